This design comes from an exercise in tuning for small area, a short achievable clock period and few clock cycles per item on the open sky130 flow, not from production work.
RTL that was checked went through simulation tests only; none was proved equivalent to the original.
Runs are listed by start time; runs that overlapped did not see each other's results, and the first one shown may already differ from the original design.
The series may have gaps, and a smaller design here may also do less where the tests do not look.
The RTL of runs 2, 5 to 8, 16 to 18 and 32 was laid out without a check of its function.
Power is estimated from default activity; no workload was simulated.

[design/flow/config.mk]
export PLATFORM = sky130hd
export DESIGN_NAME = SQRT
export DESIGN_NICKNAME = SQRT
export VERILOG_FILES = /design/flow/design.v
export SDC_FILE = /design/flow/constraint.sdc
export NUM_CORES = 4
export LEC_CHECK = 0
export CAP_MARGIN = 20
export CORE_MARGIN = 2
export CORE_UTILIZATION = 40
export SLEW_MARGIN = 20
[design/flow/constraint.sdc]
create_clock -name core_clock -period 10.0 [get_ports {CLK}]
set_input_delay 2.0000 -clock core_clock [delete_from_list [all_inputs] [get_ports {CLK}]]
set_output_delay 2.0000 -clock core_clock [all_outputs]
set_load 0.01 [all_outputs]
[design/flow/run.sh]
#!/bin/bash
# synth_recipe.tcl (not shown) runs the flow's synth.tcl, then flattens the netlist and writes it again
# the make line also repeats each setting of config.mk as NAME=value (left out here)
make -C /OpenROAD-flow-scripts/flow DESIGN_CONFIG=/design/flow/config.mk WORK_HOME=/design/flow/orfs CLKGATE_MAP_FILE= SYNTH_SCRIPT=/design/flow/synth_recipe.tcl finish
[design/flow/design.v]
module SQRT(
	RST,
	CLK,
	IN_VALID,
	IN,
	OUT_VALID,
	OUT
);
input CLK;
input RST;
input [15:0] IN;
input IN_VALID;
output [11:0] OUT;
output OUT_VALID;
reg OUT_VALID;
reg [25:0]in_use;
reg [4:0] IN_count;
reg [13:0] ans;
reg [11:0] OUT;
reg [25:0] x;
reg [25:0] tmp;
reg [25:0] tmp2;
reg [25:0] tmp3;
reg [25:0] tmp4;
reg [25:0] tmp5;
reg [25:0] tmp6;
reg [25:0] tmp7;
reg [25:0] tmp8;
reg [25:0] tmp9;
reg [25:0] tmp10;
reg [25:0] tmp11;
reg [25:0] tmp12;
reg [25:0] w1, w2, w3, w4, w5, w6, w7, w8, w9, w10, w11, w12, w13;
reg [13:0] a13;
always @ (posedge CLK) begin
	if(~RST) begin
		if(IN_VALID)
			in_use <= IN << 10;
	end
end
always @ (posedge CLK) begin
	if(~RST) begin
		if(IN_count == 1) begin
			w1 = 13'b1_0000_0000_0000;
			if(in_use > (w1 * w1)) w1[11] = 1;
			else begin
				w1[12] = 0;
				w1[11] = 1;
			end
			x <= w1;
		end
	end
end
always @ (posedge CLK) begin
	if(~RST) begin
		if(IN_count == 2) begin
			w2 = x;
			if(in_use > (w2 * w2)) w2[10] = 1;
			else begin
				w2[11] = 0;
				w2[10] = 1;
			end
			tmp <= w2;
		end
	end	
end
always @ (posedge CLK) begin
	if(~RST) begin
		if(IN_count == 3) begin
			w3 = tmp;
			if(in_use > (w3 * w3)) w3[9] = 1;
			else begin
				w3[10] = 0;
				w3[9] = 1;
			end
			tmp2 <= w3;
		end
	end	
end
always @ (posedge CLK) begin
	if(~RST) begin
		if(IN_count == 4) begin
			w4 = tmp2;
			if(in_use > (w4 * w4)) w4[8] = 1;
			else begin
				w4[9] = 0;
				w4[8] = 1;
			end
			tmp3 <= w4;
		end
	end	
end
always @ (posedge CLK) begin
	if(~RST) begin
		if(IN_count == 5) begin
			w5 = tmp3;
			if(in_use > (w5 * w5)) w5[7] = 1;
			else begin
				w5[8] = 0;
				w5[7] = 1;
			end
			tmp4 <= w5;
		end
	end	
end
always @ (posedge CLK) begin
	if(~RST) begin
		if(IN_count == 6) begin
			w6 = tmp4;
			if(in_use > (w6 * w6)) w6[6] = 1;
			else begin
				w6[7] = 0;
				w6[6] = 1;
			end
			tmp5 <= w6;
		end
	end	
end
always @ (posedge CLK) begin
	if(~RST) begin
		if(IN_count == 7) begin
			w7 = tmp5;
			if(in_use > (w7 * w7)) w7[5] = 1;
			else begin
				w7[6] = 0;
				w7[5] = 1;
			end
			tmp6 <= w7;
		end
	end	
end
always @ (posedge CLK) begin
	if(~RST) begin
		if(IN_count == 8) begin
			w8 = tmp6;
			if(in_use > (w8 * w8)) w8[4] = 1;
			else begin
				w8[5] = 0;
				w8[4] = 1;
			end
			tmp7 <= w8;
		end
	end	
end
always @ (posedge CLK) begin
	if(~RST) begin
		if(IN_count == 9) begin
			w9 = tmp7;
			if(in_use > (w9 * w9)) w9[3] = 1;
			else begin
				w9[4] = 0;
				w9[3] = 1;
			end
			tmp8 <= w9;
		end
	end	
end
always @ (posedge CLK) begin
	if(~RST) begin
		if(IN_count == 10) begin
			w10 = tmp8;
			if(in_use > (w10 * w10)) w10[2] = 1;
			else begin
				w10[3] = 0;
				w10[2] = 1;
			end
			tmp9 <= w10;
		end
	end	
end
always @ (posedge CLK) begin
	if(~RST) begin
		if(IN_count == 11) begin
			w11 = tmp9;
			if(in_use > (w11 * w11)) w11[1] = 1;
			else begin
				w11[2] = 0;
				w11[1] = 1;
			end
			tmp10 <= w11;
		end
	end	
end
always @ (posedge CLK) begin
	if(~RST) begin
		if(IN_count == 12) begin
			w12 = tmp10;
			if(in_use > (w12 * w12)) w12[0] = 1;
			else begin
				w12[1] = 0;
				w12[0] = 1;
			end
			tmp11 <= w12;
		end
	end	
end
always @ (posedge CLK) begin
	if(~RST) begin
		if(IN_count == 13) begin
			w13 = tmp11;
			if(in_use > (w13 * w13)) w13[0] = 1;
			else begin
				w13[0] = 0;
			end
			tmp12 <= w13;
			a13 = w13;
			if(a13[0] == 1) a13 = a13 + 1;
			a13 = a13 >> 1;	
			ans <= a13;
		end
	end	
end
always @(posedge CLK) begin
	if(RST)
		OUT_VALID <= 1'b0;
	else if(IN_count == 14) begin
		OUT <= ans;
		OUT_VALID <= 1'b1;
	end	
	else begin
		OUT_VALID <= 1'b0;
	end
end
always @(posedge CLK) begin
   if(RST)
	IN_count <= 15;
   else if(IN_VALID)
	IN_count <= 1;
   else if(IN_count != 15)
	IN_count <= IN_count +1 ;
end
endmodule
==> results of run 1 <==
## routing by layer
layer | vias up | global-route usage [%]
met5 | - | 0
met4 | 0 | 4.88
met3 | 77 | 1.60
met2 | 299 | 32.0
met1 | 9171 | 24.6
li1 | 8786 | -
## worst max-delay path, delay by kind of cell, from the launching register on
kind                     cells  cell delay [ns]
adder cells (fa/ha/maj)      8             3.50
AO/OA/AOI/OAI                9             2.12
AND/OR/NAND/NOR              6             1.27
buffers and inverters        8             0.69
flip-flops                   1             0.68
XOR/XNOR                     2             0.24
## sequential cells by signal, indices dropped and copies added, names as in the netlist, 2 cells and up
signal,flops
tmp7,8
tmp3,4
tmp9,10
tmp8,9
IN_count,5
OUT,12
tmp6,7
tmp,2
tmp2,3
tmp10,11
tmp5,6
ans,12
tmp4,5
in_use,16
tmp11,12
## path summary, 6_finish.rpt
kind              slack (ns)     start  depth (start not counted)  endpoint
setup / recovery        1.23  tmp11[3]                         33    ans[9]
hold / removal          0.41    ans[1]                          0    OUT[1]
setup reg to reg        1.23  tmp11[3]                         33    ans[9]
hold reg to reg         0.41    ans[1]                          0    OUT[1]
## power by group through the flow
stage	registers, mW	clock network (mW)	logic [mW]
after floorplan	0.621	0	1.84
after global placement	0.632	0	2.26
after detailed placement	0.632	0	2.33
after CTS	0.621	0.697	2.36
after global routing	0.624	0.713	2.72
final	0.621	0.686	2.34
## cells in the final DEF (no fill, tap or decap), drive strengths merged, types with 10 or more instances in the layout
cell / synthesis / final
nand3: 17 / 17
inv: 557 / 558
nor2: 135 / 135
a21o: 61 / 61
nor2b: 23 / 23
o21bai: 17 / 17
xor2: 55 / 55
clkdlybuf4s50: 0 / 31
o21ai: 48 / 48
o21a: 50 / 50
edfxtp: 118 / 118
clkbuf: 33 / 19
fa: 366 / 366
and2: 130 / 130
ha: 506 / 506
nor3: 33 / 33
a21oi: 85 / 85
buf: 4 / 13
nand2: 141 / 141
or2: 26 / 26
nand2b: 10 / 10
or3: 17 / 17
nand4: 25 / 25
xnor2: 125 / 125
## area by class of cell
cell class / instances / area [um^2] / share of cell area (%)
clock buffer: 19 / 443 / 1.56
clock inverter: 13 / 191 / 0.674
inverter: 561 / 2110 / 7.41
multi-input combinational: 1975 / 20500 / 72.2
sequential: 124 / 3660 / 12.9
tap: 864 / 1080 / 3.81
timing repair buffer: 44 / 408 / 1.44
## cells by family after synthesis
kind of cell | count (synthesis)
other | 1
AND/OR/NAND/NOR | 585
AO/OA/AOI/OAI | 326
flip-flops | 124
XOR/XNOR | 180
multiplexers | 11
adder cells (fa/ha/maj) | 872
buffers and inverters | 598
## through the flow
step                instance area, um^2  std cells
floorplan                         26400       2697
global placement                  27800       3568
detailed placement                27800       3568
CTS                               28400       3600
global route                      28400       3600
finish                            28400       3600
==> impl_metrics.json, run 1 <==
{
  "wl_met3_um": 1940,
  "ant_nets": 0,
  "place_ws_ns": 1.31,
  "grt-ovfl-total": 0,
  "synth_fp_nets": 3588,
  "grtUsageTotal_pct": 18.4,
  "cp_slowest_stage_delay_ns": 0.68,
  "initial_core_util_pct": 40.3,
  "coreArea_mm2": 0.0656,
  "finalPower_mw": 3.65,
  "rsz0062_at_grt": "false",
  "drt-met1-wl_um": 26800,
  "grt_antenna_before_repair": 0,
  "synthFlopType": "edfxtp_1",
  "area_growth_pct": 7.48,
  "cts.sinks": 124,
  "final.period_utilization_pct": 87.7,
  "ys_top_cells_by_area": "fa_1, ha_1, edfxtp_1, inv_1, xnor2_1",
  "period_needed_ns": 8.77,
  "cts_root_buffer": "clkbuf_16",
  "max_freq_mhz": 114,
  "firstDrtPassIters": 5,
  "synth-simple-area-share_pct": 11.3,
  "end_kind": "register",
  "critPathMaxFanout": 14,
  "wl_met2_um": 28600,
  "cts_hold_buf": 0,
  "place_hpwl_um": 47900,
  "grt_pass1_wl_um": 100000,
  "drc": 0,
  "synth.most_common_cell": "inv_1",
  "synthXorXnorAreaFrac_pct": 5.96,
  "fill_cells": 6266,
  "ir_drop_mv": 0.136,
  "timing.final.ws_setup_ns": 1.23,
  "setup.worst_path.class": "reg2reg",
  "ys_ff_latch": 124,
  "cp_common_cell": "inv_1",
  "syn_inst": 2697,
  "required_ns": 10.21,
  "min_path_type": "reg2reg",
  "clkTransAtPathRegs_ns": 0.07,
  "diodes": 0,
  "grt_pass1_vias": 19959,
  "hold_ws_ns": 0.415,
  "timing.setup.tns_ns": 0,
  "synth.cell_area_mm2": 0.0264,
  "p_clk_share_pct": 18.8,
  "crit_arrival_ns": 8.98,
  "syn_area_per_cell_um2": 9.80,
  "synthTopCellsByCount": "inv_1, ha_1, fa_1",
  "p_leak_nw": 14.4,
  "rows": 94,
  "p_switching_mw": 1.54,
  "cts_tree": "done",
  "top_layer_used": "met4",
  "final_layout_size_suffix_gt1_share_pct": 3.51,
  "die_w_um": 261,
  "wirelength_um": 58700,
  "power_density_mw_per_mm2": 128,
  "gp_congestion": 0.906,
  "drv_cap": 0,
  "synth_top_area_share_pct": 27.7,
  "clk_latency_ns": 0.45,
  "synth_seq_area_share_pct": 13.9,
  "initialDrtViolationCount": 788,
  "ios": 32,
  "final_util_pct": 43.3,
  "synth_edf_count": 118,
  "die_area_mm2": 0.0682,
  "synth_top_family_by_area": "adder cells",
  "async_flop_share_pct": 0,
  "clock_skew_ns": 0.0176,
  "hold_violations": 0,
  "wl_per_cell_um": 16.3,
  "start_kind": "register",
  "slew_viol_final": 0,
  "cp_slowest_cell": "edfxtp_1",
  "setup_viol": 0,
  "yosys.area.top_type": "fa_1",
  "via_per_inst": 5.09,
  "ctsResizeCount": 0,
  "io_buffers": 31,
  "pwr-share-seq_pct": 17.0,
  "nNetsFinal": 3614,
  "cts_max_path_buffers": 2,
  "cts_setup_buffers": 0,
  "synthAdderAreaFrac_pct": 51.7,
  "synth_mux_area_share_pct": 0.459,
  "worst_pin_slew_ns": 0.832,
  "sw_frac_of_total_pct": 42.2,
  "die_h_um": 261,
  "synth_cell_type_count": 69,
  "ys_warn_count": 1,
  "internal-power_mw": 2.11,
  "h-tree-depth": 4,
  "combPwrFrac_pct": 64.2,
  "grt_start_max_net_pins": 17,
  "cts_made_buffers": 17,
  "vias": 18333,
  "status": "timing/DRC/antenna clean",
  "relSlewSlack_pct": 44.5,
  "synth-compound-area-share_pct": 8.26
}
Testbench counts, summed over its fixed seeds: cycles 48,008, items 3,200.
==> run 2: changes to the inputs <==
==> design/flow/design.v (replaced) <==
module SQRT(
	RST,
	CLK,
	IN_VALID,
	IN,
	OUT_VALID,
	OUT
);
input CLK;
input RST;
input [15:0] IN;
input IN_VALID;
output [11:0] OUT;
output OUT_VALID;
reg OUT_VALID;
reg [11:0] OUT;
wire [25:0] M = {IN - 16'd1, 10'h3ff};
reg [15:0] rem;
reg [15:0] trial;
reg [12:0] root;
integer i;
always @(*) begin
	rem = 16'd0;
	root = 13'd0;
	for (i = 12; i >= 0; i = i - 1) begin
		rem = {rem[13:0], M[2*i+1], M[2*i]};
		trial = {1'b0, root, 2'b01};
		if (rem >= trial) begin
			rem = rem - trial;
			root = {root[11:0], 1'b1};
		end else begin
			root = {root[11:0], 1'b0};
		end
	end
end
wire [12:0] rounded = root + {12'd0, root[0]};
always @(posedge CLK) begin
	if (RST)
		OUT_VALID <= 1'b0;
	else
		OUT_VALID <= IN_VALID;
	OUT <= rounded[12:1];
end
endmodule
==> impl_metrics.json, run 2 <==
{
  "ys_warn_count": 1,
  "grt_pass1_wl_um": 52600,
  "coreArea_mm2": 0.0180,
  "cts_made_buffers": 3,
  "die_area_mm2": 0.0196,
  "grt_start_max_net_pins": 17,
  "ys_top_cells_by_area": "ha_1, xnor2_1, a21oi_1, nor2_1, nand2_1",
  "top_register": "OUT",
  "die_h_um": 140,
  "seq_area_um2": 260,
  "required_ns": 10.14,
  "place_area_mm2": 0.0120,
  "nNetsFinal": 1802,
  "synth_edf_count": 0,
  "cts_root_buffer": "clkbuf_16",
  "grt_antenna_before_repair": 1,
  "vias": 11883,
  "critPathMaxFanout": 16,
  "gr-usage-met2_pct": 55.6,
  "top_regs": "OUT (12), OUT_VALID (1)",
  "grt-ovfl-total": 0,
  "setup_viol": 12,
  "cp_slowest_stage_delay_ns": 0.45,
  "yosys.area.top_type": "ha_1",
  "crit_path_start": "IN[6]",
  "final_layout_size_suffix_gt1_share_pct": 54.8,
  "cts_max_path_buffers": 2,
  "grt.met3_usage_pct": 3.35,
  "syn_area_per_cell_um2": 7.31,
  "multiInputGateArea_mm2": 0.00798,
  "timing.final.ws_setup_ns": -15.57,
  "io_buffers": 31,
  "firstDrtPassIters": 6,
  "synth_cell_type_count": 116,
  "cts_tree": "done",
  "h-tree-depth": 1,
  "end_kind": "register",
  "ios": 32,
  "synth_top_area_share_pct": 16.4,
  "place_hpwl_um": 22800,
  "worst_pin_slew_ns": 0.678,
  "grtUsageTotal_pct": 32.0,
  "ant_nets": 0,
  "rows": 49,
  "synthFlopType": "dfxtp_1",
  "period_needed_ns": 25.57,
  "die_w_um": 140,
  "area_growth_pct": 91.8,
  "design_area_mm2": 0.0142,
  "cts.sinks": 13,
  "via_per_inst": 6.21,
  "cp_common_cell": "a21oi_2",
  "initial_core_util_pct": 41.0,
  "cp_slowest_cell": "or4_4",
  "wirelength_um": 40600,
  "layout_common_cells": "buf_4, nor2_1, nand2_1",
  "slew_viol_final": 0,
  "fill_cells": 1009,
  "synth_fp_nets": 1128,
  "synth.most_common_cell": "ha_1",
  "synth.cell_area_mm2": 0.00739,
  "wl_per_cell_um": 21.2,
  "busiest_layer": "met2",
  "grtUsageMet1_pct": 41.6,
  "synth_seq_area_share_pct": 3.52,
  "setup.worst_path.class": "in2reg",
  "layout_commonest_cell": "buf_4",
  "relSlewSlack_pct": 54.4,
  "initialDrtViolationCount": 1114,
  "cts_hold_buf": 0,
  "min_path_type": "in2reg",
  "clkTransAtPathRegs_ns": 0.05,
  "crit_arrival_ns": 25.71,
  "ys_ff_latch": 13,
  "syn_inst": 1011,
  "hold_violations": 0,
  "whs_path_depth": 2,
  "async_flop_share_pct": 0,
  "largest_reg_flops": 12,
  "status": "failed layout checks",
  "check.faults": "setup timing",
  "start_kind": "primary input",
  "rsz0062_at_grt": "true",
  "drv_cap": 0,
  "synthTopCellsByCount": "ha_1, nor2_1, nand2_1",
  "drc": 0,
  "final.period_utilization_pct": 256,
  "endpoint": "OUT[10]",
  "max_freq_mhz": 39.1,
  "grt_pass1_vias": 10955,
  "gp_congestion": 0.960
}
run 2: cell count changes in the layout (fill, tap and decap cells not counted), sizes merged, moves of 113 or more:
cell,change
ha,-409
fa,-365
and2,-113
edfxtp,-118
inv,-499
buf,+649
run 2: routing by layer:
metal	routed length [um]	part of all wire [%]	up-vias
met1	14900	37	5535
met2	18700	46	890
met4	2850	7.0	0
met3	4170	10	312
li1	-	-	5146
met5	0	0	-
run 2: kinds of logic after synthesis:
kind of cell	share of synthesized area, %
other cells	0.0508
simple gates	28.1
xor+xnor	11.2
buf+inv	4.13
compound gates	33.0
mux	3.35
flops	3.52
fa+ha+maj	16.7
run 2: cell type report:
class                   instances  area share, %
multi-input cells             922           56.3
repair buffers                684           37.1
inverters                      61           2.15
well taps                     229           2.02
flip-flops and latches         13           1.84
clock buffers                   4          0.556
diodes                          1         0.0177
run 2: worst min path at each step:
stage          slack (ns)   endpoint  from
4_1_cts              2.31  OUT_VALID   RST
3_5_place_dp         2.55  OUT_VALID   RST
2_1_floorplan        2.07  OUT_VALID   RST
3_3_place_gp         2.54  OUT_VALID   RST
6_report             2.30  OUT_VALID   RST
5_1_grt              2.30  OUT_VALID   RST
run 2: what timing repair did:
| action | 4_1_cts | 5_1_grt |
|---|---|---|
| pin swaps | 122 | 104 |
| setup buffers | 134 | 44 |
| gates resized for setup | 128 | 87 |
| setup endpoints to repair | 12 | 12 |
run 2: critical path: cells and delay by family:
family / cells / cell delay [ns]
AO/OA/AOI/OAI: 56 / 8.90
XOR/XNOR: 3 / 0.68
adder cells (fa/ha/maj): 14 / 3.34
buffers and inverters: 15 / 1.74
multiplexers: 5 / 1.15
AND/OR/NAND/NOR: 50 / 7.89
run 2: through the flow:
stage          std cells  setup TNS [ns]  hold WS (ns)  util (%)  setup slack [ns]
5_1_grt             1913         -193.78          2.30      78.6            -16.40
3_3_place_gp        1738         -167.98          2.54      66.7            -14.11
2_1_floorplan       1011         -191.02          2.07         -            -16.12
3_5_place_dp        1738         -176.86          2.55      66.7            -14.96
4_1_cts             1875         -159.32          2.31      74.3            -13.50
6_report            1914         -184.28          2.30      78.6            -15.57
Power of run 2 is not shown: default switching activity piles up to over one toggle a cycle in this logic, so the estimate is an artifact.
==> run 3: changes to the inputs <==
==> design/flow/design.v (replaced) <==
module SQRT(
	RST,
	CLK,
	IN_VALID,
	IN,
	OUT_VALID,
	OUT
);
input CLK;
input RST;
input [15:0] IN;
input IN_VALID;
output [11:0] OUT;
output OUT_VALID;
reg OUT_VALID;
reg [3:0] k;        
reg [13:0] G;       
reg [2:0] L;        
reg [11:0] Y;       
reg flag;           
wire idle = (k == 4'd15);
wire first = (k == 4'd11);
wire last = (k == 4'd0);
reg [11:0] mask;
integer i;
always @(*) begin
	for (i = 0; i < 12; i = i + 1)
		mask[i] = (i < k);
end
wire [13:0] B = {1'b0, Y, 1'b0} | {2'b00, mask};
wire formP = |Y;                    
wire cin = formP | (|L);
wire [14:0] sum = {1'b0, G} + {1'b0, ~B} + {14'd0, cin};
wire acc = sum[14];
wire xbit = L[2] ^ ~(L[1] | L[0]);   
wire inbit = (formP | acc) ? xbit : L[2];
wire [13:0] rem = acc ? sum[13:0] : G;
wire flagc = (&G[12:1]) & (G[0] | (|L));
always @(posedge CLK) begin
	if (IN_VALID) begin
		G <= {1'b0, IN[15:3]};
		L <= IN[2:0];
	end else begin
		G <= {rem[12:0], inbit};
		L <= {L[1:0], 1'b0};
	end
end
always @(posedge CLK) begin
	if (first)
		flag <= flagc;
end
always @(posedge CLK) begin
	for (i = 0; i < 12; i = i + 1) begin
		if (IN_VALID)
			Y[i] <= 1'b0;
		else if (k == i)
			Y[i] <= acc & ~(last & flag);
		else if (last & flag)
			Y[i] <= 1'b0;
	end
end
assign OUT = Y;
always @(posedge CLK) begin
	if (RST)
		k <= 4'd15;
	else if (IN_VALID)
		k <= 4'd11;
	else if (!idle)
		k <= k - 4'd1;
end
always @(posedge CLK) begin
	if (RST)
		OUT_VALID <= 1'b0;
	else
		OUT_VALID <= last;
end
endmodule
==> impl_metrics.json, run 3 <==
{
  "required_ns": 10.18,
  "clk_latency_ns": 0.29,
  "power_density_mw_per_mm2": 176,
  "ff2ff_setup_slack_ns": 6.12,
  "critPathMaxFanout": 23,
  "synthXorXnorAreaFrac_pct": 2.52,
  "crit_cells": 9,
  "ctsResizeCount": 0,
  "seq_area_um2": 711,
  "layout_common_cells": "dfxtp_1, clkdlybuf4s50_1, a21oi_1",
  "top_regs": "G (14), Y (12), k (4)",
  "syn_area_per_cell_um2": 8.35,
  "critical_path_buf_inv_count": 0,
  "async_flop_share_pct": 0,
  "synth_top_area_share_pct": 27.9,
  "internal-power_uw": 300,
  "min_path_type": "reg2reg",
  "p_leak_nw": 1.07,
  "initialDrtViolationCount": 160,
  "synth-compound-area-share_pct": 29.2,
  "ant_nets": 0,
  "cts_root_buffer": "clkbuf_8",
  "worstHoldStart": "L[1]",
  "worst_pin_slew_ns": 0.866,
  "pwr-share-seq_pct": 37.7,
  "ys_top_cells_by_area": "dfxtp_1, ha_1, a21oi_1, a311oi_1, nor2_1",
  "setup.worst_path.class": "reg2reg",
  "firstDrtPassIters": 4,
  "hold_violations": 0,
  "ir_drop_mv": 0.0874,
  "final_layout_size_suffix_gt1_share_pct": 5.75,
  "whs_path_depth": 1,
  "grt_pass1_vias": 2115,
  "cts_tree": "done",
  "drt-met1-wl_um": 3200,
  "wirelength_um": 6430,
  "r2r_cells": 9,
  "timing.setup.tns_ns": 0,
  "synthFlopType": "dfxtp_1",
  "cts.sinks": 35,
  "period_needed_ns": 3.88,
  "wl_met3_um": 326,
  "diodes": 0,
  "synth.cell_area_mm2": 0.00244,
  "ys_warn_count": 1,
  "synth_cell_type_count": 54,
  "cp_common_cell": "fa_1",
  "min_to": "L[2]",
  "h-tree-depth": 2,
  "synth.most_common_cell": "dfxtp_1",
  "die_w_um": 82.1,
  "cp_slowest_stage_delay_ns": 0.66,
  "ys_ff_latch": 35,
  "synth_edf_count": 1,
  "drc": 0,
  "fill_cells": 606,
  "vias": 2259,
  "gp_congestion": 0.809,
  "final_util_pct": 47.8,
  "wl_met2_um": 2850,
  "clock_skew_ns": 0.00972,
  "top_register": "G",
  "layout_commonest_cell": "dfxtp_1",
  "io_buffers": 31,
  "final.period_utilization_pct": 38.8,
  "rr_startpoint": "k[3]",
  "drv_cap": 0,
  "rsz0062_at_grt": "false",
  "nNetsFinal": 352,
  "initial_core_util_pct": 41.2,
  "grtUsageTotal_pct": 20.4,
  "wl_per_cell_um": 16.6,
  "multiInputGateArea_mm2": 0.00157,
  "slew_viol_final": 0,
  "syn_inst": 292,
  "sw_frac_of_total_pct": 39.6,
  "instances_no_fill": 388,
  "area_growth_pct": 16.1,
  "p_clk_share_pct": 19.5,
  "die_h_um": 82.1,
  "setup_viol": 0,
  "die_area_mm2": 0.00673,
  "synth_mux_area_share_pct": 1.33,
  "grt-ovfl-total": 0,
  "start_kind": "register",
  "yosys.area.top_type": "dfxtp_1",
  "synth_seq_area_share_pct": 29.2,
  "grt_start_max_net_pins": 29,
  "synth_top_family_by_area": "compound AO/OA/AOI/OAI gates",
  "crit_arrival_ns": 4.06,
  "synth_fp_nets": 331,
  "status": "timing/DRC/antenna clean",
  "place_hpwl_um": 4850,
  "top_layer_used": "met4",
  "critical_path.top_delay_family": "simple AND/OR/NAND/NOR gates",
  "relSlewSlack_pct": 40.8,
  "cts_setup_buffers": 0,
  "grt_antenna_before_repair": 0,
  "clkTransAtPathRegs_ns": 0.07,
  "p_switching_uw": 197,
  "rr_endpoint": "G[4]",
  "ios": 32,
  "synthAdderAreaFrac_pct": 10.9,
  "synthTopCellsByCount": "dfxtp_1, a21oi_1, nor2_1",
  "hold_ws_ns": 0.481,
  "cts_max_path_buffers": 2,
  "rows": 28,
  "cp_slowest_cell": "nor2_1",
  "cts_made_buffers": 5,
  "via_per_inst": 5.82,
  "end_kind": "register",
  "finalPower_uw": 497,
  "coreArea_mm2": 0.00592,
  "combPwrFrac_pct": 42.7,
  "grt_pass1_wl_um": 10500,
  "dpl.cell_count": 381,
  "max_freq_mhz": 258,
  "largest_reg_flops": 14,
  "synth-simple-area-share_pct": 20.7,
  "crit_chain": "nor2_1, nand2_1, fa_1, fa_1, and2b_1, o2111ai_1, a211o_1, and2_4, a221o_1",
  "cts_hold_buf": 0
}
run 3: changes by cell type in the layout (fill, tap and decap cells not counted), sizes merged, moves of 21 or more:
cell    before  now
o21ai       60   11
nand2       89   20
a21o        34    0
nor3        29    5
dfxtp       13   34
ha          97   18
xor2        25    1
o21bai      25    0
xnor2       60    6
buf        662    2
a21oi       80   25
inv         59   12
nor2        88   21
run 3: cells by family (layout without fill, tap and decap cells):
kind of cell,count (synthesis),in the layout
compound gates,97,97
xor+xnor,7,7
fa+ha+maj,20,20
buf+inv,32,53
flops,35,35
mux,3,3
simple gates,98,98
run 3: final cells by class:
type / instances / area share (%)
multi-input combinational: 225 / 55.6
sequential: 35 / 25.1
timing repair buffer: 33 / 11.5
tap: 75 / 3.32
clock buffer: 7 / 2.70
inverter: 13 / 1.72
run 3: how the worst max path moves through the flow:
stage                         from  endpoint  slack, ns
after global routing          k[3]      G[3]       5.84
after CTS                     k[3]      G[3]       6.16
after floorplan               k[0]      Y[1]       6.76
after detailed placement  IN_VALID      Y[2]       5.95
after global placement    IN_VALID      Y[2]       5.99
final                         k[3]      G[4]       6.12
run 3: worst reg2reg max path, stage by stage (launching register included):
cell and delay [ns]:
dfxtp_1 0.46, nor2_1 0.66, nand2_1 0.22, fa_1 0.48
fa_1 0.41, and2b_1 0.22, o2111ai_1 0.19, a211o_1 0.51
and2_4 0.32, a221o_1 0.31
run 3: layer usage:
metal | track usage (%) | vias up
li1 | - | 1149
met1 | 29.0 | 1046
met2 | 32.2 | 57
met3 | 3.41 | 7
met4 | 4.50 | 0
met5 | 0 | -
run 3: power by group through the flow:
stage	clock [mW]	combinational, mW	sequential [mW]
2_1_floorplan	0	0.180	0.182
3_3_place_gp	0	0.208	0.191
3_5_place_dp	0	0.210	0.190
4_1_cts	0.0979	0.211	0.187
5_1_grt	0.104	0.237	0.192
6_report	0.0971	0.212	0.187
run 3: stage by stage:
| step | area [um^2] | setup slack [ns] |
|---|---|---|
| after floorplan | 2440 | 6.76 |
| after global placement | 2750 | 5.99 |
| after detailed placement | 2750 | 5.95 |
| after CTS | 2830 | 6.16 |
| after global routing | 2830 | 5.84 |
| final | 2830 | 6.12 |
Testbench counts for the RTL of run 3, summed over its fixed seeds: cycles 41,608, items 3,200.
==> run 4: changes to the inputs <==
--- a/design/flow/config.mk
+++ b/design/flow/config.mk
@@ -5,6 +5,7 @@
 export SDC_FILE = /design/flow/constraint.sdc
 export NUM_CORES = 4
 export LEC_CHECK = 0
+export ABC_AREA = 1
 export CAP_MARGIN = 20
 export CORE_MARGIN = 2
 export CORE_UTILIZATION = 40
==> impl_metrics.json, run 4 <==
{
  "status": "timing/DRC/antenna clean",
  "pwr-share-seq_pct": 39.6,
  "syn_inst": 411,
  "crit_arrival_ns": 4.32,
  "cts_tree": "done",
  "synth.cell_area_mm2": 0.00258,
  "ys_ff_latch": 35,
  "cts_max_path_buffers": 2,
  "sw_frac_of_total_pct": 39.3,
  "synth_fp_nets": 450,
  "h-tree-depth": 2,
  "cts.sinks": 35,
  "wirelength_um": 6690,
  "rsz0062_at_grt": "false",
  "cts_hold_buf": 0,
  "grt-ovfl-total": 0,
  "gp_congestion": 0.872,
  "rows": 29,
  "clk_latency_ns": 0.29,
  "layout_commonest_cell": "nand2_1",
  "combPwrFrac_pct": 38.3,
  "required_ns": 10.19,
  "p_clk_share_pct": 22.0,
  "grt_pass1_vias": 2299,
  "initialDrtViolationCount": 160,
  "grtUsageMet1_pct": 28.4,
  "top_regs": "G (14), Y (12), k (4)",
  "ys_top_cells_by_area": "dfxtp_1, nand2_1, inv_1, ha_1, nand3_1",
  "max_freq_mhz": 242,
  "cts_made_buffers": 5,
  "wl_per_cell_um": 13.0,
  "relSlewSlack_pct": 54.0,
  "start_kind": "primary input",
  "initial_core_util_pct": 41.0,
  "min_path_type": "reg2reg",
  "final_layout_size_suffix_gt1_share_pct": 3.88,
  "synth_seq_area_share_pct": 27.6,
  "firstDrtPassIters": 5,
  "busiest_layer": "met2",
  "worst_pin_slew_ns": 0.687,
  "async_flop_share_pct": 0,
  "place_hpwl_um": 5250,
  "hold_violations": 0,
  "slew_viol_final": 0,
  "largest_reg_flops": 14,
  "die_h_um": 84.3,
  "synth_cell_type_count": 31,
  "grt_start_max_net_pins": 30,
  "synth_top_area_share_pct": 26.4,
  "critPathMaxFanout": 19,
  "end_kind": "register",
  "final_util_pct": 47.6,
  "internal-power_uw": 270,
  "power_density_mw_per_mm2": 149,
  "io_buffers": 31,
  "synthFlopType": "dfxtp_1",
  "drv_cap": 0,
  "cts_setup_buffers": 0,
  "gr-usage-met2_pct": 30.3,
  "via_per_inst": 4.91,
  "ctsResizeCount": 0,
  "p_leak_nw": 1.61,
  "layout_common_cells": "nand2_1, inv_1, nand3_1",
  "grt.met3_usage_pct": 3.44,
  "ios": 32,
  "drc": 0,
  "ir_drop_mv": 0.0951,
  "clock_skew_ns": 0.00757,
  "period_needed_ns": 4.13,
  "synthTopCellsByCount": "nand2_1, inv_1, nand3_1",
  "vias": 2527,
  "timing.setup.tns_ns": 0,
  "final.period_utilization_pct": 41.3,
  "nNetsFinal": 477,
  "grtUsageTotal_pct": 19.8,
  "grt_antenna_before_repair": 0,
  "coreArea_mm2": 0.00628,
  "grt_pass1_wl_um": 11200,
  "synth_edf_count": 1,
  "top_register": "G",
  "die_area_mm2": 0.00710,
  "die_w_um": 84.3,
  "clkTransAtPathRegs_ns": 0.07,
  "synth.most_common_cell": "nand2_1",
  "setup.worst_path.class": "in2reg",
  "cts_root_buffer": "clkbuf_8",
  "area_growth_pct": 16.0,
  "syn_area_per_cell_um2": 6.27,
  "ant_nets": 0,
  "ys_warn_count": 1,
  "yosys.area.top_type": "dfxtp_1",
  "p_switching_uw": 174,
  "diodes": 0,
  "setup_viol": 0
}
-- run 4: cell types whose count changed in the layout (fill, tap and decap cells not counted), moves of 8 or more --
cell,before,now
a311oi_1,9,0
inv_1,12,79
nand3_1,7,35
o31ai_1,8,0
nand2_1,20,123
and2_1,9,0
nor2_1,21,32
-- run 4: path summary, 6_finish.rpt --
check / startpoint / end / slack [ns] / depth (start not counted)
hold reg to reg: L[0] / L[1] / 0.45 / 2
hold / removal: L[0] / L[1] / 0.45 / 2
setup / recovery: IN_VALID / Y[2] / 5.87 / 6
setup reg to reg: k[0] / G[13] / 6.53 / 13
-- run 4: worst max-delay path, stage by stage --
cell and delay [ns]:
clkdlybuf4s50_1 0.91, clkinv_1 0.62, nand2_1 0.55, a21oi_1 0.08, o21ai_0 0.09, inv_1 0.05
-- run 4: area by class of cell --
class / count / area [um^2]
clock buffers: 7 / 76.3
well taps: 77 / 96.3
repair buffers: 31 / 310
multi-input cells: 285 / 1500
fillers: 669 / 3290
inverters: 80 / 300
flip-flops and latches: 35 / 711
-- run 4: logic make-up after synthesis --
logic type      synth area share (%)
simple gates                    37.2
buf+inv                         14.4
compound gates                  8.84
flops                           27.6
fa+ha+maj                       10.3
xor+xnor                        1.70
-- run 4: per-layer routing --
layer | share of wire [%] | wire (um)
met5 | 0 | 0
met2 | 44 | 2930
met4 | 1.5 | 100
met1 | 50 | 3370
met3 | 4.3 | 291
-- run 4: per-stage QoR --
| stage | setup WS (ns) | hold WS, ns | std cells | total power, mW | instance area, um^2 |
|---|---|---|---|---|---|
| after floorplan | 7.10 | 0.420 | 411 | 0.311 | 2580 |
| after global placement | 5.63 | 0.441 | 508 | 0.348 | 2910 |
| after detailed placement | 5.53 | 0.440 | 508 | 0.349 | 2910 |
| after CTS | 5.83 | 0.454 | 515 | 0.447 | 2990 |
| after global routing | 5.56 | 0.483 | 515 | 0.479 | 2990 |
| final | 5.87 | 0.448 | 515 | 0.444 | 2990 |
-- run 4: power by group through the flow --
stage	Sequential, mW	Combinational [mW]	Clock [mW]
2_1_floorplan	0.173	0.139	0
3_5_place_dp	0.179	0.170	0
4_1_cts	0.176	0.171	0.100
3_3_place_gp	0.179	0.169	0
6_report	0.176	0.170	0.0979
5_1_grt	0.179	0.195	0.105
==> run 5: changes to the inputs <==
==> design/flow/design.v (replaced) <==
module SQRT(
	RST,
	CLK,
	IN_VALID,
	IN,
	OUT_VALID,
	OUT
);
input CLK;
input RST;
input [15:0] IN;
input IN_VALID;
output [11:0] OUT;
output OUT_VALID;
reg OUT_VALID;
reg [3:0] k;        
reg [13:0] G;       
reg [1:0] L;        
reg [11:0] Y;       
wire idle = (k == 4'd15);
wire last = (k == 4'd0);
reg [11:0] mask;
integer i;
always @(*) begin
	for (i = 0; i < 12; i = i + 1)
		mask[i] = (i < k);
end
wire [13:0] B = {1'b0, Y, 1'b0} | {2'b00, mask};
wire formP = |Y[10:0];                   
wire cin = formP | (|L);
wire [14:0] sum = {1'b0, G} + {1'b0, ~B} + {14'd0, cin};
wire acc = sum[14];
wire xbit = L[1] ^ ~L[0];           
wire inbit = (formP | acc) ? xbit : L[1];
wire [13:0] rem = acc ? sum[13:0] : G;
wire big = (&IN[15:4]) & (|IN[3:0]);
wire top = ~big & (IN[15] | IN[14] | ((&IN[13:3]) & (|IN[2:0])));
wire [13:0] G0 = IN[15:2] - (top ? 14'd4094 : 14'd0);
always @(posedge CLK) begin
	if (IN_VALID) begin
		G <= big ? 14'd0 : G0;
		L <= big ? 2'd0 : IN[1:0];
	end else begin
		G <= {rem[12:0], inbit};
		L <= {L[0], 1'b0};
	end
end
always @(posedge CLK) begin
	for (i = 0; i < 11; i = i + 1) begin
		if (IN_VALID)
			Y[i] <= 1'b0;
		else if (k == i)
			Y[i] <= acc;
	end
	if (IN_VALID)
		Y[11] <= top;
end
assign OUT = Y;
always @(posedge CLK) begin
	if (RST)
		k <= 4'd15;
	else if (IN_VALID)
		k <= 4'd10;
	else if (!idle)
		k <= k - 4'd1;
end
always @(posedge CLK) begin
	if (RST)
		OUT_VALID <= 1'b0;
	else
		OUT_VALID <= last;
end
endmodule
--- a/design/flow/config.mk
+++ b/design/flow/config.mk
@@ -5,7 +5,6 @@
 export SDC_FILE = /design/flow/constraint.sdc
 export NUM_CORES = 4
 export LEC_CHECK = 0
-export ABC_AREA = 1
 export CAP_MARGIN = 20
 export CORE_MARGIN = 2
 export CORE_UTILIZATION = 40
==> impl_metrics.json, run 5 <==
{
  "slew_viol_final": 0,
  "ctsResizeCount": 0,
  "synthXorXnorAreaFrac_pct": 7.36,
  "ys_ff_latch": 33,
  "via_per_inst": 5.73,
  "largest_reg_flops": 14,
  "setup.worst_path.class": "in2reg",
  "synth_edf_count": 1,
  "ys_warn_count": 1,
  "synth.cell_area_mm2": 0.00262,
  "ir_drop_mv": 0.112,
  "cts.sinks": 33,
  "diodes": 0,
  "end_kind": "register",
  "crit_arrival_ns": 5.37,
  "die_h_um": 84.9,
  "min_path_type": "reg2reg",
  "clkTransAtPathRegs_ns": 0.07,
  "synthTopCellsByCount": "a21oi_1, dfxtp_1, ha_1",
  "setup_viol": 0,
  "seq_area_um2": 671,
  "whs_path_depth": 2,
  "place_ws_ns": 4.56,
  "drv_cap": 0,
  "cts_made_buffers": 5,
  "synth_top_family_by_area": "compound AO/OA/AOI/OAI gates",
  "drc": 0,
  "sw_frac_of_total_pct": 36.9,
  "synth_seq_area_share_pct": 25.6,
  "cts_hold_buf": 0,
  "period_needed_ns": 5.17,
  "nNetsFinal": 399,
  "vias": 2434,
  "required_ns": 10.20,
  "synth-compound-area-share_pct": 25.6,
  "ios": 32,
  "synth-simple-area-share_pct": 17.3,
  "cts_setup_buffers": 0,
  "area_growth_pct": 17.0,
  "grt_pass1_vias": 2339,
  "clk_latency_ns": 0.28,
  "critPathMaxFanout": 13,
  "worstHoldStart": "L[0]",
  "top_register": "G",
  "clock_skew_ns": 0.00872,
  "syn_area_per_cell_um2": 8.21,
  "grt_pass1_wl_um": 11100,
  "finalPower_uw": 475,
  "cts_root_buffer": "clkbuf_8",
  "p_switching_uw": 175,
  "multiInputGateArea_mm2": 0.00183,
  "start_kind": "primary input",
  "relSlewSlack_pct": 52.6,
  "status": "timing/DRC/antenna clean",
  "synthFlopType": "dfxtp_1",
  "min_to": "L[1]",
  "yosys.area.top_type": "dfxtp_1",
  "worst_pin_slew_ns": 0.711,
  "timing.setup.tns_ns": 0,
  "final_layout_size_suffix_gt1_share_pct": 2.87,
  "fill_cells": 610,
  "gp_congestion": 0.843,
  "ff2ff_setup_slack_ns": 6.09,
  "timing.final.ws_setup_ns": 4.83,
  "p_leak_nw": 1.32,
  "syn_inst": 319,
  "p_clk_share_pct": 21.8,
  "pwr-share-seq_pct": 36.0,
  "final_util_pct": 48.2,
  "synth_cell_type_count": 45,
  "h-tree-depth": 2,
  "internal-power_uw": 300,
  "cts_max_path_buffers": 2,
  "ys_top_cells_by_area": "dfxtp_1, ha_1, a21oi_1, xnor2_1, nand2_1",
  "firstDrtPassIters": 4,
  "r2r_cells": 10,
  "io_buffers": 31,
  "max_freq_mhz": 194,
  "combPwrFrac_pct": 42.3,
  "synth_top_area_share_pct": 24.5,
  "ant_nets": 0,
  "synth_fp_nets": 371,
  "grt-ovfl-total": 0,
  "grtUsageTotal_pct": 18.8,
  "grt_start_max_net_pins": 34,
  "rsz0062_at_grt": "false",
  "synth_mux_area_share_pct": 3.06,
  "final.period_utilization_pct": 51.7,
  "die_w_um": 84.9,
  "rows": 29,
  "place_hpwl_um": 4930,
  "hold_violations": 0,
  "coreArea_mm2": 0.00635,
  "power_density_mw_per_mm2": 155,
  "rr_startpoint": "k[3]",
  "async_flop_share_pct": 0,
  "die_area_mm2": 0.00721,
  "initial_core_util_pct": 41.2,
  "initialDrtViolationCount": 198,
  "synthAdderAreaFrac_pct": 16.6,
  "top_regs": "G (14), Y (12), k (4)",
  "rr_endpoint": "G[12]",
  "wl_per_cell_um": 15.0,
  "wirelength_um": 6390,
  "layout_common_cells": "dfxtp_1, a21oi_1, clkdlybuf4s50_1",
  "cts_tree": "done",
  "grt_antenna_before_repair": 0
}
[run 5: cell types whose count changed after synthesis, moves of 7 or more]
cell      delta
a21oi_1     +12
a311oi_1     +7
buf_2        -7
clkbuf_1     +8
ha_1        +12
inv_1       -64
mux2i_1      +8
nand2_1     -97
nand2b_1     +7
nand3_1     -31
o22ai_1     +10
xnor2_1     +10
xor2_1       +7
[run 5: power groups by stage]
| stage | Sequential (mW) | Clock (mW) | Combinational, mW |
|---|---|---|---|
| 2_1_floorplan | 0.168 | 0 | 0.164 |
| 4_1_cts | 0.171 | 0.107 | 0.202 |
| 5_1_grt | 0.174 | 0.113 | 0.227 |
| 3_3_place_gp | 0.174 | 0 | 0.198 |
| 6_report | 0.171 | 0.103 | 0.201 |
| 3_5_place_dp | 0.174 | 0 | 0.201 |
[run 5: kinds of logic after synthesis]
kind of cell	after synthesis
simple gates	94
xor+xnor	22
buf+inv	26
flops	33
fa+ha+maj	33
mux	8
compound gates	103
[run 5: routing by layer]
layer  track usage (%)  share of wire, %  up-vias
li1                  -                 -     1234
met1              26.4                50     1156
met2              30.7                46       39
met3              2.92               3.4        5
met4              3.90              0.61        0
met5                 0                 0        -
[run 5: through the flow]
step           area (um^2)  hold slack [ns]  std cells
4_1_cts               3060            0.515        425
6_report              3060            0.513        425
5_1_grt               3060            0.553        425
3_3_place_gp          2970            0.499        417
3_5_place_dp          2970            0.501        417
2_1_floorplan         2620            0.457        319
[run 5: worst max-delay path: stages]
cell and delay (ns):
clkdlybuf4s50_1 0.42, or3_1 0.41, o2111ai_1 0.30, nand2_1 0.37, inv_1 0.17, ha_1 0.17
inv_1 0.05, fa_1 0.42, a211oi_1 0.28, o21ai_0 0.15, nand2_1 0.13, or3_1 0.11
o211ai_1 0.08, xor2_1 0.15, o22ai_1 0.15
[run 5: area by class of cell]
type / instances / area share, %
multi-input combinational: 260 / 59.8
sequential: 33 / 21.9
timing repair buffer: 32 / 10.4
tap: 77 / 3.15
clock buffer: 8 / 2.94
inverter: 15 / 1.84
[run 5: worst max path at each step]
stage / start / end / slack [ns] / cells past startpoint
floorplan: IN[1] / G[13] / 5.33 / 14
global placement: IN[1] / G[13] / 4.65 / 15
detailed placement: IN[1] / G[13] / 4.56 / 15
CTS: IN[1] / G[13] / 4.85 / 15
global route: IN[1] / G[13] / 4.42 / 15
finish: IN[1] / G[13] / 4.83 / 15
==> run 6: changes to the inputs <==
==> design/flow/design.v (replaced) <==
module SQRT(
	RST,
	CLK,
	IN_VALID,
	IN,
	OUT_VALID,
	OUT
);
input CLK;
input RST;
input [15:0] IN;
input IN_VALID;
output [11:0] OUT;
output OUT_VALID;
reg OUT_VALID;
reg [3:0] k;        
reg [13:0] G;       
reg [2:0] L;        
reg [11:0] Y;       
wire idle = (k == 4'd15);
wire last = (k == 4'd0);
reg [11:0] mask;
integer i;
always @(*) begin
	for (i = 0; i < 12; i = i + 1)
		mask[i] = (i < k);
end
wire [13:0] B = {1'b0, Y, 1'b0} | {2'b00, mask};
wire formP = |Y;                    
wire cin = formP | (|L);
wire [14:0] sum = {1'b0, G} + {1'b0, ~B} + {14'd0, cin};
wire acc = sum[14];
wire xbit = L[2] ^ ~(L[1] | L[0]);   
wire inbit = (formP | acc) ? xbit : L[2];
wire [13:0] rem = acc ? sum[13:0] : G;
wire big = (&IN[15:4]) & (|IN[3:0]);
always @(posedge CLK) begin
	if (IN_VALID) begin
		G <= big ? 14'd0 : {1'b0, IN[15:3]};
		L <= big ? 3'd0 : IN[2:0];
	end else begin
		G <= {rem[12:0], inbit};
		L <= {L[1:0], 1'b0};
	end
end
always @(posedge CLK) begin
	for (i = 0; i < 12; i = i + 1) begin
		if (IN_VALID)
			Y[i] <= 1'b0;
		else if (k == i)
			Y[i] <= acc;
	end
end
assign OUT = Y;
always @(posedge CLK) begin
	if (RST)
		k <= 4'd15;
	else if (IN_VALID)
		k <= 4'd11;
	else if (!idle)
		k <= k - 4'd1;
end
always @(posedge CLK) begin
	if (RST)
		OUT_VALID <= 1'b0;
	else
		OUT_VALID <= last;
end
endmodule
--- a/design/flow/config.mk
+++ b/design/flow/config.mk
@@ -7,5 +7,6 @@
 export LEC_CHECK = 0
 export CAP_MARGIN = 20
 export CORE_MARGIN = 2
-export CORE_UTILIZATION = 40
+export CORE_UTILIZATION = 60
+export CTS_BUF_LIST = sky130_fd_sc_hd__clkbuf_4
 export SLEW_MARGIN = 20
==> impl_metrics.json, run 6 <==
{
  "drc": 0,
  "critPathMaxFanout": 31,
  "ys_ff_latch": 34,
  "syn_inst": 277,
  "h-tree-depth": 2,
  "r2r_cells": 10,
  "crit_path_start": "IN_VALID",
  "worst_pin_slew_ns": 0.853,
  "clk_latency_ns": 0.34,
  "nNetsFinal": 343,
  "initial_core_util_pct": 62.7,
  "wirelength_um": 6270,
  "max_freq_mhz": 253,
  "status": "timing/DRC/antenna clean",
  "top_regs": "G (14), Y (12), k (4)",
  "ff2ff_setup_slack_ns": 6.13,
  "critical_path_buf_inv_count": 3,
  "instances_no_fill": 352,
  "grtUsageTotal_pct": 31.1,
  "layout_common_cells": "dfxtp_1, clkdlybuf4s50_1, nor2_1, nand2_1, ha_1",
  "ir_drop_mv": 0.0965,
  "min_path_type": "reg2reg",
  "via_per_inst": 6.51,
  "cts_max_path_buffers": 2,
  "grt_start_max_net_pins": 32,
  "power_density_mw_per_mm2": 162,
  "die_w_um": 66.1,
  "crit_arrival_ns": 4.20,
  "hold_violations": 0,
  "setup_viol": 0,
  "async_flop_share_pct": 0,
  "largest_reg_flops": 14,
  "relSlewSlack_pct": 42.9,
  "clock_skew_ns": 0.00425,
  "diodes": 0,
  "crit_chain": "clkdlybuf4s50_1, buf_4, inv_1, nor2_1, and2_1, a41oi_1, o31ai_1",
  "final_layout_size_suffix_gt1_share_pct": 6.91,
  "end_kind": "register",
  "io_buffers": 31,
  "vias": 2290,
  "synthTopCellsByCount": "dfxtp_1, nand2_1, nor2_1",
  "rr_endpoint": "G[4]",
  "synth.cell_area_mm2": 0.00231,
  "synth_top_area_share_pct": 29.5,
  "setup.worst_path.class": "in2reg",
  "cts_made_buffers": 5,
  "worstHoldStart": "L[0]",
  "ios": 32,
  "gp_congestion": 0.851,
  "initialDrtViolationCount": 223,
  "grt_antenna_before_repair": 0,
  "ant_nets": 0,
  "start_kind": "primary input",
  "wl_per_cell_um": 17.8,
  "yosys.area.top_type": "dfxtp_1",
  "cp_slowest_stage_delay_ns": 0.73,
  "synthFlopType": "dfxtp_1",
  "period_needed_ns": 3.95,
  "cts_hold_buf": 0,
  "min_to": "L[1]",
  "cts_tree": "done",
  "place_hpwl_um": 4610,
  "grt_pass1_wl_um": 10300,
  "synth.most_common_cell": "dfxtp_1",
  "rows": 22,
  "ys_top_cells_by_area": "dfxtp_1, ha_1, nand2_1, nor2_1, a21oi_1",
  "top_register": "G",
  "slew_viol_final": 0,
  "synth_seq_area_share_pct": 29.5,
  "syn_area_per_cell_um2": 8.34,
  "rsz0062_at_grt": "false",
  "whs_path_depth": 1,
  "drv_cap": 0,
  "ys_warn_count": 1,
  "cp_slowest_cell": "nor2_1",
  "coreArea_mm2": 0.00369,
  "die_area_mm2": 0.00436,
  "grt_pass1_vias": 2086,
  "ctsResizeCount": 0,
  "synth_edf_count": 0,
  "firstDrtPassIters": 5,
  "synth_fp_nets": 316,
  "cts.sinks": 34,
  "critical_path.top_delay_family": "buffers and inverters",
  "cts_setup_buffers": 0,
  "die_h_um": 66.1,
  "cts_root_buffer": "clkbuf_4",
  "rr_startpoint": "k[3]",
  "layout_commonest_cell": "dfxtp_1",
  "synth_cell_type_count": 53,
  "grt-ovfl-total": 0,
  "dpl.cell_count": 345,
  "timing.setup.tns_ns": 0,
  "p_leak_nw": 1.06,
  "area_growth_pct": 15.8,
  "final.period_utilization_pct": 39.5,
  "clkTransAtPathRegs_ns": 0.11,
  "required_ns": 10.25
}
[run 6: changes by cell type after synthesis, sizes merged, moves of 5 or more]
cell,previous run,this run
xnor2,13,5
and2,2,7
mux2i,8,1
ha,30,18
o21ai,16,11
a21oi,32,19
nand3,5,12
o311ai,0,6
o22ai,10,2
xor2,9,4
[run 6: worst max-delay path by stage]
stage	to	slack [ns]	cells past startpoint
detailed placement	G[7]	5.75	7
finish	G[7]	6.05	7
floorplan	G[4]	6.81	12
global route	G[4]	5.89	10
global placement	G[10]	5.80	7
CTS	G[7]	6.12	7
[run 6: logic make-up (layout without fill, tap and decap cells)]
family / Yosys count / count (layout) / synth area share, %
simple gates: 99 / 99 / 21.9
compound gates: 90 / 90 / 28.8
flops: 34 / 34 / 29.5
buf+inv: 24 / 51 / 4.55
fa+ha+maj: 20 / 20 / 11.5
xor+xnor: 9 / 9 / 3.41
mux: 1 / 1 / 0.433
[run 6: layout make-up]
cell class / instances / area (um^2)
multi-input combinational: 219 / 1530
inverter: 12 / 45.0
clock buffer: 5 / 37.5
timing repair buffer: 32 / 318
clock inverter: 2 / 10.0
fill: 322 / 1010
sequential: 34 / 681
tap: 48 / 60.1
[run 6: where the power goes]
group          total (mW)  switching (mW)  internal [mW]  leakage, nW
clock network      0.0741          0.0488         0.0253       0.0308
registers           0.174          0.0161          0.158        0.281
logic               0.185           0.111         0.0740        0.753
[run 6: metal layers]
| metal | GRT usage (%) | share of wire [%] |
|---|---|---|
| met4 | 6.12 | 1.2 |
| met2 | 47.2 | 43 |
| met1 | 45.6 | 49 |
| met5 | 0 | 0 |
| met3 | 6.64 | 7.0 |
[run 6: worst register-to-register path, delay by kind of cell, from the launching register on]
| family | cells | cell delay, ns |
|---|---|---|
| AO/OA/AOI/OAI | 4 | 1.27 |
| flip-flops | 1 | 0.50 |
| adder cells (fa/ha/maj) | 2 | 0.96 |
| AND/OR/NAND/NOR | 4 | 1.06 |
[run 6: per-stage QoR]
| stage | utilization (%) | area [um^2] | hold slack, ns | worst slack (ns) | total power, mW |
|---|---|---|---|---|---|
| 2_1_floorplan | - | 2310 | 0.448 | 6.81 | 0.313 |
| 3_3_place_gp | 71.3 | 2630 | 0.459 | 5.80 | 0.354 |
| 3_5_place_dp | 71.3 | 2630 | 0.480 | 5.75 | 0.359 |
| 4_1_cts | 72.6 | 2680 | 0.488 | 6.12 | 0.431 |
| 5_1_grt | 72.6 | 2680 | 0.530 | 5.89 | 0.462 |
| 6_report | 72.6 | 2680 | 0.492 | 6.05 | 0.434 |
==> run 7: changes to the inputs <==
--- a/design/flow/config.mk
+++ b/design/flow/config.mk
@@ -7,6 +7,5 @@
 export LEC_CHECK = 0
 export CAP_MARGIN = 20
 export CORE_MARGIN = 2
-export CORE_UTILIZATION = 60
-export CTS_BUF_LIST = sky130_fd_sc_hd__clkbuf_4
+export CORE_UTILIZATION = 40
 export SLEW_MARGIN = 20
==> impl_metrics.json, run 7 <==
{
  "ios": 32,
  "h-tree-depth": 2,
  "p_clk_share_pct": 22.7,
  "busiest_layer": "met2",
  "drv_cap": 0,
  "required_ns": 10.20,
  "initialDrtViolationCount": 146,
  "die_w_um": 80.0,
  "grt_pass1_wl_um": 10400,
  "synthFlopType": "dfxtp_1",
  "hold_ws_ns": 0.487,
  "initial_core_util_pct": 41.7,
  "gr-usage-met2_pct": 31.6,
  "coreArea_mm2": 0.00554,
  "final_layout_size_suffix_gt1_share_pct": 6.89,
  "internal-power_uw": 288,
  "via_per_inst": 5.84,
  "syn_inst": 277,
  "power_density_mw_per_mm2": 169,
  "grt_antenna_before_repair": 0,
  "synthTopCellsByCount": "dfxtp_1, nand2_1, nor2_1",
  "cts.sinks": 34,
  "place_hpwl_um": 4660,
  "synth_edf_count": 0,
  "io_buffers": 31,
  "period_needed_ns": 3.97,
  "sw_frac_of_total_pct": 38.0,
  "nNetsFinal": 343,
  "synth.cell_area_mm2": 0.00231,
  "instances_no_fill": 377,
  "gp_congestion": 0.871,
  "layout_commonest_cell": "dfxtp_1",
  "status": "timing/DRC/antenna clean",
  "ant_nets": 0,
  "grt.met3_usage_pct": 3.62,
  "final.period_utilization_pct": 39.7,
  "ir_drop_mv": 0.0684,
  "seq_area_um2": 681,
  "setup_viol": 0,
  "cts_max_path_buffers": 2,
  "ys_warn_count": 1,
  "clock_skew_ns": 0.00272,
  "diodes": 0,
  "yosys.area.top_type": "dfxtp_1",
  "cts_made_buffers": 5,
  "area_growth_pct": 19.0,
  "slew_viol_final": 0,
  "top_regs": "G (14), Y (12), k (4)",
  "ys_ff_latch": 34,
  "dpl.cell_count": 369,
  "multiInputGateArea_mm2": 0.00153,
  "drc": 0,
  "vias": 2203,
  "clkTransAtPathRegs_ns": 0.07,
  "layout_common_cells": "dfxtp_1, clkdlybuf4s50_1, nor2_1, nand2_1, ha_1",
  "timing.setup.tns_ns": 0,
  "hold_violations": 0,
  "rsz0062_at_grt": "false",
  "synth_cell_type_count": 53,
  "clk_latency_ns": 0.28,
  "ys_top_cells_by_area": "dfxtp_1, ha_1, nand2_1, nor2_1, a21oi_1",
  "worst_pin_slew_ns": 0.842,
  "r2r_cells": 10,
  "ctsResizeCount": 0,
  "min_path_type": "reg2reg",
  "worstHoldStart": "G[12]",
  "cts_setup_buffers": 0,
  "synth_seq_area_share_pct": 29.5,
  "grtUsageTotal_pct": 21.1,
  "cts_root_buffer": "clkbuf_8",
  "wirelength_um": 6220,
  "p_leak_nw": 1.08,
  "rr_startpoint": "k[3]",
  "wl_per_cell_um": 16.5,
  "rr_endpoint": "G[3]",
  "p_switching_uw": 177,
  "relSlewSlack_pct": 43.7,
  "cts_hold_buf": 0,
  "place_ws_ns": 5.74,
  "ff2ff_setup_slack_ns": 6.09,
  "synth.most_common_cell": "dfxtp_1",
  "async_flop_share_pct": 0,
  "rows": 27,
  "critPathMaxFanout": 31,
  "synth_fp_nets": 316,
  "grt-ovfl-total": 0,
  "min_to": "G[13]",
  "syn_area_per_cell_um2": 8.34,
  "largest_reg_flops": 14,
  "die_area_mm2": 0.00640,
  "grt_pass1_vias": 2057,
  "grt_start_max_net_pins": 32,
  "crit_arrival_ns": 4.17,
  "end_kind": "register",
  "setup.worst_path.class": "in2reg",
  "fill_cells": 564,
  "grtUsageMet1_pct": 30.9,
  "firstDrtPassIters": 4,
  "synth_top_area_share_pct": 29.5,
  "die_h_um": 80.0,
  "whs_path_depth": 2,
  "timing.final.ws_setup_ns": 6.03,
  "cts_tree": "done",
  "max_freq_mhz": 252,
  "combPwrFrac_pct": 39.7,
  "top_register": "G",
  "pwr-share-seq_pct": 37.6,
  "start_kind": "primary input"
}
run 7: cell count changes in the layout (fill, tap and decap cells not counted):
cell	change
clkbuf_1	+1
clkinv_2	-1
clkbuf_4	-5
clkbuf_8	+6
run 7: routing by layer:
layer	vias to the layer above	share of wire, %
met2	54	46
met1	1042	48
met3	6	5.1
li1	1101	-
met5	-	0
met4	0	1.1
run 7: power groups by stage:
stage / combinational [mW] / clock (mW) / sequential [mW]
floorplan: 0.141 / 0 / 0.172
global placement: 0.181 / 0 / 0.179
detailed placement: 0.181 / 0 / 0.178
CTS: 0.182 / 0.108 / 0.175
global route: 0.205 / 0.114 / 0.178
finish: 0.184 / 0.106 / 0.175
run 7: worst max path at each step:
stage,startpoint,end,depth (start not counted)
floorplan,k[0],G[4],12
global placement,IN_VALID,G[7],7
detailed placement,IN_VALID,G[7],7
CTS,IN_VALID,G[7],7
global route,k[3],G[3],10
finish,IN_VALID,G[7],7
run 7: area by class of cell:
| type | count | area share, % |
|---|---|---|
| multi-input cells | 219 | 55.5 |
| well taps | 72 | 3.28 |
| repair buffers | 32 | 11.6 |
| flip-flops and latches | 34 | 24.7 |
| clock inverters | 1 | 0.182 |
| clock buffers | 7 | 3.14 |
| inverters | 12 | 1.64 |
run 7: critical path, stage by stage:
cell and delay [ns]:
clkdlybuf4s50_1 0.45, buf_4 0.31, inv_1 0.28, nor2_1 0.72, and2_1 0.24, a41oi_1 0.05, o31ai_1 0.10
run 7: per-stage QoR:
step	power, mW	util, %	cell area, um^2
detailed placement	0.359	48.0	2660
floorplan	0.313	-	2310
finish	0.464	49.6	2750
global route	0.496	49.6	2750
global placement	0.360	48.0	2660
CTS	0.465	49.6	2750
run 7: cell families (layout without fill, tap and decap cells):
kind of cell	after synthesis	count (layout)	synth area share, %
XOR/XNOR	9	9	3.41
adder cells (fa/ha/maj)	20	20	11.5
buffers and inverters	24	52	4.55
AND/OR/NAND/NOR	99	99	21.9
AO/OA/AOI/OAI	90	90	28.8
multiplexers	1	1	0.433
flip-flops	34	34	29.5
==> run 8: changes to the inputs <==
--- a/design/flow/design.v
+++ b/design/flow/design.v
@@ -35,7 +35,7 @@
 wire [13:0] rem = acc ? sum[13:0] : G;
 wire big = (&IN[15:4]) & (|IN[3:0]);
 always @(posedge CLK) begin
-	if (IN_VALID) begin
+	if (idle) begin
 		G <= big ? 14'd0 : {1'b0, IN[15:3]};
 		L <= big ? 3'd0 : IN[2:0];
 	end else begin
@@ -45,7 +45,7 @@
 end
 always @(posedge CLK) begin
 	for (i = 0; i < 12; i = i + 1) begin
-		if (IN_VALID)
+		if (idle)
 			Y[i] <= 1'b0;
 		else if (k == i)
 			Y[i] <= acc;
--- a/design/flow/config.mk
+++ b/design/flow/config.mk
@@ -7,5 +7,5 @@
 export LEC_CHECK = 0
 export CAP_MARGIN = 20
 export CORE_MARGIN = 2
-export CORE_UTILIZATION = 40
+export CORE_UTILIZATION = 60
 export SLEW_MARGIN = 20
==> impl_metrics.json, run 8 <==
{
  "cts_made_buffers": 5,
  "wl_per_cell_um": 16.2,
  "cts_max_path_buffers": 2,
  "vias": 2060,
  "syn_area_per_cell_um2": 8.32,
  "ios": 32,
  "grt_pass1_wl_um": 9110,
  "slew_viol_final": 0,
  "status": "timing/DRC/antenna clean",
  "grt_antenna_before_repair": 0,
  "synth_fp_nets": 304,
  "die_area_mm2": 0.00418,
  "cts_setup_buffers": 0,
  "synth.cell_area_mm2": 0.00220,
  "instances_no_fill": 339,
  "synth_cell_type_count": 52,
  "crit_arrival_ns": 3.92,
  "place_ws_ns": 6.11,
  "ff2ff_setup_slack_ns": 6.26,
  "cts_tree": "done",
  "grt-ovfl-total": 0,
  "setup_viol": 0,
  "cts.sinks": 34,
  "synth_top_area_share_pct": 30.9,
  "ctsResizeCount": 0,
  "worst_pin_slew_ns": 0.963,
  "min_path_type": "reg2reg",
  "power_density_mw_per_mm2": 158,
  "clock_skew_ns": 0.00869,
  "coreArea_mm2": 0.00361,
  "area_growth_pct": 17.7,
  "synth_edf_count": 0,
  "end_kind": "register",
  "layout_common_cells": "dfxtp_1, clkdlybuf4s50_1, nand2_1",
  "grt_start_max_net_pins": 20,
  "wirelength_um": 5490,
  "async_flop_share_pct": 0,
  "top_register": "G",
  "ys_ff_latch": 34,
  "yosys.area.top_type": "dfxtp_1",
  "setup.worst_path.class": "reg2reg",
  "ys_top_cells_by_area": "dfxtp_1, ha_1, a21oi_1, nand2_1, nor2_1",
  "synthTopCellsByCount": "dfxtp_1, nand2_1, nor2_1",
  "drc": 0,
  "finalPower_uw": 409,
  "ir_drop_mv": 0.118,
  "ys_warn_count": 1,
  "start_kind": "register",
  "top_regs": "G (14), Y (12), k (4)",
  "final_util_pct": 72.0,
  "place_hpwl_um": 4200,
  "critPathMaxFanout": 19,
  "relSlewSlack_pct": 35.5,
  "final.period_utilization_pct": 37.4,
  "initialDrtViolationCount": 175,
  "drv_cap": 0,
  "final_layout_size_suffix_gt1_share_pct": 6.19,
  "dpl.cell_count": 331,
  "diodes": 0,
  "grt_pass1_vias": 1940,
  "synth_seq_area_share_pct": 30.9,
  "synthFlopType": "dfxtp_1",
  "die_h_um": 64.6,
  "via_per_inst": 6.08,
  "required_ns": 10.18,
  "rows": 22,
  "io_buffers": 31,
  "syn_inst": 265,
  "p_leak_nw": 1.09,
  "initial_core_util_pct": 61.1,
  "timing.setup.tns_ns": 0,
  "cts_hold_buf": 0,
  "timing.final.ws_setup_ns": 6.26,
  "grtUsageTotal_pct": 28.9,
  "period_needed_ns": 3.74,
  "hold_violations": 0,
  "clkTransAtPathRegs_ns": 0.07,
  "max_freq_mhz": 267,
  "h-tree-depth": 2,
  "rsz0062_at_grt": "false",
  "largest_reg_flops": 14,
  "die_w_um": 64.6,
  "cts_root_buffer": "clkbuf_8",
  "layout_commonest_cell": "dfxtp_1",
  "clk_latency_ns": 0.30,
  "synth.most_common_cell": "dfxtp_1",
  "firstDrtPassIters": 4,
  "nNetsFinal": 329,
  "gp_congestion": 0.918,
  "ant_nets": 0
}
-- run 8: cell types whose count changed after synthesis, moves of 4 or more --
cell,before,now
mux2i_1,1,7
and2_1,7,2
a211oi_1,8,4
a32oi_1,0,4
nand3_1,12,5
-- run 8: final timing paths --
kind / start / endpoint / cells after the start
max: k[3] / G[1] / 10
min: L[0] / L[1] / 1
max reg2reg: k[3] / G[1] / 10
min reg2reg: L[0] / L[1] / 1
-- run 8: layout make-up --
cell class / instances / area, um^2
Clock inverter: 1 / 5.00
Inverter: 11 / 41.3
Fill cell: 309 / 1010
Multi-Input combinational cell: 207 / 1410
Tap cell: 48 / 60.1
Clock buffer: 7 / 86.3
Sequential cell: 34 / 681
Timing Repair Buffer: 31 / 310
-- run 8: critical path, cell delays in order, from the launching register on --
cell	delay, ns
dfxtp_1	0.49
nor2_1	0.41
nand2_1	0.19
fa_1	0.45
fa_1	0.43
nor2b_1	0.17
o211ai_1	0.17
a211oi_2	0.32
or2_1	0.59
a21oi_1	0.19
a22o_1	0.21
-- run 8: layer usage --
metal,up-vias,GRT usage [%],wire length [um]
met2,74,47.4,2590
met1,964,37.8,2480
met3,7,7.12,351
met5,-,0,0
li1,1015,-,-
met4,0,7.98,68
-- run 8: cell families (layout without fill, tap and decap cells) --
kind of cell               after synthesis  count (layout)  share of synthesized area, %
buffers and inverters                   24              50                          5.22
xor gates and xnor gates                11              11                          4.37
AOI/OAI and AO/OA                       80              80                          25.0
adders and majority gates               20              20                          12.0
DFF                                     34              34                          30.9
and+or+nand+nor                         89              89                          19.3
muxes                                    7               7                          3.18
-- run 8: power breakdown --
group | switching, mW | leakage, nW | internal [mW] | total [mW]
Sequential | 0.0117 | 0.281 | 0.152 | 0.164
Clock | 0.0515 | 0.0482 | 0.0555 | 0.107
Combinational | 0.0811 | 0.765 | 0.0575 | 0.139
-- run 8: per-stage QoR --
step	cell area, um^2	hold slack (ns)
3_3_place_gp	2500	0.465
6_report	2590	0.482
4_1_cts	2590	0.486
2_1_floorplan	2200	0.450
3_5_place_dp	2500	0.471
5_1_grt	2590	0.509
==> run 9: changes to the inputs <==
==> design/flow/design.v (replaced) <==
module SQRT(
	RST,
	CLK,
	IN_VALID,
	IN,
	OUT_VALID,
	OUT
);
input CLK;
input RST;
input [15:0] IN;
input IN_VALID;
output [11:0] OUT;
output OUT_VALID;
reg OUT_VALID;
reg [3:0] k;        
reg [13:0] G;       
reg [2:0] L;        
reg [12:0] B;       
reg formP;          
wire idle = (k == 4'd15);
wire last = (k == 4'd0);
wire cin = formP | (|L);
wire [14:0] sum = {1'b0, G} + {2'b01, ~B} + {14'd0, cin};
wire acc = sum[14];
wire xbit = L[2] ^ ~(L[1] | L[0]);   
wire inbit = (formP | acc) ? xbit : L[2];
wire [13:0] rem = acc ? sum[13:0] : G;
wire big = (&IN[15:4]) & (|IN[3:0]);
always @(posedge CLK) begin
	if (idle) begin
		G <= big ? 14'd0 : {1'b0, IN[15:3]};
		L <= big ? 3'd0 : IN[2:0];
		formP <= 1'b0;
	end else begin
		formP <= formP | acc;
		G <= {rem[12:0], inbit};
		L <= {L[1:0], 1'b0};
	end
end
integer i;
always @(posedge CLK) begin
	for (i = 0; i < 13; i = i + 1) begin
		if (idle)
			B[i] <= (i < 11);
		else if (k == i - 1)
			B[i] <= acc;
		else if (k == i + 1)
			B[i] <= 1'b0;
	end
end
assign OUT = B[12:1];
always @(posedge CLK) begin
	if (RST)
		k <= 4'd15;
	else if (IN_VALID)
		k <= 4'd11;
	else if (!idle)
		k <= k - 4'd1;
end
always @(posedge CLK) begin
	if (RST)
		OUT_VALID <= 1'b0;
	else
		OUT_VALID <= last;
end
endmodule
==> impl_metrics.json, run 9 <==
{
  "final.period_utilization_pct": 35.8,
  "area_growth_pct": 14.9,
  "synth.cell_area_mm2": 0.00223,
  "syn_inst": 270,
  "finalPower_uw": 583,
  "hold_violations": 0,
  "crit_chain": "clkdlybuf4s50_1, nor4_1, nor4_1, nor2_1, nand2_1, o221ai_1",
  "cts_made_buffers": 5,
  "largest_reg_flops": 14,
  "clk_latency_ns": 0.29,
  "ios": 32,
  "ys_warn_count": 1,
  "start_kind": "primary input",
  "grt_pass1_vias": 1791,
  "gp_congestion": 0.886,
  "synth.most_common_cell": "dfxtp_1",
  "cts_max_path_buffers": 2,
  "synth_fp_nets": 308,
  "ant_nets": 0,
  "synthFlopType": "dfxtp_1",
  "rows": 22,
  "clkTransAtPathRegs_ns": 0.07,
  "cts.sinks": 36,
  "p_leak_nw": 1.14,
  "setup_viol": 0,
  "place_hpwl_um": 3760,
  "dpl.cell_count": 329,
  "slew_viol_final": 0,
  "ff2ff_setup_slack_ns": 6.85,
  "grt_pass1_wl_um": 8420,
  "worstHoldStart": "L[0]",
  "synth_top_area_share_pct": 32.3,
  "synth_seq_area_share_pct": 32.3,
  "cts_setup_buffers": 0,
  "synth_cell_type_count": 46,
  "clock_skew_ns": 0.00562,
  "relSlewSlack_pct": 34.5,
  "instances_no_fill": 337,
  "setup.worst_path.class": "in2reg",
  "min_to": "L[1]",
  "r2r_cells": 12,
  "ir_drop_mv": 0.107,
  "grt-ovfl-total": 0,
  "die_area_mm2": 0.00423,
  "initial_core_util_pct": 61.5,
  "die_h_um": 65.0,
  "worst_pin_slew_ns": 0.979,
  "power_density_mw_per_mm2": 227,
  "cts_tree": "done",
  "ys_top_cells_by_area": "dfxtp_1, ha_1, o21ai_0, nand2_1, mux2i_1",
  "critPathMaxFanout": 16,
  "place_area_mm2": 0.00248,
  "hold_ws_ns": 0.483,
  "cts_hold_buf": 0,
  "layout_common_cells": "dfxtp_1, nand2_1, clkdlybuf4s50_1",
  "coreArea_mm2": 0.00363,
  "cts_root_buffer": "clkbuf_8",
  "rr_startpoint": "L[1]",
  "status": "timing/DRC/antenna clean",
  "initialDrtViolationCount": 140,
  "period_needed_ns": 3.58,
  "drv_cap": 0,
  "diodes": 0,
  "io_buffers": 31,
  "rsz0062_at_grt": "false",
  "top_regs": "G (14), B (13), k (4)",
  "required_ns": 10.20,
  "max_freq_mhz": 280,
  "grtUsageTotal_pct": 25.7,
  "design_area_mm2": 0.00257,
  "vias": 1925,
  "async_flop_share_pct": 0,
  "nNetsFinal": 326,
  "ys_ff_latch": 36,
  "timing.final.ws_setup_ns": 6.42,
  "place_ws_ns": 6.14,
  "cp_slowest_cell": "nor2_1",
  "min_path_type": "reg2reg",
  "drc": 0,
  "synth_edf_count": 0,
  "synthTopCellsByCount": "dfxtp_1, nand2_1, o21ai_0",
  "syn_area_per_cell_um2": 8.28,
  "yosys.area.top_type": "dfxtp_1",
  "crit_arrival_ns": 3.78,
  "cp_common_cell": "nor4_1",
  "ctsResizeCount": 0,
  "wirelength_um": 4960,
  "final_layout_size_suffix_gt1_share_pct": 5.19,
  "grt_antenna_before_repair": 0,
  "firstDrtPassIters": 4,
  "whs_path_depth": 1,
  "h-tree-depth": 2,
  "grt_start_max_net_pins": 20,
  "top_register": "G",
  "fill_cells": 330,
  "cp_slowest_stage_delay_ns": 0.74,
  "wl_per_cell_um": 14.7,
  "rr_endpoint": "B[1]",
  "timing.setup.tns_ns": 0,
  "final_util_pct": 70.7,
  "via_per_inst": 5.71,
  "end_kind": "register",
  "layout_commonest_cell": "dfxtp_1",
  "die_w_um": 65.0
}
-- run 9: cell types whose count changed after synthesis, moves of 6 or more --
cell,change
nand2_1,+6
a21oi_1,-10
inv_1,+13
a311oi_1,-8
nor2_1,-8
buf_4,+11
o21ai_0,+14
-- run 9: kinds of logic after synthesis --
kind of cell | after synthesis | synth area share, %
AO/OA/AOI/OAI | 75 | 21.8
AND/OR/NAND/NOR | 75 | 15.8
buffers and inverters | 43 | 9.63
flip-flops | 36 | 32.3
adder cells (fa/ha/maj) | 19 | 11.3
XOR/XNOR | 12 | 4.70
multiplexers | 10 | 4.48
-- run 9: worst max-delay path by stage --
stage          startpoint    end  slack [ns]  depth (start not counted)
4_1_cts             IN[0]  G[12]        6.45                          6
3_5_place_dp        IN[0]  G[12]        6.14                          6
5_1_grt             IN[0]   G[7]        6.28                          6
3_3_place_gp        IN[0]   G[8]        6.17                          6
2_1_floorplan       IN[0]  G[11]        6.99                          6
6_report            IN[0]  G[12]        6.42                          6
-- run 9: area by class of cell --
cell class	count	area (um^2)	share of cell area, %
clock inverters	2	10.0	0.390
repair buffers	31	310	12.1
well taps	48	60.1	2.34
multi-input cells	191	1300	50.6
clock buffers	6	82.6	3.21
flip-flops and latches	36	721	28.1
inverters	23	86.3	3.36
-- run 9: power by group --
part / internal, mW / total (mW) / switching [mW] / leakage (nW)
Combinational: 0.119 / 0.276 / 0.157 / 0.795
Sequential: 0.176 / 0.198 / 0.0221 / 0.298
Clock: 0.0550 / 0.109 / 0.0537 / 0.0510
Total: 0.350 / 0.583 / 0.233 / 1.14
-- run 9: metal layers --
metal  up-vias  global-route usage [%]  part of all wire, %
met5         -                       0                    0
met4         0                    8.85                  1.1
met3         7                    4.17                  3.8
met2        41                    40.7                   46
met1       900                    35.5                   49
li1        977                       -                    -
-- run 9: critical path: cells and delay by family --
family | cells | cell delay (ns)
buf+inv | 1 | 0.41
compound gates | 1 | 0.11
simple gates | 4 | 1.26
Testbench counts for the RTL of run 9, summed over its fixed seeds: cycles 41,608, items 3,200.
==> run 10: changes to the inputs <==
==> design/flow/flow/run.sh (new file) <==
#!/bin/bash
# Standard layout, with the smallest buffer on each input and output port.
set -euo pipefail
export BUFFER_PORTS_ARGS="-buffer_cell sky130_fd_sc_hd__buf_1"
bash standard.sh > standard_make.log 2>&1
==> design/flow/standard.sh (new file) <==
#!/bin/bash
# synth_recipe.tcl (not shown) runs the flow's synth.tcl, then flattens the netlist and writes it again
# the make line also repeats each setting of config.mk as NAME=value (left out here)
make -C /OpenROAD-flow-scripts/flow DESIGN_CONFIG=/design/flow/config.mk WORK_HOME=/design/flow/orfs CLKGATE_MAP_FILE= SYNTH_SCRIPT=/design/flow/synth_recipe.tcl "${@:-finish}"
removed: design/flow/run.sh
==> impl_metrics.json, run 10 <==
{
  "die_w_um": 65.0,
  "diodes": 0,
  "synthFlopType": "dfxtp_1",
  "synthTopCellsByCount": "dfxtp_1, nand2_1, o21ai_0",
  "endpoint": "G[12]",
  "ios": 32,
  "h-tree-depth": 2,
  "worst_pin_slew_ns": 0.937,
  "final_util_pct": 64.9,
  "yosys.area.top_type": "dfxtp_1",
  "synth.most_common_cell": "dfxtp_1",
  "start_kind": "primary input",
  "area_growth_pct": 5.60,
  "syn_area_per_cell_um2": 8.28,
  "clkTransAtPathRegs_ns": 0.07,
  "max_freq_mhz": 316,
  "final.period_utilization_pct": 31.6,
  "slew_viol_final": 0,
  "nNetsFinal": 326,
  "rsz0062_at_grt": "false",
  "drv_cap": 0,
  "end_kind": "register",
  "ys_top_cells_by_area": "dfxtp_1, ha_1, o21ai_0, nand2_1, mux2i_1",
  "async_flop_share_pct": 0,
  "vias": 1863,
  "initialDrtViolationCount": 95,
  "grt-ovfl-total": 0,
  "critPathMaxFanout": 16,
  "via_per_inst": 5.54,
  "period_needed_ns": 3.16,
  "coreArea_mm2": 0.00363,
  "timing.final.ws_setup_ns": 6.84,
  "cts.sinks": 36,
  "synth_top_area_share_pct": 32.3,
  "ir_drop_mv": 0.106,
  "cts_made_buffers": 5,
  "top_regs": "G (14), B (13), k (4)",
  "layout_common_cells": "dfxtp_1, nand2_1, buf_1",
  "required_ns": 10.21,
  "timing.setup.tns_ns": 0,
  "ctsResizeCount": 0,
  "place_hpwl_um": 3740,
  "p_leak_nw": 1.05,
  "ys_ff_latch": 36,
  "r2r_cells": 12,
  "io_buffers": 31,
  "wl_per_cell_um": 14.4,
  "rows": 22,
  "initial_core_util_pct": 61.5,
  "grt_pass1_vias": 1833,
  "hold_violations": 0,
  "synth.cell_area_mm2": 0.00223,
  "gp_congestion": 0.824,
  "rr_endpoint": "G[2]",
  "cts_hold_buf": 0,
  "firstDrtPassIters": 4,
  "wirelength_um": 4830,
  "min_path_type": "reg2reg",
  "cts_tree": "done",
  "die_h_um": 65.0,
  "die_area_mm2": 0.00423,
  "synth_cell_type_count": 46,
  "grt_antenna_before_repair": 0,
  "power_density_mw_per_mm2": 239,
  "relSlewSlack_pct": 37.3,
  "ys_warn_count": 1,
  "cts_setup_buffers": 0,
  "final_layout_size_suffix_gt1_share_pct": 4.51,
  "synth_edf_count": 0,
  "ff2ff_setup_slack_ns": 6.87,
  "rr_startpoint": "L[1]",
  "cts_root_buffer": "clkbuf_8",
  "crit_arrival_ns": 3.37,
  "syn_inst": 270,
  "clock_skew_ns": 0.00454,
  "setup_viol": 0,
  "place_ws_ns": 6.53,
  "grt_start_max_net_pins": 20,
  "fill_cells": 343,
  "grt_pass1_wl_um": 8270,
  "cts_max_path_buffers": 2,
  "drc": 0,
  "synth_fp_nets": 308,
  "top_register": "G",
  "layout_commonest_cell": "dfxtp_1",
  "hold_ws_ns": 0.486,
  "crit_path_start": "IN[0]",
  "synth_seq_area_share_pct": 32.3,
  "grtUsageTotal_pct": 25.6,
  "status": "timing/DRC/antenna clean",
  "largest_reg_flops": 14,
  "clk_latency_ns": 0.29,
  "ant_nets": 0,
  "setup.worst_path.class": "in2reg"
}
-- run 10: cell types whose count changed in the layout (fill, tap and decap cells not counted), sizes merged --
cell | before | now
buf | 0 | 31
clkinv | 2 | 1
clkdlybuf4s50 | 31 | 0
-- run 10: how the worst min path moves through the flow --
stage / end / slack (ns) / from / cells past startpoint
floorplan: L[2] / 0.45 / L[1] / 1
global placement: L[2] / 0.47 / L[1] / 1
detailed placement: L[2] / 0.47 / L[1] / 1
CTS: L[2] / 0.48 / L[1] / 1
global route: L[1] / 0.52 / L[0] / 1
finish: L[2] / 0.49 / L[1] / 1
-- run 10: area by class of cell --
type	instances	area (um^2)	share of cell area, %
inverters	23	86.3	3.66
clock inverters	1	5.00	0.212
well taps	48	60.1	2.55
clock buffers	6	72.6	3.08
multi-input cells	191	1300	55.0
repair buffers	31	116	4.93
flip-flops and latches	36	721	30.5
-- run 10: report_power, final --
group | internal [mW] | total, mW | switching (mW)
clock | 0.0474 | 0.0986 | 0.0513
sequential | 0.176 | 0.199 | 0.0225
combinational | 0.110 | 0.268 | 0.158
-- run 10: cells by family after synthesis --
logic type                 count (synthesis)  synth area share (%)
AOI/OAI and AO/OA                         75                  21.8
and+or+nand+nor                           75                  15.8
buffers and inverters                     43                  9.63
DFF                                       36                  32.3
adders and majority gates                 19                  11.3
xor gates and xnor gates                  12                  4.70
muxes                                     10                  4.48
-- run 10: per-layer routing --
metal / wire (um) / vias to the layer above / part of all wire (%) / global-route usage [%]
li1: - / 973 / - / -
met1: 2440 / 854 / 51 / 34.4
met2: 2160 / 32 / 45 / 40.5
met3: 188 / 4 / 3.9 / 5.90
met4: 36 / 0 / 0.75 / 8.85
met5: 0 / - / 0 / 0
-- run 10: critical path: stages --
cell and delay [ns]:
buf_1 0.08, nor4_1 0.26, nor4_1 0.09, nor2_1 0.71
nand2_1 0.14, o221ai_1 0.10
-- run 10: per-stage QoR --
stage / std cells / total power, mW / area [um^2]
after floorplan: 270 / 0.424 / 2230
after global placement: 329 / 0.465 / 2280
after detailed placement: 329 / 0.469 / 2280
after CTS: 336 / 0.567 / 2360
after global routing: 336 / 0.607 / 2360
final: 336 / 0.565 / 2360
==> run 11: changes to the inputs <==
==> design/flow/flow/run.sh (replaced) <==
#!/bin/bash
# Standard layout, with the smallest buffer on each input and output port,
# and timing repair aimed at a setup slack well beyond the required 0.
set -euo pipefail
export BUFFER_PORTS_ARGS="-buffer_cell sky130_fd_sc_hd__buf_1"
export SETUP_SLACK_MARGIN=6.8
bash standard.sh > standard_make.log 2>&1
==> impl_metrics.json, run 11 <==
{
  "final_util_pct": 65.6,
  "drv_cap": 0,
  "top_regs": "G (14), B (13), k (4)",
  "status": "timing/DRC/antenna clean",
  "place_area_mm2": 0.00228,
  "p_leak_nw": 1.05,
  "grtUsageTotal_pct": 25.6,
  "hold_violations": 0,
  "setup_viol": 0,
  "place_hpwl_um": 3740,
  "cp_slowest_cell": "nor4_1",
  "rsz0062_at_grt": "false",
  "end_kind": "register",
  "start_kind": "primary input",
  "ant_nets": 0,
  "layout_commonest_cell": "dfxtp_1",
  "crit_arrival_ns": 3.10,
  "synth_top_area_share_pct": 32.3,
  "grt_antenna_before_repair": 0,
  "diodes": 0,
  "synthTopCellsByCount": "dfxtp_1, nand2_1, o21ai_0",
  "ir_drop_mv": 0.106,
  "clock_skew_ns": 0.00431,
  "timing.setup.tns_ns": 0,
  "grt-ovfl-total": 0,
  "via_per_inst": 5.56,
  "h-tree-depth": 2,
  "synthFlopType": "dfxtp_1",
  "grt_start_max_net_pins": 20,
  "die_h_um": 65.0,
  "synth.most_common_cell": "dfxtp_1",
  "synth_seq_area_share_pct": 32.3,
  "synth_fp_nets": 308,
  "cts_made_buffers": 5,
  "cts_root_buffer": "clkbuf_8",
  "largest_reg_flops": 14,
  "wl_per_cell_um": 14.3,
  "final.period_utilization_pct": 29.2,
  "design_area_mm2": 0.00238,
  "yosys.area.top_type": "dfxtp_1",
  "coreArea_mm2": 0.00363,
  "slew_viol_final": 0,
  "synth.cell_area_mm2": 0.00223,
  "syn_inst": 270,
  "finalPower_uw": 589,
  "initialDrtViolationCount": 73,
  "crit_chain": "buf_1, nand4_1, nor4_1, nor2_2, a22o_1",
  "cts_tree": "done",
  "power_density_mw_per_mm2": 247,
  "grt_pass1_wl_um": 8270,
  "cp_slowest_stage_delay_ns": 0.35,
  "gp_congestion": 0.824,
  "firstDrtPassIters": 5,
  "setup.worst_path.class": "in2reg",
  "max_freq_mhz": 343,
  "synth_edf_count": 0,
  "syn_area_per_cell_um2": 8.28,
  "ios": 32,
  "grt_pass1_vias": 1833,
  "final_layout_size_suffix_gt1_share_pct": 5.19,
  "fill_cells": 340,
  "required_ns": 10.18,
  "clk_latency_ns": 0.29,
  "area_growth_pct": 6.61,
  "critPathMaxFanout": 16,
  "ys_ff_latch": 36,
  "io_buffers": 31,
  "synth_cell_type_count": 46,
  "ys_top_cells_by_area": "dfxtp_1, ha_1, o21ai_0, nand2_1, mux2i_1",
  "die_area_mm2": 0.00423,
  "layout_common_cells": "dfxtp_1, nand2_1, buf_1",
  "wirelength_um": 4840,
  "min_path_type": "reg2reg",
  "top_register": "G",
  "cts.sinks": 36,
  "cts_max_path_buffers": 2,
  "rows": 22,
  "drc": 0,
  "period_needed_ns": 2.92,
  "hold_ws_ns": 0.487,
  "relSlewSlack_pct": 53.7,
  "die_w_um": 65.0,
  "nNetsFinal": 327,
  "initial_core_util_pct": 61.5,
  "ys_warn_count": 1,
  "async_flop_share_pct": 0,
  "worst_pin_slew_ns": 0.693,
  "clkTransAtPathRegs_ns": 0.07,
  "vias": 1874
}
run 11: cell counts after synthesis:
No cell type changed its count.
run 11: path summary, 6_finish.rpt:
path | start | depth (start not counted) | endpoint | slack (ns)
setup / recovery | IN[13] | 5 | G[2] | 7.08
hold / removal | L[1] | 1 | L[2] | 0.49
setup reg to reg | L[1] | 13 | G[2] | 7.15
hold reg to reg | L[1] | 1 | L[2] | 0.49
run 11: repair_timing:
item,CTS,global route
endpoints found under the setup margin,0,26
gates resized for setup,0,1
buffers inserted,0,1
hold buffers,0,0
run 11: layer usage:
| metal | GRT usage [%] | part of all wire (%) |
|---|---|---|
| met2 | 40.5 | 44 |
| met4 | 8.85 | 1.1 |
| met5 | 0 | 0 |
| met3 | 5.90 | 4.1 |
| met1 | 34.4 | 50 |
run 11: layout make-up:
class                           instances  area, um^2  share of cell area (%)
Clock inverter                          1        5.00                   0.210
Clock buffer                            6        72.6                    3.05
Sequential cell                        36         721                    30.3
Timing Repair Buffer                   32         136                    5.72
Multi-Input combinational cell        191        1300                    54.6
Inverter                               23        86.3                    3.62
Tap cell                               48        60.1                    2.52
run 11: logic make-up after synthesis:
kind of cell	Yosys count	share of synthesized area [%]
XOR/XNOR	12	4.70
flip-flops	36	32.3
AO/OA/AOI/OAI	75	21.8
multiplexers	10	4.48
buffers and inverters	43	9.63
AND/OR/NAND/NOR	75	15.8
adder cells (fa/ha/maj)	19	11.3
run 11: where the power goes:
part | leakage (nW) | internal, mW | total (mW) | switching, mW
registers | 0.298 | 0.176 | 0.199 | 0.0225
clock network | 0.0410 | 0.0474 | 0.0993 | 0.0519
logic | 0.716 | 0.130 | 0.291 | 0.161
total | 1.05 | 0.353 | 0.589 | 0.235
run 11: per-stage QoR:
stage / cells / setup WS (ns)
after floorplan: 270 / 6.99
after global placement: 329 / 6.52
after detailed placement: 329 / 6.53
after CTS: 336 / 6.85
after global routing: 337 / 6.86
final: 337 / 7.08
run 11: worst max-delay path: cells and delay by family:
family | cells | cell delay (ns)
buffers and inverters | 1 | 0.10
AOI/OAI and AO/OA | 1 | 0.30
and+or+nand+nor | 3 | 0.69
==> run 12: changes to the inputs <==
==> design/flow/flow/run.sh (replaced) <==
#!/bin/bash
# Standard layout, with the smallest buffer on each input and output port,
# and timing repair aimed at a setup slack well beyond the required 0.
set -euo pipefail
export BUFFER_PORTS_ARGS="-buffer_cell sky130_fd_sc_hd__buf_1"
export SETUP_SLACK_MARGIN=7.3
bash standard.sh > standard_make.log 2>&1
==> impl_metrics.json, run 12 <==
{
  "max_freq_mhz": 342,
  "ir_drop_mv": 0.139,
  "worst_pin_slew_ns": 0.849,
  "grt_pass1_vias": 1945,
  "timing.final.ws_setup_ns": 7.07,
  "grtUsageTotal_pct": 28.6,
  "combPwrFrac_pct": 52.5,
  "crit_arrival_ns": 3.11,
  "grt_start_max_net_pins": 21,
  "setup.worst_path.class": "in2reg",
  "grt_pass1_wl_um": 9190,
  "top_regs": "G (14), B (13), k (4)",
  "sw_frac_of_total_pct": 39.2,
  "wirelength_um": 5910,
  "top_register": "G",
  "grt_antenna_before_repair": 0,
  "critPathMaxFanout": 8,
  "die_w_um": 65.0,
  "pwr-share-seq_pct": 28.7,
  "p_switching_uw": 268,
  "cts_max_path_buffers": 2,
  "required_ns": 10.18,
  "setup_viol": 0,
  "diodes": 0,
  "synthTopCellsByCount": "dfxtp_1, nand2_1, o21ai_0",
  "p_clk_share_pct": 18.8,
  "coreArea_mm2": 0.00363,
  "nNetsFinal": 348,
  "synth_top_area_share_pct": 32.3,
  "ff2ff_setup_slack_ns": 7.27,
  "layout_commonest_cell": "nand2_1",
  "wl_per_cell_um": 16.5,
  "instances_no_fill": 359,
  "cts_root_buffer": "clkbuf_8",
  "place_area_mm2": 0.00230,
  "vias": 2070,
  "ys_ff_latch": 36,
  "initialDrtViolationCount": 166,
  "die_h_um": 65.0,
  "async_flop_share_pct": 0,
  "synthFlopType": "dfxtp_1",
  "final.period_utilization_pct": 29.3,
  "timing.setup.tns_ns": 0,
  "hold_violations": 0,
  "synth_fp_nets": 308,
  "synth_seq_area_share_pct": 32.3,
  "ant_nets": 0,
  "drv_cap": 0,
  "critical_path.top_delay_family": "simple AND/OR/NAND/NOR gates",
  "syn_inst": 270,
  "rows": 22,
  "relSlewSlack_pct": 43.2,
  "largest_reg_flops": 14,
  "cts_tree": "done",
  "via_per_inst": 5.77,
  "grt-ovfl-total": 0,
  "rsz0062_at_grt": "true",
  "die_area_mm2": 0.00423,
  "crit_chain": "buf_1, nand4_1, nor4_4, buf_4, nor2_4, a22o_1",
  "h-tree-depth": 2,
  "status": "timing/DRC/antenna clean",
  "critical_path_buf_inv_count": 2,
  "drc": 0,
  "cp_slowest_cell": "nor4_4",
  "cp_slowest_stage_delay_ns": 0.30,
  "cts.sinks": 36,
  "period_needed_ns": 2.93,
  "io_buffers": 31,
  "clk_latency_ns": 0.30,
  "dpl.cell_count": 329,
  "final_layout_size_suffix_gt1_share_pct": 28.6,
  "yosys.area.top_type": "dfxtp_1",
  "internal-power_uw": 416,
  "synth_cell_type_count": 46,
  "synth_edf_count": 0,
  "clkTransAtPathRegs_ns": 0.07,
  "synth.cell_area_mm2": 0.00223,
  "ys_top_cells_by_area": "dfxtp_1, ha_1, o21ai_0, nand2_1, mux2i_1",
  "area_growth_pct": 27.1,
  "synth.most_common_cell": "dfxtp_1",
  "ios": 32,
  "p_leak_nw": 1.28,
  "firstDrtPassIters": 4,
  "ys_warn_count": 1,
  "syn_area_per_cell_um2": 8.28,
  "power_density_mw_per_mm2": 241,
  "layout_common_cells": "nand2_1, dfxtp_1, inv_1",
  "clock_skew_ns": 0.00654,
  "design_area_mm2": 0.00284,
  "place_ws_ns": 6.46,
  "cts_made_buffers": 5,
  "slew_viol_final": 0,
  "start_kind": "primary input",
  "min_path_type": "reg2reg",
  "initial_core_util_pct": 61.5,
  "place_hpwl_um": 3760,
  "gp_congestion": 0.862,
  "end_kind": "register"
}
-- run 12: cell types whose count changed in the layout (fill, tap and decap cells not counted), sizes merged --
cell and change:
buf +19, bufinv +1, clkinvlp +1, nor2 +1
-- run 12: metal layers --
layer	vias up	wire length [um]	global-route usage (%)
met2	60	2970	47.3
met5	-	0	0
met1	978	2550	37.4
met3	12	276	4.86
met4	0	117	10.7
li1	1020	-	-
-- run 12: kinds of logic after synthesis --
kind of cell / share of synthesized area (%)
AO/OA/AOI/OAI: 21.8
XOR/XNOR: 4.70
adder cells (fa/ha/maj): 11.3
buffers and inverters: 9.63
flip-flops: 32.3
multiplexers: 4.48
AND/OR/NAND/NOR: 15.8
-- run 12: path summary, 6_finish.rpt --
kind | start | to | depth (start not counted)
worst max-delay path | IN[14] | G[0] | 6
worst min-delay path | L[1] | L[2] | 1
worst max register to register | L[2] | G[7] | 13
worst min register to register | L[1] | L[2] | 1
-- run 12: repair_timing --
| action | 4_1_cts | 5_1_grt |
|---|---|---|
| pin swaps | 7 | 20 |
| setup endpoints to repair | 41 | 42 |
| hold buffers | 0 | 0 |
| cloned | 1 | 0 |
| gates resized for setup | 50 | 34 |
| buffers inserted | 15 | 6 |
-- run 12: final cells by class --
| cell class | count | area, um^2 |
|---|---|---|
| clock buffer | 5 | 68.8 |
| multi-input combinational | 192 | 1410 |
| timing repair buffer | 52 | 434 |
| sequential | 36 | 743 |
| clock inverter | 3 | 42.5 |
| inverter | 23 | 86.3 |
| tap | 48 | 60.1 |
| fill | 266 | 793 |
-- run 12: worst reg2reg max path: cells and delay by family, from the launching register on --
kind	cells	cell delay (ns)
buffers and inverters	3	0.29
AO/OA/AOI/OAI	4	0.44
AND/OR/NAND/NOR	2	0.32
flip-flops	1	0.31
multiplexers	1	0.25
adder cells (fa/ha/maj)	3	1.01
-- run 12: metrics by stage --
step	utilization (%)	power (mW)	hold WS [ns]
after global placement	63.2	0.469	0.473
after detailed placement	63.2	0.472	0.479
after CTS	74.1	0.649	0.488
final	78.2	0.684	0.472
after global routing	78.2	0.728	0.490
after floorplan	-	0.427	0.450
-- run 12: power by group through the flow --
stage	clock network, mW	logic [mW]	registers (mW)
6_report	0.128	0.359	0.196
5_1_grt	0.136	0.391	0.201
4_1_cts	0.131	0.324	0.195
3_5_place_dp	0	0.274	0.198
3_3_place_gp	0	0.271	0.198
2_1_floorplan	0	0.235	0.192
==> run 13: changes to the inputs <==
--- a/design/flow/config.mk
+++ b/design/flow/config.mk
@@ -8,4 +8,5 @@
 export CAP_MARGIN = 20
 export CORE_MARGIN = 2
 export CORE_UTILIZATION = 60
+export CTS_BUF_LIST = sky130_fd_sc_hd__clkbuf_4
 export SLEW_MARGIN = 20
==> impl_metrics.json, run 13 <==
{
  "ys_ff_latch": 36,
  "synth_edf_count": 0,
  "ios": 32,
  "hold_violations": 0,
  "cts_max_path_buffers": 2,
  "ir_drop_mv": 0.133,
  "critPathMaxFanout": 2,
  "crit_chain": "buf_6",
  "cts_tree": "done",
  "status": "timing/DRC/antenna clean",
  "diodes": 0,
  "power_density_mw_per_mm2": 235,
  "synth_cell_type_count": 46,
  "slew_viol_final": 0,
  "drc": 0,
  "die_area_mm2": 0.00423,
  "period_needed_ns": 2.86,
  "grtUsageTotal_pct": 27.7,
  "min_path_type": "reg2reg",
  "grt_pass1_vias": 1967,
  "hold_ws_ns": 0.479,
  "grt_pass1_wl_um": 8980,
  "busiest_layer": "met2",
  "worst_pin_slew_ns": 0.846,
  "syn_inst": 270,
  "rows": 22,
  "cp_slowest_stage_delay_ns": 0.38,
  "endpoint": "OUT[5]",
  "final.period_utilization_pct": 28.6,
  "rr_startpoint": "L[0]",
  "gp_congestion": 0.862,
  "initial_core_util_pct": 61.5,
  "area_growth_pct": 24.0,
  "critical_path.top_delay_family": "flip-flops",
  "clock_skew_ns": 0.0135,
  "syn_area_per_cell_um2": 8.28,
  "drv_cap": 0,
  "required_ns": 8.00,
  "synth_top_area_share_pct": 32.3,
  "gr-usage-met2_pct": 44.8,
  "cp_slowest_cell": "dfxtp_2",
  "synth.cell_area_mm2": 0.00223,
  "crit_path_start": "B[6]",
  "place_hpwl_um": 3760,
  "relSlewSlack_pct": 43.5,
  "h-tree-depth": 2,
  "end_kind": "primary output",
  "setup.worst_path.class": "reg2out",
  "die_h_um": 65.0,
  "p_leak_nw": 1.24,
  "fill_cells": 272,
  "initialDrtViolationCount": 158,
  "via_per_inst": 5.78,
  "yosys.area.top_type": "dfxtp_1",
  "rsz0062_at_grt": "true",
  "clkTransAtPathRegs_ns": 0.12,
  "cts_hold_buf": 0,
  "critical_path_buf_inv_count": 1,
  "timing.setup.tns_ns": 0,
  "io_buffers": 31,
  "cts_made_buffers": 5,
  "coreArea_mm2": 0.00363,
  "async_flop_share_pct": 0,
  "ys_top_cells_by_area": "dfxtp_1, ha_1, o21ai_0, nand2_1, mux2i_1",
  "layout_commonest_cell": "nand2_1",
  "grt_antenna_before_repair": 0,
  "wirelength_um": 5800,
  "top_register": "G",
  "layout_common_cells": "nand2_1, dfxtp_1, inv_1",
  "firstDrtPassIters": 4,
  "max_freq_mhz": 350,
  "cts_root_buffer": "clkbuf_4",
  "wl_per_cell_um": 16.4,
  "r2r_cells": 13,
  "vias": 2045,
  "synth_seq_area_share_pct": 32.3,
  "start_kind": "register",
  "synthFlopType": "dfxtp_1",
  "grt-ovfl-total": 0,
  "setup_viol": 0,
  "crit_cells": 1,
  "synth_fp_nets": 308,
  "rr_endpoint": "G[6]",
  "ys_warn_count": 1,
  "synthTopCellsByCount": "dfxtp_1, nand2_1, o21ai_0",
  "nNetsFinal": 343,
  "ff2ff_setup_slack_ns": 7.38,
  "die_w_um": 65.0,
  "cts.sinks": 36,
  "grtUsageMet1_pct": 36.0,
  "clk_latency_ns": 0.37,
  "top_regs": "G (14), B (13), k (4)",
  "grt.met3_usage_pct": 6.42,
  "grt_start_max_net_pins": 21,
  "final_layout_size_suffix_gt1_share_pct": 26.1,
  "synth.most_common_cell": "dfxtp_1",
  "largest_reg_flops": 14,
  "crit_arrival_ns": 0.86,
  "ant_nets": 0
}
==> run 13: cell counts after synthesis <==
Identical to the previous run, type by type.
==> run 13: cell families after synthesis <==
logic type / after synthesis / share of synthesized area (%)
buffers and inverters: 43 / 9.63
muxes: 10 / 4.48
DFF: 36 / 32.3
and+or+nand+nor: 75 / 15.8
AOI/OAI and AO/OA: 75 / 21.8
adders and majority gates: 19 / 11.3
xor gates and xnor gates: 12 / 4.70
==> run 13: per-stage QoR <==
stage          total power, mW  worst slack, ns  cells  util, %  instance area, um^2
2_1_floorplan            0.427             7.05    270        -                 2250
3_3_place_gp             0.469             6.48    329     63.2                 2300
3_5_place_dp             0.472             6.46    329     63.2                 2300
4_1_cts                  0.622             7.15    352     72.5                 2630
5_1_grt                  0.694             7.11    354     76.3                 2770
6_report                 0.651             7.14    354     76.3                 2770
==> run 13: routing by layer <==
metal	part of all wire [%]	vias up
li1	-	1012
met1	43	969
met2	50	49
met3	5.2	15
met4	2.6	0
met5	0	-
==> run 13: what timing repair did <==
action	in CTS	in global routing
gates resized for setup	44	38
setup buffers	14	2
endpoints found under the setup margin	41	42
gates cloned	1	0
pin swaps	4	14
==> run 13: how the worst min path moves through the flow <==
stage               slack, ns  endpoint  startpoint  cells past startpoint
floorplan                0.45      L[2]        L[1]                      1
global placement         0.47      L[1]        L[0]                      1
detailed placement       0.48      L[2]        L[1]                      1
CTS                      0.50      L[2]        L[1]                      1
global route             0.50      L[2]        L[1]                      1
finish                   0.48      L[2]        L[1]                      1
==> run 13: cell type report <==
type                    instances  area [um^2]  area share (%)
clock buffers                   5         37.5            1.35
clock inverters                 3         42.5            1.53
inverters                      23         86.3            3.12
multi-input cells             192         1390            50.0
flip-flops and latches         36          742            26.8
well taps                      48         60.1            2.17
repair buffers                 47          417            15.0
==> run 13: where the power goes <==
part / total [mW] / leakage [nW] / internal [mW] / switching, mW
clock network: 0.105 / 0.0412 / 0.0521 / 0.0533
logic: 0.350 / 0.905 / 0.163 / 0.187
registers: 0.196 / 0.295 / 0.176 / 0.0196
total: 0.651 / 1.24 / 0.391 / 0.260
==> run 14: changes to the inputs <==
==> design/flow/flow/run.sh (replaced) <==
#!/bin/bash
# Standard layout, except:
# - ABC maps the logic with flow/area.abc (area-oriented) instead of the speed script;
#   everything else in synthesis is the standard script (synth_recipe.tcl), so the
#   registers and their names are the standard synthesis's;
# - the smallest buffer on each input and output port;
# - timing repair aimed at a setup slack well beyond the required 0.
set -euo pipefail
W=$PWD
export BUFFER_PORTS_ARGS="-buffer_cell sky130_fd_sc_hd__buf_1"
export SETUP_SLACK_MARGIN=6.8
export MY_ABC_SCRIPT=$W/flow/area.abc
export FLOW_SYNTH_TCL=$W/synth_recipe.tcl
sed "s#SYNTH_SCRIPT=[^ ]*#SYNTH_SCRIPT=$W/flow/my_synth.tcl#" standard.sh > my_standard.sh
grep -q "SYNTH_SCRIPT=$W/flow/my_synth.tcl" my_standard.sh
bash my_standard.sh > standard_make.log 2>&1
==> design/flow/flow/area.abc (new file) <==
strash
dch
map -a
topo
==> design/flow/flow/my_synth.tcl (new file) <==
# The standard synthesis, with its ABC mapping script replaced by the one in MY_ABC_SCRIPT.
proc abc {args} {
  set i [lsearch -exact $args -script]
  if { $i >= 0 && [info exists ::env(MY_ABC_SCRIPT)] } {
    set args [lreplace $args [expr {$i + 1}] [expr {$i + 1}] $::env(MY_ABC_SCRIPT)]
  }
  yosys abc {*}$args
}
source $::env(FLOW_SYNTH_TCL)
--- a/design/flow/config.mk
+++ b/design/flow/config.mk
@@ -8,5 +8,4 @@
 export CAP_MARGIN = 20
 export CORE_MARGIN = 2
 export CORE_UTILIZATION = 60
-export CTS_BUF_LIST = sky130_fd_sc_hd__clkbuf_4
 export SLEW_MARGIN = 20
==> impl_metrics.json, run 14 <==
{
  "status": "timing/DRC/antenna clean",
  "cts_made_buffers": 5,
  "ant_nets": 0,
  "critPathMaxFanout": 4,
  "p_switching_uw": 194,
  "synth_fp_nets": 326,
  "firstDrtPassIters": 4,
  "period_needed_ns": 2.94,
  "required_ns": 8.00,
  "nNetsFinal": 355,
  "final.period_utilization_pct": 29.4,
  "min_path_type": "reg2reg",
  "ys_top_cells_by_area": "dfxtp_1, clkinv_1, ha_1, o21ai_0, nand2_1",
  "combPwrFrac_pct": 43.7,
  "setup_viol": 0,
  "ys_warn_count": 1,
  "layout_commonest_cell": "clkinv_1",
  "clock_skew_ns": 0.0103,
  "dpl.cell_count": 356,
  "die_w_um": 64.0,
  "cts_root_buffer": "clkbuf_4",
  "grt_pass1_vias": 1840,
  "ios": 32,
  "wirelength_um": 4860,
  "grt.met3_usage_pct": 5.28,
  "wl_per_cell_um": 13.4,
  "synth_top_area_share_pct": 33.4,
  "whs_path_depth": 2,
  "diodes": 0,
  "io_buffers": 31,
  "synth.cell_area_mm2": 0.00216,
  "rr_endpoint": "G[0]",
  "busiest_layer": "met2",
  "grt-ovfl-total": 0,
  "pwr-share-seq_pct": 41.0,
  "synth.most_common_cell": "clkinv_1",
  "grtUsageMet1_pct": 33.1,
  "rr_startpoint": "L[2]",
  "start_kind": "register",
  "p_leak_nw": 0.881,
  "grt_antenna_before_repair": 0,
  "synthTopCellsByCount": "clkinv_1, dfxtp_1, nand2_1",
  "sw_frac_of_total_pct": 41.6,
  "final_layout_size_suffix_gt1_share_pct": 3.79,
  "clkTransAtPathRegs_ns": 0.10,
  "worst_pin_slew_ns": 0.472,
  "synth_cell_type_count": 27,
  "area_growth_pct": 7.71,
  "initialDrtViolationCount": 107,
  "gp_congestion": 0.904,
  "r2r_cells": 15,
  "vias": 1981,
  "syn_area_per_cell_um2": 7.49,
  "ir_drop_mv": 0.106,
  "ff2ff_setup_slack_ns": 7.11,
  "cp_slowest_stage_delay_ns": 0.43,
  "place_hpwl_um": 3770,
  "top_register": "G",
  "cts_tree": "done",
  "critical_path_buf_inv_count": 1,
  "end_kind": "primary output",
  "critical_path.top_delay_family": "flip-flops",
  "internal-power_uw": 272,
  "top_regs": "G (14), B (13), k (4)",
  "ys_ff_latch": 36,
  "max_freq_mhz": 340,
  "coreArea_mm2": 0.00339,
  "grt_pass1_wl_um": 8410,
  "instances_no_fill": 363,
  "synth_edf_count": 0,
  "hold_violations": 0,
  "relSlewSlack_pct": 68.3,
  "fill_cells": 322,
  "clk_latency_ns": 0.34,
  "async_flop_share_pct": 0,
  "rows": 21,
  "initial_core_util_pct": 63.6,
  "synthFlopType": "dfxtp_1",
  "grt_start_max_net_pins": 22,
  "drv_cap": 0,
  "hold_ws_ns": 0.471,
  "via_per_inst": 5.46,
  "p_clk_share_pct": 15.3,
  "cp_slowest_cell": "dfxtp_1",
  "power_density_mw_per_mm2": 201,
  "rsz0062_at_grt": "false",
  "drc": 0,
  "die_area_mm2": 0.00409,
  "grtUsageTotal_pct": 26.7,
  "cts_max_path_buffers": 2,
  "gr-usage-met2_pct": 46.9,
  "die_h_um": 64.0,
  "timing.setup.tns_ns": 0,
  "crit_arrival_ns": 0.94,
  "setup.worst_path.class": "reg2out",
  "design_area_mm2": 0.00232,
  "crit_chain": "buf_1",
  "yosys.area.top_type": "dfxtp_1",
  "synth_seq_area_share_pct": 33.4,
  "place_area_mm2": 0.00228,
  "min_to": "L[1]",
  "h-tree-depth": 2,
  "largest_reg_flops": 14,
  "cts.sinks": 36,
  "layout_common_cells": "clkinv_1, dfxtp_1, buf_1",
  "worstHoldStart": "L[0]",
  "slew_viol_final": 0,
  "syn_inst": 288
}
-- run 14: changes by cell type in the layout (fill, tap and decap cells not counted), sizes merged, moves of 6 or more --
cell / previous run / this run
nor3: 4 / 13
a31oi: 1 / 7
nand3: 2 / 10
o22ai: 4 / 12
clkinv: 1 / 58
xnor2: 10 / 2
inv: 23 / 0
a21oi: 12 / 19
buf: 47 / 34
mux2i: 10 / 0
-- run 14: worst max path at each step --
stage / start / to / slack [ns] / depth (start not counted)
finish: B[1] / OUT[0] / 7.06 / 1
global route: L[2] / G[0] / 6.90 / 15
CTS: L[2] / G[0] / 7.03 / 15
detailed placement: IN[15] / G[1] / 6.91 / 5
global placement: IN[14] / G[11] / 6.94 / 5
floorplan: IN[11] / G[11] / 6.71 / 3
-- run 14: cell type report --
type / count / area (um^2) / area share [%]
Clock buffer: 6 / 41.3 / 1.78
Sequential cell: 36 / 721 / 31.0
Timing Repair Buffer: 34 / 139 / 5.98
Multi-Input combinational cell: 183 / 1140 / 49.3
Tap cell: 46 / 57.6 / 2.48
Clock inverter: 1 / 5.00 / 0.215
Inverter: 57 / 215 / 9.26
-- run 14: metrics by stage --
stage	total power [mW]	setup WS (ns)	utilization, %
final	0.467	7.06	68.5
after global routing	0.512	6.90	68.5
after CTS	0.469	7.03	68.5
after detailed placement	0.398	6.91	67.2
after global placement	0.395	6.94	67.2
after floorplan	0.342	6.71	-
-- run 14: timing repair --
action	4_1_cts	5_1_grt
endpoints found under the setup margin	0	2
buffers inserted	0	0
gates resized for setup	0	1
hold buffers	0	0
-- run 14: cells by family after synthesis --
group | share of synthesized area (%)
xor gates and xnor gates | 3.65
adders and majority gates | 11.7
DFF | 33.4
buffers and inverters | 14.1
and+or+nand+nor | 15.1
AOI/OAI and AO/OA | 22.0
-- run 14: power by group through the flow --
stage               Combinational, mW  Clock (mW)  Sequential [mW]
floorplan                       0.155           0            0.187
global placement                0.200           0            0.195
detailed placement              0.202           0            0.196
CTS                             0.203      0.0740            0.192
global route                    0.236      0.0803            0.195
finish                          0.204      0.0715            0.191
-- run 14: metal layers --
layer	share of wire, %	up-vias
li1	-	1042
met1	45	894
met2	50	40
met3	3.9	5
met4	1.1	0
met5	0	-
==> run 15: changes to the inputs <==
==> design/flow/flow/area.abc (replaced) <==
strash
&get -n
&dch -f
&nf -R 1000
&put
topo
==> impl_metrics.json, run 15 <==
{
  "synthFlopType": "dfxtp_1",
  "drv_cap": 0,
  "nNetsFinal": 334,
  "ys_top_cells_by_area": "dfxtp_1, ha_1, nand2_1, o21ai_0, a21oi_1",
  "initial_core_util_pct": 62.8,
  "drc": 0,
  "grtUsageTotal_pct": 25.5,
  "min_path_type": "reg2reg",
  "rr_endpoint": "G[11]",
  "synth_fp_nets": 299,
  "yosys.area.top_type": "dfxtp_1",
  "synth.most_common_cell": "nand2_1",
  "ys_ff_latch": 36,
  "slew_viol_final": 0,
  "start_kind": "register",
  "synth_seq_area_share_pct": 34.4,
  "timing.setup.tns_ns": 0,
  "cts.sinks": 36,
  "ir_drop_mv": 0.143,
  "gp_congestion": 0.877,
  "endpoint": "G[11]",
  "cts_max_path_buffers": 2,
  "synth_cell_type_count": 29,
  "die_h_um": 63.1,
  "setup_viol": 0,
  "cts_root_buffer": "clkbuf_4",
  "whs_path_depth": 2,
  "grt_pass1_wl_um": 8000,
  "die_w_um": 63.1,
  "grt_pass1_vias": 1853,
  "timing.final.ws_setup_ns": 6.96,
  "worst_pin_slew_ns": 0.860,
  "grt.met3_usage_pct": 6.07,
  "required_ns": 10.27,
  "critPathMaxFanout": 7,
  "design_area_mm2": 0.00239,
  "via_per_inst": 5.89,
  "layout_commonest_cell": "nand2_1",
  "wl_per_cell_um": 14.5,
  "power_density_mw_per_mm2": 277,
  "place_ws_ns": 6.45,
  "crit_arrival_ns": 3.31,
  "synth_edf_count": 0,
  "diodes": 0,
  "r2r_cells": 14,
  "synth.cell_area_mm2": 0.00209,
  "clk_latency_ns": 0.36,
  "synthTopCellsByCount": "nand2_1, dfxtp_1, o21ai_0",
  "clock_skew_ns": 0.0102,
  "rsz0062_at_grt": "false",
  "ios": 32,
  "place_area_mm2": 0.00219,
  "final.period_utilization_pct": 30.4,
  "rr_startpoint": "L[2]",
  "max_freq_mhz": 329,
  "syn_area_per_cell_um2": 8.02,
  "crit_path_start": "L[2]",
  "ant_nets": 0,
  "end_kind": "register",
  "grt-ovfl-total": 0,
  "setup.worst_path.class": "reg2reg",
  "die_area_mm2": 0.00398,
  "synth_top_area_share_pct": 34.4,
  "h-tree-depth": 2,
  "gr-usage-met2_pct": 43.0,
  "grt_antenna_before_repair": 0,
  "place_hpwl_um": 3180,
  "ys_warn_count": 1,
  "ff2ff_setup_slack_ns": 6.96,
  "cts_made_buffers": 5,
  "firstDrtPassIters": 4,
  "status": "timing/DRC/antenna clean",
  "grt_start_max_net_pins": 21,
  "wirelength_um": 4990,
  "cts_tree": "done",
  "p_leak_nw": 0.984,
  "largest_reg_flops": 14,
  "cts_hold_buf": 0,
  "coreArea_mm2": 0.00334,
  "clkTransAtPathRegs_ns": 0.11,
  "io_buffers": 31,
  "area_growth_pct": 14.3,
  "busiest_layer": "met2",
  "top_regs": "G (14), B (13), k (4)",
  "vias": 2021,
  "rows": 21,
  "initialDrtViolationCount": 127,
  "async_flop_share_pct": 0,
  "hold_violations": 0,
  "relSlewSlack_pct": 42.6,
  "grtUsageMet1_pct": 31.0,
  "syn_inst": 261,
  "layout_common_cells": "nand2_1, dfxtp_1, buf_1",
  "period_needed_ns": 3.04,
  "top_register": "G",
  "final_layout_size_suffix_gt1_share_pct": 7.41
}
[run 15: changes by cell type in the layout (fill, tap and decap cells not counted), moves of 4 or more]
cell and change:
a21o_1 +6, a21oi_4 +4, a32oi_1 +6, clkinv_1 -39, nand2_1 +21, nor2_1 -11
nor3_1 -11, o21ai_0 +5, o22ai_1 -12, xnor2_1 +8
[run 15: kinds of logic (layout without fill, tap and decap cells)]
group           after synthesis  in the layout  share of synthesized area, %
fa+ha+maj                    19             19                          12.1
compound gates               80             83                          23.1
flops                        36             36                          34.4
buf+inv                      29             62                          7.35
xor+xnor                     14             14                          5.85
simple gates                 83             83                          17.3
[run 15: worst max-delay path, stage by stage (launching register included)]
cell and delay (ns):
dfxtp_1 0.34, clkinv_1 0.07, ha_1 0.19, nor2b_1 0.15, fa_1 0.40, fa_1 0.44, o21ai_2 0.19, nand3_1 0.09
nand2_1 0.14, nand2_1 0.11, and3_4 0.23, a21oi_4 0.22, buf_4 0.18, a21oi_1 0.06, a21o_1 0.15
[run 15: report_power, final]
part           leakage, nW  internal (mW)  switching, mW  total (mW)
sequential           0.298          0.178         0.0218       0.200
clock               0.0515         0.0663         0.0504       0.117
combinational        0.634          0.139          0.208       0.346
[run 15: cell type report]
type / count / area (um^2)
multi-input combinational: 199 / 1300
fill: 288 / 942
sequential: 36 / 721
timing repair buffer: 37 / 161
clock buffer: 7 / 65.1
inverter: 17 / 63.8
tap: 46 / 57.6
clock inverter: 1 / 30.0
[run 15: metrics by stage]
| step | total power, mW | hold slack (ns) | cells | utilization [%] |
|---|---|---|---|---|
| 4_1_cts | 0.591 | 0.491 | 336 | 69.2 |
| 2_1_floorplan | 0.394 | 0.448 | 261 | - |
| 6_report | 0.663 | 0.493 | 343 | 71.8 |
| 3_3_place_gp | 0.444 | 0.472 | 326 | 65.6 |
| 3_5_place_dp | 0.450 | 0.472 | 326 | 65.6 |
| 5_1_grt | 0.705 | 0.532 | 343 | 71.8 |
[run 15: repair_timing]
item,in CTS,in global routing
setup buffers,0,6
resized for setup,1,8
endpoints found under the setup margin,27,30
cloned,2,1
[run 15: worst min path at each step]
stage,from,to,slack (ns)
4_1_cts,B[0],B[0],0.49
3_3_place_gp,B[0],B[0],0.47
6_report,B[0],B[0],0.49
2_1_floorplan,B[0],B[0],0.45
3_5_place_dp,B[0],B[0],0.47
5_1_grt,B[0],B[0],0.53
[run 15: per-layer routing]
| layer | up-vias | part of all wire, % |
|---|---|---|
| li1 | 999 | - |
| met1 | 950 | 45 |
| met2 | 63 | 49 |
| met3 | 9 | 4.8 |
| met4 | 0 | 1.6 |
| met5 | - | 0 |
==> run 16: changes to the inputs <==
--- a/design/flow/design.v
+++ b/design/flow/design.v
@@ -17,6 +17,7 @@
 reg [13:0] G;       
 reg [2:0] L;        
 reg [12:0] B;       
+reg flag;           
 reg formP;          
 wire idle = (k == 4'd15);
 wire last = (k == 4'd0);
@@ -26,11 +27,13 @@
 wire xbit = L[2] ^ ~(L[1] | L[0]);   
 wire inbit = (formP | acc) ? xbit : L[2];
 wire [13:0] rem = acc ? sum[13:0] : G;
-wire big = (&IN[15:4]) & (|IN[3:0]);
+wire first = (k == 4'd11);
+wire big = first ? (&G[12:1]) & (G[0] | (|L)) : flag;
 always @(posedge CLK) begin
+	flag <= big;
 	if (idle) begin
-		G <= big ? 14'd0 : {1'b0, IN[15:3]};
-		L <= big ? 3'd0 : IN[2:0];
+		G <= {1'b0, IN[15:3]};
+		L <= IN[2:0];
 		formP <= 1'b0;
 	end else begin
 		formP <= formP | acc;
@@ -44,7 +47,7 @@
 		if (idle)
 			B[i] <= (i < 11);
 		else if (k == i - 1)
-			B[i] <= acc;
+			B[i] <= acc & ~big;
 		else if (k == i + 1)
 			B[i] <= 1'b0;
 	end
==> design/flow/flow/run.sh (replaced) <==
#!/bin/bash
# Standard layout, with the smallest buffer on each input and output port,
# and timing repair aimed at a setup slack well beyond the required 0.
set -euo pipefail
export BUFFER_PORTS_ARGS="-buffer_cell sky130_fd_sc_hd__buf_1"
export SETUP_SLACK_MARGIN=7.1
bash standard.sh > standard_make.log 2>&1
removed: design/flow/flow/area.abc
removed: design/flow/flow/my_synth.tcl
==> impl_metrics.json, run 16 <==
{
  "async_flop_share_pct": 0,
  "required_ns": 8.00,
  "instances_no_fill": 388,
  "wl_per_cell_um": 14.9,
  "multiInputGateArea_mm2": 0.00151,
  "p_clk_share_pct": 18.6,
  "synth_top_family_by_area": "compound AO/OA/AOI/OAI gates",
  "via_per_inst": 5.88,
  "crit_arrival_ns": 0.86,
  "seq_area_um2": 742,
  "max_freq_mhz": 350,
  "grt_antenna_before_repair": 0,
  "status": "timing/DRC/antenna clean",
  "p_switching_uw": 257,
  "p_leak_nw": 1.18,
  "syn_area_per_cell_um2": 7.55,
  "synthAdderAreaFrac_pct": 10.7,
  "min_path_type": "reg2reg",
  "start_kind": "register",
  "die_area_mm2": 0.00465,
  "setup_viol": 0,
  "critPathMaxFanout": 4,
  "io_buffers": 31,
  "slew_viol_final": 0,
  "critical_path.top_delay_family": "flip-flops",
  "drv_cap": 0,
  "synth_fp_nets": 367,
  "grt_pass1_wl_um": 9240,
  "synth-simple-area-share_pct": 19.9,
  "die_w_um": 68.2,
  "final_layout_size_suffix_gt1_share_pct": 5.92,
  "firstDrtPassIters": 4,
  "ys_warn_count": 1,
  "ant_nets": 0,
  "rows": 23,
  "period_needed_ns": 2.86,
  "cts_root_buffer": "clkbuf_8",
  "synth-compound-area-share_pct": 24.3,
  "top_register": "G",
  "final.period_utilization_pct": 28.6,
  "gp_congestion": 0.917,
  "ys_top_cells_by_area": "dfxtp_1, ha_1, o21ai_0, nand2_1, a21oi_1",
  "h-tree-depth": 2,
  "synthXorXnorAreaFrac_pct": 3.19,
  "end_kind": "primary output",
  "sw_frac_of_total_pct": 41.6,
  "top_regs": "G (14), B (13), k (4)",
  "dpl.cell_count": 379,
  "cts_made_buffers": 5,
  "wirelength_um": 5780,
  "cts_tree": "done",
  "crit_path_start": "B[3]",
  "grt_pass1_vias": 2021,
  "rsz0062_at_grt": "true",
  "synth_top_area_share_pct": 29.9,
  "diodes": 0,
  "drc": 0,
  "clk_latency_ns": 0.29,
  "coreArea_mm2": 0.00397,
  "power_density_mw_per_mm2": 235,
  "layout_commonest_cell": "nand2_1",
  "initial_core_util_pct": 62.3,
  "critical_path_buf_inv_count": 1,
  "syn_inst": 328,
  "synthTopCellsByCount": "nand2_1, dfxtp_1, o21ai_0",
  "synth_mux_area_share_pct": 2.07,
  "timing.setup.tns_ns": 0,
  "synth.most_common_cell": "nand2_1",
  "timing.final.ws_setup_ns": 7.14,
  "synth_cell_type_count": 41,
  "place_ws_ns": 7.05,
  "synthFlopType": "dfxtp_1",
  "crit_chain": "buf_1",
  "die_h_um": 68.2,
  "grtUsageTotal_pct": 26.7,
  "grt-ovfl-total": 0,
  "initialDrtViolationCount": 185,
  "synth_seq_area_share_pct": 29.9,
  "grt_start_max_net_pins": 29,
  "ys_ff_latch": 37,
  "rr_startpoint": "L[1]",
  "cp_slowest_cell": "dfxtp_1",
  "yosys.area.top_type": "dfxtp_1",
  "fill_cells": 378,
  "cts_max_path_buffers": 2,
  "worstHoldStart": "L[0]",
  "layout_common_cells": "nand2_1, dfxtp_1, o21ai_0",
  "place_hpwl_um": 4220,
  "ios": 32,
  "hold_violations": 0,
  "synth.cell_area_mm2": 0.00247,
  "relSlewSlack_pct": 42.1,
  "clkTransAtPathRegs_ns": 0.07,
  "synth_edf_count": 0,
  "internal-power_uw": 361,
  "largest_reg_flops": 14,
  "clock_skew_ns": 0.00405,
  "area_growth_pct": 6.22,
  "vias": 2281,
  "combPwrFrac_pct": 46.9,
  "nNetsFinal": 376,
  "cts.sinks": 37,
  "worst_pin_slew_ns": 0.866,
  "cp_slowest_stage_delay_ns": 0.39,
  "pwr-share-seq_pct": 34.4,
  "ir_drop_mv": 0.128,
  "setup.worst_path.class": "reg2out"
}
run 16: changes by cell type after synthesis, sizes merged, moves of 5 or more:
cell,previous run,this run
clkinv,17,0
a32oi,6,0
nor2,9,24
nand2,50,42
and2,1,6
inv,0,20
o211ai,1,6
o21ai,28,37
clkbuf,0,16
run 16: stage by stage:
stage / power, mW / cell area, um^2 / hold WS [ns] / util [%]
detailed placement: 0.496 / 2500 / 0.434 / 62.9
global placement: 0.496 / 2500 / 0.439 / 62.9
CTS: 0.614 / 2610 / 0.445 / 65.7
finish: 0.619 / 2630 / 0.443 / 66.2
global route: 0.662 / 2630 / 0.484 / 66.2
floorplan: 0.429 / 2470 / 0.422 / -
run 16: metal layers:
layer	up-vias	wire, um	track usage [%]
met5	-	0	0
met4	0	76	7.75
met3	8	293	5.59
met2	71	2670	42.2
met1	1046	2750	36.5
li1	1156	-	-
run 16: kinds of logic (layout without fill, tap and decap cells):
kind of cell / after synthesis / in the layout
AOI/OAI and AO/OA: 98 / 98
adders and majority gates: 20 / 20
buffers and inverters: 52 / 62
DFF: 37 / 37
xor gates and xnor gates: 9 / 9
muxes: 5 / 5
and+or+nand+nor: 107 / 107
run 16: path summary, 6_finish.rpt:
path / end / slack [ns] / cells after the start
max: OUT[2] / 7.14 / 1
min: L[1] / 0.44 / 2
max reg2reg: G[11] / 7.25 / 12
min reg2reg: L[1] / 0.44 / 2
run 16: what timing repair did:
| action | CTS | global route |
|---|---|---|
| setup buffers | 1 | 0 |
| pin swaps | 1 | 1 |
| hold buffers | 0 | 0 |
| endpoints found under the setup margin | 13 | 28 |
| gates resized for setup | 1 | 8 |
run 16: layout make-up:
cell class | instances | share of cell area, %
multi-input cells | 239 | 57.4
flip-flops and latches | 37 | 28.2
repair buffers | 34 | 5.28
clock buffers | 7 | 3.66
inverters | 20 | 2.86
well taps | 50 | 2.38
clock inverters | 1 | 0.190
run 16: tightest hold or removal path: cells and delay by family (launching register included):
family | cells | cell delay, ns
DFF | 1 | 0.31
and+or+nand+nor | 2 | 0.09
run 16: power by group through the flow:
| stage | logic [mW] | clock network (mW) | registers (mW) |
|---|---|---|---|
| 2_1_floorplan | 0.228 | 0 | 0.201 |
| 3_3_place_gp | 0.280 | 0 | 0.216 |
| 3_5_place_dp | 0.280 | 0 | 0.216 |
| 4_1_cts | 0.284 | 0.118 | 0.213 |
| 5_1_grt | 0.323 | 0.122 | 0.217 |
| 6_report | 0.290 | 0.115 | 0.213 |
==> run 17: changes to the inputs <==
==> design/flow/flow/run.sh (replaced) <==
#!/bin/bash
# Standard layout, except:
# - ABC maps the logic with flow/area.abc (area-oriented) instead of the speed script;
#   everything else in synthesis is the standard script (synth_recipe.tcl), so the
#   registers and their names are the standard synthesis's;
# - the smallest buffer on each input and output port;
# - timing repair aimed at a setup slack well beyond the required 0.
set -euo pipefail
W=$PWD
export BUFFER_PORTS_ARGS="-buffer_cell sky130_fd_sc_hd__buf_1"
export SETUP_SLACK_MARGIN=7.1
export MY_ABC_SCRIPT=$W/flow/area.abc
export FLOW_SYNTH_TCL=$W/synth_recipe.tcl
sed "s#SYNTH_SCRIPT=[^ ]*#SYNTH_SCRIPT=$W/flow/my_synth.tcl#" standard.sh > my_standard.sh
grep -q "SYNTH_SCRIPT=$W/flow/my_synth.tcl" my_standard.sh
bash my_standard.sh > standard_make.log 2>&1
==> design/flow/flow/area.abc (new file) <==
strash
dch
map -a
topo
==> design/flow/flow/my_synth.tcl (new file) <==
# The standard synthesis, with its ABC mapping script replaced by the one in MY_ABC_SCRIPT.
proc abc {args} {
  set i [lsearch -exact $args -script]
  if { $i >= 0 && [info exists ::env(MY_ABC_SCRIPT)] } {
    set args [lreplace $args [expr {$i + 1}] [expr {$i + 1}] $::env(MY_ABC_SCRIPT)]
  }
  yosys abc {*}$args
}
source $::env(FLOW_SYNTH_TCL)
==> impl_metrics.json, run 17 <==
{
  "die_w_um": 64.5,
  "dpl.cell_count": 367,
  "critical_path.top_delay_family": "flip-flops",
  "crit_arrival_ns": 0.86,
  "hold_violations": 0,
  "cp_slowest_stage_delay_ns": 0.38,
  "grt_pass1_wl_um": 8360,
  "crit_chain": "clkbuf_2",
  "layout_commonest_cell": "clkinv_1",
  "vias": 2024,
  "combPwrFrac_pct": 40.8,
  "relSlewSlack_pct": 71.1,
  "clock_skew_ns": 0.0108,
  "critPathMaxFanout": 3,
  "max_freq_mhz": 349,
  "fill_cells": 288,
  "wirelength_um": 4840,
  "clk_latency_ns": 0.35,
  "p_switching_uw": 212,
  "synth_cell_type_count": 21,
  "cts_tree": "done",
  "critical_path_buf_inv_count": 1,
  "ys_ff_latch": 37,
  "ir_drop_mv": 0.114,
  "p_leak_nw": 0.999,
  "pwr-share-seq_pct": 37.8,
  "internal-power_uw": 312,
  "ant_nets": 0,
  "wl_per_cell_um": 12.8,
  "top_regs": "G (14), B (13), k (4)",
  "ys_warn_count": 1,
  "final.period_utilization_pct": 28.6,
  "async_flop_share_pct": 0,
  "final_layout_size_suffix_gt1_share_pct": 13.5,
  "worst_pin_slew_ns": 0.431,
  "ff2ff_setup_slack_ns": 7.27,
  "initial_core_util_pct": 64.3,
  "endpoint": "OUT[3]",
  "min_path_type": "reg2reg",
  "cp_slowest_cell": "dfxtp_2",
  "crit_cells": 1,
  "setup.worst_path.class": "reg2out",
  "finalPower_uw": 524,
  "syn_inst": 301,
  "cts_made_buffers": 5,
  "setup_viol": 0,
  "sw_frac_of_total_pct": 40.4,
  "grt_antenna_before_repair": 0,
  "p_clk_share_pct": 21.3,
  "required_ns": 8.00,
  "firstDrtPassIters": 4,
  "ios": 32,
  "nNetsFinal": 371,
  "synthTopCellsByCount": "clkinv_1, nand2_1, dfxtp_1",
  "rr_startpoint": "L[2]",
  "status": "timing/DRC/antenna clean",
  "cts_max_path_buffers": 2,
  "end_kind": "primary output",
  "rr_endpoint": "B[12]",
  "largest_reg_flops": 14,
  "r2r_cells": 15,
  "gp_congestion": 0.841,
  "diodes": 0,
  "grt_pass1_vias": 1917,
  "power_density_mw_per_mm2": 210,
  "top_register": "G",
  "area_growth_pct": 13.4,
  "clkTransAtPathRegs_ns": 0.12,
  "coreArea_mm2": 0.00342,
  "period_needed_ns": 2.86,
  "synth_seq_area_share_pct": 33.7,
  "initialDrtViolationCount": 93,
  "timing.setup.tns_ns": 0,
  "synth_top_area_share_pct": 33.7,
  "synth.cell_area_mm2": 0.00220,
  "yosys.area.top_type": "dfxtp_1",
  "via_per_inst": 5.34,
  "slew_viol_final": 0,
  "ys_top_cells_by_area": "dfxtp_1, ha_1, clkinv_1, nand2_1, o21ai_0",
  "grt-ovfl-total": 0,
  "synth.most_common_cell": "clkinv_1",
  "cts.sinks": 37,
  "synthFlopType": "dfxtp_1",
  "cts_root_buffer": "clkbuf_4",
  "rows": 21,
  "rsz0062_at_grt": "false",
  "grtUsageTotal_pct": 25.7,
  "syn_area_per_cell_um2": 7.30,
  "synth_fp_nets": 340,
  "io_buffers": 31,
  "start_kind": "register",
  "die_area_mm2": 0.00416,
  "drc": 0,
  "layout_common_cells": "clkinv_1, nand2_1, o21ai_0",
  "grt_start_max_net_pins": 39,
  "crit_path_start": "B[4]",
  "die_h_um": 64.5,
  "synth_edf_count": 0,
  "drv_cap": 0,
  "instances_no_fill": 379,
  "h-tree-depth": 2,
  "cts_hold_buf": 0,
  "place_hpwl_um": 3550
}
## run 17: changes by cell type in the layout (fill, tap and decap cells not counted), moves of 10 or more
cell,delta
buf_1,-12
dfxtp_1,-10
inv_1,-20
clkinv_1,+47
## run 17: through the flow
step           cell area [um^2]  hold slack (ns)  setup WS, ns  util [%]
2_1_floorplan              2210            0.409          7.11         -
3_3_place_gp               2310            0.423          6.74      67.7
3_5_place_dp               2310            0.428          6.67      67.7
4_1_cts                    2440            0.460          7.10      71.6
5_1_grt                    2490            0.478          7.08      72.9
6_report                   2490            0.459          7.14      72.9
## run 17: area by class of cell
| class | instances | area (um^2) | area share, % |
|---|---|---|---|
| clock inverters | 2 | 37.5 | 1.51 |
| multi-input cells | 204 | 1230 | 49.5 |
| well taps | 46 | 57.6 | 2.31 |
| flip-flops and latches | 37 | 759 | 30.5 |
| repair inverters | 1 | 3.75 | 0.151 |
| repair buffers | 35 | 161 | 6.48 |
| clock buffers | 6 | 51.3 | 2.06 |
| inverters | 48 | 186 | 7.49 |
## run 17: repair_timing
item | 4_1_cts | 5_1_grt
buffers inserted | 1 | 2
gates cloned | 1 | 0
resized for setup | 17 | 18
pin swaps | 1 | 2
endpoints found under the setup margin | 26 | 36
## run 17: worst min-delay path by stage
stage / start / end / slack [ns] / depth (start not counted)
6_report: L[0] / L[1] / 0.46 / 2
5_1_grt: L[1] / L[2] / 0.48 / 2
4_1_cts: L[0] / L[1] / 0.46 / 2
3_5_place_dp: flag / flag / 0.43 / 2
3_3_place_gp: flag / flag / 0.42 / 2
2_1_floorplan: flag / flag / 0.41 / 2
## run 17: cell families after synthesis
group                    synth area share [%]
AND/OR/NAND/NOR                          18.6
adder cells (fa/ha/maj)                  12.1
flip-flops                               33.7
buffers and inverters                    12.3
XOR/XNOR                                 3.59
AO/OA/AOI/OAI                            19.7
## run 17: power groups by stage
stage          Clock, mW  Sequential [mW]  Combinational (mW)
2_1_floorplan          0            0.195               0.155
3_3_place_gp           0            0.202               0.193
3_5_place_dp           0            0.201               0.195
4_1_cts            0.113            0.198               0.209
5_1_grt            0.120            0.202               0.243
6_report           0.112            0.198               0.214
## run 17: layer usage
metal	track usage (%)	part of all wire [%]	up-vias
met5	0	0	-
met4	8.51	2.0	0
met3	5.38	4.9	8
met2	44.0	48	49
met1	32.3	46	897
li1	-	-	1070
==> run 18: changes to the inputs <==
==> design/flow/design.v (replaced) <==
module SQRT(
	RST,
	CLK,
	IN_VALID,
	IN,
	OUT_VALID,
	OUT
);
input CLK;
input RST;
input [15:0] IN;
input IN_VALID;
output [11:0] OUT;
output OUT_VALID;
reg OUT_VALID;
reg [3:0] k;        
reg [13:0] G;       
reg [2:0] L;        
reg [11:0] Y;       
wire idle = (k == 4'd15);
wire last = (k == 4'd0);
reg [11:0] mask;
integer i;
always @(*) begin
	for (i = 0; i < 12; i = i + 1)
		mask[i] = (i < k);
end
wire [13:0] B = {1'b0, Y, 1'b0} | {2'b00, mask};
wire formP = |Y;                    
wire cin = formP | (|L);
wire [14:0] sum = {1'b0, G} + {1'b0, ~B} + {14'd0, cin};
wire acc = sum[14];
wire xbit = L[2] ^ ~(L[1] | L[0]);   
wire inbit = (formP | acc) ? xbit : L[2];
wire [13:0] rem = acc ? sum[13:0] : G;
wire big = (&IN[15:4]) & (|IN[3:0]);
always @(posedge CLK) begin
	if (idle) begin
		G <= big ? 14'd0 : {1'b0, IN[15:3]};
		L <= big ? 3'd0 : IN[2:0];
	end else begin
		G <= {rem[12:0], inbit};
		L <= {L[1:0], 1'b0};
	end
end
always @(posedge CLK) begin
	for (i = 0; i < 12; i = i + 1) begin
		if (idle)
			Y[i] <= 1'b0;
		else if (k == i)
			Y[i] <= acc;
	end
end
assign OUT = Y;
always @(posedge CLK) begin
	if (RST)
		k <= 4'd15;
	else if (IN_VALID)
		k <= 4'd11;
	else if (!idle)
		k <= k - 4'd1;
end
always @(posedge CLK) begin
	if (RST)
		OUT_VALID <= 1'b0;
	else
		OUT_VALID <= last;
end
endmodule
--- a/design/flow/flow/run.sh
+++ b/design/flow/flow/run.sh
@@ -8,7 +8,7 @@
 set -euo pipefail
 W=$PWD
 export BUFFER_PORTS_ARGS="-buffer_cell sky130_fd_sc_hd__buf_1"
-export SETUP_SLACK_MARGIN=7.1
+export SETUP_SLACK_MARGIN=6.8
 export MY_ABC_SCRIPT=$W/flow/area.abc
 export FLOW_SYNTH_TCL=$W/synth_recipe.tcl
 sed "s#SYNTH_SCRIPT=[^ ]*#SYNTH_SCRIPT=$W/flow/my_synth.tcl#" standard.sh > my_standard.sh
==> impl_metrics.json, run 18 <==
{
  "syn_area_per_cell_um2": 7.34,
  "period_needed_ns": 2.96,
  "largest_reg_flops": 14,
  "gp_congestion": 0.933,
  "area_growth_pct": 17.1,
  "h-tree-depth": 2,
  "instances_no_fill": 370,
  "final.period_utilization_pct": 29.6,
  "r2r_cells": 15,
  "place_hpwl_um": 3780,
  "ir_drop_mv": 0.0883,
  "rr_endpoint": "G[11]",
  "synth_seq_area_share_pct": 33.3,
  "ff2ff_setup_slack_ns": 7.08,
  "vias": 2039,
  "grt-ovfl-total": 0,
  "slew_viol_final": 0,
  "pwr-share-seq_pct": 39.9,
  "grtUsageTotal_pct": 28.2,
  "power_density_mw_per_mm2": 183,
  "top_regs": "G (14), Y (12), k (4)",
  "min_path_type": "reg2reg",
  "clock_skew_ns": 0.0136,
  "drv_cap": 0,
  "required_ns": 8.00,
  "synth_edf_count": 0,
  "grt_pass1_vias": 1927,
  "worst_pin_slew_ns": 0.704,
  "max_freq_mhz": 338,
  "p_switching_uw": 177,
  "place_ws_ns": 6.36,
  "die_area_mm2": 0.00390,
  "ys_warn_count": 1,
  "initialDrtViolationCount": 104,
  "worstHoldStart": "L[0]",
  "die_w_um": 62.4,
  "critPathMaxFanout": 4,
  "clkTransAtPathRegs_ns": 0.11,
  "rows": 21,
  "timing.final.ws_setup_ns": 7.04,
  "final_layout_size_suffix_gt1_share_pct": 9.26,
  "whs_path_depth": 2,
  "setup.worst_path.class": "reg2out",
  "crit_arrival_ns": 0.96,
  "rsz0062_at_grt": "false",
  "io_buffers": 31,
  "start_kind": "register",
  "cts_tree": "done",
  "cp_slowest_stage_delay_ns": 0.44,
  "design_area_mm2": 0.00240,
  "ys_top_cells_by_area": "dfxtp_1, ha_1, clkinv_1, o21ai_0, nor2_1",
  "grt_pass1_wl_um": 8760,
  "hold_violations": 0,
  "relSlewSlack_pct": 52.9,
  "drc": 0,
  "cts.sinks": 34,
  "sw_frac_of_total_pct": 40.2,
  "nNetsFinal": 362,
  "combPwrFrac_pct": 41.8,
  "internal-power_uw": 263,
  "ys_ff_latch": 34,
  "rr_startpoint": "k[0]",
  "status": "timing/DRC/antenna clean",
  "end_kind": "primary output",
  "clk_latency_ns": 0.34,
  "synthFlopType": "dfxtp_1",
  "grt_start_max_net_pins": 25,
  "hold_ws_ns": 0.468,
  "cp_slowest_cell": "dfxtp_1",
  "firstDrtPassIters": 4,
  "p_clk_share_pct": 18.3,
  "cts_root_buffer": "clkbuf_4",
  "fill_cells": 293,
  "via_per_inst": 5.51,
  "layout_common_cells": "clkinv_1, nor2_1, dfxtp_1",
  "synth.most_common_cell": "clkinv_1",
  "p_leak_nw": 0.967,
  "diodes": 0,
  "grt_antenna_before_repair": 0,
  "synth.cell_area_mm2": 0.00205,
  "ant_nets": 0,
  "synth_cell_type_count": 25,
  "place_area_mm2": 0.00225,
  "setup_viol": 0,
  "layout_commonest_cell": "clkinv_1",
  "crit_chain": "buf_1",
  "ios": 32,
  "min_to": "L[1]",
  "finalPower_uw": 440,
  "synth_fp_nets": 318,
  "die_h_um": 62.4,
  "async_flop_share_pct": 0,
  "syn_inst": 279,
  "cts_made_buffers": 5,
  "critical_path.top_delay_family": "flip-flops",
  "synth_top_area_share_pct": 33.3,
  "cts_max_path_buffers": 2,
  "initial_core_util_pct": 61.8,
  "dpl.cell_count": 356,
  "final_util_pct": 72.4,
  "wirelength_um": 5160,
  "timing.setup.tns_ns": 0,
  "top_register": "G",
  "critical_path_buf_inv_count": 1,
  "yosys.area.top_type": "dfxtp_1",
  "wl_per_cell_um": 13.9,
  "synthTopCellsByCount": "clkinv_1, nor2_1, dfxtp_1",
  "coreArea_mm2": 0.00331
}
[run 18: metal layers]
layer,track usage [%],vias up,wire length [um]
li1,-,1064,-
met1,36.3,906,2430
met2,46.9,60,2420
met3,6.85,9,237
met5,0,-,0
met4,8.33,0,62
[run 18: power groups by stage]
stage	combinational [mW]	clock, mW	sequential (mW)
final	0.184	0.0806	0.175
after detailed placement	0.160	0	0.178
after CTS	0.174	0.0825	0.174
after global placement	0.158	0	0.177
after global routing	0.206	0.0895	0.177
after floorplan	0.127	0	0.172
[run 18: logic make-up (layout without fill, tap and decap cells)]
family	Yosys count	after routing	synth area share (%)
and+or+nand+nor	83	83	17.2
AOI/OAI and AO/OA	85	85	23.4
DFF	34	34	33.3
adders and majority gates	20	20	13.0
xor gates and xnor gates	11	11	4.71
buffers and inverters	46	91	8.44
[run 18: worst max path at each step]
stage	slack, ns	from	to	depth (start not counted)
floorplan	6.83	k[0]	G[11]	15
global placement	6.50	k[0]	G[12]	15
detailed placement	6.36	k[0]	G[12]	15
CTS	6.82	k[0]	G[12]	15
global route	6.83	k[3]	G[12]	14
finish	7.04	Y[0]	OUT[0]	1
[run 18: layout make-up]
type / instances / area [um^2] / area share (%)
clock buffer: 7 / 55.1 / 2.30
timing repair buffer: 37 / 161 / 6.74
inverter: 46 / 189 / 7.89
multi-input combinational: 199 / 1240 / 52.0
clock inverter: 1 / 5.00 / 0.209
tap: 46 / 57.6 / 2.40
sequential: 34 / 683 / 28.5
[run 18: repair_timing]
item,4_1_cts,5_1_grt
pin swaps,2,3
resized for setup,8,8
hold buffers,0,0
buffers inserted,3,3
setup endpoints to repair,26,27
gates cloned,0,0
==> run 19: changes to the inputs <==
==> design/flow/design.v (replaced) <==
module SQRT(
	RST,
	CLK,
	IN_VALID,
	IN,
	OUT_VALID,
	OUT
);
input CLK;
input RST;
input [15:0] IN;
input IN_VALID;
output [11:0] OUT;
output OUT_VALID;
reg OUT_VALID;
reg [13:0] G;       
reg [2:0] L;        
reg [13:0] E;       
reg formP;          
wire idle = ~E[0];
reg [12:0] hot;
reg run;
integer i;
always @(*) begin
	run = 1'b1;
	for (i = 0; i < 13; i = i + 1) begin
		run = run & E[i];
		hot[i] = run & ~E[i+1];
	end
end
wire last = hot[0];
wire [12:0] B = E[13:1];
wire cin = formP | (|L);
wire [14:0] sum = {1'b0, G} + {2'b01, ~B} + {14'd0, cin};
wire acc = sum[14];
wire xbit = L[2] ^ ~(L[1] | L[0]);   
wire inbit = (formP | acc) ? xbit : L[2];
wire [13:0] rem = acc ? sum[13:0] : G;
wire big = (&IN[15:4]) & (|IN[3:0]);
always @(posedge CLK) begin
	if (idle) begin
		G <= big ? 14'd0 : {1'b0, IN[15:3]};
		L <= big ? 3'd0 : IN[2:0];
		formP <= 1'b0;
	end else begin
		G <= {rem[12:0], inbit};
		L <= {L[1:0], 1'b0};
		formP <= formP | acc;
	end
end
always @(posedge CLK) begin
	if (RST)
		E[0] <= 1'b0;
	else if (IN_VALID)
		E[0] <= 1'b1;
	else if (hot[0])
		E[0] <= 1'b0;
	for (i = 1; i < 14; i = i + 1) begin
		if (IN_VALID)
			E[i] <= (i < 12);
		else if (i >= 2 && hot[i-2])
			E[i] <= acc;
		else if (i < 13 && hot[i])
			E[i] <= 1'b0;
	end
end
assign OUT = E[13:2];
always @(posedge CLK) begin
	if (RST)
		OUT_VALID <= 1'b0;
	else
		OUT_VALID <= last;
end
endmodule
==> impl_metrics.json, run 19 <==
{
  "p_leak_nw": 0.896,
  "wl_per_cell_um": 12.1,
  "synth.most_common_cell": "clkinv_1",
  "die_w_um": 60.6,
  "die_area_mm2": 0.00368,
  "min_path_type": "reg2reg",
  "crit_chain": "clkinv_1, ha_1, clkinv_1, nor2_1, fa_2, fa_2, o21ai_2, nand3_1, nand2_2, a21oi_2, o31ai_2, nand2_1, inv_2, nor2_4, buf_4, a21oi_1, o22ai_1",
  "design_area_mm2": 0.00216,
  "clock_skew_ns": 0.0135,
  "top_regs": "E (14), G (14), L (3)",
  "synthTopCellsByCount": "clkinv_1, dfxtp_1, nor2_1",
  "cts.sinks": 33,
  "ant_nets": 0,
  "grt_pass1_wl_um": 7020,
  "critPathMaxFanout": 8,
  "cts_tree": "done",
  "async_flop_share_pct": 0,
  "place_area_mm2": 0.00203,
  "hold_ws_ns": 0.476,
  "finalPower_uw": 350,
  "critical_path_buf_inv_count": 4,
  "layout_common_cells": "clkinv_1, dfxtp_1, buf_1",
  "nNetsFinal": 330,
  "rsz0062_at_grt": "false",
  "grt-ovfl-total": 0,
  "yosys.area.top_type": "dfxtp_1",
  "final_layout_size_suffix_gt1_share_pct": 8.75,
  "drc": 0,
  "status": "timing/DRC/antenna clean",
  "clk_latency_ns": 0.34,
  "syn_inst": 263,
  "ys_top_cells_by_area": "dfxtp_1, clkinv_1, ha_1, nor2_1, a21oi_1",
  "clkTransAtPathRegs_ns": 0.09,
  "grt_pass1_vias": 1736,
  "synth_fp_nets": 297,
  "drv_cap": 0,
  "firstDrtPassIters": 4,
  "place_ws_ns": 6.40,
  "end_kind": "register",
  "timing.final.ws_setup_ns": 7.00,
  "cp_slowest_stage_delay_ns": 0.42,
  "relSlewSlack_pct": 66.7,
  "synth_edf_count": 0,
  "syn_area_per_cell_um2": 7.32,
  "area_growth_pct": 12.4,
  "power_density_mw_per_mm2": 162,
  "layout_commonest_cell": "clkinv_1",
  "final_util_pct": 70.8,
  "start_kind": "register",
  "vias": 1826,
  "required_ns": 10.20,
  "instances_no_fill": 341,
  "wirelength_um": 4140,
  "via_per_inst": 5.35,
  "crit_arrival_ns": 3.20,
  "h-tree-depth": 2,
  "ios": 32,
  "cts_root_buffer": "clkbuf_4",
  "worstHoldStart": "L[1]",
  "setup_viol": 0,
  "synthFlopType": "dfxtp_1",
  "coreArea_mm2": 0.00305,
  "worst_pin_slew_ns": 0.487,
  "ys_warn_count": 3,
  "critical_path.top_delay_family": "adder cells",
  "rows": 20,
  "initialDrtViolationCount": 93,
  "crit_path_start": "L[2]",
  "setup.worst_path.class": "reg2reg",
  "period_needed_ns": 3.00,
  "grt_start_max_net_pins": 17,
  "dpl.cell_count": 326,
  "final.period_utilization_pct": 30.0,
  "initial_core_util_pct": 63.0,
  "cts_made_buffers": 5,
  "synth_top_area_share_pct": 34.3,
  "synth_cell_type_count": 25,
  "cts_max_path_buffers": 2,
  "ff2ff_setup_slack_ns": 7.00,
  "io_buffers": 31,
  "diodes": 0,
  "timing.setup.tns_ns": 0,
  "gp_congestion": 0.816,
  "grt_antenna_before_repair": 0,
  "slew_viol_final": 0,
  "rr_startpoint": "L[2]",
  "place_hpwl_um": 3100,
  "synth_seq_area_share_pct": 34.3,
  "cp_slowest_cell": "fa_2",
  "max_freq_mhz": 333,
  "hold_violations": 0,
  "synth.cell_area_mm2": 0.00192,
  "grtUsageTotal_pct": 25.6,
  "die_h_um": 60.6,
  "ir_drop_mv": 0.129,
  "ys_ff_latch": 33
}
[run 19: cell types whose count changed after synthesis, sizes merged, moves of 3 or more]
cell,before,now
buf,0,12
o21ai,31,22
ha,18,13
xor2,9,5
nor2,40,32
nand2,19,27
a21oi,29,23
nand3,9,6
a211oi,3,0
[run 19: cells by family (layout without fill, tap and decap cells)]
| family | count (synthesis) | after routing | share of synthesized area (%) |
|---|---|---|---|
| compound gates | 72 | 72 | 21.7 |
| buf+inv | 60 | 93 | 14.0 |
| fa+ha+maj | 15 | 15 | 10.5 |
| flops | 33 | 33 | 34.3 |
| simple gates | 77 | 78 | 16.7 |
| xor+xnor | 6 | 6 | 2.73 |
[run 19: final cells by class]
| cell class | instances | area, um^2 |
|---|---|---|
| clock buffers | 6 | 41.3 |
| clock inverters | 2 | 10.0 |
| fillers | 288 | 891 |
| inverters | 48 | 185 |
| multi-input cells | 171 | 1050 |
| flip-flops and latches | 33 | 661 |
| well taps | 44 | 55.1 |
| repair buffers | 37 | 161 |
[run 19: routing by layer]
layer | global-route usage (%) | up-vias | wire length, um
li1 | - | 955 | -
met1 | 30.2 | 818 | 1810
met2 | 45.5 | 44 | 2060
met3 | 5.54 | 9 | 199
met4 | 9.32 | 0 | 60
met5 | 0 | - | 0
[run 19: where the power goes]
group          total [mW]  switching [mW]  internal [mW]
clock network      0.0700          0.0433         0.0267
logic               0.123          0.0756         0.0471
registers           0.157          0.0107          0.146
[run 19: what timing repair did]
action,CTS,global route
resized for setup,5,7
hold buffers,0,0
endpoints found under the setup margin,18,22
buffers inserted,1,5
cloned,1,0
pin swaps,2,6
[run 19: worst paths after layout]
| check | end | cells past startpoint |
|---|---|---|
| worst max-delay path | G[1] | 17 |
| worst min-delay path | L[2] | 2 |
| worst max register to register | G[1] | 17 |
| worst min register to register | L[2] | 2 |
[run 19: worst reg2reg max path, stage by stage (launching register included)]
cell,delay [ns]
dfxtp_1,0.35
clkinv_1,0.07
ha_1,0.19
clkinv_1,0.05
nor2_1,0.04
fa_2,0.36
fa_2,0.42
o21ai_2,0.16
nand3_1,0.11
nand2_2,0.11
a21oi_2,0.08
o31ai_2,0.22
nand2_1,0.11
inv_2,0.11
nor2_4,0.07
buf_4,0.16
a21oi_1,0.16
o22ai_1,0.10
Testbench counts for the RTL of run 19, summed over its fixed seeds: cycles 41,608, items 3,200.
==> run 20: changes to the inputs <==
--- a/design/flow/flow/run.sh
+++ b/design/flow/flow/run.sh
@@ -8,7 +8,7 @@
 set -euo pipefail
 W=$PWD
 export BUFFER_PORTS_ARGS="-buffer_cell sky130_fd_sc_hd__buf_1"
-export SETUP_SLACK_MARGIN=6.8
+export SETUP_SLACK_MARGIN=7.1
 export MY_ABC_SCRIPT=$W/flow/area.abc
 export FLOW_SYNTH_TCL=$W/synth_recipe.tcl
 sed "s#SYNTH_SCRIPT=[^ ]*#SYNTH_SCRIPT=$W/flow/my_synth.tcl#" standard.sh > my_standard.sh
==> impl_metrics.json, run 20 <==
{
  "status": "timing/DRC/antenna clean",
  "drc": 0,
  "ir_drop_mv": 0.118,
  "crit_arrival_ns": 0.87,
  "critical_path_buf_inv_count": 1,
  "grt_start_max_net_pins": 14,
  "synthTopCellsByCount": "clkinv_1, dfxtp_1, nor2_1",
  "hold_violations": 0,
  "layout_common_cells": "clkinv_1, dfxtp_1, nor2_1",
  "cts_max_path_buffers": 2,
  "place_hpwl_um": 3110,
  "grt-ovfl-total": 0,
  "wirelength_um": 4820,
  "area_growth_pct": 23.5,
  "async_flop_share_pct": 0,
  "p_leak_nw": 0.995,
  "coreArea_mm2": 0.00305,
  "synth_top_area_share_pct": 34.3,
  "rsz0062_at_grt": "true",
  "firstDrtPassIters": 4,
  "ys_ff_latch": 33,
  "cts_made_buffers": 5,
  "syn_inst": 263,
  "synth_seq_area_share_pct": 34.3,
  "cts_tree": "done",
  "final_layout_size_suffix_gt1_share_pct": 23.5,
  "crit_path_start": "E[12]",
  "die_h_um": 60.6,
  "synthFlopType": "dfxtp_1",
  "cts.sinks": 33,
  "synth_fp_nets": 297,
  "cts_hold_buf": 0,
  "clkTransAtPathRegs_ns": 0.10,
  "top_regs": "E (14), G (14), L (3)",
  "place_ws_ns": 6.37,
  "syn_area_per_cell_um2": 7.32,
  "max_freq_mhz": 349,
  "gp_congestion": 0.847,
  "multiInputGateArea_mm2": 0.00113,
  "die_area_mm2": 0.00368,
  "timing.setup.tns_ns": 0,
  "drv_cap": 0,
  "ant_nets": 0,
  "setup.worst_path.class": "reg2out",
  "nNetsFinal": 340,
  "grt_antenna_before_repair": 0,
  "critPathMaxFanout": 4,
  "ys_warn_count": 3,
  "final.period_utilization_pct": 28.7,
  "yosys.area.top_type": "dfxtp_1",
  "setup_viol": 0,
  "slew_viol_final": 0,
  "initialDrtViolationCount": 86,
  "h-tree-depth": 2,
  "layout_commonest_cell": "clkinv_1",
  "synth_cell_type_count": 25,
  "cp_slowest_stage_delay_ns": 0.38,
  "crit_chain": "clkbuf_2",
  "clock_skew_ns": 0.00431,
  "clk_latency_ns": 0.34,
  "grtUsageTotal_pct": 28.0,
  "timing.final.ws_setup_ns": 7.13,
  "min_path_type": "reg2reg",
  "end_kind": "primary output",
  "initial_core_util_pct": 63.0,
  "critical_path.top_delay_family": "flip-flops",
  "via_per_inst": 5.52,
  "relSlewSlack_pct": 67.0,
  "rows": 20,
  "period_needed_ns": 2.87,
  "grt_pass1_wl_um": 7500,
  "cts_root_buffer": "clkbuf_4",
  "diodes": 0,
  "worst_pin_slew_ns": 0.495,
  "ios": 32,
  "fill_cells": 248,
  "grt_pass1_vias": 1772,
  "rr_startpoint": "L[2]",
  "synth_edf_count": 0,
  "wl_per_cell_um": 13.7,
  "die_w_um": 60.6,
  "synth.most_common_cell": "clkinv_1",
  "ys_top_cells_by_area": "dfxtp_1, clkinv_1, ha_1, nor2_1, a21oi_1",
  "synth.cell_area_mm2": 0.00192,
  "power_density_mw_per_mm2": 170,
  "start_kind": "register",
  "seq_area_um2": 671,
  "required_ns": 8.00,
  "vias": 1937,
  "worstHoldStart": "L[0]",
  "io_buffers": 31,
  "cp_slowest_cell": "dfxtp_1"
}
## run 20: area by class of cell
type	instances	share of cell area (%)
tap	44	2.32
sequential	33	28.2
clock inverter	1	0.211
multi-input combinational	172	47.6
timing repair buffer	46	10.9
inverter	48	8.00
clock buffer	7	2.74
## run 20: power by group
part           switching [mW]  total, mW  internal, mW
clock                  0.0447     0.0854        0.0407
sequential             0.0125      0.159         0.146
combinational          0.0932      0.160        0.0672
total                   0.150      0.404         0.254
## run 20: repair_timing
item,in CTS,in global routing
gates cloned,2,0
resized for setup,31,33
pin swaps,12,15
setup buffers,10,5
endpoints found under the setup margin,32,37
## run 20: cells by family after synthesis
logic type | Yosys count | synth area share (%)
AND/OR/NAND/NOR | 77 | 16.7
AO/OA/AOI/OAI | 72 | 21.7
buffers and inverters | 60 | 14.0
flip-flops | 33 | 34.3
adder cells (fa/ha/maj) | 15 | 10.5
XOR/XNOR | 6 | 2.73
## run 20: worst paths after layout
path	endpoint	slack, ns	depth (start not counted)
setup / recovery	OUT[10]	7.13	1
hold / removal	L[1]	0.49	2
setup reg to reg	G[0]	7.17	18
hold reg to reg	L[1]	0.49	2
## run 20: per-stage QoR
step	cell area [um^2]	hold WS [ns]	power, mW	utilization (%)	cells
floorplan	1950	0.429	0.242	-	263
global placement	2030	0.444	0.266	66.6	326
detailed placement	2030	0.457	0.268	66.6	326
CTS	2260	0.479	0.383	73.9	346
global route	2380	0.545	0.426	77.8	351
finish	2380	0.490	0.404	77.8	351
## run 20: layer usage
layer / GRT usage, % / wire, um / vias up
li1: - / - / 974
met1: 32.5 / 2020 / 894
met2: 50.7 / 2440 / 57
met3: 4.05 / 249 / 12
met4: 12.4 / 108 / 0
met5: 0 / 0 / -
==> run 21: changes to the inputs <==
--- a/design/flow/flow/run.sh
+++ b/design/flow/flow/run.sh
@@ -8,7 +8,7 @@
 set -euo pipefail
 W=$PWD
 export BUFFER_PORTS_ARGS="-buffer_cell sky130_fd_sc_hd__buf_1"
-export SETUP_SLACK_MARGIN=7.1
+export SETUP_SLACK_MARGIN=6.8
 export MY_ABC_SCRIPT=$W/flow/area.abc
 export FLOW_SYNTH_TCL=$W/synth_recipe.tcl
 sed "s#SYNTH_SCRIPT=[^ ]*#SYNTH_SCRIPT=$W/flow/my_synth.tcl#" standard.sh > my_standard.sh
==> design/flow/flow/area.abc (replaced) <==
strash
&get -n
&dch -f
&nf -R 1000
&put
topo
==> impl_metrics.json, run 21 <==
{
  "via_per_inst": 5.72,
  "timing.final.ws_setup_ns": 6.97,
  "place_ws_ns": 6.51,
  "start_kind": "register",
  "synth_fp_nets": 271,
  "p_switching_uw": 125,
  "clk_latency_ns": 0.34,
  "p_leak_nw": 0.838,
  "wl_per_cell_um": 13.7,
  "nNetsFinal": 304,
  "synth_seq_area_share_pct": 35.6,
  "fill_cells": 278,
  "synth.cell_area_mm2": 0.00186,
  "ys_ff_latch": 33,
  "ir_drop_mv": 0.130,
  "cts_tree": "done",
  "top_regs": "E (14), G (14), L (3)",
  "grt_pass1_vias": 1554,
  "dpl.cell_count": 289,
  "syn_area_per_cell_um2": 7.84,
  "async_flop_share_pct": 0,
  "synth_cell_type_count": 29,
  "rsz0062_at_grt": "false",
  "relSlewSlack_pct": 53.9,
  "finalPower_uw": 347,
  "yosys.area.top_type": "dfxtp_1",
  "multiInputGateArea_mm2": 0.00108,
  "wl_met3_um": 162,
  "place_area_mm2": 0.00193,
  "pwr-share-seq_pct": 45.7,
  "final_layout_size_suffix_gt1_share_pct": 7.01,
  "cts_hold_buf": 0,
  "required_ns": 10.29,
  "period_needed_ns": 3.03,
  "diodes": 0,
  "synth_edf_count": 0,
  "internal-power_uw": 222,
  "drc": 0,
  "hold_ws_ns": 0.512,
  "instances_no_fill": 304,
  "design_area_mm2": 0.00205,
  "coreArea_mm2": 0.00300,
  "grt_pass1_wl_um": 6620,
  "h-tree-depth": 2,
  "grt-ovfl-total": 0,
  "die_h_um": 59.7,
  "worst_pin_slew_ns": 0.691,
  "layout_commonest_cell": "o21ai_0",
  "seq_area_um2": 661,
  "cts_made_buffers": 5,
  "io_buffers": 31,
  "ys_warn_count": 3,
  "slew_viol_final": 0,
  "initial_core_util_pct": 61.9,
  "synthFlopType": "dfxtp_1",
  "hold_violations": 0,
  "combPwrFrac_pct": 33.0,
  "area_growth_pct": 10.5,
  "cts_max_path_buffers": 2,
  "drt-met1-wl_um": 1860,
  "wl_met2_um": 2050,
  "die_area_mm2": 0.00356,
  "final.period_utilization_pct": 30.3,
  "ant_nets": 0,
  "status": "timing/DRC/antenna clean",
  "cts.sinks": 33,
  "setup.worst_path.class": "reg2reg",
  "place_hpwl_um": 2980,
  "setup_viol": 0,
  "wirelength_um": 4170,
  "p_clk_share_pct": 21.3,
  "critPathMaxFanout": 7,
  "grt_antenna_before_repair": 0,
  "syn_inst": 237,
  "die_w_um": 59.7,
  "layout_common_cells": "o21ai_0, dfxtp_1, buf_1",
  "initialDrtViolationCount": 97,
  "power_density_mw_per_mm2": 169,
  "sw_frac_of_total_pct": 36.0,
  "gp_congestion": 0.803,
  "max_freq_mhz": 330,
  "end_kind": "register",
  "top_layer_used": "met4",
  "cts_root_buffer": "clkbuf_4",
  "synth_top_area_share_pct": 35.6,
  "vias": 1739,
  "grt_start_max_net_pins": 26,
  "min_path_type": "reg2reg",
  "synthTopCellsByCount": "o21ai_0, dfxtp_1, nand2_1",
  "firstDrtPassIters": 4,
  "timing.setup.tns_ns": 0,
  "clock_skew_ns": 0.0139,
  "final_util_pct": 68.4,
  "ios": 32,
  "grtUsageTotal_pct": 25.0,
  "rows": 20,
  "drv_cap": 0,
  "crit_arrival_ns": 3.32,
  "ys_top_cells_by_area": "dfxtp_1, o21ai_0, ha_1, nand2_1, buf_4",
  "synth.most_common_cell": "o21ai_0",
  "clkTransAtPathRegs_ns": 0.10
}
## run 21: cell types whose count changed in the layout (fill, tap and decap cells not counted), moves of 6 or more
cell	change
dfxtp_1	+6
buf_1	+12
clkinv_1	-25
buf_4	-6
clkbuf_2	-10
a21oi_1	-6
o21ai_0	+21
o22ai_1	-13
## run 21: worst max-delay path, stage by stage (launching register included)
cell      delay [ns]
dfxtp_1         0.35
clkinv_1        0.07
ha_1            0.18
nor2b_1         0.13
fa_1            0.41
fa_2            0.39
o21ai_2         0.18
nand3_1         0.09
nand2_1         0.13
a21oi_1         0.13
o21ai_2         0.17
nand2_2         0.14
and2_4          0.22
o32ai_1         0.26
and2_0          0.15
## run 21: layer usage
layer,vias up,track usage [%]
li1,897,-
met1,800,30.8
met2,35,40.4
met3,7,6.06
met4,0,12.7
met5,-,0
## run 21: cells by family after synthesis
group           share of synthesized area (%)
flops                                    35.6
compound gates                           22.6
buf+inv                                  8.48
fa+ha+maj                                10.9
xor+xnor                                 4.24
simple gates                             18.2
## run 21: repair_timing
action                     4_1_cts  5_1_grt
resized for setup                4        8
setup buffers                    0        5
cloned                           0        2
setup endpoints to repair       25       29
## run 21: power groups by stage
stage / Clock (mW) / Sequential, mW / Combinational, mW
4_1_cts: 0.0752 / 0.158 / 0.0931
3_5_place_dp: 0 / 0.161 / 0.0904
5_1_grt: 0.0811 / 0.160 / 0.128
2_1_floorplan: 0 / 0.157 / 0.0711
6_report: 0.0739 / 0.158 / 0.114
3_3_place_gp: 0 / 0.161 / 0.0892
## run 21: final timing paths
check	start	end	slack, ns	cells after the start
hold reg to reg	L[0]	L[1]	0.51	1
setup reg to reg	L[2]	E[12]	6.97	14
hold / removal	L[0]	L[1]	0.51	1
setup / recovery	L[2]	E[12]	6.97	14
## run 21: final cells by class
| class | count | share of cell area [%] |
|---|---|---|
| timing repair buffer | 36 | 7.50 |
| clock buffer | 8 | 2.38 |
| sequential | 33 | 32.2 |
| inverter | 18 | 3.29 |
| tap | 33 | 2.01 |
| multi-input combinational | 176 | 52.7 |
==> run 22: changes to the inputs <==
--- a/design/flow/flow/run.sh
+++ b/design/flow/flow/run.sh
@@ -8,7 +8,7 @@
 set -euo pipefail
 W=$PWD
 export BUFFER_PORTS_ARGS="-buffer_cell sky130_fd_sc_hd__buf_1"
-export SETUP_SLACK_MARGIN=6.8
+export SETUP_SLACK_MARGIN=6.5
 export MY_ABC_SCRIPT=$W/flow/area.abc
 export FLOW_SYNTH_TCL=$W/synth_recipe.tcl
 sed "s#SYNTH_SCRIPT=[^ ]*#SYNTH_SCRIPT=$W/flow/my_synth.tcl#" standard.sh > my_standard.sh
==> impl_metrics.json, run 22 <==
{
  "gr-usage-met2_pct": 38.0,
  "die_area_mm2": 0.00356,
  "cts_hold_buf": 0,
  "grt_pass1_vias": 1472,
  "finalPower_uw": 322,
  "grt.met3_usage_pct": 6.49,
  "cts_setup_buffers": 0,
  "layout_commonest_cell": "o21ai_0",
  "period_needed_ns": 3.20,
  "ys_warn_count": 3,
  "die_h_um": 59.7,
  "clkTransAtPathRegs_ns": 0.09,
  "initialDrtViolationCount": 106,
  "synth_fp_nets": 271,
  "ctsResizeCount": 1,
  "pwr-share-seq_pct": 48.9,
  "area_growth_pct": 6.80,
  "slew_viol_final": 0,
  "grt_start_max_net_pins": 26,
  "min_path_type": "reg2reg",
  "synth_seq_area_share_pct": 35.6,
  "synth.cell_area_mm2": 0.00186,
  "cts_max_path_buffers": 2,
  "rows": 20,
  "status": "timing/DRC/antenna clean",
  "firstDrtPassIters": 4,
  "synthTopCellsByCount": "o21ai_0, dfxtp_1, nand2_1",
  "async_flop_share_pct": 0,
  "ys_ff_latch": 33,
  "drc": 0,
  "final_layout_size_suffix_gt1_share_pct": 2.65,
  "coreArea_mm2": 0.00300,
  "final.period_utilization_pct": 32.0,
  "dpl.cell_count": 289,
  "cts_made_buffers": 5,
  "clock_skew_ns": 0.00423,
  "syn_area_per_cell_um2": 7.84,
  "diodes": 0,
  "p_leak_nw": 0.805,
  "grtUsageTotal_pct": 22.5,
  "drv_cap": 0,
  "start_kind": "register",
  "synth_cell_type_count": 29,
  "timing.setup.tns_ns": 0,
  "grt_antenna_before_repair": 0,
  "wl_per_cell_um": 12.4,
  "synthFlopType": "dfxtp_1",
  "layout_common_cells": "o21ai_0, dfxtp_1, buf_1",
  "initial_core_util_pct": 61.9,
  "rsz0062_at_grt": "false",
  "yosys.area.top_type": "dfxtp_1",
  "grtUsageMet1_pct": 27.1,
  "end_kind": "register",
  "nNetsFinal": 297,
  "place_hpwl_um": 2830,
  "synth_edf_count": 0,
  "gp_congestion": 0.803,
  "io_buffers": 31,
  "busiest_layer": "met2",
  "hold_violations": 0,
  "wirelength_um": 3680,
  "ant_nets": 0,
  "internal-power_uw": 210,
  "fill_cells": 296,
  "sw_frac_of_total_pct": 34.7,
  "instances_no_fill": 297,
  "vias": 1683,
  "crit_arrival_ns": 3.48,
  "multiInputGateArea_mm2": 0.00105,
  "die_w_um": 59.7,
  "max_freq_mhz": 313,
  "ir_drop_mv": 0.109,
  "synth_top_area_share_pct": 35.6,
  "top_regs": "E (14), G (14), L (3)",
  "combPwrFrac_pct": 29.2,
  "relSlewSlack_pct": 41.7,
  "cts.sinks": 33,
  "via_per_inst": 5.67,
  "cts_root_buffer": "clkbuf_4",
  "clk_latency_ns": 0.33,
  "required_ns": 10.28,
  "p_switching_uw": 112,
  "syn_inst": 237,
  "synth.most_common_cell": "o21ai_0",
  "cts_tree": "done",
  "p_clk_share_pct": 21.9,
  "critPathMaxFanout": 25,
  "h-tree-depth": 2,
  "setup_viol": 0,
  "worst_pin_slew_ns": 0.871,
  "power_density_mw_per_mm2": 162,
  "ys_top_cells_by_area": "dfxtp_1, o21ai_0, ha_1, nand2_1, buf_4",
  "ios": 32,
  "grt-ovfl-total": 0,
  "setup.worst_path.class": "reg2reg",
  "grt_pass1_wl_um": 6010,
  "seq_area_um2": 661
}
run 22: cell count changes in the layout (fill, tap and decap cells not counted):
cell	previous run	this run
a2111oi_1	1	0
nand2_1	28	29
buf_4	5	0
nor2_2	1	0
fa_2	1	0
nand2_2	1	0
o21ai_1	0	1
nor2_1	21	22
fa_1	1	2
o21ai_2	2	0
a2111oi_0	0	1
o21ai_0	37	38
and2_2	2	0
run 22: worst max-delay path: stages (launching register included):
cell and delay (ns):
dfxtp_1 0.34, clkinv_1 0.06, ha_1 0.18, nor2b_1 0.13
fa_1 0.40, fa_1 0.43, o21ai_1 0.21, nand3_1 0.10
nand2_1 0.12, a21oi_1 0.11, o21ai_0 0.22, nand2_1 0.16
and2_4 0.26, o32ai_1 0.27, and2_0 0.15
run 22: layout make-up:
cell class / count / area share (%)
multi-input combinational: 174 / 52.9
tap: 33 / 2.08
timing repair buffer: 31 / 5.86
inverter: 18 / 3.40
clock buffer: 8 / 2.46
sequential: 33 / 33.3
run 22: kinds of logic after synthesis:
group	share of synthesized area (%)
compound gates	22.6
flops	35.6
simple gates	18.2
xor+xnor	4.24
buf+inv	8.48
fa+ha+maj	10.9
run 22: power groups by stage:
stage / clock network [mW] / registers (mW) / logic, mW
CTS: 0.0734 / 0.157 / 0.0909
global placement: 0 / 0.161 / 0.0898
detailed placement: 0 / 0.160 / 0.0901
global route: 0.0801 / 0.159 / 0.107
finish: 0.0705 / 0.157 / 0.0941
floorplan: 0 / 0.157 / 0.0710
run 22: routing by layer:
metal / wire length (um) / vias up
met5: 0 / -
met2: 1760 / 30
met1: 1710 / 763
met4: 63 / 0
li1: - / 881
met3: 148 / 9
run 22: path summary, 6_finish.rpt:
path	start	endpoint	slack, ns	depth (start not counted)
setup / recovery	L[2]	E[12]	6.80	14
hold / removal	L[0]	L[1]	0.49	1
hold reg to reg	L[0]	L[1]	0.49	1
setup reg to reg	L[2]	E[12]	6.80	14
run 22: per-stage QoR:
step | utilization (%) | setup slack, ns | hold WS (ns) | area, um^2
final | 66.1 | 6.80 | 0.487 | 1980
after global placement | 64.1 | 6.43 | 0.465 | 1930
after floorplan | - | 6.77 | 0.456 | 1860
after global routing | 66.1 | 6.50 | 0.525 | 1980
after detailed placement | 64.1 | 6.33 | 0.468 | 1930
after CTS | 65.8 | 6.53 | 0.491 | 1970
==> run 23: changes to the inputs <==
--- a/design/flow/flow/run.sh
+++ b/design/flow/flow/run.sh
@@ -8,7 +8,7 @@
 set -euo pipefail
 W=$PWD
 export BUFFER_PORTS_ARGS="-buffer_cell sky130_fd_sc_hd__buf_1"
-export SETUP_SLACK_MARGIN=6.5
+export SETUP_SLACK_MARGIN=7.0
 export MY_ABC_SCRIPT=$W/flow/area.abc
 export FLOW_SYNTH_TCL=$W/synth_recipe.tcl
 sed "s#SYNTH_SCRIPT=[^ ]*#SYNTH_SCRIPT=$W/flow/my_synth.tcl#" standard.sh > my_standard.sh
==> impl_metrics.json, run 23 <==
{
  "rr_endpoint": "E[12]",
  "ys_top_cells_by_area": "dfxtp_1, o21ai_0, ha_1, nand2_1, buf_4",
  "rsz0062_at_grt": "false",
  "internal-power_uw": 224,
  "ys_warn_count": 3,
  "worst_pin_slew_ns": 0.722,
  "ir_drop_mv": 0.107,
  "final_util_pct": 70.3,
  "ant_nets": 0,
  "crit_chain": "buf_1",
  "timing.setup.tns_ns": 0,
  "rows": 20,
  "synth_edf_count": 0,
  "cts_made_buffers": 5,
  "io_buffers": 31,
  "synth.cell_area_mm2": 0.00186,
  "firstDrtPassIters": 4,
  "hold_violations": 0,
  "die_area_mm2": 0.00356,
  "async_flop_share_pct": 0,
  "cts_max_path_buffers": 2,
  "p_switching_uw": 123,
  "ff2ff_setup_slack_ns": 7.17,
  "relSlewSlack_pct": 51.8,
  "final.period_utilization_pct": 29.3,
  "clk_latency_ns": 0.33,
  "diodes": 0,
  "layout_commonest_cell": "o21ai_0",
  "via_per_inst": 5.81,
  "ys_ff_latch": 33,
  "cts_root_buffer": "clkbuf_4",
  "synth_seq_area_share_pct": 35.6,
  "nNetsFinal": 308,
  "power_density_mw_per_mm2": 164,
  "synth.most_common_cell": "o21ai_0",
  "syn_area_per_cell_um2": 7.84,
  "grtUsageTotal_pct": 25.8,
  "slew_viol_final": 0,
  "coreArea_mm2": 0.00300,
  "critical_path.top_delay_family": "flip-flops",
  "h-tree-depth": 2,
  "whs_path_depth": 1,
  "finalPower_uw": 347,
  "vias": 1777,
  "r2r_cells": 14,
  "synth_fp_nets": 271,
  "synth_cell_type_count": 29,
  "rr_startpoint": "L[2]",
  "place_area_mm2": 0.00193,
  "grt_antenna_before_repair": 0,
  "clkTransAtPathRegs_ns": 0.10,
  "pwr-share-seq_pct": 45.6,
  "gp_congestion": 0.894,
  "worstHoldStart": "L[0]",
  "grt_start_max_net_pins": 23,
  "setup.worst_path.class": "reg2out",
  "dpl.cell_count": 289,
  "wirelength_um": 4140,
  "min_path_type": "reg2reg",
  "die_w_um": 59.7,
  "start_kind": "register",
  "synthTopCellsByCount": "o21ai_0, dfxtp_1, nand2_1",
  "grt-ovfl-total": 0,
  "area_growth_pct": 13.6,
  "critical_path_buf_inv_count": 1,
  "drc": 0,
  "fill_cells": 268,
  "synthFlopType": "dfxtp_1",
  "place_hpwl_um": 2820,
  "cp_slowest_stage_delay_ns": 0.43,
  "grt_pass1_wl_um": 6820,
  "cts.sinks": 33,
  "cp_slowest_cell": "dfxtp_1",
  "p_clk_share_pct": 19.2,
  "initial_core_util_pct": 61.9,
  "period_needed_ns": 2.93,
  "initialDrtViolationCount": 153,
  "combPwrFrac_pct": 35.2,
  "drv_cap": 0,
  "design_area_mm2": 0.00211,
  "setup_viol": 0,
  "synth_top_area_share_pct": 35.6,
  "grt_pass1_vias": 1546,
  "layout_common_cells": "o21ai_0, dfxtp_1, buf_1",
  "end_kind": "primary output",
  "min_to": "L[1]",
  "wl_per_cell_um": 13.5,
  "clock_skew_ns": 0.00757,
  "top_regs": "E (14), G (14), L (3)",
  "p_leak_nw": 0.864,
  "cts_tree": "done",
  "instances_no_fill": 306,
  "yosys.area.top_type": "dfxtp_1",
  "crit_arrival_ns": 0.93,
  "die_h_um": 59.7,
  "final_layout_size_suffix_gt1_share_pct": 11.7,
  "max_freq_mhz": 341,
  "ios": 32,
  "required_ns": 8.00,
  "syn_inst": 237,
  "status": "timing/DRC/antenna clean",
  "sw_frac_of_total_pct": 35.5,
  "critPathMaxFanout": 6
}
## run 23: cell counts after synthesis
No cell type changed its count.
## run 23: routing by layer
| layer | routed length [um] | part of all wire (%) | global-route usage [%] |
|---|---|---|---|
| met5 | 0 | 0 | 0 |
| met4 | 44 | 1.1 | 9.21 |
| met3 | 249 | 6.0 | 6.28 |
| met2 | 2010 | 49 | 42.2 |
| met1 | 1840 | 44 | 32.8 |
## run 23: cell families after synthesis
group,count (synthesis),synth area share [%]
compound gates,73,22.6
xor+xnor,9,4.24
fa+ha+maj,15,10.9
buf+inv,30,8.48
flops,33,35.6
simple gates,77,18.2
## run 23: layout make-up
cell class                      instances  area (um^2)  share of cell area, %
Multi-Input combinational cell        176         1110                   52.7
Timing Repair Buffer                   40          184                   8.71
Tap cell                               33         41.3                   1.96
Clock buffer                            5         37.5                   1.78
Clock inverter                          1         5.00                  0.237
Sequential cell                        33          663                   31.4
Inverter                               18         67.6                   3.20
## run 23: power by group through the flow
stage               sequential (mW)  clock, mW  combinational [mW]
CTS                           0.158     0.0689               0.104
floorplan                     0.157          0              0.0716
detailed placement            0.161          0              0.0898
finish                        0.158     0.0666               0.122
global route                  0.160     0.0728               0.137
global placement              0.161          0              0.0895
## run 23: through the flow
stage / hold slack [ns] / setup slack [ns]
after global placement: 0.468 / 6.76
after detailed placement: 0.469 / 6.68
after global routing: 0.524 / 7.00
after CTS: 0.494 / 6.99
final: 0.490 / 7.07
after floorplan: 0.456 / 7.03
## run 23: worst max-delay path by stage
stage,from,end,slack (ns),depth (start not counted)
floorplan,L[2],E[12],7.03,14
global placement,IN[0],G[6],6.76,6
detailed placement,L[2],G[0],6.68,16
CTS,L[2],G[0],6.99,16
global route,L[1],E[12],7.00,14
finish,E[8],OUT[6],7.07,1
## run 23: timing repair
action / in CTS / in global routing
setup buffers: 1 / 8
pin swaps: 4 / 6
gates resized for setup: 11 / 10
hold buffers: 0 / 0
cloned: 2 / 0
endpoints found under the setup margin: 26 / 30
==> run 24: changes to the inputs <==
--- a/design/flow/flow/run.sh
+++ b/design/flow/flow/run.sh
@@ -8,7 +8,7 @@
 set -euo pipefail
 W=$PWD
 export BUFFER_PORTS_ARGS="-buffer_cell sky130_fd_sc_hd__buf_1"
-export SETUP_SLACK_MARGIN=7.0
+export SETUP_SLACK_MARGIN=7.15
 export MY_ABC_SCRIPT=$W/flow/area.abc
 export FLOW_SYNTH_TCL=$W/synth_recipe.tcl
 sed "s#SYNTH_SCRIPT=[^ ]*#SYNTH_SCRIPT=$W/flow/my_synth.tcl#" standard.sh > my_standard.sh
==> impl_metrics.json, run 24 <==
{
  "synth.most_common_cell": "o21ai_0",
  "gp_congestion": 0.794,
  "grt_start_max_net_pins": 23,
  "hold_ws_ns": 0.490,
  "diodes": 0,
  "cts_root_buffer": "clkbuf_4",
  "wl_per_cell_um": 13.4,
  "end_kind": "primary output",
  "nNetsFinal": 317,
  "cts_hold_buf": 0,
  "synthTopCellsByCount": "o21ai_0, dfxtp_1, nand2_1",
  "critical_path.top_delay_family": "flip-flops",
  "synth_fp_nets": 271,
  "start_kind": "register",
  "timing.final.ws_setup_ns": 7.19,
  "grtUsageTotal_pct": 25.3,
  "slew_viol_final": 0,
  "synth_seq_area_share_pct": 35.6,
  "drc": 0,
  "synth_cell_type_count": 29,
  "coreArea_mm2": 0.00300,
  "die_w_um": 59.7,
  "place_hpwl_um": 2860,
  "combPwrFrac_pct": 35.1,
  "die_area_mm2": 0.00356,
  "p_switching_uw": 124,
  "cts.sinks": 33,
  "io_buffers": 31,
  "place_area_mm2": 0.00196,
  "initialDrtViolationCount": 71,
  "hold_violations": 0,
  "status": "timing/DRC/antenna clean",
  "timing.setup.tns_ns": 0,
  "r2r_cells": 14,
  "cts_tree": "done",
  "ir_drop_mv": 0.111,
  "ys_ff_latch": 33,
  "h-tree-depth": 2,
  "internal-power_uw": 225,
  "p_leak_nw": 0.935,
  "yosys.area.top_type": "dfxtp_1",
  "rr_endpoint": "E[12]",
  "synth.cell_area_mm2": 0.00186,
  "power_density_mw_per_mm2": 153,
  "via_per_inst": 5.69,
  "cts_max_path_buffers": 2,
  "ys_warn_count": 3,
  "clock_skew_ns": 0.0112,
  "die_h_um": 59.7,
  "endpoint": "OUT[6]",
  "p_clk_share_pct": 19.8,
  "rr_startpoint": "L[1]",
  "critical_path_buf_inv_count": 1,
  "cp_slowest_stage_delay_ns": 0.35,
  "sw_frac_of_total_pct": 35.5,
  "final_util_pct": 76.1,
  "rows": 20,
  "grt-ovfl-total": 0,
  "initial_core_util_pct": 61.9,
  "ios": 32,
  "final_layout_size_suffix_gt1_share_pct": 24.6,
  "cp_slowest_cell": "dfxtp_4",
  "crit_arrival_ns": 0.81,
  "crit_chain": "buf_2",
  "ff2ff_setup_slack_ns": 7.23,
  "synth_edf_count": 0,
  "drv_cap": 0,
  "critPathMaxFanout": 2,
  "clkTransAtPathRegs_ns": 0.10,
  "pwr-share-seq_pct": 45.1,
  "ys_top_cells_by_area": "dfxtp_1, o21ai_0, ha_1, nand2_1, buf_4",
  "layout_commonest_cell": "o21ai_0",
  "wirelength_um": 4250,
  "final.period_utilization_pct": 28.1,
  "grt_pass1_vias": 1590,
  "min_path_type": "reg2reg",
  "setup.worst_path.class": "reg2out",
  "fill_cells": 249,
  "grt_antenna_before_repair": 0,
  "top_regs": "E (14), G (14), L (3)",
  "syn_area_per_cell_um2": 7.84,
  "period_needed_ns": 2.81,
  "rsz0062_at_grt": "true",
  "syn_inst": 237,
  "synthFlopType": "dfxtp_1",
  "required_ns": 8.00,
  "crit_cells": 1,
  "place_ws_ns": 6.87,
  "relSlewSlack_pct": 51.8,
  "firstDrtPassIters": 4,
  "synth_top_area_share_pct": 35.6,
  "crit_path_start": "E[8]",
  "setup_viol": 0,
  "design_area_mm2": 0.00228,
  "async_flop_share_pct": 0,
  "worst_pin_slew_ns": 0.721,
  "grt_pass1_wl_um": 6780,
  "vias": 1804,
  "cts_made_buffers": 5,
  "layout_common_cells": "o21ai_0, nand2_1, nor2_1",
  "clk_latency_ns": 0.33,
  "ant_nets": 0,
  "area_growth_pct": 23.0,
  "max_freq_mhz": 356
}
==> run 24: cell counts after synthesis <==
No cell type changed its count.
==> run 24: kinds of logic (layout without fill, tap and decap cells) <==
family                     after synthesis  count (layout)  share of synthesized area (%)
and+or+nand+nor                         77              79                           18.2
AOI/OAI and AO/OA                       73              73                           22.6
DFF                                     33              33                           35.6
buffers and inverters                   30              75                           8.48
adders and majority gates               15              15                           10.9
xor gates and xnor gates                 9               9                           4.24
==> run 24: cell type report <==
class,instances,area (um^2),area share [%]
Sequential cell,33,687,30.1
Clock buffer,8,48.8,2.14
Inverter,18,70.1,3.07
Tap cell,33,41.3,1.81
Multi-Input combinational cell,176,1160,50.7
Timing Repair Buffer,49,279,12.2
==> run 24: power groups by stage <==
stage | clock [mW] | combinational (mW) | sequential, mW
floorplan | 0 | 0.0741 | 0.157
global route | 0.0785 | 0.135 | 0.159
detailed placement | 0 | 0.0937 | 0.161
CTS | 0.0723 | 0.116 | 0.158
finish | 0.0691 | 0.122 | 0.157
global placement | 0 | 0.0928 | 0.161
==> run 24: per-stage QoR <==
| stage | power (mW) | instances |
|---|---|---|
| detailed placement | 0.255 | 289 |
| CTS | 0.346 | 309 |
| floorplan | 0.231 | 237 |
| global route | 0.373 | 317 |
| finish | 0.349 | 317 |
| global placement | 0.254 | 289 |
==> run 24: how the worst min path moves through the flow <==
stage,slack (ns),to,startpoint,cells past startpoint
after CTS,0.49,L[2],L[1],1
after detailed placement,0.47,L[1],L[0],1
after global placement,0.46,L[1],L[0],1
after global routing,0.52,L[1],L[0],1
after floorplan,0.46,L[2],L[1],1
final,0.49,L[1],L[0],1
==> run 24: metal layers <==
metal / GRT usage [%] / vias up / share of wire, % / routed length, um
met5: 0 / - / 0 / 0
met4: 8.57 / 0 / 1.3 / 54
met3: 5.84 / 6 / 3.6 / 154
met2: 41.5 / 45 / 50 / 2120
met1: 32.7 / 833 / 45 / 1930
li1: - / 920 / - / -
==> run 24: what timing repair did <==
action,in CTS,in global routing
pin swaps,10,11
setup endpoints to repair,37,32
setup buffers,10,8
resized for setup,43,11
cloned,2,0
==> run 25: changes to the inputs <==
--- a/design/flow/design.v
+++ b/design/flow/design.v
@@ -17,6 +17,7 @@
 reg [2:0] L;        
 reg [13:0] E;       
 reg formP;          
+reg cin;            
 wire idle = ~E[0];
 reg [12:0] hot;
 reg run;
@@ -30,7 +31,6 @@
 end
 wire last = hot[0];
 wire [12:0] B = E[13:1];
-wire cin = formP | (|L);
 wire [14:0] sum = {1'b0, G} + {2'b01, ~B} + {14'd0, cin};
 wire acc = sum[14];
 wire xbit = L[2] ^ ~(L[1] | L[0]);   
@@ -42,7 +42,9 @@
 		G <= big ? 14'd0 : {1'b0, IN[15:3]};
 		L <= big ? 3'd0 : IN[2:0];
 		formP <= 1'b0;
+		cin <= |IN[2:0];
 	end else begin
+		cin <= formP | acc | (|L[1:0]);
 		G <= {rem[12:0], inbit};
 		L <= {L[1:0], 1'b0};
 		formP <= formP | acc;
--- a/design/flow/flow/run.sh
+++ b/design/flow/flow/run.sh
@@ -8,7 +8,7 @@
 set -euo pipefail
 W=$PWD
 export BUFFER_PORTS_ARGS="-buffer_cell sky130_fd_sc_hd__buf_1"
-export SETUP_SLACK_MARGIN=7.15
+export SETUP_SLACK_MARGIN=7.0
 export MY_ABC_SCRIPT=$W/flow/area.abc
 export FLOW_SYNTH_TCL=$W/synth_recipe.tcl
 sed "s#SYNTH_SCRIPT=[^ ]*#SYNTH_SCRIPT=$W/flow/my_synth.tcl#" standard.sh > my_standard.sh
==> impl_metrics.json, run 25 <==
{
  "worst_pin_slew_ns": 0.717,
  "instances_no_fill": 298,
  "critPathMaxFanout": 5,
  "firstDrtPassIters": 4,
  "yosys.area.top_type": "dfxtp_1",
  "diodes": 0,
  "grt-ovfl-total": 0,
  "final.period_utilization_pct": 29.4,
  "top_regs": "E (14), G (14), L (3)",
  "status": "timing/DRC/antenna clean",
  "slew_viol_final": 0,
  "cts_root_buffer": "clkbuf_4",
  "max_freq_mhz": 340,
  "cp_slowest_stage_delay_ns": 0.44,
  "power_density_mw_per_mm2": 164,
  "crit_arrival_ns": 0.94,
  "rr_startpoint": "E[1]",
  "syn_area_per_cell_um2": 7.78,
  "h-tree-depth": 2,
  "ant_nets": 0,
  "crit_chain": "buf_1",
  "cts_made_buffers": 5,
  "cts_max_path_buffers": 2,
  "synthFlopType": "dfxtp_1",
  "rows": 20,
  "rsz0062_at_grt": "false",
  "synth_edf_count": 0,
  "wl_per_cell_um": 12.9,
  "ys_ff_latch": 34,
  "synthAdderAreaFrac_pct": 10.2,
  "synth_top_area_share_pct": 36.4,
  "synth_seq_area_share_pct": 36.4,
  "cts_hold_buf": 0,
  "drc": 0,
  "critical_path.top_delay_family": "flip-flops",
  "io_buffers": 31,
  "ys_top_cells_by_area": "dfxtp_1, o21ai_0, ha_1, nand2_1, buf_4",
  "grt_pass1_vias": 1583,
  "min_to": "E[1]",
  "nNetsFinal": 299,
  "synth_fp_nets": 273,
  "wirelength_um": 3830,
  "start_kind": "register",
  "ir_drop_mv": 0.0965,
  "via_per_inst": 5.69,
  "synth_top_family_by_area": "compound AO/OA/AOI/OAI gates",
  "drv_cap": 0,
  "grtUsageTotal_pct": 24.3,
  "synth.most_common_cell": "o21ai_0",
  "initial_core_util_pct": 62.2,
  "rr_endpoint": "G[10]",
  "critical_path_buf_inv_count": 1,
  "whs_path_depth": 2,
  "timing.setup.tns_ns": 0,
  "design_area_mm2": 0.00202,
  "r2r_cells": 13,
  "place_area_mm2": 0.00194,
  "worstHoldStart": "E[1]",
  "layout_common_cells": "o21ai_0, dfxtp_1, nand2_1",
  "cp_slowest_cell": "dfxtp_1",
  "end_kind": "primary output",
  "final_util_pct": 67.2,
  "syn_inst": 240,
  "synth.cell_area_mm2": 0.00187,
  "required_ns": 8.00,
  "finalPower_uw": 331,
  "die_w_um": 59.8,
  "cts.sinks": 34,
  "min_path_type": "reg2reg",
  "die_h_um": 59.8,
  "initialDrtViolationCount": 63,
  "synthTopCellsByCount": "o21ai_0, dfxtp_1, nand2_1",
  "crit_path_start": "E[2]",
  "clkTransAtPathRegs_ns": 0.10,
  "clock_skew_ns": 0.00822,
  "seq_area_um2": 681,
  "async_flop_share_pct": 0,
  "timing.final.ws_setup_ns": 7.06,
  "ff2ff_setup_slack_ns": 7.17,
  "p_leak_nw": 0.822,
  "place_ws_ns": 6.58,
  "ios": 32,
  "grt_antenna_before_repair": 0,
  "place_hpwl_um": 2960,
  "hold_violations": 0,
  "synth-compound-area-share_pct": 21.9,
  "cts_tree": "done",
  "ys_warn_count": 3,
  "gp_congestion": 0.818,
  "fill_cells": 279,
  "setup_viol": 0,
  "synth_cell_type_count": 27,
  "layout_commonest_cell": "o21ai_0",
  "grt_start_max_net_pins": 25,
  "area_growth_pct": 7.97,
  "setup.worst_path.class": "reg2out",
  "period_needed_ns": 2.94,
  "grt_pass1_wl_um": 6560,
  "coreArea_mm2": 0.00300,
  "hold_ws_ns": 0.505,
  "dpl.cell_count": 292,
  "relSlewSlack_pct": 52.2,
  "multiInputGateArea_mm2": 0.00106,
  "final_layout_size_suffix_gt1_share_pct": 4.53,
  "clk_latency_ns": 0.33,
  "synthXorXnorAreaFrac_pct": 3.75,
  "vias": 1696,
  "synth_mux_area_share_pct": 0,
  "synth-simple-area-share_pct": 19.5,
  "die_area_mm2": 0.00358
}
-- run 25: cell types whose count changed after synthesis, sizes merged, moves of 2 or more --
cell | before | now
nand2 | 30 | 34
o21ai | 39 | 37
nand3 | 8 | 10
nor2 | 22 | 24
a22o | 5 | 3
-- run 25: timing repair --
action                                  4_1_cts  5_1_grt
endpoints found under the setup margin       24       25
gates resized for setup                       3        9
buffers inserted                              0        0
-- run 25: cells by family after synthesis --
group,count (synthesis)
flip-flops,34
buffers and inverters,29
adder cells (fa/ha/maj),14
AND/OR/NAND/NOR,84
AO/OA/AOI/OAI,71
XOR/XNOR,8
-- run 25: per-layer routing --
metal / wire length [um] / global-route usage [%]
met4: 65 / 10.8
met1: 1700 / 29.7
met2: 1950 / 41.3
met5: 0 / 0
met3: 117 / 4.33
-- run 25: area by class of cell --
type | instances | share of cell area (%)
Inverter | 17 | 3.16
Tap cell | 33 | 2.05
Timing Repair Buffer | 31 | 5.77
Sequential cell | 34 | 33.7
Multi-Input combinational cell | 177 | 52.7
Clock buffer | 6 | 2.54
-- run 25: worst max path at each step --
stage	end	cells after the start	slack, ns
floorplan	G[2]	4	7.06
global placement	G[10]	13	6.66
detailed placement	G[10]	13	6.58
CTS	G[10]	13	6.91
global route	G[10]	13	6.99
finish	OUT[0]	1	7.06
-- run 25: report_power, final --
group          internal, mW  switching (mW)  total [mW]
sequential            0.150          0.0119       0.162
combinational        0.0355          0.0590      0.0945
clock                0.0317          0.0429      0.0745
total                 0.217           0.114       0.331
Testbench counts for the RTL of run 25, summed over its fixed seeds: cycles 41,608, items 3,200.
==> run 26: changes to the inputs <==
--- a/design/flow/config.mk
+++ b/design/flow/config.mk
@@ -8,4 +8,7 @@
 export CAP_MARGIN = 20
 export CORE_MARGIN = 2
 export CORE_UTILIZATION = 60
+export CTS_BUF_LIST = sky130_fd_sc_hd__clkbuf_8
+export CTS_CLUSTER_DIAMETER = 200
+export CTS_CLUSTER_SIZE = 40
 export SLEW_MARGIN = 20
==> impl_metrics.json, run 26 <==
{
  "status": "timing/DRC/antenna clean",
  "cts_tree": "done",
  "grt_start_max_net_pins": 25,
  "top_regs": "E (14), G (14), L (3)",
  "worst_pin_slew_ns": 0.729,
  "timing.setup.tns_ns": 0,
  "cts_root_buffer": "clkbuf_8",
  "hold_violations": 0,
  "diodes": 0,
  "synthTopCellsByCount": "o21ai_0, dfxtp_1, nand2_1",
  "synthXorXnorAreaFrac_pct": 3.75,
  "max_freq_mhz": 339,
  "cts_made_buffers": 5,
  "vias": 1698,
  "clkTransAtPathRegs_ns": 0.06,
  "wirelength_um": 3900,
  "ir_drop_mv": 0.0886,
  "synth_fp_nets": 273,
  "synth_mux_area_share_pct": 0,
  "grt_antenna_before_repair": 0,
  "synth-simple-area-share_pct": 19.5,
  "crit_arrival_ns": 3.12,
  "cts.sinks": 34,
  "setup.worst_path.class": "in2reg",
  "place_hpwl_um": 2960,
  "initialDrtViolationCount": 100,
  "grtUsageTotal_pct": 24.1,
  "die_w_um": 59.8,
  "grt-ovfl-total": 0,
  "synth_seq_area_share_pct": 36.4,
  "layout_common_cells": "o21ai_0, dfxtp_1, nand2_1",
  "synth_top_area_share_pct": 36.4,
  "synthFlopType": "dfxtp_1",
  "clk_latency_ns": 0.28,
  "io_buffers": 31,
  "die_area_mm2": 0.00358,
  "ios": 32,
  "synth_cell_type_count": 27,
  "cp_slowest_cell": "nor4_2",
  "period_needed_ns": 2.95,
  "start_kind": "primary input",
  "setup_viol": 0,
  "synth.most_common_cell": "o21ai_0",
  "p_leak_nw": 0.847,
  "clock_skew_ns": 0.00910,
  "grt_pass1_vias": 1547,
  "required_ns": 10.17,
  "syn_inst": 240,
  "coreArea_mm2": 0.00300,
  "finalPower_uw": 356,
  "die_h_um": 59.8,
  "syn_area_per_cell_um2": 7.78,
  "ff2ff_setup_slack_ns": 7.21,
  "relSlewSlack_pct": 51.3,
  "final.period_utilization_pct": 29.5,
  "slew_viol_final": 0,
  "power_density_mw_per_mm2": 171,
  "grt_pass1_wl_um": 6500,
  "initial_core_util_pct": 62.2,
  "rsz0062_at_grt": "true",
  "layout_commonest_cell": "o21ai_0",
  "yosys.area.top_type": "dfxtp_1",
  "drc": 0,
  "area_growth_pct": 11.3,
  "async_flop_share_pct": 0,
  "synth_top_family_by_area": "compound AO/OA/AOI/OAI gates",
  "via_per_inst": 5.68,
  "critPathMaxFanout": 16,
  "synth.cell_area_mm2": 0.00187,
  "end_kind": "register",
  "cts_max_path_buffers": 2,
  "synth-compound-area-share_pct": 21.9,
  "rows": 20,
  "nNetsFinal": 300,
  "final_layout_size_suffix_gt1_share_pct": 5.26,
  "ys_ff_latch": 34,
  "h-tree-depth": 2,
  "firstDrtPassIters": 4,
  "ant_nets": 0,
  "synthAdderAreaFrac_pct": 10.2,
  "ys_warn_count": 3,
  "cts_hold_buf": 0,
  "gp_congestion": 0.818,
  "ys_top_cells_by_area": "dfxtp_1, o21ai_0, ha_1, nand2_1, buf_4",
  "drv_cap": 0,
  "synth_edf_count": 0,
  "wl_per_cell_um": 13.0,
  "crit_chain": "buf_1, nand4_1, nor4_2, nor2_4, buf_12, a22o_1",
  "min_path_type": "reg2reg",
  "cp_slowest_stage_delay_ns": 0.40
}
## run 26: layout make-up
| type | instances | area [um^2] |
|---|---|---|
| Sequential cell | 34 | 681 |
| Fill cell | 269 | 925 |
| Multi-Input combinational cell | 177 | 1070 |
| Timing Repair Buffer | 32 | 136 |
| Inverter | 17 | 63.8 |
| Tap cell | 33 | 41.3 |
| Clock buffer | 6 | 82.6 |
## run 26: routing by layer
metal  track usage (%)  part of all wire (%)  vias up
met5                 0                     0        -
met4              7.94                  0.46        0
met3              5.63                   4.3        2
met2              40.8                    51       32
met1              29.9                    44      762
li1                  -                     -      902
## run 26: cell families (layout without fill, tap and decap cells)
family	after synthesis	after routing
adder cells (fa/ha/maj)	14	14
XOR/XNOR	8	8
AO/OA/AOI/OAI	71	71
buffers and inverters	29	55
AND/OR/NAND/NOR	84	84
flip-flops	34	34
## run 26: where the power goes
part	internal [mW]	total (mW)	switching [mW]
registers	0.150	0.162	0.0119
clock network	0.0530	0.0971	0.0441
logic	0.0370	0.0969	0.0599
total	0.240	0.356	0.116
## run 26: final timing paths
path,from,to,cells past startpoint
setup / recovery,IN[14],G[2],6
hold / removal,E[1],E[1],2
setup reg to reg,E[1],G[0],16
hold reg to reg,E[1],E[1],2
## run 26: per-stage QoR
| stage | util (%) | setup WS (ns) | instance area, um^2 | hold WS [ns] | instances |
|---|---|---|---|---|---|
| 2_1_floorplan | - | 7.06 | 1870 | 0.460 | 240 |
| 3_3_place_gp | 64.5 | 6.66 | 1940 | 0.478 | 292 |
| 3_5_place_dp | 64.5 | 6.58 | 1940 | 0.488 | 292 |
| 4_1_cts | 67.6 | 7.05 | 2030 | 0.497 | 298 |
| 5_1_grt | 69.2 | 6.94 | 2080 | 0.515 | 299 |
| 6_report | 69.2 | 7.05 | 2080 | 0.497 | 299 |
## run 26: worst max-delay path: cells and delay by family
kind                   cells  cell delay (ns)
AOI/OAI and AO/OA          1             0.22
and+or+nand+nor            3             0.63
buffers and inverters      2             0.26
## run 26: timing repair
action	in CTS	in global routing
endpoints found under the setup margin	24	17
pin swaps	0	1
setup buffers	0	1
gates cloned	0	0
gates resized for setup	5	8
==> run 27: changes to the inputs <==
==> design/flow/config.mk (replaced) <==
export PLATFORM = sky130hd
export DESIGN_NAME = SQRT
export DESIGN_NICKNAME = SQRT
export VERILOG_FILES = /design/flow/design.v
export SDC_FILE = /design/flow/constraint.sdc
export NUM_CORES = 4
export LEC_CHECK = 0
export CAP_MARGIN = 20
export CORE_MARGIN = 2
export CORE_UTILIZATION = 75
export SLEW_MARGIN = 20
==> impl_metrics.json, run 27 <==
{
  "status": "timing/DRC/antenna clean",
  "diodes": 0,
  "drv_cap": 0,
  "worstHoldStart": "E[1]",
  "ys_top_cells_by_area": "dfxtp_1, o21ai_0, ha_1, nand2_1, buf_4",
  "die_area_mm2": 0.00291,
  "clk_latency_ns": 0.35,
  "busiest_layer": "met2",
  "final_layout_size_suffix_gt1_share_pct": 5.99,
  "cts_root_buffer": "clkbuf_4",
  "cp_slowest_cell": "dfxtp_1",
  "timing.setup.tns_ns": 0,
  "firstDrtPassIters": 4,
  "layout_commonest_cell": "o21ai_0",
  "rsz0062_at_grt": "true",
  "h-tree-depth": 2,
  "synthFlopType": "dfxtp_1",
  "ff2ff_setup_slack_ns": 7.18,
  "min_path_type": "reg2reg",
  "hold_violations": 0,
  "rows": 18,
  "synth_seq_area_share_pct": 36.4,
  "end_kind": "primary output",
  "worst_pin_slew_ns": 0.762,
  "required_ns": 8.00,
  "max_freq_mhz": 338,
  "crit_chain": "buf_1",
  "grt_pass1_vias": 1532,
  "grt_start_max_net_pins": 25,
  "via_per_inst": 5.94,
  "synth_top_area_share_pct": 36.4,
  "grtUsageTotal_pct": 30.3,
  "p_switching_uw": 124,
  "cts.sinks": 34,
  "p_clk_share_pct": 33.7,
  "initial_core_util_pct": 77.5,
  "grt_pass1_wl_um": 6240,
  "relSlewSlack_pct": 49.1,
  "crit_cells": 1,
  "ys_warn_count": 3,
  "final.period_utilization_pct": 29.6,
  "drc": 0,
  "vias": 1764,
  "cts_made_buffers": 5,
  "pwr-share-seq_pct": 41.2,
  "grt-ovfl-total": 0,
  "synth_cell_type_count": 27,
  "combPwrFrac_pct": 25.1,
  "synth_fp_nets": 273,
  "wirelength_um": 4230,
  "critical_path_buf_inv_count": 1,
  "period_needed_ns": 2.96,
  "async_flop_share_pct": 0,
  "layout_common_cells": "o21ai_0, dfxtp_1, nand2_1",
  "p_leak_nw": 0.850,
  "syn_inst": 240,
  "grt_antenna_before_repair": 0,
  "synth.most_common_cell": "o21ai_0",
  "cts_hold_buf": 0,
  "synth.cell_area_mm2": 0.00187,
  "ios": 32,
  "yosys.area.top_type": "dfxtp_1",
  "slew_viol_final": 0,
  "ys_ff_latch": 34,
  "die_h_um": 53.9,
  "ir_drop_mv": 0.161,
  "rr_startpoint": "E[3]",
  "crit_arrival_ns": 0.96,
  "ant_nets": 0,
  "crit_path_start": "E[3]",
  "hold_ws_ns": 0.503,
  "initialDrtViolationCount": 28,
  "sw_frac_of_total_pct": 31.3,
  "syn_area_per_cell_um2": 7.78,
  "nNetsFinal": 299,
  "clkTransAtPathRegs_ns": 0.11,
  "critPathMaxFanout": 5,
  "r2r_cells": 12,
  "start_kind": "register",
  "gr-usage-met2_pct": 54.9,
  "io_buffers": 31,
  "grtUsageMet1_pct": 33.3,
  "setup.worst_path.class": "reg2out",
  "rr_endpoint": "G[12]",
  "top_regs": "E (14), G (14), L (3)",
  "cts_max_path_buffers": 2,
  "wl_per_cell_um": 14.2,
  "grt.met3_usage_pct": 8.61,
  "critical_path.top_delay_family": "flip-flops",
  "coreArea_mm2": 0.00241,
  "die_w_um": 53.9,
  "setup_viol": 0,
  "clock_skew_ns": 0.0107,
  "endpoint": "OUT[1]",
  "cp_slowest_stage_delay_ns": 0.44,
  "area_growth_pct": 11.7,
  "place_hpwl_um": 2900,
  "power_density_mw_per_mm2": 190,
  "cts_tree": "done",
  "synthTopCellsByCount": "o21ai_0, dfxtp_1, nand2_1",
  "synth_edf_count": 0,
  "gp_congestion": 0.835,
  "internal-power_uw": 271
}
run 27: worst min-delay path: cells and delay by family, from the launching register on:
kind             cells  cell delay, ns
and+or+nand+nor      2            0.12
DFF                  1            0.36
run 27: per-stage QoR:
stage                     cell area (um^2)  utilization (%)  setup WS [ns]  total power [mW]  std cells
after global placement                1930             80.3           6.72             0.251        289
after global routing                  2090             86.6           6.98             0.413        297
after detailed placement              1930             80.3           6.63             0.254        289
after CTS                             2050             85.0           7.00             0.386        297
after floorplan                       1870                -           7.06             0.230        240
final                                 2090             86.6           7.04             0.395        297
run 27: cell families (layout without fill, tap and decap cells):
logic type / count (synthesis) / count (layout) / share of synthesized area (%)
compound gates: 71 / 71 / 21.9
xor+xnor: 8 / 8 / 3.75
fa+ha+maj: 14 / 14 / 10.2
buf+inv: 29 / 56 / 8.24
flops: 34 / 34 / 36.4
simple gates: 84 / 84 / 19.5
run 27: per-layer routing:
metal  up-vias  share of wire [%]
li1        895                  -
met1       824                 42
met2        36                 53
met3         9                3.2
met4         0                1.8
met5         -                  0
run 27: layout make-up:
class / count / area (um^2)
clock inverters: 2 / 60.1
inverters: 17 / 63.8
fillers: 152 / 324
repair buffers: 31 / 116
flip-flops and latches: 34 / 682
well taps: 30 / 37.5
multi-input cells: 177 / 1070
clock buffers: 6 / 51.3
run 27: how the worst min path moves through the flow:
| stage | endpoint | cells after the start | slack, ns |
|---|---|---|---|
| finish | E[1] | 2 | 0.50 |
| global route | E[1] | 2 | 0.54 |
| global placement | E[1] | 2 | 0.48 |
| floorplan | formP | 2 | 0.46 |
| CTS | E[1] | 2 | 0.50 |
| detailed placement | E[1] | 2 | 0.49 |
run 27: power groups by stage:
stage                     sequential [mW]  clock, mW  combinational (mW)
final                               0.163      0.133              0.0993
after detailed placement            0.165          0              0.0883
after CTS                           0.162      0.132              0.0910
after floorplan                     0.161          0              0.0689
after global placement              0.165          0              0.0855
after global routing                0.165      0.138               0.110
run 27: what timing repair did:
action / 4_1_cts / 5_1_grt
setup buffers: 0 / 0
setup endpoints to repair: 24 / 25
gates resized for setup: 4 / 11
==> run 28: changes to the inputs <==
--- a/design/flow/flow/run.sh
+++ b/design/flow/flow/run.sh
@@ -8,7 +8,8 @@
 set -euo pipefail
 W=$PWD
 export BUFFER_PORTS_ARGS="-buffer_cell sky130_fd_sc_hd__buf_1"
-export SETUP_SLACK_MARGIN=7.0
+export SETUP_SLACK_MARGIN=6.9
+export RECOVER_POWER=100
 export MY_ABC_SCRIPT=$W/flow/area.abc
 export FLOW_SYNTH_TCL=$W/synth_recipe.tcl
 sed "s#SYNTH_SCRIPT=[^ ]*#SYNTH_SCRIPT=$W/flow/my_synth.tcl#" standard.sh > my_standard.sh
--- a/design/flow/config.mk
+++ b/design/flow/config.mk
@@ -7,5 +7,5 @@
 export LEC_CHECK = 0
 export CAP_MARGIN = 20
 export CORE_MARGIN = 2
-export CORE_UTILIZATION = 75
+export CORE_UTILIZATION = 60
 export SLEW_MARGIN = 20
==> impl_metrics.json, run 28 <==
{
  "status": "timing/DRC/antenna clean",
  "yosys.area.top_type": "dfxtp_1",
  "synth_seq_area_share_pct": 36.4,
  "finalPower_uw": 326,
  "synthTopCellsByCount": "o21ai_0, dfxtp_1, nand2_1",
  "pwr-share-seq_pct": 49.7,
  "die_h_um": 59.8,
  "rr_startpoint": "E[1]",
  "design_area_mm2": 0.00199,
  "end_kind": "register",
  "cts_root_buffer": "clkbuf_4",
  "hold_ws_ns": 0.505,
  "synth_cell_type_count": 27,
  "ios": 32,
  "relSlewSlack_pct": 24.0,
  "max_freq_mhz": 287,
  "crit_arrival_ns": 3.70,
  "area_growth_pct": 6.43,
  "final_layout_size_suffix_gt1_share_pct": 2.26,
  "start_kind": "register",
  "fill_cells": 283,
  "synth.most_common_cell": "o21ai_0",
  "drc": 0,
  "crit_path_start": "E[1]",
  "async_flop_share_pct": 0,
  "synthFlopType": "dfxtp_1",
  "syn_area_per_cell_um2": 7.78,
  "synth_fp_nets": 273,
  "setup_viol": 0,
  "period_needed_ns": 3.48,
  "wirelength_um": 3870,
  "p_leak_nw": 0.811,
  "drv_cap": 0,
  "grt-ovfl-total": 0,
  "final.period_utilization_pct": 34.8,
  "h-tree-depth": 2,
  "p_switching_uw": 112,
  "ys_warn_count": 3,
  "combPwrFrac_pct": 27.6,
  "worstHoldStart": "E[1]",
  "drt-met1-wl_um": 1730,
  "die_area_mm2": 0.00358,
  "timing.final.ws_setup_ns": 6.52,
  "cts_hold_buf": 0,
  "synth_top_area_share_pct": 36.4,
  "setup.worst_path.class": "reg2reg",
  "top_regs": "E (14), G (14), L (3)",
  "ant_nets": 0,
  "gp_congestion": 0.818,
  "rsz0062_at_grt": "false",
  "wl_met2_um": 1990,
  "clkTransAtPathRegs_ns": 0.10,
  "ir_drop_mv": 0.0956,
  "firstDrtPassIters": 4,
  "io_buffers": 31,
  "grtUsageTotal_pct": 24.3,
  "grt_pass1_wl_um": 6560,
  "place_ws_ns": 6.58,
  "initial_core_util_pct": 62.2,
  "p_clk_share_pct": 22.7,
  "layout_commonest_cell": "o21ai_0",
  "clock_skew_ns": 0.00657,
  "via_per_inst": 5.73,
  "clk_latency_ns": 0.33,
  "cts_max_path_buffers": 2,
  "grt_start_max_net_pins": 25,
  "grt_pass1_vias": 1583,
  "place_hpwl_um": 2960,
  "initialDrtViolationCount": 67,
  "cts_made_buffers": 5,
  "synth_edf_count": 0,
  "wl_met3_um": 90,
  "cts_tree": "done",
  "min_path_type": "reg2reg",
  "ys_top_cells_by_area": "dfxtp_1, o21ai_0, ha_1, nand2_1, buf_4",
  "nNetsFinal": 299,
  "synth.cell_area_mm2": 0.00187,
  "worst_pin_slew_ns": 1.14,
  "ys_ff_latch": 34,
  "place_area_mm2": 0.00194,
  "sw_frac_of_total_pct": 34.2,
  "required_ns": 10.22,
  "vias": 1708,
  "coreArea_mm2": 0.00300,
  "slew_viol_final": 0,
  "wl_per_cell_um": 13.0,
  "critPathMaxFanout": 24,
  "timing.setup.tns_ns": 0,
  "top_layer_used": "met4",
  "die_w_um": 59.8,
  "syn_inst": 240,
  "layout_common_cells": "o21ai_0, dfxtp_1, nand2_1",
  "diodes": 0,
  "grt_antenna_before_repair": 0,
  "cts.sinks": 34,
  "power_density_mw_per_mm2": 164,
  "hold_violations": 0,
  "rows": 20,
  "internal-power_uw": 214
}
==> run 28: cell counts after synthesis <==
Identical to the previous run, type by type.
==> run 28: final timing paths <==
check | end | slack [ns] | depth (start not counted)
worst max-delay path | G[10] | 6.52 | 13
worst min-delay path | E[1] | 0.50 | 2
worst max register to register | G[10] | 6.52 | 13
worst min register to register | E[1] | 0.50 | 2
==> run 28: what timing repair did <==
action,4_1_cts,5_1_grt
gates cloned,0,0
pin swaps,0,0
setup buffers,0,0
endpoints found under the setup margin,24,12
resized for setup,3,5
==> run 28: cells by family (layout without fill, tap and decap cells) <==
| kind of cell | Yosys count | in the layout | synth area share (%) |
|---|---|---|---|
| AO/OA/AOI/OAI | 71 | 71 | 21.9 |
| XOR/XNOR | 8 | 8 | 3.75 |
| adder cells (fa/ha/maj) | 14 | 14 | 10.2 |
| buffers and inverters | 29 | 54 | 8.24 |
| flip-flops | 34 | 34 | 36.4 |
| AND/OR/NAND/NOR | 84 | 84 | 19.5 |
==> run 28: area by class of cell <==
cell class | instances | area, um^2 | share of cell area (%)
Sequential cell | 34 | 681 | 34.2
Clock buffer | 6 | 51.3 | 2.58
Inverter | 17 | 63.8 | 3.21
Multi-Input combinational cell | 177 | 1030 | 52.0
Timing Repair Buffer | 31 | 116 | 5.85
Tap cell | 33 | 41.3 | 2.08
==> run 28: per-layer routing <==
layer	vias to the layer above	track usage, %
li1	908	-
met1	769	29.7
met2	24	41.3
met3	7	4.33
met4	0	10.8
met5	-	0
==> run 28: power groups by stage <==
stage / clock network [mW] / logic, mW / registers, mW
final: 0.0740 / 0.0900 / 0.162
after global routing: 0.0809 / 0.104 / 0.164
after CTS: 0.0768 / 0.0905 / 0.162
after detailed placement: 0 / 0.0885 / 0.165
after global placement: 0 / 0.0873 / 0.166
after floorplan: 0 / 0.0689 / 0.161
==> run 28: stage by stage <==
step           utilization, %  cells
6_report                 66.2    298
5_1_grt                  66.2    298
4_1_cts                  66.4    298
3_5_place_dp             64.5    292
3_3_place_gp             64.5    292
2_1_floorplan               -    240
==> run 28: worst max-delay path: stages (launching register included) <==
cell      delay [ns]
dfxtp_1         0.35
clkinv_1        0.08
fa_1            0.19
clkinv_1        0.08
fa_1            0.40
o21ai_0         0.29
nand3_1         0.11
nand2_1         0.13
a21oi_1         0.11
o21ai_0         0.23
nand2_1         0.13
and2_0          0.59
a311oi_1        0.52
o21ai_0         0.14
==> run 29: changes to the inputs <==
--- a/design/flow/flow/run.sh
+++ b/design/flow/flow/run.sh
@@ -8,8 +8,7 @@
 set -euo pipefail
 W=$PWD
 export BUFFER_PORTS_ARGS="-buffer_cell sky130_fd_sc_hd__buf_1"
-export SETUP_SLACK_MARGIN=6.9
-export RECOVER_POWER=100
+export SETUP_SLACK_MARGIN=6.8
 export MY_ABC_SCRIPT=$W/flow/area.abc
 export FLOW_SYNTH_TCL=$W/synth_recipe.tcl
 sed "s#SYNTH_SCRIPT=[^ ]*#SYNTH_SCRIPT=$W/flow/my_synth.tcl#" standard.sh > my_standard.sh
==> impl_metrics.json, run 29 <==
{
  "final_layout_size_suffix_gt1_share_pct": 3.38,
  "clk_latency_ns": 0.35,
  "coreArea_mm2": 0.00300,
  "synth_cell_type_count": 27,
  "synthTopCellsByCount": "o21ai_0, dfxtp_1, nand2_1",
  "layout_common_cells": "o21ai_0, dfxtp_1, nand2_1",
  "place_ws_ns": 6.56,
  "crit_chain": "buf_1",
  "end_kind": "primary output",
  "grt-ovfl-total": 0,
  "critical_path_buf_inv_count": 1,
  "diodes": 0,
  "ff2ff_setup_slack_ns": 7.13,
  "power_density_mw_per_mm2": 163,
  "ys_top_cells_by_area": "dfxtp_1, o21ai_0, ha_1, nand2_1, buf_4",
  "ios": 32,
  "grtUsageTotal_pct": 24.8,
  "wl_per_cell_um": 13.0,
  "syn_inst": 240,
  "synth.most_common_cell": "o21ai_0",
  "cp_slowest_cell": "dfxtp_1",
  "p_leak_nw": 0.813,
  "cts_tree": "done",
  "multiInputGateArea_mm2": 0.00105,
  "cts_max_path_buffers": 2,
  "place_hpwl_um": 2950,
  "cts_made_buffers": 5,
  "setup_viol": 0,
  "cts_root_buffer": "clkbuf_4",
  "ir_drop_mv": 0.130,
  "via_per_inst": 5.73,
  "synth_fp_nets": 273,
  "status": "timing/DRC/antenna clean",
  "cp_slowest_stage_delay_ns": 0.43,
  "synth_top_area_share_pct": 36.4,
  "layout_commonest_cell": "o21ai_0",
  "nNetsFinal": 299,
  "ys_ff_latch": 34,
  "critical_path.top_delay_family": "flip-flops",
  "ant_nets": 0,
  "die_h_um": 59.8,
  "crit_arrival_ns": 0.96,
  "critPathMaxFanout": 6,
  "wirelength_um": 3890,
  "grt_pass1_wl_um": 6600,
  "grt_antenna_before_repair": 0,
  "vias": 1713,
  "h-tree-depth": 2,
  "timing.final.ws_setup_ns": 7.04,
  "seq_area_um2": 681,
  "io_buffers": 31,
  "final.period_utilization_pct": 29.6,
  "grt_pass1_vias": 1515,
  "clock_skew_ns": 0.0147,
  "die_w_um": 59.8,
  "die_area_mm2": 0.00358,
  "start_kind": "register",
  "yosys.area.top_type": "dfxtp_1",
  "drv_cap": 0,
  "relSlewSlack_pct": 54.6,
  "async_flop_share_pct": 0,
  "cts_hold_buf": 0,
  "grt_start_max_net_pins": 25,
  "top_regs": "E (14), G (14), L (3)",
  "timing.setup.tns_ns": 0,
  "ys_warn_count": 3,
  "cts.sinks": 34,
  "rsz0062_at_grt": "false",
  "slew_viol_final": 0,
  "syn_area_per_cell_um2": 7.78,
  "area_growth_pct": 7.03,
  "synthFlopType": "dfxtp_1",
  "rows": 20,
  "drc": 0,
  "synth_seq_area_share_pct": 36.4,
  "gp_congestion": 0.821,
  "max_freq_mhz": 338,
  "fill_cells": 275,
  "setup.worst_path.class": "reg2out",
  "synth_edf_count": 0,
  "hold_violations": 0,
  "required_ns": 8.00,
  "initialDrtViolationCount": 65,
  "initial_core_util_pct": 62.2,
  "period_needed_ns": 2.96,
  "worst_pin_slew_ns": 0.681,
  "clkTransAtPathRegs_ns": 0.10,
  "firstDrtPassIters": 5,
  "min_path_type": "reg2reg",
  "synth.cell_area_mm2": 0.00187
}
==> run 29: kinds of logic (layout without fill, tap and decap cells) <==
group,count (synthesis),count (layout),share of synthesized area (%)
simple gates,84,84,19.5
fa+ha+maj,14,14,10.2
buf+inv,29,55,8.24
flops,34,34,36.4
compound gates,71,71,21.9
xor+xnor,8,8,3.75
==> run 29: repair_timing <==
action,in CTS,in global routing
buffers inserted,0,0
setup endpoints to repair,22,27
cloned,0,0
resized for setup,1,7
==> run 29: layer usage <==
metal | share of wire, % | up-vias | GRT usage, %
li1 | - | 906 | -
met1 | 46 | 768 | 29.5
met2 | 49 | 33 | 42.4
met3 | 4.2 | 6 | 6.71
met4 | 1.1 | 0 | 9.21
met5 | 0 | - | 0
==> run 29: final cells by class <==
type | instances | area share (%)
Multi-Input combinational cell | 177 | 52.6
Sequential cell | 34 | 34.0
Timing Repair Buffer | 31 | 5.82
Inverter | 17 | 3.19
Clock buffer | 7 | 2.25
Tap cell | 33 | 2.07
==> run 29: stage by stage <==
stage / instance area (um^2) / std cells / hold WS, ns / power (mW) / utilization, %
2_1_floorplan: 1870 / 240 / 0.460 / 0.230 / -
3_3_place_gp: 1940 / 292 / 0.478 / 0.252 / 64.5
5_1_grt: 2000 / 299 / 0.522 / 0.351 / 66.6
6_report: 2000 / 299 / 0.499 / 0.326 / 66.6
3_5_place_dp: 1940 / 292 / 0.489 / 0.254 / 64.5
4_1_cts: 1980 / 299 / 0.502 / 0.323 / 66.0
==> run 29: worst paths after layout <==
check        start      to  cells past startpoint
max           E[8]  OUT[6]                      1
min           E[1]    E[1]                      2
max reg2reg   E[1]    G[0]                     16
min reg2reg   E[1]    E[1]                      2
==> run 29: where the power goes <==
part           leakage [nW]  internal, mW  switching [mW]  total [mW]
registers             0.282         0.150          0.0120       0.162
logic                 0.506        0.0352          0.0584      0.0936
clock network        0.0254        0.0265          0.0439      0.0703
==> run 30: changes to the inputs <==
--- a/design/flow/flow/run.sh
+++ b/design/flow/flow/run.sh
@@ -8,7 +8,7 @@
 set -euo pipefail
 W=$PWD
 export BUFFER_PORTS_ARGS="-buffer_cell sky130_fd_sc_hd__buf_1"
-export SETUP_SLACK_MARGIN=6.8
+export SETUP_SLACK_MARGIN=6.7
 export MY_ABC_SCRIPT=$W/flow/area.abc
 export FLOW_SYNTH_TCL=$W/synth_recipe.tcl
 sed "s#SYNTH_SCRIPT=[^ ]*#SYNTH_SCRIPT=$W/flow/my_synth.tcl#" standard.sh > my_standard.sh
==> impl_metrics.json, run 30 <==
{
  "hold_violations": 0,
  "cp_common_cell": "nor4_1",
  "p_leak_nw": 0.809,
  "critPathMaxFanout": 16,
  "vias": 1707,
  "cts_tree": "done",
  "min_path_type": "reg2reg",
  "cts_hold_buf": 0,
  "initial_core_util_pct": 62.2,
  "ys_ff_latch": 34,
  "end_kind": "register",
  "layout_commonest_cell": "o21ai_0",
  "wirelength_um": 3880,
  "die_w_um": 59.8,
  "worstHoldStart": "E[1]",
  "h-tree-depth": 2,
  "status": "timing/DRC/antenna clean",
  "crit_chain": "buf_1, nor4_1, nor4_1, nor2_1, nand2_1, o21ai_0",
  "required_ns": 10.27,
  "pwr-share-seq_pct": 50.1,
  "ff2ff_setup_slack_ns": 6.99,
  "p_clk_share_pct": 21.7,
  "synthFlopType": "dfxtp_1",
  "nNetsFinal": 299,
  "grt_start_max_net_pins": 25,
  "initialDrtViolationCount": 72,
  "setup.worst_path.class": "in2reg",
  "setup_viol": 0,
  "place_ws_ns": 6.56,
  "io_buffers": 31,
  "start_kind": "primary input",
  "combPwrFrac_pct": 28.1,
  "rr_endpoint": "G[0]",
  "area_growth_pct": 6.56,
  "rr_startpoint": "E[1]",
  "finalPower_uw": 323,
  "layout_common_cells": "o21ai_0, dfxtp_1, nand2_1",
  "worst_pin_slew_ns": 0.865,
  "syn_inst": 240,
  "cts.sinks": 34,
  "p_switching_uw": 113,
  "max_freq_mhz": 319,
  "grt_antenna_before_repair": 0,
  "r2r_cells": 16,
  "grt_pass1_wl_um": 6600,
  "cts_made_buffers": 5,
  "drv_cap": 0,
  "synth_fp_nets": 273,
  "yosys.area.top_type": "dfxtp_1",
  "clkTransAtPathRegs_ns": 0.09,
  "whs_path_depth": 2,
  "cp_slowest_cell": "nor2_1",
  "cts_root_buffer": "clkbuf_4",
  "drc": 0,
  "coreArea_mm2": 0.00300,
  "ys_warn_count": 3,
  "hold_ws_ns": 0.498,
  "internal-power_uw": 210,
  "timing.setup.tns_ns": 0,
  "clk_latency_ns": 0.34,
  "crit_arrival_ns": 3.40,
  "synth_seq_area_share_pct": 36.4,
  "firstDrtPassIters": 4,
  "cp_slowest_stage_delay_ns": 0.67,
  "min_to": "E[1]",
  "syn_area_per_cell_um2": 7.78,
  "grt_pass1_vias": 1515,
  "relSlewSlack_pct": 42.1,
  "synth.cell_area_mm2": 0.00187,
  "ir_drop_mv": 0.132,
  "wl_per_cell_um": 13.0,
  "rsz0062_at_grt": "true",
  "power_density_mw_per_mm2": 162,
  "die_area_mm2": 0.00358,
  "ant_nets": 0,
  "ys_top_cells_by_area": "dfxtp_1, o21ai_0, ha_1, nand2_1, buf_4",
  "gp_congestion": 0.821,
  "diodes": 0,
  "ios": 32,
  "grt-ovfl-total": 0,
  "sw_frac_of_total_pct": 34.9,
  "instances_no_fill": 299,
  "slew_viol_final": 0,
  "synth.most_common_cell": "o21ai_0",
  "period_needed_ns": 3.13,
  "place_hpwl_um": 2950,
  "async_flop_share_pct": 0,
  "synth_edf_count": 0,
  "top_regs": "E (14), G (14), L (3)",
  "clock_skew_ns": 0.0157,
  "timing.final.ws_setup_ns": 6.87,
  "grtUsageTotal_pct": 24.8,
  "dpl.cell_count": 292,
  "rows": 20,
  "cts_max_path_buffers": 2,
  "synth_cell_type_count": 27,
  "synth_top_area_share_pct": 36.4,
  "final_layout_size_suffix_gt1_share_pct": 3.01,
  "via_per_inst": 5.71,
  "synthTopCellsByCount": "o21ai_0, dfxtp_1, nand2_1",
  "die_h_um": 59.8,
  "final.period_utilization_pct": 31.3
}
==> run 30: layout make-up <==
cell class | instances | area [um^2]
Inverter | 17 | 63.8
Sequential cell | 34 | 681
Clock buffer | 7 | 45.0
Timing Repair Buffer | 31 | 116
Fill cell | 278 | 1010
Multi-Input combinational cell | 177 | 1040
Tap cell | 33 | 41.3
==> run 30: repair_timing <==
action                                 CTS  global route
endpoints found under the hold margin    0             0
buffers inserted                         0             0
gates resized for setup                  1             3
setup endpoints to repair               10            22
==> run 30: through the flow <==
step | utilization, % | instance area, um^2
2_1_floorplan | - | 1870
3_3_place_gp | 64.5 | 1940
3_5_place_dp | 64.5 | 1940
4_1_cts | 66.0 | 1980
5_1_grt | 66.3 | 1990
6_report | 66.3 | 1990
==> run 30: power by group through the flow <==
stage	sequential [mW]	clock [mW]	combinational [mW]
after floorplan	0.161	0	0.0689
after global placement	0.166	0	0.0869
after detailed placement	0.166	0	0.0883
after CTS	0.162	0.0719	0.0891
after global routing	0.164	0.0788	0.106
final	0.162	0.0702	0.0910
==> run 30: worst max-delay path by stage <==
stage          depth (start not counted)  start    end  slack (ns)
2_1_floorplan                          4  IN[1]   G[2]        6.86
3_3_place_gp                           6  IN[1]  G[12]        6.53
3_5_place_dp                           6  IN[1]  G[11]        6.56
4_1_cts                               13   E[1]  G[10]        6.84
5_1_grt                               16   E[1]   G[0]        6.65
6_report                               6  IN[1]  G[11]        6.87
==> run 30: logic make-up after synthesis <==
logic type / count (synthesis) / synth area share (%)
buf+inv: 29 / 8.24
simple gates: 84 / 19.5
xor+xnor: 8 / 3.75
fa+ha+maj: 14 / 10.2
flops: 34 / 36.4
compound gates: 71 / 21.9
==> run 30: layer usage <==
layer,global-route usage (%),wire length [um]
met4,9.21,59
met2,42.4,1880
met3,6.71,146
met5,0,0
met1,29.5,1790
==> run 30: worst max-delay path, delay by kind of cell <==
kind | cells | cell delay, ns
and+or+nand+nor | 4 | 1.20
buffers and inverters | 1 | 0.10
AOI/OAI and AO/OA | 1 | 0.11
==> run 31: changes to the inputs <==
--- a/design/flow/flow/run.sh
+++ b/design/flow/flow/run.sh
@@ -8,7 +8,7 @@
 set -euo pipefail
 W=$PWD
 export BUFFER_PORTS_ARGS="-buffer_cell sky130_fd_sc_hd__buf_1"
-export SETUP_SLACK_MARGIN=6.7
+export SETUP_SLACK_MARGIN=6.9
 export MY_ABC_SCRIPT=$W/flow/area.abc
 export FLOW_SYNTH_TCL=$W/synth_recipe.tcl
 sed "s#SYNTH_SCRIPT=[^ ]*#SYNTH_SCRIPT=$W/flow/my_synth.tcl#" standard.sh > my_standard.sh
==> impl_metrics.json, run 31 <==
{
  "async_flop_share_pct": 0,
  "drc": 0,
  "coreArea_mm2": 0.00300,
  "fill_cells": 281,
  "max_freq_mhz": 340,
  "timing.setup.tns_ns": 0,
  "syn_inst": 240,
  "io_buffers": 31,
  "ctsResizeCount": 3,
  "layout_common_cells": "o21ai_0, dfxtp_1, nand2_1",
  "die_area_mm2": 0.00358,
  "gp_congestion": 0.818,
  "synth.most_common_cell": "o21ai_0",
  "design_area_mm2": 0.00200,
  "ys_warn_count": 3,
  "multiInputGateArea_mm2": 0.00105,
  "whs_path_depth": 2,
  "top_regs": "E (14), G (14), L (3)",
  "initial_core_util_pct": 62.2,
  "die_w_um": 59.8,
  "synth_cell_type_count": 27,
  "ios": 32,
  "cp_slowest_stage_delay_ns": 0.44,
  "ff2ff_setup_slack_ns": 7.15,
  "min_path_type": "reg2reg",
  "synth.cell_area_mm2": 0.00187,
  "grt_pass1_vias": 1583,
  "status": "timing/DRC/antenna clean",
  "clock_skew_ns": 0.00867,
  "setup_viol": 0,
  "critPathMaxFanout": 5,
  "synth_seq_area_share_pct": 36.4,
  "place_hpwl_um": 2960,
  "vias": 1716,
  "rr_startpoint": "E[1]",
  "min_to": "E[1]",
  "r2r_cells": 13,
  "grt_start_max_net_pins": 25,
  "h-tree-depth": 2,
  "hold_violations": 0,
  "relSlewSlack_pct": 53.1,
  "ant_nets": 0,
  "cts.sinks": 34,
  "grtUsageTotal_pct": 24.3,
  "wl_met2_um": 1990,
  "wl_per_cell_um": 13.0,
  "period_needed_ns": 2.94,
  "required_ns": 8.00,
  "initialDrtViolationCount": 67,
  "cp_slowest_cell": "dfxtp_1",
  "layout_commonest_cell": "o21ai_0",
  "grt_antenna_before_repair": 0,
  "critical_path.top_delay_family": "flip-flops",
  "worst_pin_slew_ns": 0.702,
  "rr_endpoint": "G[10]",
  "wirelength_um": 3880,
  "place_area_mm2": 0.00194,
  "end_kind": "primary output",
  "final.period_utilization_pct": 29.4,
  "drv_cap": 0,
  "syn_area_per_cell_um2": 7.78,
  "rows": 20,
  "setup.worst_path.class": "reg2out",
  "ir_drop_mv": 0.0966,
  "wl_met3_um": 83,
  "diodes": 0,
  "worstHoldStart": "E[1]",
  "cts_hold_buf": 0,
  "cts_tree": "done",
  "grt_pass1_wl_um": 6560,
  "area_growth_pct": 7.10,
  "final_layout_size_suffix_gt1_share_pct": 3.40,
  "start_kind": "register",
  "cts_max_path_buffers": 2,
  "drt-met1-wl_um": 1740,
  "slew_viol_final": 0,
  "ys_ff_latch": 34,
  "yosys.area.top_type": "dfxtp_1",
  "seq_area_um2": 681,
  "top_layer_used": "met4",
  "synthTopCellsByCount": "o21ai_0, dfxtp_1, nand2_1",
  "firstDrtPassIters": 4,
  "via_per_inst": 5.76,
  "ys_top_cells_by_area": "dfxtp_1, o21ai_0, ha_1, nand2_1, buf_4",
  "cts_made_buffers": 5,
  "clkTransAtPathRegs_ns": 0.09,
  "nNetsFinal": 299,
  "clk_latency_ns": 0.33,
  "power_density_mw_per_mm2": 165,
  "critical_path_buf_inv_count": 1,
  "cts_root_buffer": "clkbuf_4",
  "synth_top_area_share_pct": 36.4,
  "p_leak_nw": 0.817,
  "cts_setup_buffers": 0,
  "synthFlopType": "dfxtp_1",
  "synth_fp_nets": 273,
  "crit_arrival_ns": 0.94,
  "synth_edf_count": 0,
  "die_h_um": 59.8,
  "rsz0062_at_grt": "false",
  "crit_chain": "buf_1",
  "grt-ovfl-total": 0
}
## run 31: cells by family (layout without fill, tap and decap cells)
| family | count (synthesis) | in the layout | synth area share (%) |
|---|---|---|---|
| buf+inv | 29 | 54 | 8.24 |
| fa+ha+maj | 14 | 14 | 10.2 |
| xor+xnor | 8 | 8 | 3.75 |
| simple gates | 84 | 84 | 19.5 |
| compound gates | 71 | 71 | 21.9 |
| flops | 34 | 34 | 36.4 |
## run 31: how the worst max path moves through the flow
| stage | start | to | slack [ns] | depth (start not counted) |
|---|---|---|---|---|
| 2_1_floorplan | IN[1] | G[2] | 7.06 | 4 |
| 3_3_place_gp | E[1] | G[10] | 6.66 | 13 |
| 3_5_place_dp | E[1] | G[10] | 6.58 | 13 |
| 4_1_cts | E[1] | G[10] | 6.91 | 13 |
| 5_1_grt | E[1] | G[0] | 6.90 | 16 |
| 6_report | E[2] | OUT[0] | 7.06 | 1 |
## run 31: metal layers
metal  up-vias  GRT usage (%)
met3         7           4.33
met4         0           10.8
met5         -              0
met2        26           41.3
li1        907              -
met1       776           29.7
## run 31: area by class of cell
cell class	instances	share of cell area [%]
multi-input combinational	177	52.3
tap	33	2.06
sequential	34	34.0
inverter	17	3.19
clock buffer	6	2.56
timing repair buffer	31	5.82
## run 31: report_power, final
group          switching [mW]  total, mW  leakage (nW)  internal (mW)
logic                  0.0586     0.0934         0.504         0.0348
registers              0.0119      0.162         0.282          0.150
clock network          0.0424     0.0740        0.0302         0.0316
## run 31: per-stage QoR
stage	total power [mW]	std cells	setup WS [ns]	hold WS, ns	util (%)
6_report	0.330	298	7.06	0.504	66.6
5_1_grt	0.353	298	6.90	0.520	66.6
4_1_cts	0.330	298	6.91	0.502	66.4
3_5_place_dp	0.254	292	6.58	0.488	64.5
3_3_place_gp	0.253	292	6.66	0.478	64.5
2_1_floorplan	0.230	240	7.06	0.460	-
==> run 32: changes to the inputs <==
--- a/design/flow/design.v
+++ b/design/flow/design.v
@@ -18,6 +18,7 @@
 reg [13:0] E;       
 reg formP;          
 reg cin;            
+reg flag;           
 wire idle = ~E[0];
 reg [12:0] hot;
 reg run;
@@ -36,11 +37,12 @@
 wire xbit = L[2] ^ ~(L[1] | L[0]);   
 wire inbit = (formP | acc) ? xbit : L[2];
 wire [13:0] rem = acc ? sum[13:0] : G;
-wire big = (&IN[15:4]) & (|IN[3:0]);
+wire big = hot[11] ? (&G[12:1]) & (G[0] | (|L)) : flag;
 always @(posedge CLK) begin
+	flag <= big;
 	if (idle) begin
-		G <= big ? 14'd0 : {1'b0, IN[15:3]};
-		L <= big ? 3'd0 : IN[2:0];
+		G <= {1'b0, IN[15:3]};
+		L <= IN[2:0];
 		formP <= 1'b0;
 		cin <= |IN[2:0];
 	end else begin
@@ -61,7 +63,7 @@
 		if (IN_VALID)
 			E[i] <= (i < 12);
 		else if (i >= 2 && hot[i-2])
-			E[i] <= acc;
+			E[i] <= acc & ~big;
 		else if (i < 13 && hot[i])
 			E[i] <= 1'b0;
 	end
--- a/design/flow/flow/run.sh
+++ b/design/flow/flow/run.sh
@@ -8,7 +8,7 @@
 set -euo pipefail
 W=$PWD
 export BUFFER_PORTS_ARGS="-buffer_cell sky130_fd_sc_hd__buf_1"
-export SETUP_SLACK_MARGIN=6.9
+export SETUP_SLACK_MARGIN=7.1
 export MY_ABC_SCRIPT=$W/flow/area.abc
 export FLOW_SYNTH_TCL=$W/synth_recipe.tcl
 sed "s#SYNTH_SCRIPT=[^ ]*#SYNTH_SCRIPT=$W/flow/my_synth.tcl#" standard.sh > my_standard.sh
==> impl_metrics.json, run 32 <==
{
  "io_buffers": 31,
  "synth_seq_area_share_pct": 36.0,
  "relSlewSlack_pct": 60.3,
  "grt_pass1_wl_um": 6440,
  "cts_made_buffers": 5,
  "setup_viol": 0,
  "synth.cell_area_mm2": 0.00195,
  "crit_path_start": "E[12]",
  "grt_antenna_before_repair": 0,
  "synth_cell_type_count": 28,
  "cts_hold_buf": 0,
  "crit_cells": 1,
  "grt_start_max_net_pins": 37,
  "h-tree-depth": 2,
  "end_kind": "primary output",
  "ant_nets": 0,
  "synth-simple-area-share_pct": 13.6,
  "diodes": 0,
  "synth.most_common_cell": "dfxtp_1",
  "start_kind": "register",
  "ys_warn_count": 3,
  "clk_latency_ns": 0.35,
  "wirelength_um": 4230,
  "cp_slowest_stage_delay_ns": 0.38,
  "power_density_mw_per_mm2": 171,
  "layout_commonest_cell": "clkinv_1",
  "slew_viol_final": 0,
  "firstDrtPassIters": 4,
  "area_growth_pct": 20.5,
  "cts_tree": "done",
  "ys_ff_latch": 35,
  "final_util_pct": 76.3,
  "cts.sinks": 35,
  "critical_path_buf_inv_count": 1,
  "hold_ws_ns": 0.471,
  "ir_drop_mv": 0.103,
  "gp_congestion": 0.821,
  "synth_top_family_by_area": "compound AO/OA/AOI/OAI gates",
  "period_needed_ns": 2.86,
  "max_freq_mhz": 349,
  "synthXorXnorAreaFrac_pct": 4.95,
  "hold_violations": 0,
  "final_layout_size_suffix_gt1_share_pct": 22.4,
  "final.period_utilization_pct": 28.6,
  "ios": 32,
  "wl_per_cell_um": 13.0,
  "synth_top_area_share_pct": 36.0,
  "nNetsFinal": 314,
  "timing.setup.tns_ns": 0,
  "worst_pin_slew_ns": 0.596,
  "layout_common_cells": "clkinv_1, o21ai_0, dfxtp_1, nor2_1, buf_1",
  "whs_path_depth": 1,
  "finalPower_uw": 402,
  "worstHoldStart": "flag",
  "drv_cap": 0,
  "min_path_type": "reg2reg",
  "cp_slowest_cell": "dfxtp_2",
  "synthTopCellsByCount": "dfxtp_1, clkinv_1, o21ai_0",
  "synthFlopType": "dfxtp_1",
  "synth-compound-area-share_pct": 21.6,
  "r2r_cells": 14,
  "initialDrtViolationCount": 146,
  "cts_root_buffer": "clkbuf_4",
  "rows": 20,
  "yosys.area.top_type": "dfxtp_1",
  "syn_area_per_cell_um2": 8.15,
  "rr_startpoint": "G[0]",
  "async_flop_share_pct": 0,
  "critPathMaxFanout": 3,
  "synth_edf_count": 0,
  "fill_cells": 245,
  "clock_skew_ns": 0.0117,
  "clkTransAtPathRegs_ns": 0.11,
  "cts_max_path_buffers": 2,
  "top_regs": "E (14), G (14), L (3)",
  "vias": 1787,
  "coreArea_mm2": 0.00308,
  "synth_mux_area_share_pct": 2.83,
  "p_leak_nw": 0.952,
  "setup.worst_path.class": "reg2out",
  "crit_arrival_ns": 0.86,
  "status": "timing/DRC/antenna clean",
  "rsz0062_at_grt": "false",
  "die_area_mm2": 0.00372,
  "grt_pass1_vias": 1564,
  "crit_chain": "clkbuf_2",
  "synth_fp_nets": 273,
  "die_w_um": 61.0,
  "ys_top_cells_by_area": "dfxtp_1, ha_1, o21ai_0, clkinv_1, buf_4",
  "via_per_inst": 5.50,
  "die_h_um": 61.0,
  "synthAdderAreaFrac_pct": 10.4,
  "critical_path.top_delay_family": "flip-flops",
  "drc": 0,
  "grtUsageTotal_pct": 23.5,
  "initial_core_util_pct": 63.3,
  "place_hpwl_um": 2910,
  "required_ns": 8.00,
  "syn_inst": 239,
  "grt-ovfl-total": 0
}
run 32: cell types whose count changed after synthesis, sizes merged, moves of 4 or more:
cell    change
nor2b       +4
o22ai      +11
mux2        +4
o21ai      -10
clkinv     +14
nand2      -22
run 32: final cells by class:
type                       count  area [um^2]  area share, %
inverter                      31          118           5.01
timing repair buffer          46          264           11.2
clock buffer                   5         37.5           1.60
clock inverter                 3         15.0          0.640
multi-input combinational    161         1120           47.9
sequential                    35          734           31.3
tap                           44         55.1           2.35
run 32: per-stage QoR:
| step | cells | setup slack (ns) | cell area (um^2) |
|---|---|---|---|
| final | 325 | 7.14 | 2350 |
| after global routing | 325 | 7.10 | 2350 |
| after CTS | 319 | 7.10 | 2240 |
| after detailed placement | 302 | 6.73 | 2060 |
| after global placement | 302 | 6.81 | 2060 |
| after floorplan | 239 | 7.12 | 1980 |
run 32: kinds of logic (layout without fill, tap and decap cells):
group,after synthesis,in the layout
compound gates,72,72
flops,35,35
xor+xnor,11,11
buf+inv,43,85
mux,5,5
fa+ha+maj,15,15
simple gates,58,58
run 32: layer usage:
layer / vias up / wire [um] / GRT usage (%)
li1: 916 / - / -
met1: 827 / 1910 / 27.8
met2: 32 / 2080 / 40.4
met3: 12 / 112 / 5.33
met4: 0 / 125 / 10.6
met5: - / 0 / 0
run 32: repair_timing:
action / 4_1_cts / 5_1_grt
gates cloned: 1 / 0
pin swaps: 6 / 8
resized for setup: 20 / 23
setup buffers: 8 / 6
setup endpoints to repair: 36 / 38
run 32: report_power, final:
part / internal (mW) / switching [mW]
clock network: 0.0261 / 0.0479
registers: 0.156 / 0.0174
logic: 0.0728 / 0.0811
run 32: path summary, 6_finish.rpt:
check / to / slack (ns)
max reg2reg: G[2] / 7.21
min: flag / 0.47
max: OUT[10] / 7.14
min reg2reg: flag / 0.47
==> run 33: changes to the inputs <==
--- a/design/flow/design.v
+++ b/design/flow/design.v
@@ -18,7 +18,6 @@
 reg [13:0] E;       
 reg formP;          
 reg cin;            
-reg flag;           
 wire idle = ~E[0];
 reg [12:0] hot;
 reg run;
@@ -37,12 +36,11 @@
 wire xbit = L[2] ^ ~(L[1] | L[0]);   
 wire inbit = (formP | acc) ? xbit : L[2];
 wire [13:0] rem = acc ? sum[13:0] : G;
-wire big = hot[11] ? (&G[12:1]) & (G[0] | (|L)) : flag;
+wire big = (&IN[15:4]) & (|IN[3:0]);
 always @(posedge CLK) begin
-	flag <= big;
 	if (idle) begin
-		G <= {1'b0, IN[15:3]};
-		L <= IN[2:0];
+		G <= big ? 14'd0 : {1'b0, IN[15:3]};
+		L <= big ? 3'd0 : IN[2:0];
 		formP <= 1'b0;
 		cin <= |IN[2:0];
 	end else begin
@@ -63,7 +61,7 @@
 		if (IN_VALID)
 			E[i] <= (i < 12);
 		else if (i >= 2 && hot[i-2])
-			E[i] <= acc & ~big;
+			E[i] <= acc;
 		else if (i < 13 && hot[i])
 			E[i] <= 1'b0;
 	end
--- a/design/flow/flow/run.sh
+++ b/design/flow/flow/run.sh
@@ -8,7 +8,8 @@
 set -euo pipefail
 W=$PWD
 export BUFFER_PORTS_ARGS="-buffer_cell sky130_fd_sc_hd__buf_1"
-export SETUP_SLACK_MARGIN=7.1
+export SETUP_SLACK_MARGIN=6.9
+export CTS_ARGS="-sink_clustering_enable -repair_clock_nets -dont_use_dummy_load -sink_clustering_size 50 -sink_clustering_max_diameter 200 -root_buf sky130_fd_sc_hd__clkbuf_8 -buf_list sky130_fd_sc_hd__clkbuf_8"
 export MY_ABC_SCRIPT=$W/flow/area.abc
 export FLOW_SYNTH_TCL=$W/synth_recipe.tcl
 sed "s#SYNTH_SCRIPT=[^ ]*#SYNTH_SCRIPT=$W/flow/my_synth.tcl#" standard.sh > my_standard.sh
==> impl_metrics.json, run 33 <==
{
  "place_hpwl_um": 2960,
  "io_buffers": 31,
  "critical_path.top_delay_family": "simple AND/OR/NAND/NOR gates",
  "rows": 20,
  "grt_pass1_wl_um": 6540,
  "synth.most_common_cell": "o21ai_0",
  "max_freq_mhz": 341,
  "relSlewSlack_pct": 50.7,
  "ant_nets": 0,
  "p_leak_nw": 0.824,
  "synth_cell_type_count": 27,
  "grt_pass1_vias": 1565,
  "ios": 32,
  "cts_max_path_buffers": 2,
  "worst_pin_slew_ns": 0.738,
  "nNetsFinal": 299,
  "clock_skew_ns": 0.0106,
  "status": "timing/DRC/antenna clean",
  "clk_latency_ns": 0.28,
  "die_h_um": 59.8,
  "grt_start_max_net_pins": 25,
  "ys_top_cells_by_area": "dfxtp_1, o21ai_0, ha_1, nand2_1, buf_4",
  "clkTransAtPathRegs_ns": 0.06,
  "ff2ff_setup_slack_ns": 7.11,
  "ir_drop_mv": 0.0865,
  "start_kind": "primary input",
  "hold_violations": 0,
  "initialDrtViolationCount": 53,
  "end_kind": "register",
  "layout_common_cells": "o21ai_0, dfxtp_1, nand2_1",
  "slew_viol_final": 0,
  "yosys.area.top_type": "dfxtp_1",
  "synthTopCellsByCount": "o21ai_0, dfxtp_1, nand2_1",
  "die_w_um": 59.8,
  "cp_slowest_cell": "nor4_1",
  "setup_viol": 0,
  "firstDrtPassIters": 4,
  "async_flop_share_pct": 0,
  "initial_core_util_pct": 62.2,
  "drc": 0,
  "critical_path_buf_inv_count": 1,
  "grt-ovfl-total": 0,
  "cts.sinks": 34,
  "fill_cells": 279,
  "min_path_type": "reg2reg",
  "drv_cap": 0,
  "syn_area_per_cell_um2": 7.78,
  "cts_hold_buf": 0,
  "synth_seq_area_share_pct": 36.4,
  "vias": 1712,
  "wirelength_um": 3890,
  "synth_top_area_share_pct": 36.4,
  "required_ns": 10.17,
  "diodes": 0,
  "synthFlopType": "dfxtp_1",
  "synth_fp_nets": 273,
  "synth_edf_count": 0,
  "cts_root_buffer": "clkbuf_8",
  "via_per_inst": 5.76,
  "setup.worst_path.class": "in2reg",
  "period_needed_ns": 2.93,
  "coreArea_mm2": 0.00300,
  "grtUsageTotal_pct": 24.2,
  "crit_arrival_ns": 3.10,
  "rsz0062_at_grt": "false",
  "final_util_pct": 67.4,
  "cts_tree": "done",
  "final.period_utilization_pct": 29.3,
  "cts_made_buffers": 5,
  "hold_ws_ns": 0.498,
  "ys_ff_latch": 34,
  "syn_inst": 240,
  "critPathMaxFanout": 16,
  "gp_congestion": 0.818,
  "die_area_mm2": 0.00358,
  "final_layout_size_suffix_gt1_share_pct": 3.03,
  "top_regs": "E (14), G (14), L (3)",
  "layout_commonest_cell": "o21ai_0",
  "synth.cell_area_mm2": 0.00187,
  "ys_warn_count": 3,
  "wl_per_cell_um": 13.1,
  "cp_slowest_stage_delay_ns": 0.46,
  "h-tree-depth": 2,
  "power_density_mw_per_mm2": 169,
  "crit_chain": "buf_1, nand4_1, nor4_1, nor2_4, a22o_1",
  "timing.setup.tns_ns": 0,
  "grt_antenna_before_repair": 0,
  "area_growth_pct": 8.31
}
==> run 33: changes by cell type after synthesis, sizes merged, moves of 3 or more <==
cell    before  now
nor2b        5    1
mux2         4    0
nand3        7   10
o21ai       27   37
clkinv      31   17
a21o         4    1
a31oi       12    9
a22o         0    3
and2         0    3
o22ai       11    0
nand2       12   34
==> run 33: per-stage QoR <==
step,std cells,cell area [um^2],total power [mW],setup slack [ns]
after floorplan,240,1870,0.230,7.06
after global placement,292,1940,0.253,6.66
after detailed placement,292,1940,0.254,6.58
after CTS,297,2010,0.344,6.90
after global routing,297,2020,0.367,6.90
final,297,2020,0.343,7.07
==> run 33: timing repair <==
item / CTS / global route
gates cloned: 0 / 0
setup buffers: 0 / 0
setup endpoints to repair: 24 / 14
gates resized for setup: 3 / 6
==> run 33: metal layers <==
metal	wire length (um)	part of all wire [%]	up-vias	track usage, %
met5	0	0	-	0
met4	18	0.46	0	7.94
met3	180	4.6	2	5.63
met2	2010	52	38	41.3
met1	1670	43	770	29.7
li1	-	-	902	-
==> run 33: where the power goes <==
part	total [mW]	switching, mW	internal (mW)
Sequential	0.162	0.0119	0.150
Clock	0.0868	0.0420	0.0447
Combinational	0.0936	0.0588	0.0349
==> run 33: final cells by class <==
class | instances | area, um^2 | area share, %
clock buffers | 5 | 68.8 | 3.40
inverters | 17 | 63.8 | 3.15
multi-input cells | 177 | 1050 | 52.0
well taps | 33 | 41.3 | 2.04
repair buffers | 31 | 116 | 5.75
flip-flops and latches | 34 | 681 | 33.6
==> run 33: worst reg2reg max path, stage by stage, from the launching register on <==
cell and delay (ns):
dfxtp_1 0.34, clkinv_1 0.08, fa_1 0.19, clkinv_1 0.08, fa_1 0.41, o21ai_1 0.22, nand3_1 0.11, nand2_1 0.13
a21oi_1 0.12, o21ai_1 0.18, nand2_1 0.15, and2_4 0.27, a311oi_1 0.35, o21ai_0 0.14
==> run 33: worst paths after layout <==
path / from / to / depth (start not counted)
max: IN[14] / G[2] / 5
min reg2reg: E[1] / E[1] / 2
max reg2reg: E[1] / G[10] / 13
min: E[1] / E[1] / 2
==> run 33: cell families (layout without fill, tap and decap cells) <==
logic type               Yosys count  after routing  synth area share (%)
XOR/XNOR                           8              8                  3.75
flip-flops                        34             34                  36.4
adder cells (fa/ha/maj)           14             14                  10.2
buffers and inverters             29             53                  8.24
AND/OR/NAND/NOR                   84             84                  19.5
AO/OA/AOI/OAI                     71             71                  21.9
Testbench counts for the RTL of run 33, summed over its fixed seeds: cycles 41,608, items 3,200.
==> run 34: changes to the inputs <==
--- a/design/flow/flow/run.sh
+++ b/design/flow/flow/run.sh
@@ -9,7 +9,7 @@
 W=$PWD
 export BUFFER_PORTS_ARGS="-buffer_cell sky130_fd_sc_hd__buf_1"
 export SETUP_SLACK_MARGIN=6.9
-export CTS_ARGS="-sink_clustering_enable -repair_clock_nets -dont_use_dummy_load -sink_clustering_size 50 -sink_clustering_max_diameter 200 -root_buf sky130_fd_sc_hd__clkbuf_8 -buf_list sky130_fd_sc_hd__clkbuf_8"
+export CTS_ARGS="-sink_clustering_enable -repair_clock_nets -dont_use_dummy_load"
 export MY_ABC_SCRIPT=$W/flow/area.abc
 export FLOW_SYNTH_TCL=$W/synth_recipe.tcl
 sed "s#SYNTH_SCRIPT=[^ ]*#SYNTH_SCRIPT=$W/flow/my_synth.tcl#" standard.sh > my_standard.sh
==> impl_metrics.json, run 34 <==
{
  "synth_top_area_share_pct": 36.4,
  "ys_ff_latch": 34,
  "instances_no_fill": 297,
  "clk_latency_ns": 0.33,
  "clkTransAtPathRegs_ns": 0.09,
  "syn_area_per_cell_um2": 7.78,
  "nNetsFinal": 299,
  "synthFlopType": "dfxtp_1",
  "final.period_utilization_pct": 29.3,
  "area_growth_pct": 6.36,
  "syn_inst": 240,
  "synth.cell_area_mm2": 0.00187,
  "hold_violations": 0,
  "grt_pass1_wl_um": 6550,
  "die_area_mm2": 0.00358,
  "cts_tree": "done",
  "drv_cap": 0,
  "wirelength_um": 3860,
  "synth_seq_area_share_pct": 36.4,
  "layout_common_cells": "o21ai_0, dfxtp_1, nand2_1",
  "ios": 32,
  "cts.sinks": 34,
  "final_layout_size_suffix_gt1_share_pct": 3.03,
  "setup_viol": 0,
  "grt-ovfl-total": 0,
  "place_area_mm2": 0.00194,
  "max_freq_mhz": 341,
  "cts_hold_buf": 0,
  "power_density_mw_per_mm2": 160,
  "ant_nets": 0,
  "grt_start_max_net_pins": 25,
  "place_hpwl_um": 2960,
  "cts_root_buffer": "clkbuf_4",
  "critical_path.top_delay_family": "flip-flops",
  "rows": 20,
  "top_regs": "E (14), G (14), L (3)",
  "initial_core_util_pct": 62.2,
  "grt_pass1_vias": 1578,
  "via_per_inst": 5.73,
  "wl_per_cell_um": 13.0,
  "coreArea_mm2": 0.00300,
  "io_buffers": 31,
  "ys_warn_count": 3,
  "p_leak_nw": 0.809,
  "finalPower_uw": 319,
  "cp_slowest_stage_delay_ns": 0.43,
  "synth_edf_count": 0,
  "rsz0062_at_grt": "false",
  "status": "timing/DRC/antenna clean",
  "hold_ws_ns": 0.504,
  "min_path_type": "reg2reg",
  "crit_chain": "buf_1",
  "gp_congestion": 0.818,
  "relSlewSlack_pct": 53.3,
  "grtUsageMet1_pct": 29.7,
  "yosys.area.top_type": "dfxtp_1",
  "grt_antenna_before_repair": 0,
  "die_w_um": 59.8,
  "setup.worst_path.class": "reg2out",
  "clock_skew_ns": 0.0166,
  "end_kind": "primary output",
  "grtUsageTotal_pct": 24.2,
  "h-tree-depth": 2,
  "critical_path_buf_inv_count": 1,
  "required_ns": 8.00,
  "cts_made_buffers": 5,
  "design_area_mm2": 0.00199,
  "dpl.cell_count": 292,
  "async_flop_share_pct": 0,
  "firstDrtPassIters": 4,
  "die_h_um": 59.8,
  "vias": 1702,
  "start_kind": "register",
  "period_needed_ns": 2.93,
  "layout_commonest_cell": "o21ai_0",
  "synthTopCellsByCount": "o21ai_0, dfxtp_1, nand2_1",
  "synth_fp_nets": 273,
  "synth_cell_type_count": 27,
  "timing.setup.tns_ns": 0,
  "grt.met3_usage_pct": 4.33,
  "diodes": 0,
  "busiest_layer": "met2",
  "cts_max_path_buffers": 2,
  "crit_arrival_ns": 0.93,
  "drc": 0,
  "ir_drop_mv": 0.0965,
  "worst_pin_slew_ns": 0.700,
  "gr-usage-met2_pct": 41.3,
  "cp_slowest_cell": "dfxtp_1",
  "critPathMaxFanout": 5,
  "initialDrtViolationCount": 73,
  "slew_viol_final": 0,
  "synth.most_common_cell": "o21ai_0",
  "ys_top_cells_by_area": "dfxtp_1, o21ai_0, ha_1, nand2_1, buf_4"
}
==> run 34: cell count changes in the layout (fill, tap and decap cells not counted) <==
cell / change
clkbuf_4: +5
clkbuf_8: -5
nor2_2: +1
nor2_4: -1
==> run 34: kinds of logic (layout without fill, tap and decap cells) <==
logic type      count (synthesis)  in the layout  synth area share, %
simple gates                   84             84                 19.5
xor+xnor                        8              8                 3.75
buf+inv                        29             53                 8.24
compound gates                 71             71                 21.9
fa+ha+maj                      14             14                 10.2
flops                          34             34                 36.4
==> run 34: layout make-up <==
| type | count | area [um^2] |
|---|---|---|
| clock buffer | 5 | 37.5 |
| fill | 280 | 1020 |
| inverter | 17 | 63.8 |
| multi-input combinational | 177 | 1050 |
| sequential | 34 | 681 |
| tap | 33 | 41.3 |
| timing repair buffer | 31 | 116 |
==> run 34: report_power, final <==
part	switching, mW	total, mW	internal, mW
Combinational	0.0585	0.0933	0.0348
Clock	0.0398	0.0633	0.0235
Sequential	0.0119	0.162	0.150
Total	0.110	0.319	0.208
==> run 34: timing repair <==
item,in CTS,in global routing
endpoints found under the setup margin,24,12
setup buffers,0,0
resized for setup,3,5
==> run 34: final timing paths <==
path | start | endpoint | slack, ns | cells past startpoint
worst max-delay path | E[2] | OUT[0] | 7.07 | 1
worst min-delay path | E[1] | E[1] | 0.50 | 2
worst max register to register | E[1] | G[10] | 7.14 | 13
worst min register to register | E[1] | E[1] | 0.50 | 2
==> run 34: metal layers <==
layer | vias to the layer above | share of wire (%) | wire (um)
li1 | 902 | - | -
met1 | 759 | 44 | 1690
met2 | 35 | 51 | 1950
met3 | 6 | 4.2 | 161
met4 | 0 | 1.1 | 44
met5 | - | 0 | 0
==> run 34: through the flow <==
step	utilization, %	setup slack, ns
6_report	66.2	7.07
4_1_cts	65.9	6.91
5_1_grt	66.2	6.90
3_3_place_gp	64.5	6.66
2_1_floorplan	-	7.06
3_5_place_dp	64.5	6.58
==> run 35: changes to the inputs <==
--- a/design/flow/config.mk
+++ b/design/flow/config.mk
@@ -7,5 +7,5 @@
 export LEC_CHECK = 0
 export CAP_MARGIN = 20
 export CORE_MARGIN = 2
-export CORE_UTILIZATION = 60
+export CORE_UTILIZATION = 65
 export SLEW_MARGIN = 20
==> impl_metrics.json, run 35 <==
{
  "status": "timing/DRC/antenna clean",
  "start_kind": "register",
  "ios": 32,
  "gp_congestion": 0.845,
  "cts_hold_buf": 0,
  "wirelength_um": 3870,
  "min_path_type": "reg2reg",
  "synth.most_common_cell": "o21ai_0",
  "clock_skew_ns": 0.0142,
  "cts_root_buffer": "clkbuf_4",
  "synth_top_area_share_pct": 36.4,
  "final.period_utilization_pct": 29.5,
  "die_w_um": 57.6,
  "slew_viol_final": 0,
  "crit_chain": "buf_1",
  "ant_nets": 0,
  "vias": 1738,
  "clkTransAtPathRegs_ns": 0.09,
  "timing.final.ws_setup_ns": 7.05,
  "ys_ff_latch": 34,
  "die_area_mm2": 0.00332,
  "end_kind": "primary output",
  "setup_viol": 0,
  "hold_violations": 0,
  "synth_fp_nets": 273,
  "cp_slowest_cell": "dfxtp_1",
  "setup.worst_path.class": "reg2out",
  "period_needed_ns": 2.95,
  "required_ns": 8.00,
  "max_freq_mhz": 339,
  "place_ws_ns": 6.55,
  "worst_pin_slew_ns": 0.732,
  "critical_path_buf_inv_count": 1,
  "syn_inst": 240,
  "cts_tree": "done",
  "dpl.cell_count": 290,
  "grt-ovfl-total": 0,
  "area_growth_pct": 7.17,
  "via_per_inst": 5.89,
  "instances_no_fill": 295,
  "initialDrtViolationCount": 85,
  "ys_warn_count": 3,
  "cts_made_buffers": 5,
  "rows": 19,
  "timing.setup.tns_ns": 0,
  "critical_path.top_delay_family": "flip-flops",
  "async_flop_share_pct": 0,
  "coreArea_mm2": 0.00273,
  "grt_pass1_vias": 1598,
  "cts.sinks": 34,
  "cp_slowest_stage_delay_ns": 0.44,
  "wl_per_cell_um": 13.1,
  "final_layout_size_suffix_gt1_share_pct": 4.17,
  "grtUsageTotal_pct": 25.8,
  "critPathMaxFanout": 6,
  "drc": 0,
  "synth_edf_count": 0,
  "rsz0062_at_grt": "false",
  "clk_latency_ns": 0.34,
  "synthTopCellsByCount": "o21ai_0, dfxtp_1, nand2_1",
  "layout_commonest_cell": "o21ai_0",
  "grt_pass1_wl_um": 6540,
  "nNetsFinal": 299,
  "crit_arrival_ns": 0.95,
  "p_leak_nw": 0.813,
  "drv_cap": 0,
  "synth.cell_area_mm2": 0.00187,
  "ff2ff_setup_slack_ns": 7.14,
  "relSlewSlack_pct": 51.2,
  "ir_drop_mv": 0.167,
  "synth_seq_area_share_pct": 36.4,
  "h-tree-depth": 2,
  "cts_max_path_buffers": 2,
  "place_hpwl_um": 2940,
  "grt_antenna_before_repair": 0,
  "syn_area_per_cell_um2": 7.78,
  "die_h_um": 57.6,
  "initial_core_util_pct": 68.3,
  "synth_cell_type_count": 27,
  "grt_start_max_net_pins": 25,
  "top_regs": "E (14), G (14), L (3)",
  "synthFlopType": "dfxtp_1",
  "ys_top_cells_by_area": "dfxtp_1, o21ai_0, ha_1, nand2_1, buf_4",
  "power_density_mw_per_mm2": 161,
  "cts_setup_buffers": 0,
  "firstDrtPassIters": 4,
  "yosys.area.top_type": "dfxtp_1",
  "diodes": 0,
  "layout_common_cells": "o21ai_0, dfxtp_1, nand2_1",
  "io_buffers": 31
}
run 35: through the flow:
step | hold slack, ns | instance area [um^2] | utilization, % | total power [mW]
global placement | 0.476 | 1940 | 70.8 | 0.252
global route | 0.522 | 2000 | 73.2 | 0.344
CTS | 0.497 | 1980 | 72.3 | 0.320
floorplan | 0.460 | 1870 | - | 0.230
finish | 0.498 | 2000 | 73.2 | 0.323
detailed placement | 0.484 | 1940 | 70.8 | 0.255
run 35: path summary, 6_finish.rpt:
path | cells after the start | end | start
setup / recovery | 1 | OUT[6] | E[8]
hold / removal | 2 | E[1] | E[1]
setup reg to reg | 12 | G[12] | E[1]
hold reg to reg | 2 | E[1] | E[1]
run 35: worst min-delay path: stages, from the launching register on:
cell and delay, ns:
dfxtp_1 0.35, nand2_1 0.07, nand2_1 0.05
run 35: final cells by class:
class / instances / area, um^2
Timing Repair Buffer: 31 / 116
Fill cell: 245 / 732
Inverter: 17 / 63.8
Clock buffer: 5 / 37.5
Multi-Input combinational cell: 177 / 1060
Sequential cell: 34 / 681
Tap cell: 31 / 38.8
run 35: logic make-up after synthesis:
group | count (synthesis) | share of synthesized area [%]
AO/OA/AOI/OAI | 71 | 21.9
XOR/XNOR | 8 | 3.75
adder cells (fa/ha/maj) | 14 | 10.2
buffers and inverters | 29 | 8.24
flip-flops | 34 | 36.4
AND/OR/NAND/NOR | 84 | 19.5
run 35: layer usage:
metal | routed length [um] | track usage (%) | up-vias
met1 | 1650 | 29.3 | 804
met4 | 65 | 10.3 | 0
met3 | 156 | 7.37 | 8
li1 | - | - | 893
met2 | 2000 | 45.5 | 33
met5 | 0 | 0 | -
run 35: timing repair:
action / 4_1_cts / 5_1_grt
resized for setup: 3 / 8
pin swaps: 0 / 0
endpoints found under the setup margin: 24 / 13
run 35: where the power goes:
part	leakage [nW]	internal [mW]	switching, mW
Sequential	0.282	0.150	0.0117
Clock	0.0230	0.0234	0.0418
Combinational	0.508	0.0358	0.0600
Total	0.813	0.209	0.114
==> run 36: changes to the inputs <==
--- a/design/flow/config.mk
+++ b/design/flow/config.mk
@@ -7,5 +7,5 @@
 export LEC_CHECK = 0
 export CAP_MARGIN = 20
 export CORE_MARGIN = 2
-export CORE_UTILIZATION = 65
+export CORE_UTILIZATION = 45
 export SLEW_MARGIN = 20
==> impl_metrics.json, run 36 <==
{
  "initialDrtViolationCount": 87,
  "synth-simple-area-share_pct": 19.5,
  "whs_path_depth": 2,
  "worstHoldStart": "E[1]",
  "max_freq_mhz": 348,
  "via_per_inst": 5.37,
  "fill_cells": 429,
  "synth.most_common_cell": "o21ai_0",
  "die_area_mm2": 0.00468,
  "synthFlopType": "dfxtp_1",
  "rows": 23,
  "h-tree-depth": 2,
  "synthAdderAreaFrac_pct": 10.2,
  "cp_slowest_cell": "dfxtp_1",
  "gp_congestion": 0.818,
  "vias": 1692,
  "drc": 0,
  "synth_cell_type_count": 27,
  "r2r_cells": 16,
  "top_layer_used": "met4",
  "status": "timing/DRC/antenna clean",
  "rr_endpoint": "G[0]",
  "ys_top_cells_by_area": "dfxtp_1, o21ai_0, ha_1, nand2_1, buf_4",
  "critical_path.top_delay_family": "flip-flops",
  "setup_viol": 0,
  "end_kind": "primary output",
  "critPathMaxFanout": 6,
  "timing.setup.tns_ns": 0,
  "grt_pass1_vias": 1533,
  "die_w_um": 68.4,
  "synth_top_area_share_pct": 36.4,
  "place_hpwl_um": 2970,
  "io_buffers": 31,
  "rr_startpoint": "E[1]",
  "synth_edf_count": 0,
  "period_needed_ns": 2.87,
  "ir_drop_mv": 0.119,
  "clock_skew_ns": 0.0122,
  "layout_common_cells": "o21ai_0, dfxtp_1, nand2_1",
  "top_regs": "E (14), G (14), L (3)",
  "wirelength_um": 3950,
  "diodes": 0,
  "design_area_mm2": 0.00206,
  "synth_fp_nets": 273,
  "final_util_pct": 51.5,
  "ys_ff_latch": 34,
  "drt-met1-wl_um": 1770,
  "place_area_mm2": 0.00196,
  "die_h_um": 68.4,
  "wl_per_cell_um": 12.5,
  "cts_made_buffers": 5,
  "ios": 32,
  "cts_hold_buf": 0,
  "syn_inst": 240,
  "min_to": "E[1]",
  "synth_seq_area_share_pct": 36.4,
  "slew_viol_final": 0,
  "ys_warn_count": 3,
  "worst_pin_slew_ns": 0.734,
  "start_kind": "register",
  "wl_met2_um": 1970,
  "grtUsageTotal_pct": 18.5,
  "min_path_type": "reg2reg",
  "ant_nets": 0,
  "critical_path_buf_inv_count": 1,
  "synthXorXnorAreaFrac_pct": 3.75,
  "crit_arrival_ns": 0.87,
  "power_density_mw_per_mm2": 168,
  "setup.worst_path.class": "reg2out",
  "cp_slowest_stage_delay_ns": 0.42,
  "cts_tree": "done",
  "ff2ff_setup_slack_ns": 7.19,
  "grt_pass1_wl_um": 6400,
  "coreArea_mm2": 0.00400,
  "grt_start_max_net_pins": 25,
  "wl_met3_um": 143,
  "clk_latency_ns": 0.29,
  "layout_commonest_cell": "o21ai_0",
  "nNetsFinal": 300,
  "hold_violations": 0,
  "firstDrtPassIters": 4,
  "synth_mux_area_share_pct": 0,
  "rsz0062_at_grt": "true",
  "drv_cap": 0,
  "relSlewSlack_pct": 51.0,
  "grt_antenna_before_repair": 0,
  "syn_area_per_cell_um2": 7.78,
  "required_ns": 8.00,
  "yosys.area.top_type": "dfxtp_1",
  "synth-compound-area-share_pct": 21.9,
  "cts.sinks": 34,
  "p_leak_nw": 0.833,
  "crit_chain": "buf_1",
  "initial_core_util_pct": 46.7,
  "async_flop_share_pct": 0,
  "synth.cell_area_mm2": 0.00187,
  "synth_top_family_by_area": "compound AO/OA/AOI/OAI gates",
  "clkTransAtPathRegs_ns": 0.06,
  "final_layout_size_suffix_gt1_share_pct": 3.40,
  "cts_max_path_buffers": 2,
  "area_growth_pct": 10.2,
  "cts_root_buffer": "clkbuf_8",
  "synthTopCellsByCount": "o21ai_0, dfxtp_1, nand2_1",
  "final.period_utilization_pct": 28.7,
  "finalPower_uw": 345,
  "grt-ovfl-total": 0
}
-- run 36: layout make-up --
cell class | instances | area [um^2] | area share, %
Clock buffer | 5 | 68.8 | 3.34
Inverter | 17 | 63.8 | 3.10
Multi-Input combinational cell | 177 | 1050 | 50.9
Sequential cell | 34 | 681 | 33.0
Tap cell | 50 | 62.6 | 3.04
Timing Repair Buffer | 32 | 136 | 6.62
-- run 36: stage by stage --
stage / cells / hold WS, ns / worst slack, ns
finish: 315 / 0.497 / 7.13
global route: 315 / 0.543 / 6.87
CTS: 314 / 0.493 / 7.01
detailed placement: 309 / 0.484 / 6.63
global placement: 309 / 0.484 / 6.69
floorplan: 240 / 0.460 / 7.06
-- run 36: layer usage --
metal  GRT usage (%)  vias to the layer above
met4            6.75                        0
met1            22.1                      758
met2            32.1                       36
met5               0                        -
li1                -                      892
met3            3.95                        6
-- run 36: power breakdown --
group | switching [mW] | total [mW] | internal [mW]
combinational | 0.0572 | 0.0929 | 0.0356
clock | 0.0450 | 0.0898 | 0.0448
sequential | 0.0120 | 0.162 | 0.150
-- run 36: how the worst max path moves through the flow --
stage,cells after the start,end,start
CTS,16,G[0],E[1]
global placement,13,G[2],E[1]
finish,1,OUT[6],E[8]
detailed placement,13,G[2],E[1]
floorplan,4,G[2],IN[1]
global route,12,G[12],E[1]
-- run 36: cells by family (layout without fill, tap and decap cells) --
group	count (synthesis)	in the layout
flops	34	34
simple gates	84	84
compound gates	71	71
buf+inv	29	54
fa+ha+maj	14	14
xor+xnor	8	8
-- run 36: timing repair --
item / CTS / global route
gates resized for setup: 3 / 5
setup buffers: 0 / 1
pin swaps: 0 / 1
endpoints found under the setup margin: 24 / 16

static timing again, ports no longer ideal:
No port has a modelled driver above. Below, the same layouts with a new extraction and two added sets of constraints. Step 1 assumes that a clkbuf_16 drives the clock port and a buf_2 every other input. Step 2, shift: input delay + t, output delay - t, t = (earliest + latest rising clock arrival at the registers) / 2. This alone moves slack from input paths to output paths. Three values: no drivers, after step 1, after step 2; two values: the first two.
| run | shift t [ns] | slack for setup (ns) | worst setup path at the end | worst data-port slew with drivers (ns) |
|---|---|---|---|---|
| run 1 | 0.501 | 1.231 / 1.231 / 1.231 | register to register | 0.04 |
| run 2 | 0.274 | -15.570 / -15.566 / -15.840 | input to register | 0.07 |
| run 3 | 0.308 | 6.118 / 6.118 / 5.950 | input to register | 0.04 |
| run 4 | 0.318 | 5.870 / 5.876 / 5.558 | input to register | 0.03 |
| run 5 | 0.304 | 4.834 / 4.840 / 4.535 | input to register | 0.04 |
| run 6 | 0.364 | 6.052 / 6.053 / 5.689 | input to register | 0.04 |
| run 7 | 0.311 | 6.032 / 6.037 / 5.725 | input to register | 0.04 |
| run 8 | 0.319 | 6.259 / 6.259 / 6.132 | input to register | 0.04 |
| run 9 | 0.314 | 6.422 / 6.427 / 6.113 | input to register | 0.03 |
| run 10 | 0.312 | 6.840 / 6.846 / 6.534 | input to register | 0.03 |
| run 11 | 0.312 | 7.084 / 7.084 / 6.774 | input to register | 0.03 |
| run 12 | 0.317 | 7.072 / 7.069 / 6.752 | input to register | 0.05 |
| run 13 | 0.383 | 7.143 / 7.122 / 6.775 | input to register | 0.06 |
| run 14 | 0.358 | 7.058 / 7.034 / 6.901 | input to register | 0.03 |
| run 15 | 0.377 | 6.956 / 6.956 / 6.768 | input to register | 0.03 |
| run 16 | 0.316 | 7.142 / 7.115 / 7.248 | register to register | 0.04 |
| run 17 | 0.368 | 7.138 / 7.113 / 7.268 | register to register | 0.03 |
| run 18 | 0.357 | 7.041 / 7.020 / 6.773 | input to register | 0.04 |
| run 19 | 0.355 | 6.997 / 6.982 / 6.799 | input to register | 0.04 |
| run 20 | 0.363 | 7.134 / 7.111 / 6.838 | input to register | 0.04 |
| run 21 | 0.360 | 6.969 / 6.969 / 6.736 | input to register | 0.03 |
| run 22 | 0.351 | 6.802 / 6.802 / 6.523 | input to register | 0.03 |
| run 23 | 0.344 | 7.067 / 7.047 / 6.839 | input to register | 0.03 |
| run 24 | 0.345 | 7.193 / 7.171 / 6.875 | input to register | 0.03 |
| run 25 | 0.351 | 7.055 / 7.034 / 6.777 | input to register | 0.03 |
| run 26 | 0.299 | 7.049 / 7.051 / 6.752 | input to register | 0.03 |
| run 27 | 0.364 | 7.044 / 7.022 / 6.763 | input to register | 0.03 |
| run 28 | 0.351 | 6.519 / 6.519 / 6.505 | input to register | 0.03 |
| run 29 | 0.361 | 7.042 / 7.020 / 6.777 | input to register | 0.03 |
| run 30 | 0.357 | 6.868 / 6.870 / 6.513 | input to register | 0.03 |
| run 31 | 0.351 | 7.058 / 7.037 / 6.774 | input to register | 0.03 |
| run 32 | 0.361 | 7.138 / 7.116 / 7.211 | register to register | 0.03 |
| run 33 | 0.296 | 7.067 / 7.069 / 6.773 | input to register | 0.03 |
| run 34 | 0.340 | 7.067 / 7.046 / 6.779 | input to register | 0.03 |
| run 35 | 0.360 | 7.049 / 7.026 / 6.800 | input to register | 0.03 |
| run 36 | 0.305 | 7.126 / 7.101 / 6.833 | input to register | 0.03 |
For run 13, which loses most, drivers alone change the setup slack by -0.021 ns; drivers and shift together by -0.368 ns.
